What follows belongs to an exercise in optimizing a design on an open flow for small area; a production flow would make more cautious choices. At most, simulation tests tie the RTL to the original design; equivalence was not proved. Runs are listed by start time; runs that overlapped did not see each other's results, and the first one shown may already differ from the original design. The series may have gaps, and a smaller design here may also do less where the tests do not look. No functional check of the RTL was part of runs 1 and 4 to 6. Power figures rest on the tool's default switching activity, not on a simulated workload.

--- design/flow/design.v ---
module selector(
 input [7:0]addr,
 input [7:0]counter,
 input [7:0]version,
 input [7:0]dac,
 output reg [7:0]data
);
always @*
begin
   case(addr)
      8'h00:  data = version;
      8'h02:  data = dac;
      8'h03:  data = dac;
      8'h04:  data = dac;
      8'h05:  data = dac;
      8'h06:  data = dac;
      8'h07:  data = dac;
      8'h08:  data = dac;
      8'h09:  data = dac;
      8'h23:  data = dac;
      8'h24:  data = dac;
      8'h25:  data = dac;
      8'h47:  data = dac;
      8'h48:  data = dac;
      8'h26:  data = counter;
      8'h27:  data = counter;
      8'h28:  data = counter;
      8'h29:  data = counter;
      8'h2a:  data = counter;
      8'h2b:  data = counter;
      8'h2c:  data = counter;
      8'h2d:  data = counter;
      8'h2e:  data = counter;
      8'h2f:  data = counter;
      8'h30:  data = counter;
      8'h31:  data = counter;
      8'h32:  data = counter;
      8'h33:  data = counter;
      8'h34:  data = counter;
      8'h35:  data = counter;
      8'h36:  data = counter;
      8'h37:  data = counter;
      8'h38:  data = counter;
      8'h39:  data = counter;
      8'h3a:  data = counter;
      8'h3b:  data = counter;
      default:
  	     data = 0;
   endcase
end
endmodule
module command #(parameter CLK_FREQ=200000000)
(
	input	clk, input reset, input init,
	output reg reset_out,
	input we_addr_vjtag,
	input [7:0]addr_vjtag,
	input we_addr_export,
	input [7:0]addr_export,
	output reg [7:0]addr,
	input write_vjtag,
	input write_export,
	input write32_export,
	output reg sw_out,
	output reg sw_out32,	
	input [7:0]data_in_export,
	input [7:0]data_in_vjtag,
	input [31:0]data_in32_export,
	output reg [7:0]data_out,
	output reg [31:0]data_out32
); 
	(* syn_encoding = "safe" *) reg [5:0] state;
	parameter D0 = 0, R0 = 1, R1 = 2, SW0 = 3, SW1 = 4, vjtag_AD0 = 5, vjtag_AD1 = 6, export_AD0 = 7, export_AD1 = 8, INIT0 = 9, SW0_export = 10, SW1_export = 11, SW0_export32 = 12, SW1_export32 = 13;
	localparam integer delay = CLK_FREQ/2500000;
	integer res_count;
	integer sw_count;
	integer AD_count;
	always @ (posedge clk) begin
			case (state)
				D0: begin
					reset_out <= 1'b0;
					sw_out  <= 1'b0;
					sw_out32  <= 1'b0;
					 if(!reset || (addr == 8'h01 && data_out == 8'h02))
							state <= R0;
					 if(write_vjtag)
							state <= SW0;
					if(write_export)
							state <= SW0_export;
					if(write32_export)
							state <= SW0_export32;
					 if(we_addr_vjtag)
							state <= vjtag_AD0;
					 if(we_addr_export)
							state <= export_AD0;
					 if(init)
							state <= INIT0;
				end
				R0: begin
					res_count <= CLK_FREQ/1000;
					state <= R1;
					end
				R1:
					if (res_count > 0) begin
						state <= R1;
						res_count <= res_count - 1;
						addr <= 8'h00;
						reset_out <= 1'b1;
					end
					else begin
						state <= D0;
					end
				SW0: begin
					sw_count <= delay;
					state <= SW1;
					end
				SW1:
					if (sw_count > 0) begin
						state <= SW1;
						sw_count <= sw_count - 1;
						sw_out  <= 1'b1;
						data_out <= data_in_vjtag;
					end
					else begin
						state <= D0;
					end
				SW0_export: begin
					sw_count <= delay;
					state <= SW1_export;
					end
				SW1_export:
					if (sw_count > 0) begin
						state <= SW1_export;
						sw_count <= sw_count - 1;
						sw_out  <= 1'b1;
						data_out <= data_in_export;
					end
					else begin
						state <= D0;
					end
				SW0_export32: begin
					sw_count <= delay;
					state <= SW1_export32;
					end
				SW1_export32:
					if (sw_count > 0) begin
						state <= SW1_export32;
						sw_count <= sw_count - 1;
						sw_out32  <= 1'b1;
						data_out32 <= data_in32_export;
					end
					else begin
						state <= D0;
					end
				vjtag_AD0: begin
					AD_count <= delay;
					state <= vjtag_AD1;
					end
				vjtag_AD1:
					if (AD_count > 0) begin
						state <= vjtag_AD1;
						AD_count <= AD_count - 1;
						addr <= addr_vjtag;
					end
					else begin
						state <= D0;
					end
				export_AD0: begin
					AD_count <= delay;
					state <= export_AD1;
					end
				export_AD1:
					if (AD_count > 0) begin
						state <= export_AD1;
						AD_count <= AD_count - 1;
						addr <= addr_export;	
					end
					else begin
						state <= D0;
					end
				INIT0: begin
					addr <= 0;
					state <= D0;
				end
				default:
						state <= D0;
			endcase
			if (init) begin
				state <= INIT0;
				res_count <= 0;
				sw_count <= 0;
				AD_count <= 0;
				reset_out <= 1'b0;
				sw_out <= 1'b0;
				sw_out32 <= 1'b0;
				addr <= 8'h00;
				data_out <= 8'h00;
				data_out32 <= 32'h00000000;
			end
	end
endmodule
module counter
#(
	parameter DATA_WIDTH=8, parameter ADDR_WIDTH=22, parameter CLK_FREQ=200000000
 )
 (
	input wire clk,
	input wire [DATA_WIDTH-1:0]addr,
	input wire [DATA_WIDTH-1:0]data_in, output reg [DATA_WIDTH-1:0]data_out,
	input wire we, input wire initialization, input wire res,
	output wire [31:0]counter_time_ex,
	output wire [31:0]data_ex0,
	output wire [31:0]data_ex1,
	output wire [31:0]data_ex2,
	output wire [31:0]data_ex3,
	input wire start,
	output reg stop,
	input wire [3:0]signal 
);
(* syn_encoding = "safe" *) reg [3:0] state;
parameter init = 0, idle = 1, write = 2, counter = 3, delay = 4, end_counter = 5;
reg [DATA_WIDTH-1:0]ram[ADDR_WIDTH-1:0];
reg [31:0]count_time;
reg [31:0]sec;
reg [31:0]data[3:0];
reg [7:0]secTime;  
assign counter_time_ex[7:0] 	= ram[6];
assign counter_time_ex[15:8] 	= ram[7];
assign counter_time_ex[23:16] = ram[8];
assign counter_time_ex[31:24] = ram[9];
assign data_ex0[7:0] 	 = ram[2];
assign data_ex0[15:8]  = ram[3];
assign data_ex0[23:16] = ram[4];
assign data_ex0[31:24] = ram[5];
assign data_ex1[7:0] 	 = ram[10];
assign data_ex1[15:8]  = ram[11];
assign data_ex1[23:16] = ram[12];
assign data_ex1[31:24] = ram[13];
assign data_ex2[7:0] 	 = ram[14];
assign data_ex2[15:8]  = ram[15];
assign data_ex2[23:16] = ram[16];
assign data_ex2[31:24] = ram[17];
assign data_ex3[7:0] 	 = ram[18];
assign data_ex3[15:8]  = ram[19];
assign data_ex3[23:16] = ram[20];
assign data_ex3[31:24] = ram[21];
wire [3:0]enable;
assign enable = ram[0][7:4];
reg reset;
reg [3:0]signal_s1;
reg [3:0]signal_s2;
wire [3:0]rise;
assign rise = signal_s1 & ~signal_s2;
always @ (posedge clk) begin
	signal_s1 <= signal;
	signal_s2 <= signal_s1;
	if (initialization) begin
		signal_s1 <= 4'b0000;
		signal_s2 <= 4'b0000;
	end
end
always @ (posedge clk) begin
	if (reset || initialization)
		data[0] <= 0;
	else if (rise[0])
		data[0] <= data[0] + enable[3];
end
always @ (posedge clk) begin
	if (reset || initialization)
		data[1] <= 0;
	else if (rise[1])
		data[1] <= data[1] + enable[2];
end
always @ (posedge clk) begin
	if (reset || initialization)
		data[2] <= 0;
	else if (rise[2])
		data[2] <= data[2] + enable[1];
end
always @ (posedge clk) begin
	if (reset || initialization)
		data[3] <= 0;
	else if (rise[3])
		data[3] <= data[3] + enable[0];
end
always @ (posedge clk) begin
	if (reset || initialization)
		count_time <= 0;
	else if (rise[0])
		count_time <= count_time + 1;
end
always @ (posedge clk) begin 
	case(state)
		init: begin
			if(res || initialization || (ram[0][0] == 1'b1)) begin
				state <= init;
			end
			ram[0]  	<= 0;
			ram[1]  	<= 0;
			ram[2]  	<= 0;
			ram[3]  	<= 0;
			ram[4]  	<= 0;
			ram[5]  	<= 0;
			ram[6]  	<= 0;
			ram[7]  	<= 0;
			ram[8]  	<= 0;
			ram[9]  	<= 0;
			ram[10]  <= 0;
			ram[11]  <= 0;
			ram[12]  <= 0;
			ram[13]  <= 0;
			ram[14]  <= 0;
			ram[15]  <= 0;
			ram[16]  <= 0;
			ram[17]  <= 0;
			ram[18]  <= 0;
			ram[19]  <= 0;
			ram[20]  <= 0;
			ram[21]	<= 0;
			sec 	  	<= 0;
			secTime 	<= 0;
			stop 	  	<= 0;
			state   	<= idle;
		end
		idle: begin
			if(res || initialization || (ram[0][0] == 1'b1)) begin
				state <= init;
			end
			if(start) begin
				state <= delay;
			end
			if(we)
				state <= write;
			case(addr)
				8'h26:  data_out <= ram[0];
				8'h27:  data_out <= ram[1];
				8'h28:  data_out <= ram[2];
				8'h29:  data_out <= ram[3];
				8'h2a:  data_out <= ram[4];
				8'h2b:  data_out <= ram[5];
				8'h2c:  data_out <= ram[6];
				8'h2d:  data_out <= ram[7];
				8'h2e:  data_out <= ram[8];
				8'h2f:  data_out <= ram[9];
				8'h30:  data_out <= ram[10];
				8'h31:  data_out <= ram[11];
				8'h32:  data_out <= ram[12];
				8'h33:  data_out <= ram[13];
				8'h34:  data_out <= ram[14];
				8'h35:  data_out <= ram[15];
				8'h36:  data_out <= ram[16];
				8'h37:  data_out <= ram[17];
				8'h38:  data_out <= ram[18];
				8'h39:  data_out <= ram[19];
				8'h3a:  data_out <= ram[20];
				8'h3b:  data_out <= ram[21];
			endcase
		end
		write: begin
			if(res || initialization || (ram[0][0] == 1'b1)) begin
				state <= init;
			end
			case(addr)
				8'h26:  ram[0] <= data_in;
				8'h27:  ram[1] <= data_in;
				8'h28:  ram[2] <= data_in;
				8'h29:  ram[3] <= data_in;
				8'h2a:  ram[4] <= data_in;
				8'h2b:  ram[5] <= data_in;
				8'h2c:  ram[6] <= data_in;
				8'h2d:  ram[7] <= data_in;
				8'h2e:  ram[8] <= data_in;
				8'h2f:  ram[9] <= data_in;
				8'h30:  ram[10] <= data_in;
				8'h31:  ram[11] <= data_in;
				8'h32:  ram[12] <= data_in;
				8'h33:  ram[13] <= data_in;
				8'h34:  ram[14] <= data_in;
				8'h35:  ram[15] <= data_in;
				8'h36:  ram[16] <= data_in;
				8'h37:  ram[17] <= data_in;
				8'h38:  ram[18] <= data_in;
				8'h39:  ram[19] <= data_in;
				8'h3a:  ram[20] <= data_in;
				8'h3b:  ram[21] <= data_in;
			endcase
			state <= idle;
		end
		delay: begin
			if(res || initialization || (ram[0][0] == 1'b1))
				state 	<= init;
			if(sec == CLK_FREQ/1000-2) begin
				reset 	<= 1;
			end
			if(sec == CLK_FREQ/1000-1) begin
				reset 	<= 0;
				sec 		<= 0;
				secTime 	<= ram[1];
				stop 		<= 0;	
				state <= counter;
			end
			else begin
				sec 		<= sec + 1;
			end
		end
		counter: begin
			if(res || initialization || (ram[0][0] == 1'b1))
				state 		<= init;
	   	if(secTime > 0) begin
				if(sec == CLK_FREQ-1) begin
					secTime 	<= secTime - 1'b1;
					sec 		<= 0;
				end
				else begin
					sec 		<= sec + 1;
				end
			end
			else begin
				sec 	 <= 0;
				stop 	 <= 1;
				ram[2] <= data[0][7:0];
				ram[3] <= data[0][15:8];
				ram[4] <= data[0][23:16];
				ram[5] <= data[0][31:24];
				ram[6] <= count_time[7:0];
				ram[7] <= count_time[15:8];
				ram[8] <= count_time[23:16];
				ram[9] <= count_time[31:24];
				ram[10] <= data[1][7:0];
				ram[11] <= data[1][15:8];
				ram[12] <= data[1][23:16];
				ram[13] <= data[1][31:24];
				ram[14] <= data[2][7:0];
				ram[15] <= data[2][15:8];
				ram[16] <= data[2][23:16];
				ram[17] <= data[2][31:24];
				ram[18] <= data[3][7:0];
				ram[19] <= data[3][15:8];
				ram[20] <= data[3][23:16];
				ram[21] <= data[3][31:24];
				state  <= end_counter;
			end
		end
		end_counter: begin
			if(res || initialization || (ram[0][0] == 1'b1))
				state <= init;
			if(sec == CLK_FREQ/100) begin
				stop 	<= 0;
				sec 	<= 0;
				state <= idle;
			end
			else begin
				sec 	<= sec + 1;
			end
		end
	endcase
	if (initialization) begin
		state <= init;
		ram[0] <= 0; ram[1] <= 0; ram[2] <= 0; ram[3] <= 0;
		ram[4] <= 0; ram[5] <= 0; ram[6] <= 0; ram[7] <= 0;
		ram[8] <= 0; ram[9] <= 0; ram[10] <= 0; ram[11] <= 0;
		ram[12] <= 0; ram[13] <= 0; ram[14] <= 0; ram[15] <= 0;
		ram[16] <= 0; ram[17] <= 0; ram[18] <= 0; ram[19] <= 0;
		ram[20] <= 0; ram[21] <= 0;
		sec <= 0;
		secTime <= 0;
		stop <= 0;
		reset <= 0;
		data_out <= 0;
	end
end
endmodule
module dac_7624 #(parameter CLK_FREQ=50000000)
(
 output reg READ,
 output reg nCS,
 output reg nRESET,
 output reg nLDAC,
 input wire startStep,
 output reg start_counter,
 input wire clk,
 input wire reset,
 input wire init,
 input wire write
);
(* syn_encoding = "safe" *) reg [3:0] state;
parameter INIT = 0, IDLE = 1, RESET0 = 2, RESET1 = 3, FIN0 = 4, FIN1 = 5, WRITE0 = 6, WRITE1 = 7, WRITE2 = 8, WRITE3 = 9, DLY0 = 10, DLY1 = 11;
integer res_count;
integer write_count;
integer start_count;
always @(posedge clk) begin
   if (init)  state <= INIT;
	if (reset) state <= RESET0;
   case (state)
	   INIT: begin
			READ <= 1'b1;
			nCS <= 1'b1;
		   nRESET <= 1'b1;
			nLDAC <= 1'b1;
			state <= IDLE;
		end
	   IDLE: begin
		   if (reset) begin
			   state <= RESET0;
			end
			if (init) begin 
				state <= INIT;
			end
			if (startStep) begin
				state <= FIN0;
			end
			else begin
			   if (write) begin
			      state <= DLY0;
				end
				else begin
					state <= IDLE;
				end
			end
		end
		FIN0: begin
			if (reset) begin
				state <= RESET0;
			end
			start_count <= 5;
			start_counter <= 1'b1;
			state <= FIN1;
		end
		FIN1: begin
			if (reset) begin
				start_counter <= 1'b0;
				state <= RESET0;
			end
			if (start_count > 0) begin
				start_count <= start_count - 1;
			end
			else begin
				start_counter <= 1'b0;
				state <= IDLE;
			end
		end
		RESET0: begin
			nRESET <= 1'b0;
		   res_count <= 3;
			state <= RESET1;
		end
		RESET1: begin
		   if (res_count > 0) begin
				res_count <= res_count - 1;
			end
			else begin
			   state <= INIT;
			end
		end
		DLY0: begin
			if (reset) begin
				state <= RESET0;
			end
			write_count <= 10;
			state <= DLY1;
		end
		DLY1: begin
			if (reset) begin
				state <= RESET0;
			end
			if (write_count>0) begin
				write_count <= write_count - 1;
			end
			else begin
				state <= WRITE0;
			end
		end
		WRITE0: begin
			if (reset) begin
			   state <= RESET0;
			end
			READ <= 1'b0;
			nLDAC <= 1'b0;
			write_count <= 3;
			state <= WRITE1;
		end
		WRITE1: begin
			if (reset) begin
			   state <= RESET0;
			end
		   if (write_count>0) begin
				write_count <= write_count - 1;
			end
			else begin
			   write_count <= 3;
				nCS <= 1'b0;
			   state <= WRITE2;
			end
		end
		WRITE2: begin
			if (reset) begin
			   state <= RESET0;
			end
			if (write_count>0) begin
				write_count <= write_count - 1;
			end
			else begin
				write_count <= 4;
				nCS <= 1'b1;
				state <= WRITE3;
			end
		end
		WRITE3: begin
			if (reset) begin
			   state <= RESET0;
			end
			if (write_count>0) begin
				write_count <= write_count - 1;
			end
			else begin
				nLDAC <= 1'b1;
				READ <= 1'b1;
				if (startStep) begin
					state <= FIN0;
				end
				else begin
					state <= IDLE;
				end
			end
		end
		default: begin
		   state <= IDLE;
		end
	endcase
	if (init) begin
		state <= INIT;
		res_count <= 0;
		write_count <= 0;
		start_count <= 0;
		READ <= 1'b1;
		nCS <= 1'b1;
		nRESET <= 1'b1;
		nLDAC <= 1'b1;
		start_counter <= 1'b0;
	end
end
endmodule
module dac
#(
	parameter DATA_WIDTH=8, parameter ADDR_WIDTH=11
 )
(
 input wire clk,
 input wire init, input wire res,
 input wire we, input wire [DATA_WIDTH-1:0]addr,
 input wire [DATA_WIDTH-1:0]data_in,
 output reg [DATA_WIDTH-1:0]data_out,
 input wire we32,
 input wire [31:0]data_in32,
 output wire READ,
 output wire nCS,
 output wire nRESET,
 output wire nLDAC,
 output reg [1:0]ch,
 output wire [11:0]data,
 input wire startStep,
 output wire start_counter
);
reg [DATA_WIDTH-1:0]ram[ADDR_WIDTH-1:0];
wire [3:0]mask;
assign data[7:0]  = ram[1];
assign data[11:8] = ram[2][3:0];
assign mask = ram[2][7:4];
wire reset;
assign reset = res || ram[0][0];
always @(posedge clk) begin 
	if(reset) begin
		ram[0] <= 8'b00000000;
		ram[1] <= 8'b00000000;
		ram[2] <= 8'b10001000;
	end
	if(init) begin
		ram[0] <= 8'b00000000;
		ram[1] <= 8'b00000000;
		ram[2] <= 8'b10001000;
	end
	if(we) begin
		case(addr)
			8'h02:  ram[3] <= data_in;
			8'h03:  ram[4] <= data_in;
			8'h04:  ram[5] <= data_in;
			8'h05:  ram[6] <= data_in;
			8'h06:  ram[7] <= data_in;
			8'h07:  ram[8] <= data_in;
			8'h08:  ram[9] <= data_in;
			8'h09:  ram[10] <= data_in;
			8'h23:  ram[0] <= data_in;
			8'h24:  ram[1] <= data_in;
			8'h25: begin
				ram[2] <= data_in;
				case(mask)
					4'b1000: ch <= 2'b00;
					4'b0100: ch <= 2'b01;
					4'b0010: ch <= 2'b10;
					4'b0001: ch <= 2'b11;
					default: ch <= 2'b00;
				endcase
			end
		endcase
	end
	if(we32) begin
		if(addr == 8'h47) begin
			ram[1] <= data_in32[7:0];
			ram[2] <= data_in32[15:8];
			case(mask)
				4'b1000: ch <= 2'b00;
				4'b0100: ch <= 2'b01;
				4'b0010: ch <= 2'b10;
				4'b0001: ch <= 2'b11;
				default: ch <= 2'b00;
			endcase
	  	end
	end
	case(addr)
		8'h02: 	data_out <= ram[3];
		8'h03:   data_out <= ram[4];
		8'h04: 	data_out <= ram[5];
		8'h05:   data_out <= ram[6];
		8'h06: 	data_out <= ram[7];
		8'h07:   data_out <= ram[8];
		8'h08: 	data_out <= ram[9];
		8'h09:   data_out <= ram[10];
		8'h23:	data_out <= ram[0];
		8'h24:   data_out <= ram[1];
		8'h25:   data_out <= ram[2];
		8'h47:   data_out <= ram[1];
		8'h48:	data_out <= ram[2];
	endcase
	if(reset) begin
		ram[0] <= 0;
		ram[1] <= 0;
		ram[2] <= 8'b10001000;
	end
	if(init) begin
		ram[0] <= 8'b00000000;
		ram[1] <= 8'b00000000;
		ram[2] <= 8'b10001000;
		ram[3] <= 8'b00000000;
		ram[4] <= 8'b00000000;
		ram[5] <= 8'b00000000;
		ram[6] <= 8'b00000000;
		ram[7] <= 8'b00000000;
		ram[8] <= 8'b00000000;
		ram[9] <= 8'b00000000;
		ram[10] <= 8'b00000000;
		ch <= 2'b00;
		data_out <= 8'b00000000;
	end
end
dac_7624 #(.CLK_FREQ(50000000)) dac_7624_inst
(
	READ,
	nCS,
	nRESET,
	nLDAC,
	startStep,
	start_counter,
	clk,
	reset,
	init,
	we
);
endmodule
module quadChannelCounter(
	input clock50Mhz,
	input init,
	input key_restart,
	output READ,
	output nCS,
	output nRESET,
	output nLDAC,
	output [1:0]dac_chn_out,
	output [11:0]dac_data_out,
	input  wire [7:0]host_addr,        
	input  wire      host_addr_write,  
	input  wire [7:0]host_wdata,       
	input  wire      host_write,       
	input  wire [31:0]host_wdata32,    
	input  wire      host_write32,     
	input  wire      host_start_step,  
	output wire [7:0]host_rdata,       
	output wire      stop_step,        
	output wire [31:0]time_count,      
	output wire [31:0]ch0_count,       
	output wire [31:0]ch1_count,       
	output wire [31:0]ch2_count,       
	output wire [31:0]ch3_count,       
	input [3:0]count
  );
localparam FRQ=50000000;
localparam GATE_FRQ=10000;
wire clk;
assign clk=clock50Mhz;
wire reset;
wire [7:0]data_in;
assign host_rdata = data_in;
wire [7:0]data_vjtag_out;
wire [7:0]address_vjtag;
wire addr_write_vjtag;
wire write_vjtag;
assign data_vjtag_out = 8'h00;
assign address_vjtag = 8'h00;
assign addr_write_vjtag = 1'b0;
assign write_vjtag = 1'b0;
wire write;
wire write32;
wire [7:0]data;
wire [31:0]data32;
wire [7:0]addr;
command#(.CLK_FREQ(FRQ)) command_inst
(
	clk, key_restart,
	init, reset,
	addr_write_vjtag,
	address_vjtag,
	host_addr_write,
	host_addr,
	addr,
	write_vjtag,
	host_write,
	host_write32,
	write,
	write32,
	host_wdata,
	data_vjtag_out,
	host_wdata32,
	data,
	data32
);
wire [7:0]data_counter;
wire start_counter;
counter#(.CLK_FREQ(GATE_FRQ)) counter_inst
(
	clk,
	addr,
	data, data_counter,
	write, init, reset,
	time_count,
	ch0_count,
	ch1_count,
	ch2_count,
	ch3_count,
	start_counter,
	stop_step,
	count
);
wire [7:0]data_DAC;
dac dac_inst
(
 clk,
 init, reset,
 write, addr,
 data,
 data_DAC,
 write32,
 data32,
 READ,
 nCS,
 nRESET,
 nLDAC,
 dac_chn_out,
 dac_data_out,
 host_start_step,
 start_counter
);
wire [7:0]version;
assign version[7:0] = 8'b00010000;
selector selector_data_vjtag_in(
 addr,
 data_counter,
 version,
 data_DAC,
 data_in
);
endmodule
--- design/flow/run.sh ---
#!/bin/bash
# synth_recipe.tcl (not shown) runs the flow's synth.tcl, then flattens the netlist and writes it again
# the make line also repeats each setting of config.mk as NAME=value (left out here)
make -C /OpenROAD-flow-scripts/flow DESIGN_CONFIG=/design/flow/config.mk WORK_HOME=/design/flow/orfs CLKGATE_MAP_FILE= SYNTH_SCRIPT=/design/flow/synth_recipe.tcl finish
--- design/flow/config.mk ---
export PLATFORM = sky130hd
export DESIGN_NAME = quadChannelCounter
export DESIGN_NICKNAME = quadChannelCounter
export VERILOG_FILES = /design/flow/design.v
export SDC_FILE = /design/flow/constraint.sdc
export NUM_CORES = 4
export LEC_CHECK = 0
export CAP_MARGIN = 20
export CORE_MARGIN = 2
export CORE_UTILIZATION = 40
export PLACE_DENSITY = 0.6
export SLEW_MARGIN = 20
--- design/flow/constraint.sdc ---
create_clock -name core_clock -period 10.0 [get_ports {clock50Mhz}]
set_input_delay 2.0000 -clock core_clock [delete_from_list [all_inputs] [get_ports {clock50Mhz}]]
set_output_delay 2.0000 -clock core_clock [all_outputs]
set_load 0.01 [all_outputs]
==> results of run 1 <==
-- final cells by class --
class / instances / area share (%)
multi-input cells: 3068 / 45.0
flip-flops and latches: 735 / 37.1
repair buffers: 277 / 6.71
clock buffers: 122 / 6.07
well taps: 1080 / 3.41
clock inverters: 33 / 1.17
inverters: 50 / 0.474
-- cell usage after synthesis, types with 63 or more instances --
cell,instances
nor3_1,105
a21oi_1,343
a22oi_1,73
dfxtp_1,735
nor4_1,68
clkbuf_1,211
nand4_1,63
o21ai_0,83
xnor2_1,97
nor2_1,719
xor2_1,189
nand3_1,156
a211oi_1,194
nand2_1,357
-- worst register-to-register path, stage by stage (launching register included) --
cell and delay, ns:
dfxtp_1 0.32, inv_1 0.09, ha_1 0.19, or4b_1 0.59, or3_1 0.43, nor4_1 0.51, nor2_1 0.20, o22ai_2 0.70
nor2_1 0.18, a31o_1 0.22
-- per-layer routing --
layer  share of wire, %  up-vias  wire length [um]  GRT usage, %
li1                   -    14900                 -             -
met4                3.9        0              4230          9.72
met2                 45     1044             48200          38.2
met3                6.8      215              7320          3.66
met5                  0        -                 0             0
met1                 45    14400             48400          33.5
-- through the flow --
stage / worst slack, ns / hold WS (ns)
3_5_place_dp: 4.71 / 0.434
3_3_place_gp: 4.70 / 0.427
6_report: 3.95 / 0.437
5_1_grt: 3.72 / 0.445
2_1_floorplan: 5.56 / 0.422
4_1_cts: 3.98 / 0.442
-- flip-flops by register name, indices dropped and copies added, names as in the netlist, 2 cells and up --
name and count:
counter_inst.count_time 32, counter_inst.signal_s2 4, counter_inst.ram 176, dac_inst.dac_7624_inst.res_count 32, dac_inst.dac_7624_inst.state 4, command_inst.addr 8
counter_inst.signal_s1 4, dac_inst.ram 88, counter_inst.data_out 8, command_inst.data_out 8, command_inst.data_out32 16, command_inst.sw_count 32
counter_inst.sec 32, dac_inst.dac_7624_inst.write_count 32, command_inst.state 4, dac_inst.dac_7624_inst.start_count 32, command_inst.res_count 32, dac_inst.ch 2
counter_inst.data 128, counter_inst.secTime 8, counter_inst.state 4, dac_inst.data_out 8, command_inst.AD_count 32
-- power by group through the flow --
stage	logic [uW]	clock network, uW	registers (uW)
final	2700	3200	3730
after global routing	3010	3380	3760
after CTS	2690	3260	3710
after detailed placement	2670	0	3770
after global placement	2650	0	3770
after floorplan	1960	0	3590
-- cells by family (layout without fill, tap and decap cells) --
family,count (synthesis),count (layout),share of synthesized area [%]
simple gates,1788,1788,24.9
xor+xnor,286,286,7.44
mux,69,69,2.17
flops,735,735,43.7
fa+ha+maj,20,20,0.743
compound gates,905,905,17.5
buf+inv,300,482,3.50
-- how the worst min path moves through the flow --
stage | to | slack [ns] | depth (start not counted)
finish | command_inst.res_count[30] | 0.44 | 1
global route | command_inst.res_count[30] | 0.45 | 1
CTS | command_inst.res_count[30] | 0.44 | 1
detailed placement | command_inst.res_count[30] | 0.43 | 1
global placement | command_inst.res_count[30] | 0.43 | 1
floorplan | command_inst.res_count[30] | 0.42 | 1
==> flow_summary.ini, run 1 <==
[run_status]
status = complete, no violations

[routing]
drt_wl_total_um = 108000
num_vias = 30600
dr.pass1.iters = 7
drc = 0
wire_per_inst_um = 20.1
drt-initial-drc-count = 2830
via_per_inst = 5.70
ant_nets = 0

[sta]
fin_crit_sh_pct = 60.5
skew_ns = 0.0210
slew_headroom_pct = 19.6
rsz0062_at_grt = no
final.min_clock_period_ns = 6.05
tightest_slew_ns = 1.20
finalMaxSlewViolations = 0
hold_viol = 0
finalSetupViolations = 0
fmax_mhz = 165
setup_tns_ns = 0

[clock_network]
cts_tree = built
clkLatencyLatePin_ns = 0.65
cts_hold_buffers = 0
root_buffer = clkbuf_16
cts_setup_buffers = 0
cts_resized = 0
clk_path_buf_depth = 3
numCtsBuffers = 84
cts.sinks = 735
clkTransAtPathRegs_ns = 0.06
htreeDepth = 3

[worst_setup_path]
max_stage_delay_ns = 0.72
worstPathRequired_ns = 8.00
worstRegToRegCells = 9
cp.arrival_ns = 4.05
path_delay_family = simple AND/OR/NAND/NOR gates
startpoint = command_inst.addr[3]
slowest_stage = dfxtp_1
worstPathMaxFanout = 17
path_class = reg -> out
r2r_end = command_inst.addr[3]
endpoint = host_rdata[1]
cp_num_cells = 8
cp.buffers_inverters = 2
crit_chain = nand2b_1 > or3_1 > a2111oi_2 > buf_4 > a2111o_1 > or2_1 > a22o_1 > clkdlybuf4s50_1
cp-end-kind = output port
r2r-start = command_inst.res_count[0]
start_kind = flip-flop
reg2reg_slack_ns = 6.45

[place]
post-dp-hpwl_um = 73500
place.port_buffers = 229
post-place-cells = 5210
placed_area_um2 = 36700
gp_congestion = 0.888

[yosys]
ys_seq_area_share_pct = 43.7
synthesis.area_um2 = 33700
ys_async_sr_fraction_pct = 0
avgSynthCellArea_um2 = 8.21
synth-edff-count = 0
synth_area_leaders = dfxtp_1, nor2_1, a21oi_1, xor2_1, a211oi_1
ys_types = 88
yosysTopAreaCellShare_pct = 43.7
synth_flop_cell = dfxtp_1
syn-num-nets = 4182
ys_ff_latch = 735
synthCells = 4103
ys_warn_count = 8
synth_top_cell_by_area = dfxtp_1

[power_and_ir_drop]
p_per_area_nw_per_um2 = 243
leakagePower_uw = 0.0141
power_uw = 9630
ir_worst_vdd_uv = 142
power_frac_clock_pct = 33.3
seqPwrFrac_pct = 38.7
power_switching_uw = 3390
p_int_uw = 6230
p_sw_share_pct = 35.3
pwr-share-comb_pct = 28.0

[grt]
grt_pass1_vias = 28000
antenna_found_initial = 0
overflow = 0
grt_max_degree = 99
grt_pass1_wl_um = 167000
grtUsageTotal_pct = 24.4

[die]
die_y_um = 294
die_area_um2 = 86500
dieWidth_um = 294
start_util_pct = 40.3
coreArea_um2 = 83600
io_pins = 246
rows = 106

[final_layout]
stdcell_count = 5365
ff_latch_area_um2 = 14700
final_cell_mix = dfxtp_1, nor2_1, nand2_1, a21oi_1, clkdlybuf4s50_1
multi_input_area_um2 = 17800
fillers = 8248
antenna_cells = 0
final_common_cell = dfxtp_1
area_delta_synth_final_pct = 17.7
fin_util_pct = 47.4
drive_gt1_share_pct = 5.37
nNetsFinal = 4295
final_cell_area_um2 = 39600

[worst_hold_path]
hold_start = command_inst.res_count[30]
hold_class = reg -> reg

[job]
maxCapViolations = 0
==> run 2, diff against run 1 <==
==> design/flow/design.v (replaced) <==
module quadChannelCounter(
	input clock50Mhz,
	input init,
	input key_restart,
	output READ,
	output nCS,
	output nRESET,
	output nLDAC,
	output [1:0]dac_chn_out,
	output [11:0]dac_data_out,
	input  wire [7:0]host_addr,
	input  wire      host_addr_write,
	input  wire [7:0]host_wdata,
	input  wire      host_write,
	input  wire [31:0]host_wdata32,
	input  wire      host_write32,
	input  wire      host_start_step,
	output wire [7:0]host_rdata,
	output wire      stop_step,
	output wire [31:0]time_count,
	output wire [31:0]ch0_count,
	output wire [31:0]ch1_count,
	output wire [31:0]ch2_count,
	output wire [31:0]ch3_count,
	input [3:0]count
);
wire clk = clock50Mhz;
localparam [3:0] C_D0 = 4'd0, C_INIT0 = 4'd1,
                 C_R0 = 4'd2, C_R1 = 4'd3,
                 C_SW0 = 4'd4, C_SW1 = 4'd5,
                 C_S320 = 4'd6, C_S321 = 4'd7,
                 C_AD0 = 4'd8, C_AD1 = 4'd9;
reg [3:0] c_state;
reg [15:0] c_cnt;
reg reset_out;      
reg sw_out;         
reg sw_out32;       
reg [7:0] addr;
reg [7:0] wdata;
reg [15:0] wdata32;
wire c_cnt_nz = |c_cnt;
always @(posedge clk) begin
	case (c_state)
		C_D0: begin
			reset_out <= 1'b0;
			sw_out <= 1'b0;
			sw_out32 <= 1'b0;
			if (host_addr_write)
				c_state <= C_AD0;
			else if (host_write32)
				c_state <= C_S320;
			else if (host_write)
				c_state <= C_SW0;
			else if (!key_restart || (addr == 8'h01 && wdata == 8'h02))
				c_state <= C_R0;
		end
		C_INIT0: begin
			addr <= 8'h00;
			c_state <= C_D0;
		end
		C_R0: begin
			c_cnt <= 16'd50000;
			c_state <= C_R1;
		end
		C_SW0, C_S320, C_AD0: begin
			c_cnt <= 16'd20;
			c_state <= c_state + 4'd1;
		end
		C_R1, C_SW1, C_S321, C_AD1: begin
			if (c_cnt_nz) begin
				c_cnt <= c_cnt - 16'd1;
				case (c_state)
					C_R1: begin addr <= 8'h00; reset_out <= 1'b1; end
					C_SW1: begin sw_out <= 1'b1; wdata <= host_wdata; end
					C_S321: begin sw_out32 <= 1'b1; wdata32 <= host_wdata32[15:0]; end
					default: addr <= host_addr;
				endcase
			end else
				c_state <= C_D0;
		end
		default: c_state <= C_D0;
	endcase
	if (init) begin
		c_state <= C_INIT0;
		reset_out <= 1'b0;
		sw_out <= 1'b0;
		sw_out32 <= 1'b0;
		addr <= 8'h00;
		wdata <= 8'h00;
	end
end
reg [7:0] d_ram0;           
reg [7:0] d_ram1;           
reg [7:0] d_ram2;           
reg [63:0] d_ramx;          
reg [1:0] ch;
reg [7:0] d_dout;
wire d_reset = reset_out | d_ram0[0];
reg [1:0] ch_dec;
always @* begin
	case (d_ram2[7:4])
		4'b0100: ch_dec = 2'b01;
		4'b0010: ch_dec = 2'b10;
		4'b0001: ch_dec = 2'b11;
		default: ch_dec = 2'b00;
	endcase
end
wire a_47 = addr == 8'h47;
wire w32 = sw_out32 & a_47;
integer i;
always @(posedge clk) begin
	if (sw_out) begin
		for (i = 0; i < 8; i = i + 1)
			if (addr == 8'h02 + i)
				d_ramx[i*8 +: 8] <= wdata;
		if (addr == 8'h23) d_ram0 <= wdata;
		if (addr == 8'h24) d_ram1 <= wdata;
		if (addr == 8'h25) d_ram2 <= wdata;
	end
	if (w32) begin
		d_ram1 <= wdata32[7:0];
		d_ram2 <= wdata32[15:8];
	end
	if ((sw_out && addr == 8'h25) || w32)
		ch <= ch_dec;
	case (addr)
		8'h02: d_dout <= d_ramx[7:0];
		8'h03: d_dout <= d_ramx[15:8];
		8'h04: d_dout <= d_ramx[23:16];
		8'h05: d_dout <= d_ramx[31:24];
		8'h06: d_dout <= d_ramx[39:32];
		8'h07: d_dout <= d_ramx[47:40];
		8'h08: d_dout <= d_ramx[55:48];
		8'h09: d_dout <= d_ramx[63:56];
		8'h23: d_dout <= d_ram0;
		8'h24, 8'h47: d_dout <= d_ram1;
		8'h25, 8'h48: d_dout <= d_ram2;
		default: ;
	endcase
	if (d_reset) begin
		d_ram0 <= 8'h00;
		d_ram1 <= 8'h00;
		d_ram2 <= 8'h88;
	end
	if (init) begin
		d_ram0 <= 8'h00;
		d_ram1 <= 8'h00;
		d_ram2 <= 8'h88;
		d_ramx <= 64'd0;
		ch <= 2'b00;
		d_dout <= 8'h00;
	end
end
assign dac_chn_out = ch;
assign dac_data_out = {d_ram2[3:0], d_ram1};
localparam [3:0] S_INIT = 4'd0, S_IDLE = 4'd1, S_RESET0 = 4'd2, S_RESET1 = 4'd3,
                 S_FIN0 = 4'd4, S_FIN1 = 4'd5, S_WRITE0 = 4'd6, S_WRITE1 = 4'd7,
                 S_WRITE2 = 4'd8, S_WRITE3 = 4'd9, S_DLY0 = 4'd10, S_DLY1 = 4'd11;
reg [3:0] s_state;
reg [3:0] s_cnt;
reg s_read;           
reg s_ncs;
reg s_nreset;
reg start_counter;
wire s_cnt_nz = |s_cnt;
always @(posedge clk) begin
	if (d_reset) s_state <= S_RESET0;
	case (s_state)
		S_INIT: begin
			s_read <= 1'b1;
			s_ncs <= 1'b1;
			s_nreset <= 1'b1;
			s_state <= S_IDLE;
		end
		S_IDLE: begin
			if (host_start_step) s_state <= S_FIN0;
			else if (sw_out) s_state <= S_DLY0;
			else s_state <= S_IDLE;
		end
		S_FIN0: begin
			s_cnt <= 4'd5;
			start_counter <= 1'b1;
			s_state <= S_FIN1;
		end
		S_FIN1: begin
			if (d_reset) start_counter <= 1'b0;
			if (s_cnt_nz) s_cnt <= s_cnt - 4'd1;
			else begin
				start_counter <= 1'b0;
				s_state <= S_IDLE;
			end
		end
		S_RESET0: begin
			s_nreset <= 1'b0;
			s_cnt <= 4'd3;
			s_state <= S_RESET1;
		end
		S_RESET1: begin
			if (s_cnt_nz) s_cnt <= s_cnt - 4'd1;
			else s_state <= S_INIT;
		end
		S_DLY0: begin
			s_cnt <= 4'd10;
			s_state <= S_DLY1;
		end
		S_DLY1: begin
			if (s_cnt_nz) s_cnt <= s_cnt - 4'd1;
			else s_state <= S_WRITE0;
		end
		S_WRITE0: begin
			s_read <= 1'b0;
			s_cnt <= 4'd3;
			s_state <= S_WRITE1;
		end
		S_WRITE1: begin
			if (s_cnt_nz) s_cnt <= s_cnt - 4'd1;
			else begin
				s_cnt <= 4'd3;
				s_ncs <= 1'b0;
				s_state <= S_WRITE2;
			end
		end
		S_WRITE2: begin
			if (s_cnt_nz) s_cnt <= s_cnt - 4'd1;
			else begin
				s_cnt <= 4'd4;
				s_ncs <= 1'b1;
				s_state <= S_WRITE3;
			end
		end
		S_WRITE3: begin
			if (s_cnt_nz) s_cnt <= s_cnt - 4'd1;
			else begin
				s_read <= 1'b1;
				s_state <= host_start_step ? S_FIN0 : S_IDLE;
			end
		end
		default: s_state <= S_IDLE;
	endcase
	if (init) begin
		s_state <= S_INIT;
		s_read <= 1'b1;
		s_ncs <= 1'b1;
		s_nreset <= 1'b1;
		start_counter <= 1'b0;
	end
end
assign READ = s_read;
assign nLDAC = s_read;
assign nCS = s_ncs;
assign nRESET = s_nreset;
localparam [2:0] K_INIT = 3'd0, K_IDLE = 3'd1, K_WRITE = 3'd2, K_COUNT = 3'd3,
                 K_DELAY = 3'd4, K_END = 3'd5;
reg [2:0] k_state;
reg [7:0] k_ram0;             
reg [7:0] k_ram1;             
reg [159:0] k_res;            
reg [13:0] sec;
reg [7:0] secTime;
reg stop;
reg k_reset;
reg [7:0] k_dout;
reg [3:0] sig_s1, sig_s2;
wire [3:0] rise = sig_s1 & ~sig_s2;
reg [31:0] cnt0, cnt1, cnt2, cnt3, cnt_time;
always @(posedge clk) begin
	sig_s1 <= count;
	sig_s2 <= sig_s1;
	if (init) begin
		sig_s1 <= 4'b0000;
		sig_s2 <= 4'b0000;
	end
end
wire k_clr = k_reset | init;
always @(posedge clk) begin
	if (k_clr) cnt0 <= 32'd0;
	else if (rise[0] & k_ram0[7]) cnt0 <= cnt0 + 32'd1;
	if (k_clr) cnt1 <= 32'd0;
	else if (rise[1] & k_ram0[6]) cnt1 <= cnt1 + 32'd1;
	if (k_clr) cnt2 <= 32'd0;
	else if (rise[2] & k_ram0[5]) cnt2 <= cnt2 + 32'd1;
	if (k_clr) cnt3 <= 32'd0;
	else if (rise[3] & k_ram0[4]) cnt3 <= cnt3 + 32'd1;
	if (k_clr) cnt_time <= 32'd0;
	else if (rise[0]) cnt_time <= cnt_time + 32'd1;
end
wire k_R = reset_out | k_ram0[0];
wire sec_8 = sec[3] & ~sec[0];
wire sec_9 = sec[3] & sec[0];
wire sec_100 = sec[6] & sec[5] & sec[2];
wire sec_9999 = sec[13] & sec[10] & sec[9] & sec[8] & sec[3] & sec[2] & sec[1] & sec[0];
wire k_inrange = (addr >= 8'h26) && (addr <= 8'h3b);
always @(posedge clk) begin
	case (k_state)
		K_INIT: begin
			k_ram0 <= 8'h00;
			k_ram1 <= 8'h00;
			k_res <= 160'd0;
			sec <= 14'd0;
			secTime <= 8'd0;
			stop <= 1'b0;
			k_state <= K_IDLE;
		end
		K_IDLE: begin
			if (sw_out) k_state <= K_WRITE;
			else if (start_counter) k_state <= K_DELAY;
			else if (k_R) k_state <= K_INIT;
			case (addr)
				8'h26: k_dout <= k_ram0;
				8'h27: k_dout <= k_ram1;
				8'h28: k_dout <= k_res[7:0];
				8'h29: k_dout <= k_res[15:8];
				8'h2a: k_dout <= k_res[23:16];
				8'h2b: k_dout <= k_res[31:24];
				8'h2c: k_dout <= k_res[39:32];
				8'h2d: k_dout <= k_res[47:40];
				8'h2e: k_dout <= k_res[55:48];
				8'h2f: k_dout <= k_res[63:56];
				8'h30: k_dout <= k_res[71:64];
				8'h31: k_dout <= k_res[79:72];
				8'h32: k_dout <= k_res[87:80];
				8'h33: k_dout <= k_res[95:88];
				8'h34: k_dout <= k_res[103:96];
				8'h35: k_dout <= k_res[111:104];
				8'h36: k_dout <= k_res[119:112];
				8'h37: k_dout <= k_res[127:120];
				8'h38: k_dout <= k_res[135:128];
				8'h39: k_dout <= k_res[143:136];
				8'h3a: k_dout <= k_res[151:144];
				8'h3b: k_dout <= k_res[159:152];
				default: ;
			endcase
		end
		K_WRITE: begin
			if (addr == 8'h26) k_ram0 <= wdata;
			if (addr == 8'h27) k_ram1 <= wdata;
			for (i = 0; i < 20; i = i + 1)
				if (addr == 8'h28 + i)
					k_res[i*8 +: 8] <= wdata;
			k_state <= K_IDLE;
		end
		K_DELAY: begin
			if (sec_8) k_reset <= 1'b1;
			if (sec_9) begin
				k_reset <= 1'b0;
				sec <= 14'd0;
				secTime <= k_ram1;
				k_state <= K_COUNT;
			end else begin
				sec <= sec + 14'd1;
				if (k_R) k_state <= K_INIT;
			end
		end
		K_COUNT: begin
			if (|secTime) begin
				if (sec_9999) begin
					secTime <= secTime - 8'd1;
					sec <= 14'd0;
				end else
					sec <= sec + 14'd1;
				if (k_R) k_state <= K_INIT;
			end else begin
				stop <= 1'b1;
				k_res <= {cnt3, cnt2, cnt1, cnt_time, cnt0};
				k_state <= K_END;
			end
		end
		K_END: begin
			if (sec_100) begin
				stop <= 1'b0;
				sec <= 14'd0;
				k_state <= K_IDLE;
			end else begin
				sec <= sec + 14'd1;
				if (k_R) k_state <= K_INIT;
			end
		end
		default: ;
	endcase
	if (init) begin
		k_state <= K_INIT;
		k_ram0 <= 8'h00;
		k_ram1 <= 8'h00;
		k_res <= 160'd0;
		sec <= 14'd0;
		secTime <= 8'd0;
		stop <= 1'b0;
		k_reset <= 1'b0;
		k_dout <= 8'h00;
	end
end
assign stop_step = stop;
assign ch0_count = k_res[31:0];
assign time_count = k_res[63:32];
assign ch1_count = k_res[95:64];
assign ch2_count = k_res[127:96];
assign ch3_count = k_res[159:128];
reg [7:0] rdata;
always @* begin
	case (addr)
		8'h00: rdata = 8'h10;
		8'h02, 8'h03, 8'h04, 8'h05, 8'h06, 8'h07, 8'h08, 8'h09,
		8'h23, 8'h24, 8'h25, 8'h47, 8'h48: rdata = d_dout;
		default: rdata = k_inrange ? k_dout : 8'h00;
	endcase
end
assign host_rdata = rdata;
endmodule
==> flow_summary.ini, run 2 <==
[grt]
overflow = 0
grt_pass1_vias = 21900
grtUsageTotal_pct = 27.1
grt_max_degree = 97
grt_pass1_wl_um = 139000
antenna_found_initial = 3

[place]
placed_area_um2 = 28300
post-dp-hpwl_um = 64200
place.port_buffers = 229
gp_congestion = 0.935
dp_slack_ns = 4.29

[yosys]
synth-adder-area-share_pct = 0.680
syn-num-nets = 3080
synth_top_cell_by_area = dfxtp_1
ys_warn_count = 1
synthSimpleGateAreaFrac_pct = 21.1
yosysMostFrequentCell = dfxtp_1
synthesis.area_um2 = 25800
synth_flop_cell = dfxtp_1
synth_top_family_by_area = simple AND/OR/NAND/NOR gates
synth-edff-count = 36
avgSynthCellArea_um2 = 8.57
synth_compound_area_share_pct = 20.4
synth_xor_area_share_pct = 5.51
synth_area_leaders = dfxtp_1, nor2_1, a21oi_1, a211oi_1, edfxtp_1
ys_async_sr_fraction_pct = 0
ys_types = 95
yosysTopAreaCellShare_pct = 39.5
synthTopCellsByCount = dfxtp_1, nor2_1, a21oi_1, nand2_1, a211oi_1
synthCells = 3007
ys_seq_area_share_pct = 43.7
synthMuxAreaShare_pct = 4.05
ys_ff_latch = 544

[job]
maxCapViolations = 0

[sta]
tightest_slew_ns = 1.11
fmax_mhz = 156
slew_headroom_pct = 25.7
skew_ns = 0.0376
setup_tns_ns = 0
hold_slack_ns = 0.453
rsz0062_at_grt = no
fin_crit_sh_pct = 63.9
finalMaxSlewViolations = 0
hold_viol = 0
finalSetupViolations = 0
worst_slack_ns = 3.61
final.min_clock_period_ns = 6.39

[routing]
drt_wl_total_um = 93600
wl_met3_um = 7990
route.met2.wl_um = 42000
ant_nets = 0
wire_per_inst_um = 23.4
num_vias = 23700
dr.pass1.iters = 7
via_per_inst = 5.93
drc = 0
drt-initial-drc-count = 2318
drt-met1-wl_um = 39800
highest_layer = met5

[power_and_ir_drop]
seqPwrFrac_pct = 44.6
power_frac_clock_pct = 40.2
power_switching_uw = 1670
ir_worst_vdd_uv = 139
p_sw_share_pct = 29.2
pwr-share-comb_pct = 15.2
p_per_area_nw_per_um2 = 188
p_int_uw = 4050
leakagePower_uw = 0.0103

[final_layout]
area_delta_synth_final_pct = 17.9
final_common_cell = dfxtp_1
final_cell_mix = dfxtp_1, nor2_1, a21oi_1, clkdlybuf4s50_1, nand2_1
nNetsFinal = 3175
largest_register_ffs = 160
drive_gt1_share_pct = 7.07
fin_util_pct = 47.4
top_register = k_res
top_regs = k_res: 160 flops, d_ramx: 64 flops
final_cell_area_um2 = 30400

[clock_network]
clkLatencyLatePin_ns = 0.65
cts.sinks = 544
cts_tree = built
htreeDepth = 2
numCtsBuffers = 60
root_buffer = clkbuf_16
clk_path_buf_depth = 3
cts_hold_buffers = 0
cts_resized = 0
clkTransAtPathRegs_ns = 0.06
cts_setup_buffers = 0

[die]
coreArea_um2 = 64100
die_area_um2 = 66500
die_y_um = 258
start_util_pct = 40.2
rows = 93
dieWidth_um = 258
io_pins = 246

[worst_setup_path]
start_kind = flip-flop
r2r-start = addr[0]
worstPathMaxFanout = 48
cp-end-kind = output port
worstPathRequired_ns = 8.00
cp.arrival_ns = 4.39
path_class = reg -> out
startpoint = addr[0]

[run_status]
status = complete, no violations

[worst_hold_path]
hold_start = d_ramx[41]
hold_class = reg -> reg
-- run 2: changes by cell type after synthesis, sizes merged, moves of 48 or more --
cell    change
nor4       -50
xor2       -92
nand2     -156
dfxtp     -227
nor2      -216
buf        +48
clkbuf     -75
nor3       -61
-- run 2: layout make-up --
class                           count  area, um^2
Antenna cell                        1        2.50
Clock buffer                       88        1820
Clock inverter                     24         243
Fill cell                        6092       33700
Inverter                           35         131
Multi-Input combinational cell   2205       13400
Sequential cell                   544       11300
Tap cell                          855        1070
Timing Repair Buffer              256        2500
-- run 2: cells by family (layout without fill, tap and decap cells) --
kind of cell	count (synthesis)	in the layout
buffers and inverters	258	403
AOI/OAI and AO/OA	784	784
adders and majority gates	14	14
xor gates and xnor gates	162	162
other	0	1
muxes	100	100
and+or+nand+nor	1145	1145
DFF	544	544
-- run 2: path summary, 6_finish.rpt --
path | endpoint | slack, ns | depth (start not counted)
worst max-delay path | host_rdata[4] | 3.61 | 8
worst min-delay path | d_ramx[41] | 0.45 | 2
worst max register to register | k_dout[2] | 6.28 | 7
worst min register to register | d_ramx[41] | 0.45 | 2
-- run 2: stage by stage --
step                instances  total power, uW
global route             4007             5930
CTS                      4007             5740
floorplan                3007             3050
detailed placement       3895             3450
finish                   4008             5720
global placement         3895             3440
-- run 2: power groups by stage --
stage | Combinational [uW] | Clock, uW | Sequential, uW
after floorplan | 540 | 0 | 2510
after global placement | 843 | 0 | 2590
after detailed placement | 858 | 0 | 2590
after CTS | 862 | 2330 | 2550
after global routing | 939 | 2430 | 2560
final | 868 | 2300 | 2550
-- run 2: worst max-delay path: stages (launching register included) --
cell	delay, ns
dfxtp_2	0.54
buf_4	0.63
nand3b_1	0.19
o32a_1	0.36
nor4_4	0.50
or4b_1	0.58
a22oi_1	0.18
o21ai_1	0.18
clkdlybuf4s50_1	0.60
-- run 2: metal layers --
| layer | vias up | GRT usage [%] |
|---|---|---|
| li1 | 11000 | - |
| met1 | 11500 | 36.5 |
| met3 | 205 | 5.29 |
| met4 | 4 | 10.5 |
| met2 | 1010 | 42.9 |
| met5 | - | 0 |
==> run 3, diff against run 2 <==
--- a/design/flow/config.mk
+++ b/design/flow/config.mk
@@ -8,5 +8,6 @@
 export CAP_MARGIN = 20
 export CORE_MARGIN = 2
 export CORE_UTILIZATION = 40
+export CTS_BUF_LIST = sky130_fd_sc_hd__clkbuf_4
 export PLACE_DENSITY = 0.6
 export SLEW_MARGIN = 20
==> flow_summary.ini, run 3 <==
[run_status]
status = complete, no violations

[worst_hold_path]
hold_start = d_ramx[41]
whs_endpoint = d_ramx[41]
whs_path_depth = 2
hold_class = reg -> reg

[clock_network]
clkLatencyLatePin_ns = 1.03
cts_resized = 0
cts.sinks = 544
cts_setup_buffers = 0
clkTransAtPathRegs_ns = 0.06
clk_path_buf_depth = 3
numCtsBuffers = 152
root_buffer = clkbuf_4
htreeDepth = 4
cts_hold_buffers = 0
cts_tree = built

[yosys]
ys_async_sr_fraction_pct = 0
synth-adder-area-share_pct = 0.680
synthTopCellsByCount = dfxtp_1, nor2_1, a21oi_1, nand2_1, a211oi_1
synth_compound_area_share_pct = 20.4
ys_seq_area_share_pct = 43.7
synthCells = 3007
ys_warn_count = 1
ys_ff_latch = 544
synth_top_cell_by_area = dfxtp_1
synth_area_leaders = dfxtp_1, nor2_1, a21oi_1, a211oi_1, edfxtp_1
syn-num-nets = 3080
synth_flop_cell = dfxtp_1
synthesis.area_um2 = 25800
synthSimpleGateAreaFrac_pct = 21.1
synth_xor_area_share_pct = 5.51
yosysTopAreaCellShare_pct = 39.5
ys_types = 95
synth_top_family_by_area = simple AND/OR/NAND/NOR gates
avgSynthCellArea_um2 = 8.57
synthMuxAreaShare_pct = 4.05
yosysMostFrequentCell = dfxtp_1
synth-edff-count = 36

[sta]
fin_crit_sh_pct = 68.0
tightest_slew_ns = 1.09
skew_ns = 0.0708
slew_headroom_pct = 25.5
finalMaxSlewViolations = 0
final.min_clock_period_ns = 6.80
finalSetupViolations = 0
fmax_mhz = 147
setup_tns_ns = 0
rsz0062_at_grt = no
hold_viol = 0

[final_layout]
top_register = k_res
area_delta_synth_final_pct = 17.7
fillers = 6168
stdcell_count = 4162
final_cell_mix = dfxtp_1, nor2_1, a21oi_1, clkdlybuf4s50_1, clkbuf_4
largest_register_ffs = 160
nNetsFinal = 3267
drive_gt1_share_pct = 11.0
fin_util_pct = 47.3
final_common_cell = dfxtp_1
top_regs = k_res: 160 flops, d_ramx: 64 flops

[power_and_ir_drop]
p_per_area_nw_per_um2 = 183
power_uw = 5560
ir_worst_vdd_uv = 89.0
leakagePower_uw = 0.0104

[worst_setup_path]
slowest_stage = buf_4
max_stage_delay_ns = 0.65
reg2reg_slack_ns = 6.16
path_class = reg -> out
cp.arrival_ns = 4.80
start_kind = flip-flop
worstRegToRegCells = 7
r2r_end = k_dout[2]
startpoint = addr[0]
worstPathRequired_ns = 8.00
r2r-start = addr[0]
crit_chain = buf_4 > nand3b_1 > o32a_1 > nor4_4 > or4b_1 > a22oi_1 > o21ai_1 > clkdlybuf4s50_1
worstPathMaxFanout = 48
cp-end-kind = output port

[routing]
ant_nets = 0
drc = 0
via_per_inst = 5.87
num_vias = 24400
dr.pass1.iters = 6
drt-initial-drc-count = 2299
wire_per_inst_um = 22.7
drt_wl_total_um = 94500

[grt]
antenna_found_initial = 4
grt_pass1_vias = 22600
grt_max_degree = 97
overflow = 0
grt_pass1_wl_um = 140000
grtUsageTotal_pct = 27.7

[job]
maxCapViolations = 0

[place]
post-dp-hpwl_um = 64200
post-place-cells = 3895
gp_congestion = 0.935
place.port_buffers = 229

[die]
dieWidth_um = 258
io_pins = 246
start_util_pct = 40.2
die_y_um = 258
rows = 93
die_area_um2 = 66500
coreArea_um2 = 64100
-- run 3: cell counts after synthesis --
Identical to the previous run, type by type.
-- run 3: where the power goes --
part           switching [uW]  internal [uW]
Clock                     974           1160
Sequential                210           2340
Combinational             519            347
-- run 3: layer usage --
| layer | part of all wire (%) | track usage, % |
|---|---|---|
| met5 | 0.014 | 0 |
| met4 | 3.7 | 11.6 |
| met3 | 8.6 | 7.26 |
| met2 | 45 | 42.8 |
| met1 | 43 | 36.5 |
-- run 3: area by class of cell --
type                       count  area [um^2]  area share [%]
clock buffer                 227         1700            5.62
sequential                   544        11300            37.1
multi-input combinational   2205        13400            44.1
tap                          855         1070            3.53
clock inverter                37          290           0.957
timing repair buffer         256         2500            8.24
inverter                      35          131           0.433
antenna                        3         7.51          0.0248
-- run 3: critical path: cells and delay by family, from the launching register on --
| family | cells | cell delay, ns |
|---|---|---|
| compound gates | 3 | 0.72 |
| buf+inv | 2 | 1.25 |
| flops | 1 | 0.54 |
| simple gates | 3 | 1.25 |
-- run 3: cell families (layout without fill, tap and decap cells) --
kind of cell / after synthesis / in the layout
compound gates: 784 / 784
xor+xnor: 162 / 162
fa+ha+maj: 14 / 14
buf+inv: 258 / 555
flops: 544 / 544
mux: 100 / 100
other cells: 0 / 3
simple gates: 1145 / 1145
-- run 3: worst max path at each step --
stage	endpoint	slack, ns	depth (start not counted)
after floorplan	host_rdata[0]	6.02	8
after global placement	host_rdata[4]	4.33	8
after detailed placement	host_rdata[4]	4.29	8
after CTS	host_rdata[4]	3.14	8
after global routing	host_rdata[4]	2.94	8
final	host_rdata[4]	3.20	8
-- run 3: per-stage QoR --
stage | setup slack, ns | hold slack, ns | area [um^2]
finish | 3.20 | 0.454 | 30300
CTS | 3.14 | 0.453 | 30300
global route | 2.94 | 0.475 | 30300
global placement | 4.33 | 0.439 | 28300
floorplan | 6.02 | 0.426 | 25800
detailed placement | 4.29 | 0.445 | 28300
==> run 4, diff against run 3 <==
--- a/design/flow/design.v
+++ b/design/flow/design.v
@@ -272,17 +272,23 @@
 	end
 end
 wire k_clr = k_reset | init;
+function automatic [31:0] count32(input [31:0] q, input en, input clr);
+	integer b;
+	reg t;
+	begin
+		t = en;
+		for (b = 0; b < 32; b = b + 1) begin
+			count32[b] = ~clr & (q[b] ^ t);
+			t = t & q[b];
+		end
+	end
+endfunction
 always @(posedge clk) begin
-	if (k_clr) cnt0 <= 32'd0;
-	else if (rise[0] & k_ram0[7]) cnt0 <= cnt0 + 32'd1;
-	if (k_clr) cnt1 <= 32'd0;
-	else if (rise[1] & k_ram0[6]) cnt1 <= cnt1 + 32'd1;
-	if (k_clr) cnt2 <= 32'd0;
-	else if (rise[2] & k_ram0[5]) cnt2 <= cnt2 + 32'd1;
-	if (k_clr) cnt3 <= 32'd0;
-	else if (rise[3] & k_ram0[4]) cnt3 <= cnt3 + 32'd1;
-	if (k_clr) cnt_time <= 32'd0;
-	else if (rise[0]) cnt_time <= cnt_time + 32'd1;
+	cnt0 <= count32(cnt0, rise[0] & k_ram0[7], k_clr);
+	cnt1 <= count32(cnt1, rise[1] & k_ram0[6], k_clr);
+	cnt2 <= count32(cnt2, rise[2] & k_ram0[5], k_clr);
+	cnt3 <= count32(cnt3, rise[3] & k_ram0[4], k_clr);
+	cnt_time <= count32(cnt_time, rise[0], k_clr);
 end
 wire k_R = reset_out | k_ram0[0];
 wire sec_8 = sec[3] & ~sec[0];
==> design/flow/flow/run.sh (new file) <==
#!/bin/bash
# Standard ORFS layout with two changes: port buffers use the smallest buffer
# cell, and clock-tree synthesis uses clkbuf_8 clusters without dummy loads.
set -euo pipefail
cd "$(dirname "$0")/.."
CTS="-sink_clustering_enable -repair_clock_nets -dont_use_dummy_load"
CTS="$CTS -buf_list sky130_fd_sc_hd__clkbuf_8"
CTS="$CTS -sink_clustering_size 24 -sink_clustering_max_diameter 50"
bash standard.sh \
	"BUFFER_PORTS_ARGS=-buffer_cell sky130_fd_sc_hd__buf_1" \
	"CTS_ARGS=$CTS" \
	finish > standard_make.log 2>&1
==> design/flow/standard.sh (new file) <==
#!/bin/bash
# synth_recipe.tcl (not shown) runs the flow's synth.tcl, then flattens the netlist and writes it again
# the make line also repeats each setting of config.mk as NAME=value (left out here)
make -C /OpenROAD-flow-scripts/flow DESIGN_CONFIG=/design/flow/config.mk WORK_HOME=/design/flow/orfs CLKGATE_MAP_FILE= SYNTH_SCRIPT=/design/flow/synth_recipe.tcl "${@:-finish}"
--- a/design/flow/config.mk
+++ b/design/flow/config.mk
@@ -7,7 +7,6 @@
 export LEC_CHECK = 0
 export CAP_MARGIN = 20
 export CORE_MARGIN = 2
-export CORE_UTILIZATION = 40
-export CTS_BUF_LIST = sky130_fd_sc_hd__clkbuf_4
-export PLACE_DENSITY = 0.6
+export CORE_UTILIZATION = 50
+export PLACE_DENSITY = 0.65
 export SLEW_MARGIN = 20
removed: design/flow/run.sh
==> flow_summary.ini, run 4 <==
[die]
die_area_um2 = 51900
start_util_pct = 50.3
rows = 82
coreArea_um2 = 49800
io_pins = 246
dieWidth_um = 228
die_y_um = 228

[run_status]
status = complete, no violations

[clock_network]
cts_resized = 0
cts.sinks = 544
numCtsBuffers = 55
clkLatencyLatePin_ns = 0.73
cts_tree = built
clkTransAtPathRegs_ns = 0.08
htreeDepth = 2
clk_path_buf_depth = 3
root_buffer = clkbuf_8
cts_hold_buffers = 0
cts_setup_buffers = 0

[final_layout]
drive_gt1_share_pct = 6.17
largest_register_ffs = 160
final_common_cell = dfxtp_1
final_cell_mix = dfxtp_1, nor2_1, a21oi_1, buf_1, a211oi_1
nNetsFinal = 3062
antenna_cells = 0
area_delta_synth_final_pct = 7.64
top_register = k_res
top_regs = k_res: 160 flops, d_ramx: 64 flops

[yosys]
synthSimpleGateAreaFrac_pct = 18.1
synthMuxAreaShare_pct = 4.10
synthCells = 2729
ys_warn_count = 1
avgSynthCellArea_um2 = 9.17
synth_top_cell_by_area = dfxtp_1
syn-num-nets = 2952
ys_async_sr_fraction_pct = 0
ys_ff_latch = 544
ys_seq_area_share_pct = 44.9
synth_area_leaders = dfxtp_1, ha_1, a211oi_1, a21oi_1, nor2_1
synth-edff-count = 36
synth_compound_area_share_pct = 19.5
synth_top_family_by_area = compound AO/OA/AOI/OAI gates
synth_flop_cell = dfxtp_1
synthesis.area_um2 = 25000
synthTopCellsByCount = dfxtp_1, nor2_1, a21oi_1, a211oi_1
ys_types = 88
yosysMostFrequentCell = dfxtp_1
yosysTopAreaCellShare_pct = 40.6
synth_xor_area_share_pct = 1.15
synth-adder-area-share_pct = 8.20

[place]
place.port_buffers = 229
post-dp-hpwl_um = 55000
gp_congestion = 0.936
dp_slack_ns = 3.37

[sta]
fmax_mhz = 150
setup_tns_ns = 0
finalSetupViolations = 0
rsz0062_at_grt = no
tightest_slew_ns = 1.15
slew_headroom_pct = 21.0
worst_slack_ns = 3.34
final.min_clock_period_ns = 6.66
finalMaxSlewViolations = 0
hold_viol = 0
skew_ns = 0.101
fin_crit_sh_pct = 66.6

[worst_hold_path]
hold_class = reg -> reg

[power_and_ir_drop]
ir_worst_vdd_uv = 117
power_switching_uw = 1460
p_per_area_nw_per_um2 = 168
leakagePower_uw = 0.0105
p_sw_share_pct = 32.2
pwr-share-comb_pct = 17.5
power_frac_clock_pct = 27.3
p_int_uw = 3070
seqPwrFrac_pct = 55.2

[routing]
ant_nets = 0
dr.pass1.iters = 7
via_per_inst = 6.16
wire_per_inst_um = 23.4
drt_wl_total_um = 82100
drt-initial-drc-count = 2314
num_vias = 21600
drc = 0

[worst_setup_path]
crit_top_cell = ha_1
path_class = reg -> reg
endpoint = cnt0[31]
cp-end-kind = flip-flop
r2r-start = sig_s1[0]
startpoint = sig_s1[0]
max_stage_delay_ns = 0.31
worstPathMaxFanout = 2
cp.arrival_ns = 7.24
slowest_stage = dfxtp_1
worstRegToRegCells = 35
worstPathRequired_ns = 10.58
r2r_end = cnt0[31]
start_kind = flip-flop
reg2reg_slack_ns = 3.34

[grt]
overflow = 0
grt_pass1_vias = 20200
grt_pass1_wl_um = 124000
grtUsageTotal_pct = 30.5
antenna_found_initial = 4
grt_max_degree = 137

[job]
maxCapViolations = 0
==> run 4: cell count changes in the layout (fill, tap and decap cells not counted), moves of 83 or more <==
cell	before	now
xor2_1	97	14
ha_1	14	164
buf_1	0	228
and2_1	10	164
clkbuf_4	227	1
clkdlybuf4s50_1	228	0
nor2_1	501	338
==> run 4: metal layers <==
layer | GRT usage (%) | up-vias | wire length [um]
li1 | - | 10000 | -
met3 | 6.33 | 234 | 6980
met1 | 40.0 | 10400 | 33900
met4 | 14.1 | 8 | 4290
met2 | 48.3 | 925 | 37000
met5 | 0.0919 | - | 41
==> run 4: how the worst min path moves through the flow <==
stage	start	to	slack, ns	cells after the start
floorplan	k_dout[0]	k_dout[0]	0.43	2
global placement	d_ramx[15]	d_ramx[15]	0.44	2
detailed placement	d_ramx[46]	d_ramx[46]	0.45	2
CTS	d_ramx[46]	d_ramx[46]	0.46	2
global route	d_ramx[13]	d_ramx[13]	0.48	2
finish	d_ramx[46]	d_ramx[46]	0.46	2
==> run 4: worst max-delay path: cells and delay by family (launching register included) <==
family	cells	cell delay [ns]
XOR/XNOR	1	0.16
adder cells (fa/ha/maj)	31	5.69
flip-flops	1	0.31
AND/OR/NAND/NOR	3	0.35
==> run 4: layout make-up <==
type                       count  area, um^2
clock buffer                  55         757
fill                        4624       22800
inverter                      21        78.8
multi-input combinational   1947       12800
sequential                   544       11300
tap                          672         841
timing repair buffer         270        1170
==> run 4: cell families after synthesis <==
family | after synthesis
buf+inv | 238
mux | 99
fa+ha+maj | 164
compound gates | 739
flops | 544
xor+xnor | 33
simple gates | 912
==> run 4: power groups by stage <==
stage	Sequential, uW	Combinational, uW	Clock [uW]
6_report	2500	794	1230
5_1_grt	2510	866	1340
4_1_cts	2490	786	1250
3_5_place_dp	2540	782	0
3_3_place_gp	2540	767	0
2_1_floorplan	2500	527	0
==> run 4: per-stage QoR <==
stage	std cells	power [uW]	cell area (um^2)	utilization, %	hold WS, ns
floorplan	2729	3030	25000	-	0.426
global placement	3454	3300	26200	52.6	0.440
detailed placement	3454	3330	26200	52.6	0.447
CTS	3509	4530	26900	54.1	0.458
global route	3509	4720	26900	54.2	0.478
finish	3509	4530	26900	54.2	0.457
==> run 5, diff against run 4 <==
--- a/design/flow/design.v
+++ b/design/flow/design.v
@@ -39,6 +39,11 @@
 reg [7:0] wdata;
 reg [15:0] wdata32;
 wire c_cnt_nz = |c_cnt;
+wire c_r1 = c_state == C_R1;
+wire c_sw1 = c_state == C_SW1;
+wire c_s321 = c_state == C_S321;
+wire c_ad1 = c_state == C_AD1;
+wire c_init0 = c_state == C_INIT0;
 always @(posedge clk) begin
 	case (c_state)
 		C_D0: begin
@@ -54,10 +59,7 @@
 			else if (!key_restart || (addr == 8'h01 && wdata == 8'h02))
 				c_state <= C_R0;
 		end
-		C_INIT0: begin
-			addr <= 8'h00;
-			c_state <= C_D0;
-		end
+		C_INIT0: c_state <= C_D0;
 		C_R0: begin
 			c_cnt <= 16'd50000;
 			c_state <= C_R1;
@@ -69,12 +71,9 @@
 		C_R1, C_SW1, C_S321, C_AD1: begin
 			if (c_cnt_nz) begin
 				c_cnt <= c_cnt - 16'd1;
-				case (c_state)
-					C_R1: begin addr <= 8'h00; reset_out <= 1'b1; end
-					C_SW1: begin sw_out <= 1'b1; wdata <= host_wdata; end
-					C_S321: begin sw_out32 <= 1'b1; wdata32 <= host_wdata32[15:0]; end
-					default: addr <= host_addr;
-				endcase
+				if (c_r1) reset_out <= 1'b1;
+				if (c_sw1) sw_out <= 1'b1;
+				if (c_s321) sw_out32 <= 1'b1;
 			end else
 				c_state <= C_D0;
 		end
@@ -85,10 +84,16 @@
 		reset_out <= 1'b0;
 		sw_out <= 1'b0;
 		sw_out32 <= 1'b0;
-		addr <= 8'h00;
-		wdata <= 8'h00;
 	end
 end
+always @(posedge clk) begin
+	if (init | c_init0 | ((c_r1 | c_ad1) & c_cnt_nz))
+		addr <= host_addr & {8{c_ad1 & ~init}};
+	if (init | (c_sw1 & c_cnt_nz))
+		wdata <= host_wdata & {8{~init}};
+	if (c_s321 & c_cnt_nz)
+		wdata32 <= host_wdata32[15:0];
+end
 reg [7:0] d_ram0;           
 reg [7:0] d_ram1;           
 reg [7:0] d_ram2;           
@@ -107,49 +112,27 @@
 end
 wire a_47 = addr == 8'h47;
 wire w32 = sw_out32 & a_47;
+wire d_clr = d_reset | init;
+wire [7:0] d_wd = wdata & {8{~d_clr}};
+wire d_range = (addr >= 8'h02 && addr <= 8'h09) || (addr >= 8'h23 && addr <= 8'h25) ||
+               addr == 8'h47 || addr == 8'h48;
+wire k_range = (addr >= 8'h26) && (addr <= 8'h3b);
+reg [7:0] rd;
 integer i;
 always @(posedge clk) begin
-	if (sw_out) begin
-		for (i = 0; i < 8; i = i + 1)
-			if (addr == 8'h02 + i)
-				d_ramx[i*8 +: 8] <= wdata;
-		if (addr == 8'h23) d_ram0 <= wdata;
-		if (addr == 8'h24) d_ram1 <= wdata;
-		if (addr == 8'h25) d_ram2 <= wdata;
-	end
-	if (w32) begin
-		d_ram1 <= wdata32[7:0];
-		d_ram2 <= wdata32[15:8];
-	end
-	if ((sw_out && addr == 8'h25) || w32)
-		ch <= ch_dec;
-	case (addr)
-		8'h02: d_dout <= d_ramx[7:0];
-		8'h03: d_dout <= d_ramx[15:8];
-		8'h04: d_dout <= d_ramx[23:16];
-		8'h05: d_dout <= d_ramx[31:24];
-		8'h06: d_dout <= d_ramx[39:32];
-		8'h07: d_dout <= d_ramx[47:40];
-		8'h08: d_dout <= d_ramx[55:48];
-		8'h09: d_dout <= d_ramx[63:56];
-		8'h23: d_dout <= d_ram0;
-		8'h24, 8'h47: d_dout <= d_ram1;
-		8'h25, 8'h48: d_dout <= d_ram2;
-		default: ;
-	endcase
-	if (d_reset) begin
-		d_ram0 <= 8'h00;
-		d_ram1 <= 8'h00;
-		d_ram2 <= 8'h88;
-	end
-	if (init) begin
-		d_ram0 <= 8'h00;
-		d_ram1 <= 8'h00;
-		d_ram2 <= 8'h88;
-		d_ramx <= 64'd0;
-		ch <= 2'b00;
-		d_dout <= 8'h00;
-	end
+	for (i = 0; i < 8; i = i + 1)
+		if (init | (sw_out & (addr == 8'h02 + i)))
+			d_ramx[i*8 +: 8] <= wdata & {8{~init}};
+	if (d_clr | (sw_out & (addr == 8'h23)))
+		d_ram0 <= d_wd;
+	if (d_clr | (sw_out & (addr == 8'h24)) | w32)
+		d_ram1 <= d_clr ? 8'h00 : w32 ? wdata32[7:0] : wdata;
+	if (d_clr | (sw_out & (addr == 8'h25)) | w32)
+		d_ram2 <= d_clr ? 8'h88 : w32 ? wdata32[15:8] : wdata;
+	if (init | (sw_out & (addr == 8'h25)) | w32)
+		ch <= ch_dec & {2{~init}};
+	if (init | d_range)
+		d_dout <= rd & {8{~init}};
 end
 assign dac_chn_out = ch;
 assign dac_data_out = {d_ram2[3:0], d_ram1};
@@ -295,13 +278,26 @@
 wire sec_9 = sec[3] & sec[0];
 wire sec_100 = sec[6] & sec[5] & sec[2];
 wire sec_9999 = sec[13] & sec[10] & sec[9] & sec[8] & sec[3] & sec[2] & sec[1] & sec[0];
-wire k_inrange = (addr >= 8'h26) && (addr <= 8'h3b);
+wire k_init = k_state == K_INIT;
+wire k_rclr = init | k_init;
+wire k_wr = k_state == K_WRITE;
+wire k_copy = (k_state == K_COUNT) & ~(|secTime) & ~init;
+wire [7:0] k_wd = wdata & {8{~k_rclr}};
+wire [159:0] k_cnt = {cnt3, cnt2, cnt1, cnt_time, cnt0};
+always @(posedge clk) begin
+	if (k_rclr | (k_wr & (addr == 8'h26)))
+		k_ram0 <= k_wd;
+	if (k_rclr | (k_wr & (addr == 8'h27)))
+		k_ram1 <= k_wd;
+	for (i = 0; i < 20; i = i + 1)
+		if (k_rclr | k_copy | (k_wr & (addr == 8'h28 + i)))
+			k_res[i*8 +: 8] <= k_copy ? k_cnt[i*8 +: 8] : k_wd;
+	if (init | ((k_state == K_IDLE) & k_range))
+		k_dout <= rd & {8{~init}};
+end
 always @(posedge clk) begin
 	case (k_state)
 		K_INIT: begin
-			k_ram0 <= 8'h00;
-			k_ram1 <= 8'h00;
-			k_res <= 160'd0;
 			sec <= 14'd0;
 			secTime <= 8'd0;
 			stop <= 1'b0;
@@ -311,40 +307,8 @@
 			if (sw_out) k_state <= K_WRITE;
 			else if (start_counter) k_state <= K_DELAY;
 			else if (k_R) k_state <= K_INIT;
-			case (addr)
-				8'h26: k_dout <= k_ram0;
-				8'h27: k_dout <= k_ram1;
-				8'h28: k_dout <= k_res[7:0];
-				8'h29: k_dout <= k_res[15:8];
-				8'h2a: k_dout <= k_res[23:16];
-				8'h2b: k_dout <= k_res[31:24];
-				8'h2c: k_dout <= k_res[39:32];
-				8'h2d: k_dout <= k_res[47:40];
-				8'h2e: k_dout <= k_res[55:48];
-				8'h2f: k_dout <= k_res[63:56];
-				8'h30: k_dout <= k_res[71:64];
-				8'h31: k_dout <= k_res[79:72];
-				8'h32: k_dout <= k_res[87:80];
-				8'h33: k_dout <= k_res[95:88];
-				8'h34: k_dout <= k_res[103:96];
-				8'h35: k_dout <= k_res[111:104];
-				8'h36: k_dout <= k_res[119:112];
-				8'h37: k_dout <= k_res[127:120];
-				8'h38: k_dout <= k_res[135:128];
-				8'h39: k_dout <= k_res[143:136];
-				8'h3a: k_dout <= k_res[151:144];
-				8'h3b: k_dout <= k_res[159:152];
-				default: ;
-			endcase
-		end
-		K_WRITE: begin
-			if (addr == 8'h26) k_ram0 <= wdata;
-			if (addr == 8'h27) k_ram1 <= wdata;
-			for (i = 0; i < 20; i = i + 1)
-				if (addr == 8'h28 + i)
-					k_res[i*8 +: 8] <= wdata;
-			k_state <= K_IDLE;
 		end
+		K_WRITE: k_state <= K_IDLE;
 		K_DELAY: begin
 			if (sec_8) k_reset <= 1'b1;
 			if (sec_9) begin
@@ -367,7 +331,6 @@
 				if (k_R) k_state <= K_INIT;
 			end else begin
 				stop <= 1'b1;
-				k_res <= {cnt3, cnt2, cnt1, cnt_time, cnt0};
 				k_state <= K_END;
 			end
 		end
@@ -385,14 +348,8 @@
 	endcase
 	if (init) begin
 		k_state <= K_INIT;
-		k_ram0 <= 8'h00;
-		k_ram1 <= 8'h00;
-		k_res <= 160'd0;
-		sec <= 14'd0;
-		secTime <= 8'd0;
 		stop <= 1'b0;
 		k_reset <= 1'b0;
-		k_dout <= 8'h00;
 	end
 end
 assign stop_step = stop;
@@ -401,14 +358,30 @@
 assign ch1_count = k_res[95:64];
 assign ch2_count = k_res[127:96];
 assign ch3_count = k_res[159:128];
-reg [7:0] rdata;
 always @* begin
 	case (addr)
-		8'h00: rdata = 8'h10;
-		8'h02, 8'h03, 8'h04, 8'h05, 8'h06, 8'h07, 8'h08, 8'h09,
-		8'h23, 8'h24, 8'h25, 8'h47, 8'h48: rdata = d_dout;
-		default: rdata = k_inrange ? k_dout : 8'h00;
+		8'h02: rd = d_ramx[7:0];
+		8'h03: rd = d_ramx[15:8];
+		8'h04: rd = d_ramx[23:16];
+		8'h05: rd = d_ramx[31:24];
+		8'h06: rd = d_ramx[39:32];
+		8'h07: rd = d_ramx[47:40];
+		8'h08: rd = d_ramx[55:48];
+		8'h09: rd = d_ramx[63:56];
+		8'h23: rd = d_ram0;
+		8'h24, 8'h47: rd = d_ram1;
+		8'h25, 8'h48: rd = d_ram2;
+		8'h26: rd = k_ram0;
+		8'h27: rd = k_ram1;
+		default: rd = k_res[(addr[4:0] - 5'd8)*8 +: 8];
 	endcase
 end
+reg [7:0] rdata;
+always @* begin
+	if (addr == 8'h00) rdata = 8'h10;
+	else if (d_range) rdata = d_dout;
+	else if (k_range) rdata = k_dout;
+	else rdata = 8'h00;
+end
 assign host_rdata = rdata;
 endmodule
==> design/flow/flow/run.sh (replaced) <==
#!/bin/bash
# Standard ORFS layout with two changes: port buffers use the smallest buffer
# cell, and clock-tree synthesis uses clkbuf_4 clusters without dummy loads.
set -euo pipefail
cd "$(dirname "$0")/.."
CTS="-sink_clustering_enable -repair_clock_nets -dont_use_dummy_load"
CTS="$CTS -buf_list sky130_fd_sc_hd__clkbuf_4"
CTS="$CTS -sink_clustering_size 10 -sink_clustering_max_diameter 30"
bash standard.sh \
	"BUFFER_PORTS_ARGS=-buffer_cell sky130_fd_sc_hd__buf_1" \
	"CTS_ARGS=$CTS" \
	finish > standard_make.log 2>&1
==> flow_summary.ini, run 5 <==
[routing]
drt-initial-drc-count = 1685
dr.pass1.iters = 5
via_per_inst = 5.98
drt_wl_total_um = 67600
num_vias = 16900
ant_nets = 0
drc = 0
wire_per_inst_um = 24.0

[final_layout]
area_delta_synth_final_pct = 9.58
top_register = k_res
final_cell_mix = edfxtp_1, buf_1, dfxtp_1, a21o_1
final_common_cell = edfxtp_1
drive_gt1_share_pct = 10.4
fillers = 4165
fin_util_pct = 55.1
nNetsFinal = 2415
top_regs = k_res: 160 flops, d_ramx: 64 flops
ff_latch_area_um2 = 14500
stdcell_count = 2817
multi_input_area_um2 = 9430
largest_register_ffs = 160

[yosys]
synthTopCellsByCount = edfxtp_1, dfxtp_1, a21o_1, and2_1, ha_1
avgSynthCellArea_um2 = 12.7
ys_seq_area_share_pct = 59.1
ys_warn_count = 1
synthCells = 1928
ys_async_sr_fraction_pct = 0
yosysMostFrequentCell = edfxtp_1
ys_types = 76
synth_area_leaders = edfxtp_1, dfxtp_1, ha_1, a21o_1, and2_1
synth_flop_cell = edfxtp_1
ys_ff_latch = 544
syn-num-nets = 2152
synthesis.area_um2 = 24500
synth-edff-count = 356
synth_top_cell_by_area = edfxtp_1
yosysTopAreaCellShare_pct = 43.7

[die]
die_y_um = 225
start_util_pct = 50.3
coreArea_um2 = 48600
rows = 81
dieWidth_um = 225
die_area_um2 = 50700
io_pins = 246

[clock_network]
clkTransAtPathRegs_ns = 0.09
cts_tree = built
clkLatencyLatePin_ns = 0.93
htreeDepth = 3
numCtsBuffers = 112
cts_setup_buffers = 0
clk_path_buf_depth = 3
root_buffer = clkbuf_4
cts_resized = 0
cts_hold_buffers = 0
cts.sinks = 544

[worst_setup_path]
cp.buffers_inverters = 0
worstPathRequired_ns = 10.73
slowest_stage = edfxtp_1
cp.arrival_ns = 7.47
path_delay_family = adder cells
path_class = reg -> reg
crit_top_cell = ha_1
start_kind = flip-flop
max_stage_delay_ns = 0.40
worstPathMaxFanout = 2
cp-end-kind = flip-flop

[power_and_ir_drop]
p_per_area_nw_per_um2 = 221
ir_worst_vdd_uv = 150
p_int_uw = 3840
seqPwrFrac_pct = 51.3
leakagePower_uw = 0.0118
power_switching_uw = 2080
power_frac_clock_pct = 21.2
p_sw_share_pct = 35.1
power_uw = 5920
pwr-share-comb_pct = 27.4

[grt]
antenna_found_initial = 1
overflow = 0
grtUsageTotal_pct = 26.7
grt_max_degree = 136
grt_pass1_wl_um = 100000
grt_pass1_vias = 16500

[worst_hold_path]
hold_class = reg -> reg

[place]
place.port_buffers = 229
gp_congestion = 0.926
post-dp-hpwl_um = 46900
post-place-cells = 2699

[sta]
rsz0062_at_grt = no
hold_slack_ns = 0.466
finalSetupViolations = 0
skew_ns = 0.125
finalMaxSlewViolations = 0
fin_crit_sh_pct = 67.4
setup_tns_ns = 0
tightest_slew_ns = 1.11
final.min_clock_period_ns = 6.74
slew_headroom_pct = 25.7
fmax_mhz = 148
hold_viol = 0

[run_status]
status = complete, no violations

[job]
maxCapViolations = 0
-- run 5: changes by cell type after synthesis, moves of 161 or more --
| cell | delta |
|---|---|
| a21o_1 | +161 |
| a211oi_1 | -172 |
| nor2_1 | -231 |
| a21oi_1 | -192 |
| edfxtp_1 | +320 |
| dfxtp_1 | -320 |
-- run 5: cell families after synthesis --
family / synth area share [%]
mux: 4.31
compound gates: 12.6
flops: 59.1
fa+ha+maj: 8.44
xor+xnor: 1.40
buf+inv: 2.65
simple gates: 11.6
-- run 5: per-layer routing --
layer  share of wire [%]  track usage [%]  vias to the layer above
met4                 2.8             8.57                        0
met2                  47             42.6                      749
met1                  42             36.2                     8322
met5                   0                0                        -
li1                    -                -                     7666
met3                 8.5             6.27                      120
-- run 5: area by class of cell --
| type | count | area share (%) |
|---|---|---|
| well taps | 622 | 2.90 |
| multi-input cells | 1232 | 35.2 |
| repair buffers | 271 | 4.40 |
| diodes | 6 | 0.0560 |
| clock buffers | 112 | 3.14 |
| flip-flops and latches | 544 | 53.9 |
| inverters | 30 | 0.420 |
-- run 5: metrics by stage --
stage                     cell area, um^2  worst slack (ns)
after floorplan                     24500              3.82
after global placement              25900              3.43
after detailed placement            25900              3.31
after CTS                           26800              3.23
after global routing                26800              2.96
final                               26800              3.26
-- run 5: final timing paths --
check | start | endpoint | slack, ns | cells past startpoint
min reg2reg | cnt3[4] | k_res[132] | 0.47 | 1
max reg2reg | k_ram0[5] | cnt2[31] | 3.26 | 35
min | cnt3[4] | k_res[132] | 0.47 | 1
max | k_ram0[5] | cnt2[31] | 3.26 | 35
-- run 5: power groups by stage --
stage | sequential, uW | combinational, uW | clock (uW)
2_1_floorplan | 3030 | 965 | 0
3_3_place_gp | 3070 | 1570 | 0
3_5_place_dp | 3080 | 1590 | 0
4_1_cts | 3030 | 1600 | 1290
5_1_grt | 3060 | 1720 | 1390
6_report | 3040 | 1620 | 1260
==> run 6, diff against run 5 <==
--- a/design/flow/flow/run.sh
+++ b/design/flow/flow/run.sh
@@ -5,7 +5,7 @@
 cd "$(dirname "$0")/.."
 CTS="-sink_clustering_enable -repair_clock_nets -dont_use_dummy_load"
 CTS="$CTS -buf_list sky130_fd_sc_hd__clkbuf_4"
-CTS="$CTS -sink_clustering_size 10 -sink_clustering_max_diameter 30"
+CTS="$CTS -sink_clustering_size 12 -sink_clustering_max_diameter 35"
 bash standard.sh \
 	"BUFFER_PORTS_ARGS=-buffer_cell sky130_fd_sc_hd__buf_1" \
 	"CTS_ARGS=$CTS" \
==> flow_summary.ini, run 6 <==
[run_status]
status = complete, no violations

[routing]
drt_wl_total_um = 67700
drc = 0
drt-initial-drc-count = 1722
ant_nets = 0
num_vias = 16900
dr.pass1.iters = 5
via_per_inst = 6.03
wire_per_inst_um = 24.2

[sta]
skew_ns = 0.135
fin_crit_sh_pct = 67.2
fmax_mhz = 149
finalSetupViolations = 0
slew_headroom_pct = 25.8
finalMaxSlewViolations = 0
hold_slack_ns = 0.478
hold_viol = 0
final.min_clock_period_ns = 6.72
setup_tns_ns = 0
rsz0062_at_grt = no
tightest_slew_ns = 1.11

[clock_network]
clkTransAtPathRegs_ns = 0.11
root_buffer = clkbuf_4
cts_hold_buffers = 0
clkLatencyLatePin_ns = 0.89
cts_tree = built
htreeDepth = 3
cts_resized = 0
cts.sinks = 544
clk_path_buf_depth = 3
numCtsBuffers = 98
cts_setup_buffers = 0

[die]
io_pins = 246
die_area_um2 = 50700
start_util_pct = 50.3
rows = 81
dieWidth_um = 225
coreArea_um2 = 48600
die_y_um = 225

[yosys]
synth_flop_cell = edfxtp_1
synth_xor_area_share_pct = 1.40
synth_top_cell_by_area = edfxtp_1
synthCells = 1928
synth-adder-area-share_pct = 8.44
avgSynthCellArea_um2 = 12.7
ys_warn_count = 1
synth_area_leaders = edfxtp_1, dfxtp_1, ha_1, a21o_1, and2_1
syn-num-nets = 2152
ys_ff_latch = 544
synthSimpleGateAreaFrac_pct = 11.6
synth_top_family_by_area = compound AO/OA/AOI/OAI gates
yosysTopAreaCellShare_pct = 43.7
ys_seq_area_share_pct = 59.1
synthMuxAreaShare_pct = 4.31
yosysMostFrequentCell = edfxtp_1
synth-edff-count = 356
synthesis.area_um2 = 24500
synthTopCellsByCount = edfxtp_1, dfxtp_1, a21o_1, and2_1, ha_1
ys_types = 76
ys_async_sr_fraction_pct = 0
synth_compound_area_share_pct = 12.6

[place]
gp_congestion = 0.926
place.port_buffers = 229
post-place-cells = 2699
post-dp-hpwl_um = 46900

[power_and_ir_drop]
seqPwrFrac_pct = 52.0
pwr-share-comb_pct = 27.7
power_frac_clock_pct = 20.3
p_int_uw = 3780
power_uw = 5850
ir_worst_vdd_uv = 144
power_switching_uw = 2070
p_sw_share_pct = 35.3
p_per_area_nw_per_um2 = 219
leakagePower_uw = 0.0118

[final_layout]
largest_register_ffs = 160
fillers = 4180
nNetsFinal = 2401
top_regs = k_res: 160 flops, d_ramx: 64 flops
top_register = k_res
stdcell_count = 2802
final_cell_mix = edfxtp_1, buf_1, dfxtp_1, a21o_1
final_common_cell = edfxtp_1
area_delta_synth_final_pct = 9.14
fin_util_pct = 54.9
drive_gt1_share_pct = 9.84

[worst_setup_path]
cp-end-kind = flip-flop
reg2reg_slack_ns = 3.28
cp.arrival_ns = 7.44
path_delay_family = adder cells
max_stage_delay_ns = 0.39
r2r_end = cnt2[31]
worstRegToRegCells = 35
endpoint = cnt2[31]
r2r-start = k_ram0[5]
crit_top_cell = ha_1
slowest_stage = edfxtp_1
cp.buffers_inverters = 0
path_class = reg -> reg
worstPathRequired_ns = 10.72
startpoint = k_ram0[5]
cp_num_cells = 35
start_kind = flip-flop
worstPathMaxFanout = 2

[grt]
grtUsageTotal_pct = 26.7
antenna_found_initial = 3
grt_max_degree = 136
grt_pass1_vias = 16500
overflow = 0
grt_pass1_wl_um = 100000

[job]
maxCapViolations = 0

[worst_hold_path]
hold_class = reg -> reg
[run 6: cell counts after synthesis]
No cell type changed its count.
[run 6: cells by family after synthesis]
logic type | Yosys count
flip-flops | 544
buffers and inverters | 152
multiplexers | 63
AO/OA/AOI/OAI | 438
adder cells (fa/ha/maj) | 165
AND/OR/NAND/NOR | 527
XOR/XNOR | 39
[run 6: cell type report]
cell class	count	area (um^2)	share of cell area, %
clock buffers	98	736	2.75
flip-flops and latches	544	14500	54.1
inverters	30	113	0.422
diodes	5	12.5	0.0469
well taps	622	778	2.91
multi-input cells	1232	9430	35.3
repair buffers	271	1180	4.42
[run 6: metal layers]
metal	part of all wire (%)	vias to the layer above	global-route usage, %
li1	-	7622	-
met1	42	8383	36.4
met2	47	759	42.3
met3	8.4	144	5.91
met4	3.3	0	9.38
met5	0	-	0
[run 6: how the worst min path moves through the flow]
stage	startpoint	end	slack [ns]	cells past startpoint
after global placement	sig_s1[0]	sig_s2[0]	0.45	1
after CTS	sig_s1[1]	sig_s2[1]	0.48	1
after detailed placement	sig_s1[0]	sig_s2[0]	0.45	1
after global routing	cnt_time[13]	k_res[45]	0.50	1
final	sig_s1[1]	sig_s2[1]	0.48	1
after floorplan	sig_s1[0]	sig_s2[0]	0.43	1
[run 6: power groups by stage]
| stage | Clock (uW) | Combinational, uW | Sequential, uW |
|---|---|---|---|
| 3_3_place_gp | 0 | 1570 | 3070 |
| 5_1_grt | 1300 | 1720 | 3060 |
| 4_1_cts | 1220 | 1600 | 3030 |
| 6_report | 1190 | 1620 | 3040 |
| 3_5_place_dp | 0 | 1590 | 3080 |
| 2_1_floorplan | 0 | 965 | 3030 |
[run 6: per-stage QoR]
step           setup slack (ns)  cell area, um^2
2_1_floorplan              3.82            24500
3_5_place_dp               3.31            25900
5_1_grt                    2.99            26700
3_3_place_gp               3.43            25900
6_report                   3.28            26700
4_1_cts                    3.27            26700
[run 6: worst register-to-register path: cells and delay by family, from the launching register on]
kind | cells | cell delay, ns
xor+xnor | 1 | 0.16
fa+ha+maj | 31 | 5.77
flops | 1 | 0.39
simple gates | 3 | 0.24
==> run 7, diff against run 6 <==
--- a/design/flow/design.v
+++ b/design/flow/design.v
@@ -60,17 +60,10 @@
 				c_state <= C_R0;
 		end
 		C_INIT0: c_state <= C_D0;
-		C_R0: begin
-			c_cnt <= 16'd50000;
-			c_state <= C_R1;
-		end
-		C_SW0, C_S320, C_AD0: begin
-			c_cnt <= 16'd20;
-			c_state <= c_state + 4'd1;
-		end
+		C_R0: c_state <= C_R1;
+		C_SW0, C_S320, C_AD0: c_state <= c_state + 4'd1;
 		C_R1, C_SW1, C_S321, C_AD1: begin
 			if (c_cnt_nz) begin
-				c_cnt <= c_cnt - 16'd1;
 				if (c_r1) reset_out <= 1'b1;
 				if (c_sw1) sw_out <= 1'b1;
 				if (c_s321) sw_out32 <= 1'b1;
@@ -87,6 +80,14 @@
 	end
 end
 always @(posedge clk) begin
+	if (c_state == C_R0)
+		c_cnt <= 16'd50000;
+	else if (c_state == C_SW0 || c_state == C_S320 || c_state == C_AD0)
+		c_cnt <= 16'd20;
+	else
+		c_cnt <= c_cnt - 16'd1;
+end
+always @(posedge clk) begin
 	if (init | c_init0 | ((c_r1 | c_ad1) & c_cnt_nz))
 		addr <= host_addr & {8{c_ad1 & ~init}};
 	if (init | (c_sw1 & c_cnt_nz))
@@ -147,6 +148,17 @@
 reg start_counter;
 wire s_cnt_nz = |s_cnt;
 always @(posedge clk) begin
+	case (s_state)
+		S_FIN0: s_cnt <= 4'd5;
+		S_RESET0: s_cnt <= 4'd3;
+		S_DLY0: s_cnt <= 4'd10;
+		S_WRITE0: s_cnt <= 4'd3;
+		S_WRITE1: s_cnt <= s_cnt_nz ? s_cnt - 4'd1 : 4'd3;
+		S_WRITE2: s_cnt <= s_cnt_nz ? s_cnt - 4'd1 : 4'd4;
+		default: s_cnt <= s_cnt - 4'd1;
+	endcase
+end
+always @(posedge clk) begin
 	if (d_reset) s_state <= S_RESET0;
 	case (s_state)
 		S_INIT: begin
@@ -161,59 +173,47 @@
 			else s_state <= S_IDLE;
 		end
 		S_FIN0: begin
-			s_cnt <= 4'd5;
 			start_counter <= 1'b1;
 			s_state <= S_FIN1;
 		end
 		S_FIN1: begin
 			if (d_reset) start_counter <= 1'b0;
-			if (s_cnt_nz) s_cnt <= s_cnt - 4'd1;
-			else begin
+			if (!s_cnt_nz) begin
 				start_counter <= 1'b0;
 				s_state <= S_IDLE;
 			end
 		end
 		S_RESET0: begin
 			s_nreset <= 1'b0;
-			s_cnt <= 4'd3;
 			s_state <= S_RESET1;
 		end
 		S_RESET1: begin
-			if (s_cnt_nz) s_cnt <= s_cnt - 4'd1;
-			else s_state <= S_INIT;
+			if (!s_cnt_nz) s_state <= S_INIT;
 		end
 		S_DLY0: begin
-			s_cnt <= 4'd10;
 			s_state <= S_DLY1;
 		end
 		S_DLY1: begin
-			if (s_cnt_nz) s_cnt <= s_cnt - 4'd1;
-			else s_state <= S_WRITE0;
+			if (!s_cnt_nz) s_state <= S_WRITE0;
 		end
 		S_WRITE0: begin
 			s_read <= 1'b0;
-			s_cnt <= 4'd3;
 			s_state <= S_WRITE1;
 		end
 		S_WRITE1: begin
-			if (s_cnt_nz) s_cnt <= s_cnt - 4'd1;
-			else begin
-				s_cnt <= 4'd3;
-				s_ncs <= 1'b0;
+			if (!s_cnt_nz) begin
+					s_ncs <= 1'b0;
 				s_state <= S_WRITE2;
 			end
 		end
 		S_WRITE2: begin
-			if (s_cnt_nz) s_cnt <= s_cnt - 4'd1;
-			else begin
-				s_cnt <= 4'd4;
+			if (!s_cnt_nz) begin
 				s_ncs <= 1'b1;
 				s_state <= S_WRITE3;
 			end
 		end
 		S_WRITE3: begin
-			if (s_cnt_nz) s_cnt <= s_cnt - 4'd1;
-			else begin
+			if (!s_cnt_nz) begin
 				s_read <= 1'b1;
 				s_state <= host_start_step ? S_FIN0 : S_IDLE;
 			end
@@ -295,11 +295,19 @@
 	if (init | ((k_state == K_IDLE) & k_range))
 		k_dout <= rd & {8{~init}};
 end
+wire sec_run = ((k_state == K_DELAY) & ~sec_9) |
+               ((k_state == K_COUNT) & (|secTime) & ~sec_9999) |
+               ((k_state == K_END) & ~sec_100);
+always @(posedge clk) begin
+	sec <= sec_run ? sec + 14'd1 : 14'd0;
+	if (k_state == K_DELAY)
+		secTime <= k_ram1;
+	else if ((k_state == K_COUNT) & sec_9999)
+		secTime <= secTime - 8'd1;
+end
 always @(posedge clk) begin
 	case (k_state)
 		K_INIT: begin
-			sec <= 14'd0;
-			secTime <= 8'd0;
 			stop <= 1'b0;
 			k_state <= K_IDLE;
 		end
@@ -313,21 +321,12 @@
 			if (sec_8) k_reset <= 1'b1;
 			if (sec_9) begin
 				k_reset <= 1'b0;
-				sec <= 14'd0;
-				secTime <= k_ram1;
 				k_state <= K_COUNT;
-			end else begin
-				sec <= sec + 14'd1;
-				if (k_R) k_state <= K_INIT;
-			end
+			end else if (k_R)
+				k_state <= K_INIT;
 		end
 		K_COUNT: begin
 			if (|secTime) begin
-				if (sec_9999) begin
-					secTime <= secTime - 8'd1;
-					sec <= 14'd0;
-				end else
-					sec <= sec + 14'd1;
 				if (k_R) k_state <= K_INIT;
 			end else begin
 				stop <= 1'b1;
@@ -337,12 +336,9 @@
 		K_END: begin
 			if (sec_100) begin
 				stop <= 1'b0;
-				sec <= 14'd0;
 				k_state <= K_IDLE;
-			end else begin
-				sec <= sec + 14'd1;
-				if (k_R) k_state <= K_INIT;
-			end
+			end else if (k_R)
+				k_state <= K_INIT;
 		end
 		default: ;
 	endcase
--- a/design/flow/flow/run.sh
+++ b/design/flow/flow/run.sh
@@ -5,7 +5,7 @@
 cd "$(dirname "$0")/.."
 CTS="-sink_clustering_enable -repair_clock_nets -dont_use_dummy_load"
 CTS="$CTS -buf_list sky130_fd_sc_hd__clkbuf_4"
-CTS="$CTS -sink_clustering_size 12 -sink_clustering_max_diameter 35"
+CTS="$CTS -sink_clustering_size 10 -sink_clustering_max_diameter 30"
 bash standard.sh \
 	"BUFFER_PORTS_ARGS=-buffer_cell sky130_fd_sc_hd__buf_1" \
 	"CTS_ARGS=$CTS" \
==> flow_summary.ini, run 7 <==
[run_status]
status = complete, no violations

[clock_network]
cts_resized = 0
numCtsBuffers = 113
clk_path_buf_depth = 3
cts_setup_buffers = 0
clkTransAtPathRegs_ns = 0.09
htreeDepth = 3
cts_hold_buffers = 0
cts_tree = built
cts.sinks = 544
root_buffer = clkbuf_4
clkLatencyLatePin_ns = 0.89

[worst_setup_path]
cp-end-kind = flip-flop
max_stage_delay_ns = 0.48
path_class = reg -> reg
slowest_stage = edfxtp_1
worstRegToRegCells = 34
reg2reg_slack_ns = 3.24
worstPathRequired_ns = 10.76
cp.arrival_ns = 7.52
r2r-start = k_ram0[7]
start_kind = flip-flop
worstPathMaxFanout = 2
r2r_end = cnt0[31]
crit_top_cell = ha_1

[routing]
drt_wl_total_um = 67700
wire_per_inst_um = 23.7
drt-initial-drc-count = 1595
dr.pass1.iters = 9
via_per_inst = 5.96
drc = 0
ant_nets = 0
num_vias = 17100

[sta]
skew_ns = 0.102
rsz0062_at_grt = no
hold_viol = 0
finalMaxSlewViolations = 0
setup_tns_ns = 0
fin_crit_sh_pct = 67.6
slew_headroom_pct = 22.4
finalSetupViolations = 0
tightest_slew_ns = 1.15
fmax_mhz = 148
final.min_clock_period_ns = 6.76

[final_layout]
final_cell_mix = edfxtp_1, buf_1, dfxtp_1, and2_1, ha_1
ff_latch_area_um2 = 14100
drive_gt1_share_pct = 10.6
final_cell_area_um2 = 26800
top_regs = k_res: 160 flops, d_ramx: 64 flops
fin_util_pct = 55.1
final_common_cell = edfxtp_1
fillers = 4239
area_delta_synth_final_pct = 9.48
top_register = k_res
multi_input_area_um2 = 9720
largest_register_ffs = 160
nNetsFinal = 2464

[die]
io_pins = 246
die_area_um2 = 50800
die_y_um = 225
dieWidth_um = 225
coreArea_um2 = 48600
rows = 81
start_util_pct = 50.3

[power_and_ir_drop]
power_uw = 6590
leakagePower_uw = 0.0119
ir_worst_vdd_uv = 160
p_per_area_nw_per_um2 = 246

[yosys]
ys_warn_count = 1
syn-num-nets = 2206
ys_seq_area_share_pct = 57.6
synth_top_cell_by_area = edfxtp_1
ys_types = 83
synthCells = 1982
avgSynthCellArea_um2 = 12.4
synthesis.area_um2 = 24500
yosysTopAreaCellShare_pct = 39.5
synth_flop_cell = edfxtp_1
ys_ff_latch = 544
synth_area_leaders = edfxtp_1, dfxtp_1, ha_1, a21o_1, and2_1
synth-edff-count = 322
synthTopCellsByCount = edfxtp_1, dfxtp_1, and2_1, ha_1, a21o_1
yosysMostFrequentCell = edfxtp_1
ys_async_sr_fraction_pct = 0

[grt]
grtUsageTotal_pct = 26.6
grt_pass1_wl_um = 100000
overflow = 0
antenna_found_initial = 3
grt_pass1_vias = 16800
grt_max_degree = 98

[worst_hold_path]
whs_endpoint = sig_s2[0]
hold_class = reg -> reg
hold_start = sig_s1[0]
whs_path_depth = 1

[place]
post-dp-hpwl_um = 47400
gp_congestion = 0.906
placed_area_um2 = 25900
place.port_buffers = 229

[job]
maxCapViolations = 0
run 7: layout make-up:
type                       count  area share, %
sequential                   544           52.6
multi-input combinational   1268           36.3
timing repair buffer         273           4.44
clock buffer                 113           3.16
tap                          622           2.90
inverter                      40          0.560
antenna                        2         0.0187
run 7: logic make-up (layout without fill, tap and decap cells):
family                   after synthesis  in the layout  share of synthesized area, %
other                                  0              2                             0
AND/OR/NAND/NOR                      589            589                          13.2
AO/OA/AOI/OAI                        415            415                          11.9
XOR/XNOR                              38             38                          1.36
adder cells (fa/ha/maj)              165            165                          8.43
flip-flops                           544            544                          57.6
multiplexers                          61             61                          4.44
buffers and inverters                170            426                          3.04
run 7: how the worst max path moves through the flow:
stage | start | endpoint | slack, ns | depth (start not counted)
final | k_ram0[7] | cnt0[31] | 3.24 | 34
after global routing | k_ram0[7] | cnt0[31] | 2.88 | 34
after CTS | k_ram0[7] | cnt0[31] | 3.22 | 34
after detailed placement | k_ram0[7] | cnt0[31] | 3.24 | 34
after global placement | k_ram0[7] | cnt0[31] | 3.35 | 34
after floorplan | sig_s1[0] | cnt0[30] | 3.82 | 34
run 7: power by group:
part	internal (uW)	switching (uW)	total [uW]
clock network	509	755	1260
logic	709	1330	2040
registers	2910	380	3290
total	4130	2460	6590
run 7: through the flow:
| step | cells | hold WS (ns) | setup slack (ns) |
|---|---|---|---|
| floorplan | 1982 | 0.427 | 3.82 |
| global placement | 2747 | 0.440 | 3.35 |
| detailed placement | 2747 | 0.450 | 3.24 |
| CTS | 2860 | 0.461 | 3.22 |
| global route | 2862 | 0.479 | 2.88 |
| finish | 2862 | 0.460 | 3.24 |
run 7: per-layer routing:
metal	wire, um	part of all wire, %	global-route usage, %	vias up
met2	33200	49	44.3	736
li1	-	-	-	7798
met3	5920	8.7	6.87	141
met5	13	0.019	0	-
met1	26400	39	33.5	8391
met4	2180	3.2	9.85	2
run 7: worst max-delay path: cells and delay by family, from the launching register on:
kind                     cells  cell delay (ns)
AND/OR/NAND/NOR              2             0.25
adder cells (fa/ha/maj)     31             5.78
XOR/XNOR                     1             0.13
flip-flops                   1             0.48
==> run 8, diff against run 7 <==
==> design/flow/flow/run.sh (replaced) <==
#!/bin/bash
# Layout flow: the standard ORFS layout (standard.sh) with three changes.
# 1. Synthesis runs synth_recipe.tcl behind the prelude flow/area_synth.tcl:
#    adders are left to ABC and ABC maps for area (flow/area.abc).
# 2. Port buffers use the smallest buffer cell, buf_1.
# 3. Clock-tree synthesis uses clkbuf_4 clusters and no dummy loads.
# Each tool's log is under orfs/logs/; make's output goes to standard_make.log.
set -euo pipefail
cd "$(dirname "$0")/.."
W=$PWD
{
	echo "set ::my_area_abc $W/flow/area.abc"
	cat flow/area_synth.tcl
	cat synth_recipe.tcl
} > area_synth_recipe.tcl
CTS="-sink_clustering_enable -repair_clock_nets -dont_use_dummy_load"
CTS="$CTS -buf_list sky130_fd_sc_hd__clkbuf_4"
CTS="$CTS -sink_clustering_size 10 -sink_clustering_max_diameter 30"
bash standard.sh \
	"SYNTH_SCRIPT=$W/area_synth_recipe.tcl" \
	"BUFFER_PORTS_ARGS=-buffer_cell sky130_fd_sc_hd__buf_1" \
	"CTS_ARGS=$CTS" \
	finish > standard_make.log 2>&1
==> design/flow/flow/area.abc (new file) <==
&get -n
&st
&dch -f
&nf -R 1000 -p -C 32 -F 8
&st
&dch -f
&nf -R 1000 -p -C 32 -F 8
&put
topo
==> design/flow/flow/area_synth.tcl (new file) <==
# Prelude to the standard flow's synthesis script (synth_recipe.tcl), which run.sh puts in
# front of it. Two changes to the standard synthesis, both after the registers
# are mapped, so the registers, their names and their cell types stay the same:
# - no half/full-adder extraction: ABC maps the adders with the other logic;
# - ABC runs an area-oriented script (flow/area.abc) instead of the speed one.
set ::env(ADDER_MAP_FILE) ""
proc abc {args} {
	set i [lsearch -exact $args -script]
	if {$i >= 0} {
		lset args [expr {$i + 1}] $::my_area_abc
	}
	yosys abc {*}$args
}
==> flow_summary.ini, run 8 <==
[run_status]
status = complete, no violations

[die]
die_y_um = 212
start_util_pct = 50.5
coreArea_um2 = 42900
rows = 76
die_area_um2 = 45000
dieWidth_um = 212
io_pins = 246

[final_layout]
fillers = 3718
largest_register_ffs = 160
drive_gt1_share_pct = 7.96
final_cell_area_um2 = 24500
top_regs = k_res: 160 flops, d_ramx: 64 flops
top_register = k_res
final_common_cell = edfxtp_1
nNetsFinal = 2273
fin_util_pct = 57.2
area_delta_synth_final_pct = 13.1
final_cell_mix = edfxtp_1, buf_1, dfxtp_1, a21oi_1, a21o_1

[clock_network]
cts_resized = 0
cts.sinks = 544
clkLatencyLatePin_ns = 0.86
clkTransAtPathRegs_ns = 0.08
root_buffer = clkbuf_4
cts_hold_buffers = 0
htreeDepth = 3
numCtsBuffers = 109
clk_path_buf_depth = 3
cts_tree = built
cts_setup_buffers = 0

[sta]
setup_tns_ns = 0
slew_headroom_pct = 25.0
final.min_clock_period_ns = 6.15
hold_slack_ns = 0.445
hold_viol = 0
tightest_slew_ns = 1.12
finalMaxSlewViolations = 0
finalSetupViolations = 0
rsz0062_at_grt = no
fin_crit_sh_pct = 61.5
fmax_mhz = 163
skew_ns = 0.0783

[worst_setup_path]
max_stage_delay_ns = 0.50
slowest_stage = nor2b_1
cp.arrival_ns = 6.86
start_kind = flip-flop
crit_chain = nor2b_1 > and3_1 > and2_0 > and3_1 > and2_0 > and3_1 > and2_0 > and3_1 > and2_0 > and3_1 > and2_0 > and3_1 > and2_0 > and3_1 > and2_0 > and3_1 > and2_0 > and3_1 > and2_0 > and3_1 > and2_0 > and3_1 > nor3_1
path_class = reg -> reg
crit_top_cell = and3_1
worstPathRequired_ns = 10.71
worstPathMaxFanout = 6
cp-end-kind = flip-flop

[yosys]
yosysMostFrequentCell = edfxtp_1
avgSynthCellArea_um2 = 11.8
ys_types = 52
synthTopCellsByCount = edfxtp_1, dfxtp_1, a21oi_1, a21o_1, o21ai_0
ys_ff_latch = 544
yosysTopAreaCellShare_pct = 44.6
synth-edff-count = 322
ys_async_sr_fraction_pct = 0
synthesis.area_um2 = 21700
synth_area_leaders = edfxtp_1, dfxtp_1, a21o_1, a21oi_1, o21ai_0
synth_top_cell_by_area = edfxtp_1
synthCells = 1833
ys_seq_area_share_pct = 65.1
syn-num-nets = 1892
synth_flop_cell = edfxtp_1
ys_warn_count = 1

[routing]
via_per_inst = 6.20
ant_nets = 0
dr.pass1.iters = 6
num_vias = 17400
drt-initial-drc-count = 2128
wire_per_inst_um = 23.6
drc = 0
drt_wl_total_um = 66000

[grt]
grtUsageTotal_pct = 28.9
grt_max_degree = 104
grt_pass1_vias = 16000
antenna_found_initial = 2
overflow = 0
grt_pass1_wl_um = 96900

[place]
place.port_buffers = 229
placed_area_um2 = 23700
post-dp-hpwl_um = 44100
gp_congestion = 0.878

[power_and_ir_drop]
ir_worst_vdd_uv = 130
p_per_area_nw_per_um2 = 245
leakagePower_uw = 0.0102

[job]
maxCapViolations = 0

[worst_hold_path]
hold_class = reg -> reg
[run 8: changes by cell type in the layout (fill, tap and decap cells not counted), sizes merged, moves of 40 or more]
cell	before	now
ha	165	0
a21oi	63	189
and2	171	68
o21ai	69	156
nor3	20	82
and3	4	63
a222oi	6	49
inv	40	0
[run 8: power breakdown]
part | internal (uW) | switching (uW)
Sequential | 2900 | 352
Clock | 493 | 743
Combinational | 470 | 1050
Total | 3870 | 2150
[run 8: cell families after synthesis]
kind of cell    synth area share [%]
compound gates                  19.9
simple gates                    13.8
flops                           65.1
xor+xnor                       0.889
buf+inv                        0.260
[run 8: routing by layer]
metal  vias up  share of wire, %  track usage, %
met3       153                10            6.29
met4         0               3.0            10.2
met1      8393                42            41.1
met5         -                 0               0
li1       7858                 -               -
met2       959                45            43.7
[run 8: metrics by stage]
| step | setup WS (ns) | total power (uW) | instances |
|---|---|---|---|
| floorplan | 3.01 | 3950 | 1833 |
| detailed placement | 3.99 | 4780 | 2688 |
| CTS | 3.94 | 6010 | 2797 |
| finish | 3.85 | 6010 | 2802 |
| global route | 3.31 | 6250 | 2802 |
| global placement | 4.32 | 4760 | 2687 |
[run 8: area by class of cell]
cell class | count | area, um^2 | share of cell area (%)
flip-flops and latches | 544 | 14100 | 57.6
multi-input cells | 1279 | 7610 | 31.1
repair buffers | 275 | 1200 | 4.91
clock buffers | 109 | 818 | 3.34
well taps | 585 | 732 | 2.99
inverters | 5 | 18.8 | 0.0766
diodes | 5 | 12.5 | 0.0510
[run 8: final timing paths]
kind	startpoint	endpoint	slack, ns	cells after the start
worst min-delay path	s_nreset	s_nreset	0.44	2
worst max-delay path	sig_s1[0]	cnt_time[31]	3.85	23
worst max register to register	sig_s1[0]	cnt_time[31]	3.85	23
worst min register to register	s_nreset	s_nreset	0.44	2
[run 8: worst max-delay path: cells and delay by family (launching register included)]
kind | cells | cell delay [ns]
DFF | 1 | 0.32
and+or+nand+nor | 23 | 5.65
==> run 9, diff against run 8 <==
--- a/design/flow/design.v
+++ b/design/flow/design.v
@@ -36,8 +36,10 @@
 reg sw_out;         
 reg sw_out32;       
 reg [7:0] addr;
-reg [7:0] wdata;
-reg [15:0] wdata32;
+reg [15:0] wlatch;
+reg wdata_is2;
+wire [7:0] wdata = wlatch[7:0];
+wire [15:0] wdata32 = wlatch;
 wire c_cnt_nz = |c_cnt;
 wire c_r1 = c_state == C_R1;
 wire c_sw1 = c_state == C_SW1;
@@ -56,7 +58,7 @@
 				c_state <= C_S320;
 			else if (host_write)
 				c_state <= C_SW0;
-			else if (!key_restart || (addr == 8'h01 && wdata == 8'h02))
+			else if (!key_restart || (addr == 8'h01 && wdata_is2))
 				c_state <= C_R0;
 		end
 		C_INIT0: c_state <= C_D0;
@@ -91,9 +93,11 @@
 	if (init | c_init0 | ((c_r1 | c_ad1) & c_cnt_nz))
 		addr <= host_addr & {8{c_ad1 & ~init}};
 	if (init | (c_sw1 & c_cnt_nz))
-		wdata <= host_wdata & {8{~init}};
+		wdata_is2 <= (host_wdata == 8'h02) & ~init;
+	if (c_sw1 & c_cnt_nz)
+		wlatch[7:0] <= host_wdata;
 	if (c_s321 & c_cnt_nz)
-		wdata32 <= host_wdata32[15:0];
+		wlatch <= host_wdata32[15:0];
 end
 reg [7:0] d_ram0;           
 reg [7:0] d_ram1;           
@@ -145,8 +149,8 @@
 reg s_read;           
 reg s_ncs;
 reg s_nreset;
-reg start_counter;
 wire s_cnt_nz = |s_cnt;
+wire start_counter = s_state == S_FIN1;
 always @(posedge clk) begin
 	case (s_state)
 		S_FIN0: s_cnt <= 4'd5;
@@ -173,13 +177,10 @@
 			else s_state <= S_IDLE;
 		end
 		S_FIN0: begin
-			start_counter <= 1'b1;
 			s_state <= S_FIN1;
 		end
 		S_FIN1: begin
-			if (d_reset) start_counter <= 1'b0;
 			if (!s_cnt_nz) begin
-				start_counter <= 1'b0;
 				s_state <= S_IDLE;
 			end
 		end
@@ -225,7 +226,6 @@
 		s_read <= 1'b1;
 		s_ncs <= 1'b1;
 		s_nreset <= 1'b1;
-		start_counter <= 1'b0;
 	end
 end
 assign READ = s_read;
@@ -241,7 +241,6 @@
 reg [13:0] sec;
 reg [7:0] secTime;
 reg stop;
-reg k_reset;
 reg [7:0] k_dout;
 reg [3:0] sig_s1, sig_s2;
 wire [3:0] rise = sig_s1 & ~sig_s2;
@@ -249,12 +248,12 @@
 always @(posedge clk) begin
 	sig_s1 <= count;
 	sig_s2 <= sig_s1;
-	if (init) begin
-		sig_s1 <= 4'b0000;
-		sig_s2 <= 4'b0000;
-	end
 end
-wire k_clr = k_reset | init;
+wire k_R = reset_out | k_ram0[0];
+wire sec_9 = sec[3] & sec[0];
+wire sec_100 = sec[6] & sec[5] & sec[2];
+wire sec_9999 = sec[13] & sec[10] & sec[9] & sec[8] & sec[3] & sec[2] & sec[1] & sec[0];
+wire k_clr = (k_state == K_DELAY) & sec_9;
 function automatic [31:0] count32(input [31:0] q, input en, input clr);
 	integer b;
 	reg t;
@@ -273,11 +272,6 @@
 	cnt3 <= count32(cnt3, rise[3] & k_ram0[4], k_clr);
 	cnt_time <= count32(cnt_time, rise[0], k_clr);
 end
-wire k_R = reset_out | k_ram0[0];
-wire sec_8 = sec[3] & ~sec[0];
-wire sec_9 = sec[3] & sec[0];
-wire sec_100 = sec[6] & sec[5] & sec[2];
-wire sec_9999 = sec[13] & sec[10] & sec[9] & sec[8] & sec[3] & sec[2] & sec[1] & sec[0];
 wire k_init = k_state == K_INIT;
 wire k_rclr = init | k_init;
 wire k_wr = k_state == K_WRITE;
@@ -318,9 +312,7 @@
 		end
 		K_WRITE: k_state <= K_IDLE;
 		K_DELAY: begin
-			if (sec_8) k_reset <= 1'b1;
 			if (sec_9) begin
-				k_reset <= 1'b0;
 				k_state <= K_COUNT;
 			end else if (k_R)
 				k_state <= K_INIT;
@@ -345,7 +337,6 @@
 	if (init) begin
 		k_state <= K_INIT;
 		stop <= 1'b0;
-		k_reset <= 1'b0;
 	end
 end
 assign stop_step = stop;
--- a/design/flow/config.mk
+++ b/design/flow/config.mk
@@ -7,6 +7,6 @@
 export LEC_CHECK = 0
 export CAP_MARGIN = 20
 export CORE_MARGIN = 2
-export CORE_UTILIZATION = 50
-export PLACE_DENSITY = 0.65
+export CORE_UTILIZATION = 65
+export PLACE_DENSITY = 0.75
 export SLEW_MARGIN = 20
==> flow_summary.ini, run 9 <==
[clock_network]
cts_setup_buffers = 0
clk_path_buf_depth = 3
cts_tree = built
numCtsBuffers = 99
cts_hold_buffers = 0
clkTransAtPathRegs_ns = 0.10
cts_resized = 0
htreeDepth = 3
root_buffer = clkbuf_4
clkLatencyLatePin_ns = 0.83
cts.sinks = 535

[place]
place.port_buffers = 229
gp_congestion = 0.902
post-place-cells = 2495
post-dp-hpwl_um = 40800

[sta]
skew_ns = 0.122
setup_tns_ns = 0
fin_crit_sh_pct = 61.5
hold_viol = 0
final.min_clock_period_ns = 6.15
finalSetupViolations = 0
tightest_slew_ns = 1.10
slew_headroom_pct = 26.7
fmax_mhz = 163
rsz0062_at_grt = no
finalMaxSlewViolations = 0

[routing]
drt_wl_total_um = 61400
drt-initial-drc-count = 2378
dr.pass1.iters = 9
ant_nets = 0
drc = 0
via_per_inst = 6.65
wire_per_inst_um = 23.6
num_vias = 17300

[yosys]
yosysTopAreaCellShare_pct = 44.3
avgSynthCellArea_um2 = 11.9
ys_async_sr_fraction_pct = 0
synth_flop_cell = edfxtp_1
synthTopCellsByCount = edfxtp_1, dfxtp_1, a21oi_1, a21o_1, nor2_1
synth_top_cell_by_area = edfxtp_1
synthesis.area_um2 = 21400
syn-num-nets = 1850
synthCells = 1791
yosysMostFrequentCell = edfxtp_1
ys_seq_area_share_pct = 64.9
ys_ff_latch = 535
synth-edff-count = 315
synth_area_leaders = edfxtp_1, dfxtp_1, a21o_1, a21oi_1, o21ai_0
ys_warn_count = 1
ys_types = 51

[power_and_ir_drop]
leakagePower_uw = 0.00996
ir_worst_vdd_uv = 147
p_per_area_nw_per_um2 = 236

[grt]
grt_max_degree = 101
overflow = 0
antenna_found_initial = 2
grt_pass1_vias = 15700
grtUsageTotal_pct = 35.3
grt_pass1_wl_um = 90300

[final_layout]
top_register = k_res
largest_register_ffs = 160
stdcell_count = 2596
nNetsFinal = 2214
final_common_cell = edfxtp_1
area_delta_synth_final_pct = 11.9
fillers = 2387
drive_gt1_share_pct = 7.34
final_cell_mix = edfxtp_1, buf_1, dfxtp_1, a21oi_1, a21o_1
fin_util_pct = 73.6
top_regs = k_res: 160 flops, d_ramx: 64 flops

[die]
coreArea_um2 = 32500
die_area_um2 = 34300
start_util_pct = 65.8
io_pins = 246
rows = 66
dieWidth_um = 185
die_y_um = 185

[worst_setup_path]
worstPathRequired_ns = 10.64
path_class = reg -> reg
worstPathMaxFanout = 5
slowest_stage = nor2b_1
start_kind = flip-flop
cp.arrival_ns = 6.80
crit_chain = nor2b_1 > and3_1 > and2_0 > and3_1 > and2_0 > and3_1 > and2_0 > and3_1 > and2_0 > and3_1 > and2_0 > and3_1 > and2_0 > and3_1 > and2_0 > and3_1 > and2_0 > and3_1 > and2_0 > and3_1 > and2_0 > and3_1 > xnor2_1 > nor2_1
cp-end-kind = flip-flop
max_stage_delay_ns = 0.40
crit_top_cell = and3_1

[run_status]
status = complete, no violations

[worst_hold_path]
hold_class = reg -> reg

[job]
maxCapViolations = 0
run 9: cell types whose count changed after synthesis, sizes merged, moves of 6 or more:
cell | before | now
a31oi | 19 | 13
a21oi | 189 | 179
a22o | 15 | 8
nor2b | 52 | 40
nand2 | 115 | 70
edfxtp | 322 | 315
a222oi | 49 | 39
mux2 | 0 | 8
o21ai | 156 | 143
nor2 | 132 | 144
a311oi | 3 | 14
and2 | 68 | 77
a22oi | 19 | 55
run 9: logic make-up after synthesis:
| group | synth area share (%) |
|---|---|
| DFF | 64.9 |
| xor gates and xnor gates | 0.984 |
| buffers and inverters | 0.228 |
| AOI/OAI and AO/OA | 20.1 |
| muxes | 0.422 |
| and+or+nand+nor | 13.4 |
run 9: final timing paths:
kind                                start         to  slack (ns)  cells past startpoint
worst max-delay path            sig_s1[0]   cnt0[31]        3.85                     24
worst min-delay path            sig_s1[2]  sig_s2[2]        0.33                      0
worst min register to register  sig_s1[2]  sig_s2[2]        0.33                      0
worst max register to register  sig_s1[0]   cnt0[31]        3.85                     24
run 9: stage by stage:
step / cell area, um^2 / power, uW / worst slack [ns] / hold slack [ns]
floorplan: 21400 / 3810 / 3.01 / 0.324
global placement: 23100 / 4440 / 4.29 / 0.330
detailed placement: 23100 / 4480 / 4.01 / 0.335
CTS: 23900 / 5610 / 3.94 / 0.322
global route: 23900 / 5850 / 3.30 / 0.347
finish: 23900 / 5640 / 3.85 / 0.333
run 9: routing by layer:
metal	vias to the layer above	share of wire (%)	global-route usage, %
met4	2	3.0	11.7
met3	133	13	7.37
li1	7704	-	-
met2	1185	45	53.3
met5	-	0.021	0
met1	8250	39	51.3
run 9: worst max-delay path, delay by kind of cell, from the launching register on:
kind	cells	cell delay, ns
and+or+nand+nor	23	5.56
xor gates and xnor gates	1	0.12
DFF	1	0.32
run 9: where the power goes:
| part | switching [uW] | internal (uW) | total, uW | leakage (uW) |
|---|---|---|---|---|
| clock | 707 | 450 | 1160 | 0.000455 |
| combinational | 906 | 430 | 1340 | 0.00435 |
| sequential | 326 | 2820 | 3150 | 0.00516 |
run 9: final cells by class:
| type | count | area [um^2] | area share [%] |
|---|---|---|---|
| timing repair buffer | 268 | 1150 | 4.83 |
| antenna | 1 | 2.50 | 0.0105 |
| tap | 442 | 553 | 2.31 |
| multi-input combinational | 1248 | 7570 | 31.7 |
| clock buffer | 99 | 743 | 3.11 |
| inverter | 3 | 11.3 | 0.0471 |
| sequential | 535 | 13900 | 58.0 |
==> run 10, diff against run 9 <==
--- a/design/flow/design.v
+++ b/design/flow/design.v
@@ -83,11 +83,11 @@
 end
 always @(posedge clk) begin
 	if (c_state == C_R0)
-		c_cnt <= 16'd50000;
+		c_cnt <= 16'hc65e;
 	else if (c_state == C_SW0 || c_state == C_S320 || c_state == C_AD0)
-		c_cnt <= 16'd20;
+		c_cnt <= 16'h9b06;
 	else
-		c_cnt <= c_cnt - 16'd1;
+		c_cnt <= {c_cnt[14:0], ~(c_cnt[15] ^ c_cnt[13] ^ c_cnt[12] ^ c_cnt[10])};
 end
 always @(posedge clk) begin
 	if (init | c_init0 | ((c_r1 | c_ad1) & c_cnt_nz))
--- a/design/flow/flow/run.sh
+++ b/design/flow/flow/run.sh
@@ -15,7 +15,7 @@
 } > area_synth_recipe.tcl
 CTS="-sink_clustering_enable -repair_clock_nets -dont_use_dummy_load"
 CTS="$CTS -buf_list sky130_fd_sc_hd__clkbuf_4"
-CTS="$CTS -sink_clustering_size 10 -sink_clustering_max_diameter 30"
+CTS="$CTS -sink_clustering_size 10 -sink_clustering_max_diameter 40"
 bash standard.sh \
 	"SYNTH_SCRIPT=$W/area_synth_recipe.tcl" \
 	"BUFFER_PORTS_ARGS=-buffer_cell sky130_fd_sc_hd__buf_1" \
==> flow_summary.ini, run 10 <==
[routing]
ant_nets = 0
drt-initial-drc-count = 2357
wire_per_inst_um = 24.1
dr.pass1.iters = 7
drc = 0
drt_wl_total_um = 61900
num_vias = 17200
via_per_inst = 6.69

[final_layout]
fillers = 2363
final_common_cell = edfxtp_1
multi_input_area_um2 = 7460
largest_register_ffs = 160
ff_latch_area_um2 = 13900
top_register = k_res
drive_gt1_share_pct = 5.99
top_regs = k_res: 160 flops, d_ramx: 64 flops
area_delta_synth_final_pct = 10.8
final_cell_mix = edfxtp_1, buf_1, dfxtp_1, a21o_1, a21oi_1
nNetsFinal = 2180

[yosys]
avgSynthCellArea_um2 = 11.9
synth_area_leaders = edfxtp_1, dfxtp_1, a21o_1, a21oi_1, o21ai_0
ys_seq_area_share_pct = 65.2
ys_ff_latch = 535
ys_types = 46
synth-edff-count = 315
synthesis.area_um2 = 21300
yosysTopAreaCellShare_pct = 44.5
synth_flop_cell = edfxtp_1
ys_warn_count = 1
ys_async_sr_fraction_pct = 0
syn-num-nets = 1846
synthCells = 1787
yosysMostFrequentCell = edfxtp_1
synthTopCellsByCount = edfxtp_1, dfxtp_1, a21o_1, a21oi_1, nor2_1
synth_top_cell_by_area = edfxtp_1

[worst_setup_path]
cp.buffers_inverters = 0
path_delay_family = simple AND/OR/NAND/NOR gates
max_stage_delay_ns = 0.34
start_kind = flip-flop
worstPathMaxFanout = 5
worstPathRequired_ns = 10.61
cp-end-kind = flip-flop
path_class = reg -> reg
slowest_stage = dfxtp_1
crit_chain = nor2b_1 > and3_1 > and2_0 > and3_1 > and2_0 > and3_1 > and2_0 > and3_1 > and2_0 > and3_1 > and2_0 > and3_1 > and2_0 > and3_1 > and2_0 > and3_1 > and2_0 > and3_1 > and2_0 > and3_1 > and2_0 > and3_1 > xnor2_1 > nor2_1
crit_top_cell = and3_1
reg2reg_slack_ns = 3.86
cp.arrival_ns = 6.75

[sta]
finalSetupViolations = 0
slew_headroom_pct = 23.3
final.min_clock_period_ns = 6.14
setup_tns_ns = 0
fmax_mhz = 163
rsz0062_at_grt = no
skew_ns = 0.0579
hold_viol = 0
fin_crit_sh_pct = 61.4
finalMaxSlewViolations = 0
tightest_slew_ns = 1.14

[place]
post-dp-hpwl_um = 41100
place.port_buffers = 229
gp_congestion = 0.933

[die]
coreArea_um2 = 32400
die_area_um2 = 34200
io_pins = 246
die_y_um = 185
start_util_pct = 65.7
dieWidth_um = 185
rows = 66

[grt]
overflow = 0
grt_pass1_wl_um = 91900
antenna_found_initial = 3
grtUsageTotal_pct = 36.2
grt_pass1_vias = 15800
grt_max_degree = 101

[clock_network]
root_buffer = clkbuf_4
clk_path_buf_depth = 3
htreeDepth = 3
cts_setup_buffers = 0
cts.sinks = 535
clkTransAtPathRegs_ns = 0.11
cts_hold_buffers = 0
cts_tree = built
clkLatencyLatePin_ns = 0.76
numCtsBuffers = 69
cts_resized = 0

[power_and_ir_drop]
leakagePower_uw = 0.00984
power_uw = 5070
ir_worst_vdd_uv = 179
p_per_area_nw_per_um2 = 215

[run_status]
status = complete, no violations

[job]
maxCapViolations = 0

[worst_hold_path]
hold_class = reg -> reg
[run 10: changes by cell type after synthesis, sizes merged, moves of 5 or more]
cell    delta
a31oi      +8
nor2       +5
a22oi     -14
and3       +6
clkinv     +5
nand2      +8
a21oi     -16
a21o       +5
[run 10: through the flow]
step | util [%] | setup slack (ns) | hold slack [ns] | instance area [um^2] | cells
after floorplan | - | 3.01 | 0.324 | 21300 | 1787
after global placement | 71.2 | 4.41 | 0.327 | 23000 | 2491
after detailed placement | 71.2 | 4.05 | 0.335 | 23000 | 2492
after CTS | 72.8 | 3.98 | 0.356 | 23600 | 2561
after global routing | 72.8 | 3.33 | 0.356 | 23600 | 2562
final | 72.8 | 3.86 | 0.347 | 23600 | 2563
[run 10: cell type report]
class                           count  area share [%]
Sequential cell                   535            58.8
Multi-Input combinational cell   1239            31.6
Timing Repair Buffer              268            4.88
Tap cell                          442            2.35
Clock buffer                       69            2.20
Inverter                            8           0.127
Antenna cell                        2          0.0212
[run 10: final timing paths]
path,startpoint,to,cells past startpoint
hold reg to reg,sig_s1[2],sig_s2[2],0
setup reg to reg,sig_s1[0],cnt0[31],24
setup / recovery,sig_s1[0],cnt0[31],24
hold / removal,sig_s1[2],sig_s2[2],0
[run 10: power breakdown]
group / internal [uW] / switching (uW)
Combinational: 370 / 829
Sequential: 2650 / 225
Clock: 319 / 676
[run 10: worst register-to-register path, cell delays in order, from the launching register on]
cell,delay (ns)
dfxtp_1,0.34
nor2b_1,0.32
and3_1,0.28
and2_0,0.26
and3_1,0.23
and2_0,0.26
and3_1,0.22
and2_0,0.24
and3_1,0.23
and2_0,0.27
and3_1,0.23
and2_0,0.25
and3_1,0.23
and2_0,0.25
and3_1,0.24
and2_0,0.26
and3_1,0.23
and2_0,0.26
and3_1,0.24
and2_0,0.26
and3_1,0.23
and2_0,0.24
and3_1,0.23
xnor2_1,0.14
nor2_1,0.06
[run 10: per-layer routing]
metal / GRT usage [%] / routed length (um)
met5: 0 / 0
met4: 15.6 / 2460
met2: 53.2 / 27500
met1: 51.3 / 23800
met3: 9.36 / 8110
[run 10: kinds of logic after synthesis]
kind of cell / Yosys count / synth area share (%)
AO/OA/AOI/OAI: 642 / 19.7
AND/OR/NAND/NOR: 572 / 13.7
flip-flops: 535 / 65.2
XOR/XNOR: 17 / 0.700
buffers and inverters: 13 / 0.318
multiplexers: 8 / 0.423
==> run 11, diff against run 10 <==
--- a/design/flow/design.v
+++ b/design/flow/design.v
@@ -94,10 +94,11 @@
 		addr <= host_addr & {8{c_ad1 & ~init}};
 	if (init | (c_sw1 & c_cnt_nz))
 		wdata_is2 <= (host_wdata == 8'h02) & ~init;
-	if (c_sw1 & c_cnt_nz)
-		wlatch[7:0] <= host_wdata;
+	wlatch[7:0] <= ({8{c_sw1 & c_cnt_nz}} & host_wdata) |
+	               ({8{c_s321 & c_cnt_nz}} & host_wdata32[7:0]) |
+	               ({8{~((c_sw1 | c_s321) & c_cnt_nz)}} & wlatch[7:0]);
 	if (c_s321 & c_cnt_nz)
-		wlatch <= host_wdata32[15:0];
+		wlatch[15:8] <= host_wdata32[15:8];
 end
 reg [7:0] d_ram0;           
 reg [7:0] d_ram1;           
@@ -119,6 +120,8 @@
 wire w32 = sw_out32 & a_47;
 wire d_clr = d_reset | init;
 wire [7:0] d_wd = wdata & {8{~d_clr}};
+wire d_w24 = sw_out & (addr == 8'h24);
+wire d_w25 = sw_out & (addr == 8'h25);
 wire d_range = (addr >= 8'h02 && addr <= 8'h09) || (addr >= 8'h23 && addr <= 8'h25) ||
                addr == 8'h47 || addr == 8'h48;
 wire k_range = (addr >= 8'h26) && (addr <= 8'h3b);
@@ -130,10 +133,13 @@
 			d_ramx[i*8 +: 8] <= wdata & {8{~init}};
 	if (d_clr | (sw_out & (addr == 8'h23)))
 		d_ram0 <= d_wd;
-	if (d_clr | (sw_out & (addr == 8'h24)) | w32)
-		d_ram1 <= d_clr ? 8'h00 : w32 ? wdata32[7:0] : wdata;
-	if (d_clr | (sw_out & (addr == 8'h25)) | w32)
-		d_ram2 <= d_clr ? 8'h88 : w32 ? wdata32[15:8] : wdata;
+	d_ram1 <= ({8{~d_clr & w32}} & wdata32[7:0]) |
+	          ({8{~d_clr & ~w32 & d_w24}} & wdata) |
+	          ({8{~d_clr & ~w32 & ~d_w24}} & d_ram1);
+	d_ram2 <= ({8{d_clr}} & 8'h88) |
+	          ({8{~d_clr & w32}} & wdata32[15:8]) |
+	          ({8{~d_clr & ~w32 & d_w25}} & wdata) |
+	          ({8{~d_clr & ~w32 & ~d_w25}} & d_ram2);
 	if (init | (sw_out & (addr == 8'h25)) | w32)
 		ch <= ch_dec & {2{~init}};
 	if (init | d_range)
@@ -283,21 +289,26 @@
 		k_ram0 <= k_wd;
 	if (k_rclr | (k_wr & (addr == 8'h27)))
 		k_ram1 <= k_wd;
-	for (i = 0; i < 20; i = i + 1)
-		if (k_rclr | k_copy | (k_wr & (addr == 8'h28 + i)))
-			k_res[i*8 +: 8] <= k_copy ? k_cnt[i*8 +: 8] : k_wd;
 	if (init | ((k_state == K_IDLE) & k_range))
 		k_dout <= rd & {8{~init}};
 end
+reg k_ld;
+always @(posedge clk) begin
+	for (i = 0; i < 20; i = i + 1) begin
+		k_ld = k_rclr | (k_wr & (addr == 8'h28 + i));
+		k_res[i*8 +: 8] <= ({8{k_copy}} & k_cnt[i*8 +: 8]) |
+		                   ({8{~k_copy & k_ld}} & k_wd) |
+		                   ({8{~k_copy & ~k_ld}} & k_res[i*8 +: 8]);
+	end
+end
 wire sec_run = ((k_state == K_DELAY) & ~sec_9) |
                ((k_state == K_COUNT) & (|secTime) & ~sec_9999) |
                ((k_state == K_END) & ~sec_100);
 always @(posedge clk) begin
 	sec <= sec_run ? sec + 14'd1 : 14'd0;
-	if (k_state == K_DELAY)
-		secTime <= k_ram1;
-	else if ((k_state == K_COUNT) & sec_9999)
-		secTime <= secTime - 8'd1;
+	secTime <= ({8{k_state == K_DELAY}} & k_ram1) |
+	           ({8{(k_state == K_COUNT) & sec_9999}} & (secTime - 8'd1)) |
+	           ({8{(k_state != K_DELAY) & ~((k_state == K_COUNT) & sec_9999)}} & secTime);
 end
 always @(posedge clk) begin
 	case (k_state)
@@ -345,23 +356,18 @@
 assign ch1_count = k_res[95:64];
 assign ch2_count = k_res[127:96];
 assign ch3_count = k_res[159:128];
+integer j;
 always @* begin
-	case (addr)
-		8'h02: rd = d_ramx[7:0];
-		8'h03: rd = d_ramx[15:8];
-		8'h04: rd = d_ramx[23:16];
-		8'h05: rd = d_ramx[31:24];
-		8'h06: rd = d_ramx[39:32];
-		8'h07: rd = d_ramx[47:40];
-		8'h08: rd = d_ramx[55:48];
-		8'h09: rd = d_ramx[63:56];
-		8'h23: rd = d_ram0;
-		8'h24, 8'h47: rd = d_ram1;
-		8'h25, 8'h48: rd = d_ram2;
-		8'h26: rd = k_ram0;
-		8'h27: rd = k_ram1;
-		default: rd = k_res[(addr[4:0] - 5'd8)*8 +: 8];
-	endcase
+	rd = 8'h00;
+	for (j = 0; j < 8; j = j + 1)
+		rd = rd | (d_ramx[j*8 +: 8] & {8{addr == 8'h02 + j}});
+	rd = rd | (d_ram0 & {8{addr == 8'h23}});
+	rd = rd | (d_ram1 & {8{addr == 8'h24 || addr == 8'h47}});
+	rd = rd | (d_ram2 & {8{addr == 8'h25 || addr == 8'h48}});
+	rd = rd | (k_ram0 & {8{addr == 8'h26}});
+	rd = rd | (k_ram1 & {8{addr == 8'h27}});
+	for (j = 0; j < 20; j = j + 1)
+		rd = rd | (k_res[j*8 +: 8] & {8{addr == 8'h28 + j}});
 end
 reg [7:0] rdata;
 always @* begin
==> flow_summary.ini, run 11 <==
[power_and_ir_drop]
ir_worst_vdd_uv = 175
p_per_area_nw_per_um2 = 223
leakagePower_uw = 0.00807

[sta]
finalSetupViolations = 0
setup_tns_ns = 0
fmax_mhz = 167
final.min_clock_period_ns = 5.98
rsz0062_at_grt = no
tightest_slew_ns = 1.10
skew_ns = 0.0953
fin_crit_sh_pct = 59.8
slew_headroom_pct = 25.5
finalMaxSlewViolations = 0
hold_viol = 0

[final_layout]
drive_gt1_share_pct = 4.75
area_delta_synth_final_pct = 10.5
largest_register_ffs = 160
top_register = k_res
final_cell_mix = dfxtp_1, o21ai_0, buf_1, nor2_1, a21oi_1
final_cell_area_um2 = 22400
top_regs = k_res: 160 flops, d_ramx: 64 flops
final_common_cell = dfxtp_1
nNetsFinal = 2354

[routing]
drt-initial-drc-count = 2828
num_vias = 18800
dr.pass1.iters = 11
wire_per_inst_um = 25.3
drt_wl_total_um = 68100
via_per_inst = 7.00
drc = 0
ant_nets = 0

[worst_setup_path]
crit_top_cell = and3_1
r2r-start = sig_s1[0]
cp_num_cells = 24
worstPathRequired_ns = 10.59
cp-end-kind = flip-flop
worstRegToRegCells = 24
r2r_end = cnt0[31]
path_class = reg -> reg
startpoint = sig_s1[0]
path_delay_family = simple AND/OR/NAND/NOR gates
worstPathMaxFanout = 5
max_stage_delay_ns = 0.34
reg2reg_slack_ns = 4.02
cp.buffers_inverters = 0
crit_chain = nor2b_1 > and3_1 > and2_0 > and3_1 > and2_0 > and3_1 > and2_0 > and3_1 > and2_0 > and3_1 > and2_0 > and3_1 > and2_0 > and3_1 > and2_0 > and3_1 > and2_0 > and3_1 > and2_0 > and3_1 > and2_0 > and3_1 > xnor2_1 > nor2_1
start_kind = flip-flop
slowest_stage = dfxtp_1
cp.arrival_ns = 6.57

[worst_hold_path]
whs_endpoint = sig_s2[2]
hold_start = sig_s1[2]
hold_class = reg -> reg
whs_path_depth = 0

[job]
maxCapViolations = 0

[clock_network]
root_buffer = clkbuf_4
cts_resized = 0
cts_setup_buffers = 0
htreeDepth = 3
cts_hold_buffers = 0
clk_path_buf_depth = 3
clkTransAtPathRegs_ns = 0.11
cts.sinks = 535
numCtsBuffers = 68
clkLatencyLatePin_ns = 0.76
cts_tree = built

[yosys]
synthSimpleGateAreaFrac_pct = 15.9
avgSynthCellArea_um2 = 10.3
yosysTopAreaCellShare_pct = 40.7
synth_xor_area_share_pct = 0.648
yosysMostFrequentCell = dfxtp_1
ys_seq_area_share_pct = 58.9
synth_compound_area_share_pct = 23.5
synth-edff-count = 123
synth_area_leaders = dfxtp_1, edfxtp_1, o21ai_0, a22oi_1, a222oi_1
synth-adder-area-share_pct = 0
ys_ff_latch = 535
syn-num-nets = 2029
ys_types = 47
synthesis.area_um2 = 20300
synthTopCellsByCount = dfxtp_1, o21ai_0, nor2_1, a21oi_1, a22oi_1
ys_async_sr_fraction_pct = 0
ys_warn_count = 1
synth_top_family_by_area = compound AO/OA/AOI/OAI gates
synth_top_cell_by_area = dfxtp_1
synthMuxAreaShare_pct = 0
synthCells = 1970
synth_flop_cell = dfxtp_1

[grt]
antenna_found_initial = 2
grt_pass1_vias = 17300
grtUsageTotal_pct = 40.6
grt_max_degree = 84
grt_pass1_wl_um = 102000
overflow = 0

[die]
rows = 64
io_pins = 246
die_area_um2 = 32600
coreArea_um2 = 30700
dieWidth_um = 181
start_util_pct = 66.1
die_y_um = 181

[place]
place.port_buffers = 229
gp_congestion = 0.979
placed_area_um2 = 21900
post-dp-hpwl_um = 47200

[run_status]
status = complete, no violations
## run 11: cell types whose count changed after synthesis, sizes merged, moves of 13 or more
| cell | before | now |
|---|---|---|
| a22oi | 41 | 148 |
| nor2 | 149 | 166 |
| a221o | 4 | 28 |
| a31oi | 21 | 8 |
| a222oi | 41 | 82 |
| nand2 | 78 | 123 |
| o21ai | 141 | 237 |
| clkinv | 8 | 43 |
| nor2b | 37 | 21 |
| edfxtp | 315 | 123 |
| dfxtp | 220 | 412 |
| a21o | 165 | 6 |
## run 11: worst register-to-register path, delay by kind of cell (launching register included)
| kind | cells | cell delay [ns] |
|---|---|---|
| simple gates | 23 | 5.34 |
| xor+xnor | 1 | 0.13 |
| flops | 1 | 0.34 |
## run 11: cells by family after synthesis
group | Yosys count
AO/OA/AOI/OAI | 724
flip-flops | 535
AND/OR/NAND/NOR | 648
XOR/XNOR | 15
buffers and inverters | 48
## run 11: metal layers
layer	up-vias	GRT usage (%)	part of all wire (%)
li1	8298	-	-
met1	8821	52.1	35
met2	1405	62.0	44
met3	305	10.5	14
met4	2	24.8	7.1
met5	-	0	0.016
## run 11: area by class of cell
class / count / area [um^2]
flip-flops and latches: 535 / 11900
well taps: 396 / 495
clock buffers: 68 / 510
repair buffers: 260 / 1110
multi-input cells: 1387 / 8180
diodes: 1 / 2.50
inverters: 43 / 161
fillers: 2374 / 8270
## run 11: power breakdown
part / switching [uW] / leakage (uW) / internal [uW]
Sequential: 320 / 0.00463 / 2580
Combinational: 759 / 0.00312 / 334
Clock: 684 / 0.000313 / 314
Total: 1760 / 0.00807 / 3230
## run 11: metrics by stage
step,hold WS [ns],utilization (%),cells,power [uW],setup slack [ns]
after floorplan,0.324,-,1970,3470,2.99
after global placement,0.332,71.2,2619,3950,4.37
after detailed placement,0.335,71.3,2620,3990,4.14
after CTS,0.356,72.9,2688,4940,4.11
after global routing,0.360,73.0,2690,5190,3.29
final,0.359,73.0,2690,4990,4.02
## run 11: worst max-delay path by stage
stage	endpoint	slack (ns)
after floorplan	k_res[104]	2.99
after global placement	cnt0[31]	4.37
after detailed placement	cnt0[31]	4.14
after CTS	cnt0[31]	4.11
after global routing	cnt0[31]	3.29
final	cnt0[31]	4.02
==> run 12, diff against run 11 <==
--- a/design/flow/design.v
+++ b/design/flow/design.v
@@ -250,7 +250,7 @@
 reg [7:0] k_dout;
 reg [3:0] sig_s1, sig_s2;
 wire [3:0] rise = sig_s1 & ~sig_s2;
-reg [31:0] cnt0, cnt1, cnt2, cnt3, cnt_time;
+reg [31:0] cnt1, cnt2, cnt3, cnt_time;
 always @(posedge clk) begin
 	sig_s1 <= count;
 	sig_s2 <= sig_s1;
@@ -272,7 +272,6 @@
 	end
 endfunction
 always @(posedge clk) begin
-	cnt0 <= count32(cnt0, rise[0] & k_ram0[7], k_clr);
 	cnt1 <= count32(cnt1, rise[1] & k_ram0[6], k_clr);
 	cnt2 <= count32(cnt2, rise[2] & k_ram0[5], k_clr);
 	cnt3 <= count32(cnt3, rise[3] & k_ram0[4], k_clr);
@@ -283,7 +282,7 @@
 wire k_wr = k_state == K_WRITE;
 wire k_copy = (k_state == K_COUNT) & ~(|secTime) & ~init;
 wire [7:0] k_wd = wdata & {8{~k_rclr}};
-wire [159:0] k_cnt = {cnt3, cnt2, cnt1, cnt_time, cnt0};
+wire [159:0] k_cnt = {cnt3, cnt2, cnt1, cnt_time, cnt_time};
 always @(posedge clk) begin
 	if (k_rclr | (k_wr & (addr == 8'h26)))
 		k_ram0 <= k_wd;
@@ -296,7 +295,7 @@
 always @(posedge clk) begin
 	for (i = 0; i < 20; i = i + 1) begin
 		k_ld = k_rclr | (k_wr & (addr == 8'h28 + i));
-		k_res[i*8 +: 8] <= ({8{k_copy}} & k_cnt[i*8 +: 8]) |
+		k_res[i*8 +: 8] <= ({8{k_copy & (i >= 4 || k_ram0[7])}} & k_cnt[i*8 +: 8]) |
 		                   ({8{~k_copy & k_ld}} & k_wd) |
 		                   ({8{~k_copy & ~k_ld}} & k_res[i*8 +: 8]);
 	end
==> flow_summary.ini, run 12 <==
[worst_setup_path]
cp-end-kind = flip-flop
path_class = reg -> reg
cp.arrival_ns = 6.63
start_kind = flip-flop
worstPathRequired_ns = 10.68
worstPathMaxFanout = 5

[sta]
worst_slack_ns = 4.05
finalMaxSlewViolations = 0
tightest_slew_ns = 1.15
setup_tns_ns = 0
final.min_clock_period_ns = 5.95
skew_ns = 0.0774
slew_headroom_pct = 22.7
fmax_mhz = 168
fin_crit_sh_pct = 59.5
hold_viol = 0
rsz0062_at_grt = no
finalSetupViolations = 0

[die]
die_area_um2 = 31100
die_y_um = 176
io_pins = 246
rows = 63
dieWidth_um = 176
coreArea_um2 = 29400
start_util_pct = 65.6

[place]
place.port_buffers = 229
dp_slack_ns = 4.18
post-dp-hpwl_um = 46100
gp_congestion = 0.984
post-place-cells = 2504

[grt]
grtUsageTotal_pct = 41.5
antenna_found_initial = 4
grt_pass1_wl_um = 97800
overflow = 0
grt_pass1_vias = 16200
grt_max_degree = 85

[yosys]
yosysTopAreaCellShare_pct = 39.5
syn-num-nets = 1916
synthesis.area_um2 = 19300
synth_area_leaders = dfxtp_1, edfxtp_1, o21ai_0, a22oi_1, a21oi_1
synthTopCellsByCount = dfxtp_1, o21ai_0, nor2_1, a21oi_1
avgSynthCellArea_um2 = 10.4
synthCells = 1857
ys_async_sr_fraction_pct = 0
yosysMostFrequentCell = dfxtp_1
ys_ff_latch = 503
synth-edff-count = 123
synth_flop_cell = dfxtp_1
ys_seq_area_share_pct = 58.6
ys_types = 49
synth_top_cell_by_area = dfxtp_1
ys_warn_count = 1

[power_and_ir_drop]
ir_worst_vdd_uv = 181
power_switching_uw = 1260
power_frac_clock_pct = 22.6
p_per_area_nw_per_um2 = 190
pwr-share-comb_pct = 15.1
seqPwrFrac_pct = 62.3
p_sw_share_pct = 30.9
p_int_uw = 2810
leakagePower_uw = 0.00766

[clock_network]
cts_resized = 0
cts_hold_buffers = 0
numCtsBuffers = 61
clkTransAtPathRegs_ns = 0.11
htreeDepth = 2
cts.sinks = 503
root_buffer = clkbuf_4
clk_path_buf_depth = 3
cts_tree = built
cts_setup_buffers = 0
clkLatencyLatePin_ns = 0.80

[final_layout]
nNetsFinal = 2236
drive_gt1_share_pct = 4.78
area_delta_synth_final_pct = 10.7
final_cell_mix = dfxtp_1, buf_1, o21ai_0, nor2_1, a21oi_1
final_common_cell = dfxtp_1
stdcell_count = 2566
largest_register_ffs = 160
top_regs = k_res: 160 flops, d_ramx: 64 flops
top_register = k_res

[routing]
drt-initial-drc-count = 3230
drc = 0
num_vias = 18200
ant_nets = 0
via_per_inst = 7.09
wire_per_inst_um = 25.9
drt_wl_total_um = 66400
dr.pass1.iters = 9

[worst_hold_path]
hold_class = reg -> reg

[job]
maxCapViolations = 0

[run_status]
status = complete, no violations
[run 12: cell count changes in the layout (fill, tap and decap cells not counted), moves of 12 or more]
cell,before,now
a21o_1,6,19
a21oi_1,154,134
a221o_1,28,47
a222oi_1,82,67
a22oi_1,148,108
a32oi_1,0,23
and2_0,76,62
dfxtp_1,412,380
o211ai_1,10,22
o21ai_0,237,186
[run 12: per-layer routing]
metal  track usage, %  wire, um  share of wire (%)  vias to the layer above
met4             19.4      3620                5.5                        2
li1                 -         -                  -                     7895
met5                0        12              0.018                        -
met3             11.4     10100                 15                      261
met2             61.8     28500                 43                     1458
met1             56.5     24200                 36                     8578
[run 12: layout make-up]
cell class,count,area [um^2]
repair buffers,262,1110
well taps,390,488
fillers,2219,8050
flip-flops and latches,503,11300
diodes,1,2.50
multi-input cells,1311,7850
clock buffers,61,458
inverters,38,143
[run 12: worst paths after layout]
path	cells past startpoint	slack [ns]	to	startpoint
worst max-delay path	24	4.05	cnt3[31]	k_ram0[4]
worst min-delay path	0	0.36	sig_s2[2]	sig_s1[2]
worst max register to register	24	4.05	cnt3[31]	k_ram0[4]
worst min register to register	0	0.36	sig_s2[2]	sig_s1[2]
[run 12: power by group through the flow]
stage | clock network [uW] | logic (uW) | registers, uW
global placement | 0 | 573 | 2550
floorplan | 0 | 364 | 2500
CTS | 913 | 591 | 2520
global route | 989 | 655 | 2550
detailed placement | 0 | 590 | 2560
finish | 920 | 612 | 2530
[run 12: critical path: stages, from the launching register on]
cell and delay, ns:
edfxtp_1 0.51, nand2_1 0.09, nor2_1 0.17, and3_1 0.27, and3_1 0.22, and2_0 0.24, and3_1 0.22, and2_0 0.25
and3_1 0.23, and2_0 0.25, and3_1 0.23, and2_0 0.24, and3_1 0.34, and2_0 0.29, and3_1 0.23, and2_0 0.23
and3_1 0.22, and2_0 0.24, and3_1 0.22, and2_0 0.24, and3_1 0.22, and2_0 0.24, and3_1 0.25, xnor2_1 0.13
nor2_1 0.06
[run 12: stage by stage]
step | utilization, % | hold WS (ns) | cell area [um^2] | total power (uW)
floorplan | - | 0.331 | 19300 | 2860
global placement | 71.0 | 0.337 | 20900 | 3120
detailed placement | 71.0 | 0.339 | 20900 | 3150
CTS | 72.5 | 0.369 | 21300 | 4020
global route | 72.6 | 0.378 | 21400 | 4190
finish | 72.6 | 0.365 | 21400 | 4060
[run 12: cells by family (layout without fill, tap and decap cells)]
family / count (synthesis) / in the layout / synth area share (%)
compound gates: 673 / 673 / 24.0
simple gates: 623 / 623 / 15.8
flops: 503 / 503 / 58.6
buf+inv: 43 / 361 / 0.934
xor+xnor: 14 / 14 / 0.636
mux: 1 / 1 / 0.0519
other cells: 0 / 1 / 0
==> run 13, diff against run 12 <==
--- a/design/flow/design.v
+++ b/design/flow/design.v
@@ -256,9 +256,11 @@
 	sig_s2 <= sig_s1;
 end
 wire k_R = reset_out | k_ram0[0];
-wire sec_9 = sec[3] & sec[0];
-wire sec_100 = sec[6] & sec[5] & sec[2];
-wire sec_9999 = sec[13] & sec[10] & sec[9] & sec[8] & sec[3] & sec[2] & sec[1] & sec[0];
+wire [13:0] sec_step = {sec[12:0], ~(sec[13] ^ sec[12] ^ sec[11] ^ sec[1])};
+wire sec_9 = sec[8];
+wire sec_100 = ~sec[13] & ~sec[3] & sec[2] & ~sec[1] & ~sec[0];
+wire sec_9999 = sec[13] & ~sec[12] & ~sec[10] & sec[8] & sec[7] & ~sec[6] &
+                sec[5] & sec[4] & ~sec[3] & sec[2] & ~sec[1] & sec[0];
 wire k_clr = (k_state == K_DELAY) & sec_9;
 function automatic [31:0] count32(input [31:0] q, input en, input clr);
 	integer b;
@@ -304,7 +306,7 @@
                ((k_state == K_COUNT) & (|secTime) & ~sec_9999) |
                ((k_state == K_END) & ~sec_100);
 always @(posedge clk) begin
-	sec <= sec_run ? sec + 14'd1 : 14'd0;
+	sec <= sec_run ? sec_step : 14'd0;
 	secTime <= ({8{k_state == K_DELAY}} & k_ram1) |
 	           ({8{(k_state == K_COUNT) & sec_9999}} & (secTime - 8'd1)) |
 	           ({8{(k_state != K_DELAY) & ~((k_state == K_COUNT) & sec_9999)}} & secTime);
--- a/design/flow/flow/run.sh
+++ b/design/flow/flow/run.sh
@@ -15,7 +15,7 @@
 } > area_synth_recipe.tcl
 CTS="-sink_clustering_enable -repair_clock_nets -dont_use_dummy_load"
 CTS="$CTS -buf_list sky130_fd_sc_hd__clkbuf_4"
-CTS="$CTS -sink_clustering_size 10 -sink_clustering_max_diameter 40"
+CTS="$CTS -sink_clustering_size 9 -sink_clustering_max_diameter 40"
 bash standard.sh \
 	"SYNTH_SCRIPT=$W/area_synth_recipe.tcl" \
 	"BUFFER_PORTS_ARGS=-buffer_cell sky130_fd_sc_hd__buf_1" \
==> flow_summary.ini, run 13 <==
[run_status]
status = complete, no violations

[clock_network]
clkLatencyLatePin_ns = 0.73
cts.sinks = 503
cts_resized = 0
clk_path_buf_depth = 3
numCtsBuffers = 68
cts_setup_buffers = 0
htreeDepth = 3
cts_hold_buffers = 0
root_buffer = clkbuf_4
clkTransAtPathRegs_ns = 0.09
cts_tree = built

[place]
post-place-cells = 2486
gp_congestion = 1.00
post-dp-hpwl_um = 46900
dp_slack_ns = 4.25
place.port_buffers = 229

[worst_setup_path]
cp-end-kind = output port
path_delay_family = simple AND/OR/NAND/NOR gates
start_kind = flip-flop
r2r-start = k_ram0[4]
cp.buffers_inverters = 1
reg2reg_slack_ns = 4.04
crit_chain = nor2_1 > nand2_1 > nor3b_2 > a31oi_1 > o2111ai_1 > a22oi_1 > o21ai_0 > buf_1
cp.arrival_ns = 4.12
max_stage_delay_ns = 0.89
r2r_end = cnt3[31]
slowest_stage = nor3b_2
worstPathMaxFanout = 10
path_class = reg -> out
worstPathRequired_ns = 8.00
worstRegToRegCells = 24

[final_layout]
nNetsFinal = 2231
top_regs = k_res: 160 flops, d_ramx: 64 flops
top_register = k_res
final_cell_mix = dfxtp_1, buf_1, o21ai_0, nand2_1, nor2_1
final_common_cell = dfxtp_1
largest_register_ffs = 160
stdcell_count = 2555
fillers = 2199
area_delta_synth_final_pct = 10.5
drive_gt1_share_pct = 4.56

[yosys]
synthesis.area_um2 = 19200
synth_area_leaders = dfxtp_1, edfxtp_1, o21ai_0, a22oi_1, a222oi_1
yosysTopAreaCellShare_pct = 39.6
ys_warn_count = 1
ys_ff_latch = 503
synth_flop_cell = dfxtp_1
syn-num-nets = 1915
ys_seq_area_share_pct = 58.9
synthTopCellsByCount = dfxtp_1, o21ai_0, nand2_1, nor2_1, a21oi_1
synth_top_cell_by_area = dfxtp_1
ys_async_sr_fraction_pct = 0
ys_types = 53
avgSynthCellArea_um2 = 10.3
synthCells = 1856
synth-edff-count = 123
yosysMostFrequentCell = dfxtp_1

[power_and_ir_drop]
power_switching_uw = 1500
seqPwrFrac_pct = 59.3
p_sw_share_pct = 33.7
power_frac_clock_pct = 21.8
leakagePower_uw = 0.00752
pwr-share-comb_pct = 18.9
power_uw = 4460
ir_worst_vdd_uv = 211
p_per_area_nw_per_um2 = 210
p_int_uw = 2960

[worst_hold_path]
whs_endpoint = sig_s2[2]
hold_start = sig_s1[2]
hold_class = reg -> reg
whs_path_depth = 0

[die]
die_y_um = 176
die_area_um2 = 30900
io_pins = 246
coreArea_um2 = 28900
rows = 62
dieWidth_um = 176
start_util_pct = 66.5

[routing]
drt-initial-drc-count = 3401
drt_wl_total_um = 67400
wire_per_inst_um = 26.4
num_vias = 18300
drc = 0
ant_nets = 0
dr.pass1.iters = 12
via_per_inst = 7.16

[sta]
hold_viol = 0
tightest_slew_ns = 1.14
worst_slack_ns = 3.88
skew_ns = 0.0694
final.min_clock_period_ns = 6.12
finalMaxSlewViolations = 0
setup_tns_ns = 0
rsz0062_at_grt = no
fin_crit_sh_pct = 61.2
slew_headroom_pct = 24.2
finalSetupViolations = 0
fmax_mhz = 163

[grt]
grtUsageTotal_pct = 42.9
grt_pass1_wl_um = 100000
grt_max_degree = 108
grt_pass1_vias = 16800
antenna_found_initial = 1
overflow = 0

[job]
maxCapViolations = 0
[run 13: cell families (layout without fill, tap and decap cells)]
logic type             Yosys count  after routing  synth area share (%)
AO/OA/AOI/OAI                  673            673                  23.6
AND/OR/NAND/NOR                623            623                  15.9
flip-flops                     503            503                  58.9
buffers and inverters           42            356                 0.919
XOR/XNOR                        15             15                 0.685
other                            0              1                     0
[run 13: final cells by class]
class	instances	area, um^2	share of cell area (%)
diodes	1	2.50	0.0118
clock buffers	68	510	2.41
inverters	37	139	0.655
multi-input cells	1311	7750	36.5
flip-flops and latches	503	11300	53.3
well taps	384	480	2.27
repair buffers	251	1020	4.83
[run 13: how the worst max path moves through the flow]
| stage | slack, ns | depth (start not counted) | to | from |
|---|---|---|---|---|
| global placement | 4.45 | 24 | cnt3[31] | k_ram0[4] |
| floorplan | 2.41 | 3 | k_res[136] | init |
| global route | 3.56 | 23 | cnt1[31] | k_ram0[6] |
| CTS | 4.01 | 8 | host_rdata[4] | addr[6] |
| detailed placement | 4.25 | 23 | cnt1[31] | k_ram0[6] |
| finish | 3.88 | 8 | host_rdata[4] | addr[6] |
[run 13: power by group through the flow]
stage / combinational (uW) / clock (uW) / sequential, uW
3_3_place_gp: 779 / 0 / 2650
3_5_place_dp: 808 / 0 / 2660
4_1_cts: 812 / 960 / 2620
6_report: 842 / 971 / 2640
5_1_grt: 905 / 1050 / 2660
2_1_floorplan: 505 / 0 / 2580
[run 13: stage by stage]
stage | area (um^2) | hold WS, ns | utilization (%)
floorplan | 19200 | 0.331 | -
global placement | 20700 | 0.338 | 71.7
detailed placement | 20700 | 0.347 | 71.7
CTS | 21200 | 0.362 | 73.4
global route | 21200 | 0.371 | 73.5
finish | 21200 | 0.359 | 73.5
[run 13: per-layer routing]
metal  part of all wire [%]  vias to the layer above  GRT usage [%]
li1                       -                     7861              -
met1                     35                     8479           57.2
met2                     42                     1606           62.2
met3                     16                      343           14.1
met4                    6.3                        0           22.7
met5                      0                        -              0

## afterwards: timing with drivers on the ports
How much do the figures lean on ideal ports? The routed layouts below were timed once more, with nothing changed but the port constraints. Step 1: set_driving_cell puts a clkbuf_16 on clock50Mhz and a buf_2 on each other input, an assumption about the parent block. Step 2 also shifts input and output timing later by t, the mid clock arrival at the registers, as if the neighbouring blocks saw the same clock. a / b / c = ideal ports / drivers / drivers and shift; a / b = the first two.
run | t (ns) | setup WS [ns] | clock arrival spread, ns | worst slew at a driven data input, ns
run 1 | 0.699 | 3.949 / 3.884 / 4.583 | 0.027 / 0.027 | 0.09
run 2 | 0.696 | 3.610 / 3.541 / 4.237 | 0.040 / 0.040 | 0.06
run 3 | 1.051 | 3.200 / 3.138 / 4.190 | 0.071 / 0.071 | 0.06
run 4 | 0.733 | 3.336 / 3.336 / 3.336 | 0.101 / 0.101 | 0.07
run 5 | 0.924 | 3.260 / 3.260 / 3.260 | 0.125 / 0.125 | 0.07
run 6 | 0.877 | 3.281 / 3.281 / 3.281 | 0.135 / 0.135 | 0.07
run 7 | 0.902 | 3.238 / 3.238 / 3.238 | 0.112 / 0.112 | 0.07
run 8 | 0.881 | 3.854 / 3.854 / 3.854 | 0.084 / 0.083 | 0.07
run 9 | 0.824 | 3.849 / 3.849 / 3.849 | 0.122 / 0.122 | 0.08
run 10 | 0.782 | 3.857 / 3.857 / 3.857 | 0.069 / 0.068 | 0.08
run 11 | 0.757 | 4.020 / 4.020 / 4.020 | 0.111 / 0.111 | 0.06
run 12 | 0.819 | 4.049 / 4.049 / 4.049 | 0.084 / 0.084 | 0.04
run 13 | 0.742 | 3.876 / 3.827 / 4.044 | 0.076 / 0.077 | 0.04
After both steps setup and hold are still met in every run listed.
